Background: an optimization exercise with open tools, aiming at small area. Do not read the settings as production practice. RTL that was checked went through simulation tests only; none was proved equivalent to the original. Order is by start time. A run may have started before the one above it ended, and the first run may already hold edits. Not every run is shown, and edits may drop behaviour that the tests do not exercise. No functional check of the RTL was part of run 20. In runs 8 and 12 to 26 the design's own scripts or RTL, not TritonCTS, make the clock network. The clock input has no modelled driver; a real chip could not lean on it and would need a root buffer or a full tree. Power figures rest on the tool's default switching activity, not on a simulated workload.

**flow/design.v**
```verilog
`timescale 1ns / 1ps
module bin2dec (
    input clk,
    input rst,
    input start,
    input [15:0] din,
    output done,
    output reg [15:0] dout
);
    reg [2:0] state;
    reg [31:0] data;
    reg [31:0] div;
    reg [3:0] mod;
    reg [1:0] byte_count;
    assign done = (state == 0 || state == 1) ? 1 : 0;
    always@(posedge clk)
        if (rst) begin
            state <= 0;
            data <= 0;
            div <= 0;
            mod <= 0;
            byte_count <= 0;
            dout <= 0;
        end
        else
        case (state)
        0: begin
            if (start == 1) begin
                state <= 2;
                data <= ({16'b0, din} * 1000) >> 16;
                byte_count <= 0;
            end
        end
        1: begin
            if (start == 0)
                state <= 0;
        end
        2: begin
            div <= data / 10;
            mod <= data % 10;
            state <= 4;
        end
        3: begin
            if (byte_count == 3)
                state <= 1;
            else
                state <= 2;
            data <= div;
            byte_count <= byte_count + 1;
        end
        4: begin
            dout[11:0] <= dout[15:4];
            dout[15:12] <= mod[3:0];
            state <= 3;
        end
        default: begin
            state <= 0;
        end
        endcase
endmodule
`timescale 1ns / 1ps
module current_sensor(
    input CLK100MHZ,
    input rst,
    input [15:0] adc_data,
    output [15:0] sseg_data_out
);
    localparam SAMPLE_COUNT = 1000;
    wire [15:0] data;
    reg [32:0] count;
    reg [1:0] state;
    reg [15:0] sseg_data;
    reg b2d_start;
    reg [15:0] b2d_din;
    wire [15:0] b2d_dout;
    wire b2d_done;
    assign data = adc_data;
    always @ (posedge(CLK100MHZ)) begin
        if (rst) begin
            state <= 0;
            count <= 0;
            sseg_data <= 0;
            b2d_start <= 1'b0;
            b2d_din <= 0;
        end
        else
        case (state)
        0: begin
            state <= 1;
            count <= 0;
        end
        1: begin
            if (count >= SAMPLE_COUNT) begin
                if (data > 16'hFFD0) begin
                    sseg_data <= 16'h1000;
                    state <= 0;
                end 
                else begin
                    b2d_start <= 1'b1;
                    b2d_din <= data;
                    state <= 2;
                end
            end else
            count <= count + 1'b1;
        end
        2: begin
            b2d_start <= 1'b0;
            if (b2d_done == 1'b1) begin
                sseg_data <= b2d_dout;
                state <= 0;
            end
        end
        endcase
    end
    bin2dec m_b2d (
        .clk(CLK100MHZ),
        .rst(rst),
        .start(b2d_start),
        .din(b2d_din),
        .done(b2d_done),
        .dout(b2d_dout)
    );
    assign sseg_data_out = sseg_data;
endmodule
`timescale 1ns/1ps
module comparator(
    input [15:0] current_num,
    input clk,
    input rst,
    output reg reset_out
);
    always @(posedge clk) begin
        if (rst)
            reset_out <= 0;
        else
            reset_out <= (current_num >= 900) ? 1 : 0;
    end
endmodule
`timescale 1ns / 1ps
module sevenseg_controller(
        input clk,             
        input rst,             
        input SW7,             
        input [15:0] current_num,  
        output [6:0] SEG,  
        output [3:0] AN    
    );
    reg [3:0] an_temp;
    reg [19:0] counter;  
    reg [3:0] LED_BCD;   
    reg [6:0] seg_temp;
    always @(posedge clk) begin
        if (rst)
            counter <= 0;
        else
            counter <= counter + 1;
    end
    always @(*) begin
        case(counter[19:18])
            2'b00: begin  
                an_temp = 4'b0111;
                if (SW7 == 1'b1) begin
                    LED_BCD = 4'b1010;  
                end
                else begin
                    LED_BCD = 4'b1011;  
                end
            end
            2'b01: begin  
                an_temp = 4'b1011;
                LED_BCD = ((current_num % 1000) / 100);  
            end
            2'b10: begin
                an_temp = 4'b1101;
                LED_BCD = ((current_num % 1000) % 100) / 10;  
            end
            2'b11: begin
                an_temp = 4'b1110;
                LED_BCD = ((current_num % 1000) % 100) % 10;  
            end
        endcase
    end
    assign AN = an_temp;
    always @(*) begin
        case(LED_BCD)             
            4'b0000: seg_temp = 7'b1000000;  
            4'b0001: seg_temp = 7'b1111001;  
            4'b0010: seg_temp = 7'b0100100;  
            4'b0011: seg_temp = 7'b0110000;  
            4'b0100: seg_temp = 7'b0011001;  
            4'b0101: seg_temp = 7'b0010010;  
            4'b0110: seg_temp = 7'b0000010;  
            4'b0111: seg_temp = 7'b1111000;  
            4'b1000: seg_temp = 7'b0000000;  
            4'b1001: seg_temp = 7'b0011000;  
            4'b1010: seg_temp = 7'b0101111;  
            4'b1011: seg_temp = 7'b0001110;  
            default: seg_temp = 7'b1000000;  
        endcase
    end
    assign SEG = seg_temp;
endmodule
`timescale 1ns/1ps
module motor_controller(
    input [7:0] SW,  
    input clk,
    input rst,
    input reset_in,
    output [3:0] IN
);
    reg [16:0] timer_counter;  
    reg [3:0] in_temp;
    reg [16:0] width;          
    reg [7:0] SW_out;
    always @(*) begin
        SW_out = SW;
        case (SW_out)
            8'b00000000: begin
                width = 17'd0;
            end
            8'b00000001: begin
                width = 17'd39321;   
            end
            8'b00000010: begin
                width = 17'd52428;  
            end
            8'b00000100: begin
                width = 17'd65536;  
            end
            8'b00001000: begin
                width = 17'd78643;  
            end
            8'b00010000: begin
                width = 17'd91750;  
            end
            8'b00100000: begin
                width = 17'd104858;  
            end
            8'b01000000: begin
                width = 17'd117965;  
            end
            8'b10000000: begin
                width = 17'd0;
            end
            8'b10000001: begin
                width = 17'd39321;  
            end
            8'b10000010: begin
                width = 17'd52428;  
            end
            8'b10000100: begin
                width = 17'd65536;  
            end
            8'b10001000: begin
                width = 17'd78643;  
            end
            8'b10010000: begin
                width = 17'd91750;  
            end
            8'b10100000: begin
                width = 17'd104858;  
            end
            8'b11000000: begin
                width = 17'd117965;  
            end
            default: begin
                width = 17'd0;  
            end
        endcase
    end
    always @(posedge clk) begin
        if (rst) begin
            timer_counter <= 0;
            in_temp <= 4'b0000;
        end
        else begin
        timer_counter <= timer_counter + 1;
        if ((timer_counter < width) && (SW[7] == 1) && (reset_in != 1)) begin
            in_temp <= 4'b1001;
        end
        else if ((timer_counter < width) && (SW[7] == 0) && (reset_in != 1)) begin
            in_temp <= 4'b0110;
        end
        else begin
            in_temp <= 4'b0000;
        end
        end
    end
    assign IN = in_temp;
endmodule
`timescale 1ns / 1ps
module motor_driver_top(
        input [7:0] SW,            
        input clk,                 
        input rst,                 
        input [15:0] adc_data,     
        output [7:0] LED,
        output [3:0] AN,
        output [6:0] SEG,
        output [3:0] IN
    );
    wire reset;               
    wire [15:0] current;  
    wire [3:0] in_temp;       
    wire [6:0] seg_temp;      
    wire [3:0] an_temp;       
    current_sensor u1 (.CLK100MHZ(clk),
                       .rst(rst),
                       .sseg_data_out(current),
                       .adc_data(adc_data)
                       );
    comparator u3 (.current_num(current),
                   .clk(clk),
                   .rst(rst),
                   .reset_out(reset)
                   );
    sevenseg_controller u2 (.clk(clk),
                            .rst(rst),
                            .SW7(SW[7]),
                            .current_num(current),
                            .SEG(seg_temp),
                            .AN(an_temp)
                            );
    motor_controller u0 (.SW(SW),         
                         .clk(clk),       
                         .rst(rst),
                         .reset_in(reset),
                         .IN(in_temp)
                         );
    assign SEG = seg_temp;
    assign AN = an_temp;
    assign IN = in_temp;
    assign LED = SW;
endmodule
```
**flow/run.sh**
```bash
#!/bin/bash
# synth_recipe.tcl (not shown) runs the flow's synth.tcl, then flattens the netlist and writes it again
# the make line also repeats each setting of config.mk as NAME=value (left out here)
make -C /OpenROAD-flow-scripts/flow DESIGN_CONFIG=/design/flow/config.mk WORK_HOME=/design/flow/orfs CLKGATE_MAP_FILE= SYNTH_SCRIPT=/design/flow/synth_recipe.tcl finish
```
**flow/config.mk**
```make
export PLATFORM = sky130hd
export DESIGN_NAME = motor_driver_top
export DESIGN_NICKNAME = motor_driver_top
export VERILOG_FILES = /design/flow/design.v
export SDC_FILE = /design/flow/constraint.sdc
export NUM_CORES = 4
export LEC_CHECK = 0
export CAP_MARGIN = 20
export CORE_MARGIN = 2
export CORE_UTILIZATION = 40
export SLEW_MARGIN = 20
```
**flow/constraint.sdc**
```tcl
create_clock -name core_clock -period 100.0 [get_ports {clk}]
set_input_delay 20.0000 -clock core_clock [delete_from_list [all_inputs] [get_ports {clk}]]
set_output_delay 20.0000 -clock core_clock [all_outputs]
set_load 0.01 [all_outputs]
```
==> results of run 1 <==
## worst reg2reg max path: stages, from the launching register on
cell	delay, ns
dfxtp_1	0.41
or2_2	0.34
ha_1	0.35
nand2b_1	0.16
a22o_1	0.21
nor2_1	0.44
xnor2_1	0.41
nor4b_1	0.10
nor3_1	0.52
buf_4	0.28
o21ai_0	0.18
a2111oi_0	0.66
and2_1	0.42
a211oi_1	0.09
a21oi_1	0.24
or3b_2	0.51
inv_1	0.12
o22ai_1	0.14
or4_1	0.60
inv_1	0.16
o221a_2	0.19
nor2_1	0.04
a211oi_1	0.53
nor2_1	0.11
xnor2_1	0.15
nand2_1	0.06
a21oi_1	0.13
## area by class of cell
class                      count  area [um2]  share of cell area, %
clock buffer                  21       450.4                  2.954
clock inverter                11       172.7                  1.132
inverter                      46       172.7                  1.132
multi-input combinational   1436       10360                  67.92
sequential                   150        3003                  19.69
tap                          455       569.3                  3.733
timing repair buffer          54       523.0                  3.430
## layer usage
layer / routed length [um] / GRT usage, %
met4: 764 / 5.635
met2: 15010 / 30.03
met5: 0 / 0
met1: 15980 / 25.00
met3: 982 / 2.130
## cell usage in the layout, fill, tap and decap left out, types with 46 or more instances in the layout
| cell type | Yosys | routed |
|---|---|---|
| fa_1 | 53 | 53 |
| o21ai_0 | 62 | 62 |
| dfxtp_1 | 150 | 150 |
| inv_1 | 46 | 46 |
| nand3_1 | 60 | 60 |
| ha_1 | 81 | 81 |
| nand2_1 | 178 | 178 |
| a21oi_1 | 116 | 116 |
| nor2_1 | 192 | 192 |
| clkdlybuf4s50_1 | 0 | 47 |
## stage by stage
stage               worst slack, ns  cells  area (um2)
floorplan                     58.94   1733       13990
global placement              57.77   2141       14630
detailed placement            57.71   2141       14630
CTS                           57.69   2173       15250
global route                  57.63   2173       15250
finish                        57.68   2173       15250
## final timing paths
| kind | startpoint | end | slack, ns | depth (start not counted) |
|---|---|---|---|---|
| worst max-delay path | SW[7] | SEG[5] | 57.68 | 8 |
| worst min-delay path | u1.sseg_data[0] | u1.sseg_data[0] | 0.45 | 2 |
| worst max register to register | u1.m_b2d.data[8] | u1.m_b2d.mod[3] | 92.37 | 26 |
| worst min register to register | u1.sseg_data[0] | u1.sseg_data[0] | 0.45 | 2 |
## power breakdown
part           leakage (nW)  total (mW)  switching, mW  internal [mW]
logic                  4.57      0.0241         0.0161        0.00801
clock network         0.290      0.0676         0.0251         0.0426
registers              1.21      0.0648        0.00259         0.0622
## flip-flops by register name, indices dropped and copies added, names as in the netlist
signal	cells
u2.counter	20
u1.m_b2d.data	10
u1.b2d_din	16
u1.count	33
u1.sseg_data	16
u3.reset_out	1
u0.timer_counter	17
u1.b2d_start	1
u1.m_b2d.mod	4
u0.in_temp	2
u1.m_b2d.byte_count	2
u1.m_b2d.dout	16
u1.m_b2d.div	7
u1.state	2
u1.m_b2d.state	3
## kinds of logic after synthesis
group           count (synthesis)
flops                         150
buf+inv                       147
compound gates                488
simple gates                  686
mux                            44
fa+ha+maj                     136
xor+xnor                       82
==> results_dict.tcl, run 1 <==
set metrics [dict create \
    synthAdderAreaFrac_pct 14.97 \
    via_per_inst 5.734 \
    antenna_found_initial 0 \
    finalSetupTns_ns 0 \
    diodes 0 \
    synth_nets 1893 \
    status "no timing/DRC/antenna violations" \
    min_period_over_period_pct 42.32 \
    synthArstFlopShare_pct 0 \
    dieHeight_um 191.0 \
    grt_setup_unrepaired "no" \
    clk_path_buf_depth 2 \
    post-route-util_pct 44.25 \
    rows 68 \
    grt_max_degree 65 \
    ctsResizeCount 0 \
    gp_congestion 0.8843 \
    synthesis.area_um2 13990 \
    synthDistinctLibCells 121 \
    synth_area_leader_cell "dfxtp_1" \
    synth_compound_gate_area_share_pct 26.02 \
    crit_fanout 5 \
    ios 49 \
    fmax_mhz 23.63 \
    final_nets 1865 \
    hold_path.class "flop to flop" \
    yosys_most_used_dff "dfxtp_1" \
    yosysMostFrequentCell "nor2_1" \
    wl_per_cell_um 15.06 \
    min_period_ns 42.32 \
    cts_setup_buffers 0 \
    slowest_delay_ns 0.58 \
    dp_hpwl_mm 24.63 \
    drt-total-wl_mm 32.73 \
    end_kind "output port" \
    synth_top_family_by_area "compound AO/OA/AOI/OAI gates" \
    die_w_um 191.0 \
    finalHoldViolCount 0 \
    syn2layout_area_growth_pct 8.959 \
    finalSetupViolCount 0 \
    cts_num_sinks 150 \
    synth_seq_cells 150 \
    initialDrtViolationCount 775 \
    slowest_stage "clkdlybuf4s50_1" \
    path_clk_slew_ns 0.06 \
    clockRootBuffer "clkbuf_16" \
    cts_tree "done" \
    ant_nets 0 \
    cp_top_family "buffers and inverters" \
    synth-simple-area-share_pct 24.40 \
    hold_buffers 0 \
    htreeDepth 4 \
    cap_violations 0 \
    numCtsBuffers 17 \
    overflow 0 \
    grt_pass1_vias 11740 \
    netlist_top_cells_count "nor2_1 (192), nand2_1 (178), dfxtp_1 (150)" \
    synth-seq-area-share_pct 21.46 \
    fill_cells 3384 \
    synth_warnings 5 \
    firstDrtPassIters 5 \
    die_area_um2 36500 \
    crit_top_cell "clkdlybuf4s50_1" \
    vias 12460 \
    path_cells "clkdlybuf4s50_1 > o21a_1 > o31ai_1 > inv_1 > ha_1 > or4b_4 > o221ai_1 > clkdlybuf4s50_1" \
    drive_gt1_share_pct 7.567 \
    drv_slew 0 \
    netlist_instances 1733 \
    arrival_ns 22.32 \
    synth_mux_area_share_pct 3.344 \
    clock_latency_ns 0.42 \
    portBuffers 48 \
    powerDensity_nw_per_um2 10.27 \
    synth_top_area_share_pct 21.46 \
    track_usage_pct 18.27 \
    crit_required_ns 80.00 \
    synth-edff-count 0 \
    skew_ns 0.006967 \
    grt_first_pass_wirelength_mm 56.62 \
    relSlewSlack_pct 27.88 \
    irDropWorstVdd_mv 0.01098 \
    cp_num_buf_inv 3 \
    whs_ns 0.4458 \
    worst_slew_pin_slew_ns 1.078 \
    setup.worst_path.class "input pin to output port" \
    syn_area_per_cell_um2 8.075 \
    finalPower_uw 156.5 \
    post-route-drc-count 0 \
    coreArea_um2 34460 \
    ys_top_cells_by_area "dfxtp_1 (21%), fa_1 (7.6%), ha_1 (7.2%)" \
    synthXorXnorAreaFrac_pct 5.239 \
    p_leak_nw 6.071 \
    start_kind "input pin" \
    initial_utilization_pct 40.61 \
]
==> inputs of run 2 (changes only) <==
==> flow/design.v (replaced) <==
`timescale 1ns / 1ps
module motor_driver_top(
        input [7:0] SW,
        input clk,
        input rst,
        input [15:0] adc_data,
        output [7:0] LED,
        output [3:0] AN,
        output [6:0] SEG,
        output [3:0] IN
    );
    assign LED = SW;
    reg [19:0] cnt;
    always @(posedge clk)
        if (rst) cnt <= 0;
        else cnt <= cnt + 1'b1;
    reg [9:0] m;
    wire dec = (m[9:5] == 5'b11111) & m[3] & m[0];    
    wire s2  = (m[9:5] == 5'b11111) & m[3] & m[1];    
    wire ovf = (&adc_data[15:6]) & (adc_data[5] | (adc_data[4] & |adc_data[3:0]));
    always @(posedge clk)
        if (rst | s2 | (dec & ovf)) m <= 0;
        else m <= m + 1'b1;
    reg busy;
    wire last = (m == 10'd81);
    always @(posedge clk)
        if (rst) busy <= 0;
        else if (s2) busy <= 1;
        else if (last) busy <= 0;
    wire lo = (m[9:7] == 3'b000);
    wire [6:0] ml = m[6:0];
    wire pass = lo & ((ml <= 7'd15) | (ml >= 7'd31 && ml <= 7'd46) | (ml >= 7'd62 && ml <= 7'd77));
    wire mask = lo & ((ml == 7'd31) | (ml == 7'd62));
    wire st16 = lo & ((ml == 7'd16) | (ml == 7'd47) | (ml == 7'd78));
    wire st17 = lo & ((ml == 7'd17) | (ml == 7'd48) | (ml == 7'd79));
    wire st18 = lo & ((ml == 7'd18) | (ml == 7'd49) | (ml == 7'd80));
    wire st19 = lo & ((ml == 7'd19) | (ml == 7'd50) | (ml == 7'd81));
    wire dab = busy & (st16 | st17 | st18 | st19);
    reg [15:0] W;
    reg d1, d2, cy;
    wire in = pass & ~mask & W[0];
    wire s0 = in ^ d2 ^ cy;
    wire s1 = (in & d2) | (in & cy) | (d2 & cy);
    always @(posedge clk) begin
        if (dec) W <= {adc_data[14:0], adc_data[15]};
        else W <= {pass ? s0 : W[0], W[15:1]};
        d1 <= pass ? in : ((st16 | st17) & s0);
        d2 <= d1;
        cy <= s1;
    end
    wire dbit = st16 ? (d1 & d2 & cy) :
                st17 ? (d2 ^ cy) :
                st18 ? d2 : W[12];
    reg [3:0] YH, YT, YO;
    reg YS;
    function [2:0] mod5;
        input [3:0] n;
        begin
            mod5[2] = (n[2] & ~n[1] & ~n[0]) | (n[3] & n[0]);
            mod5[1] = (~n[2] & n[1]) | (n[2] & n[1] & n[0]) | (n[3] & ~n[0]);
            mod5[0] = (~n[3] & ~n[2] & n[0]) | (n[2] & n[1] & ~n[0]) | (n[3] & ~n[0]);
        end
    endfunction
    function ge5;
        input [3:0] n;
        ge5 = n[3] | (n[2] & (n[1] | n[0]));
    endfunction
    always @(posedge clk)
        if (rst | s2) begin
            YH <= 0; YT <= 0; YO <= 0; YS <= 0;
        end else if (dab) begin
            YS <= YS | ge5(YH);
            YH <= {mod5(YH), ge5(YT)};
            YT <= {mod5(YT), ge5(YO)};
            YO <= {mod5(YO), dbit};
        end
    reg [3:0] VH, VT, VO;
    reg VG;
    always @(posedge clk)
        if (rst) begin
            VH <= 0; VT <= 0; VO <= 0; VG <= 0;
        end else if (dec & ovf) begin
            VH <= 0; VT <= 4'd9; VO <= 4'd6; VG <= 1;     
        end else if (s2) begin
            VH <= YH; VT <= YT; VO <= YO; VG <= YS | (YH == 4'd9);
        end
    reg flag;
    always @(posedge clk)
        if (rst) flag <= 0;
        else flag <= VG;
    wire [1:0] sel = cnt[19:18];
    reg [3:0] dig;
    reg [6:0] seg;
    always @(*) begin
        case (sel)
            2'd0: dig = SW[7] ? 4'd10 : 4'd11;
            2'd1: dig = VH;
            2'd2: dig = VT;
            default: dig = VO;
        endcase
        case (dig)
            4'd0: seg = 7'b1000000;
            4'd1: seg = 7'b1111001;
            4'd2: seg = 7'b0100100;
            4'd3: seg = 7'b0110000;
            4'd4: seg = 7'b0011001;
            4'd5: seg = 7'b0010010;
            4'd6: seg = 7'b0000010;
            4'd7: seg = 7'b1111000;
            4'd8: seg = 7'b0000000;
            4'd9: seg = 7'b0011000;
            4'd10: seg = 7'b0101111;
            4'd11: seg = 7'b0001110;
            default: seg = 7'b1000000;
        endcase
    end
    assign SEG = seg;
    assign AN = ~(4'b1000 >> sel);
    wire [16:0] t = cnt[16:0];
    reg p;
    always @(*)
        case (SW[6:0])
            7'b0000001: p = t < 17'd39321;
            7'b0000010: p = t < 17'd52428;
            7'b0000100: p = t < 17'd65536;
            7'b0001000: p = t < 17'd78643;
            7'b0010000: p = t < 17'd91750;
            7'b0100000: p = t < 17'd104858;
            7'b1000000: p = t < 17'd117965;
            default: p = 1'b0;
        endcase
    reg inA, inB;
    always @(posedge clk)
        if (rst) begin
            inA <= 0; inB <= 0;
        end else begin
            inA <= p & SW[7] & ~flag;
            inB <= p & ~SW[7] & ~flag;
        end
    assign IN = {inA, inB, inB, inA};
endmodule
==> run 2 against run 1 <==
Count of clock-buffer cells in the layout decreased by 10. Core utilization increased by 3.7 points. Critical path depth unchanged. Synthesized cell count decreased by 70%. Cell count decreased by 69%. Area after synthesis decreased by 69%. Design area decreased by 67%. Sequential power decreased by 49%. Die area decreased by 68%. Maximum frequency increased by 0.16%. Clock power decreased by 59%.
==> results_dict.tcl, run 2 <==
set metrics [dict create \
    portBuffers 48 \
    netlist_instances 516 \
    finalPower_uw 64.49 \
    top_regs "cnt: 20 flops, W: 16 flops, m: 10 flops" \
    grt_pass1_vias 3451 \
    clockRootBuffer "clkbuf_8" \
    largest_reg_flops 20 \
    clock_latency_ns 0.35 \
    clk_path_buf_depth 2 \
    drv_slew 0 \
    die_area_um2 11550 \
    dieHeight_um 107.5 \
    syn2layout_area_growth_pct 16.13 \
    synth_top_area_share_pct 36.93 \
    fmax_mhz 23.67 \
    irDropWorstVdd_mv 0.006503 \
    ios 49 \
    ys_top_cells_by_area "dfxtp_1 (37%), nand2_1 (5.4%), mux2_2 (3.9%)" \
    grt_setup_unrepaired "no" \
    setup.worst_path.class "input pin to output port" \
    worstHoldPathCells 0 \
    synth_seq_cells 79 \
    finalSetupTns_ns 0 \
    status "no timing/DRC/antenna violations" \
    top_register "cnt" \
    coreArea_um2 10370 \
    post-route-drc-count 0 \
    cts_setup_buffers 0 \
    synth_warnings 1 \
    crit_fanout 4 \
    numCtsBuffers 9 \
    fill_cells 1032 \
    yosys_most_used_dff "dfxtp_1" \
    dp_hpwl_mm 6.426 \
    syn_area_per_cell_um2 8.300 \
    drt-total-wl_mm 9.068 \
    synthDistinctLibCells 64 \
    finalWorstSetupSlack_ns 57.75 \
    r2r-start "m[0]" \
    min_period_over_period_pct 42.25 \
    die_w_um 107.5 \
    reg2reg_depth 9 \
    yosysMostFrequentCell "dfxtp_1" \
    gp_congestion 0.8981 \
    worstHoldStart "d1" \
    ctsResizeCount 0 \
    arrival_ns 22.25 \
    powerDensity_nw_per_um2 12.97 \
    final_nets 573 \
    diodes 0 \
    p_leak_nw 1.709 \
    end_kind "output port" \
    finalHoldViolCount 0 \
    antenna_found_initial 0 \
    via_per_inst 5.367 \
    drt-met1-wl_mm 4.468 \
    synthesis.area_um2 4283 \
    relSlewSlack_pct 47.42 \
    synth-seq-area-share_pct 36.93 \
    cts_num_sinks 79 \
    vias 3623 \
    skew_ns 0.009040 \
    synthArstFlopShare_pct 0 \
    synth_area_leader_cell "dfxtp_1" \
    synth-edff-count 0 \
    multi_input_area_um2 2421 \
    final_common_cell "dfxtp_1" \
    placed_cells 660 \
    netlist_top_cells_count "dfxtp_1 (79), nand2_1 (62), nor2_1 (45)" \
    worst_slew_pin_slew_ns 0.7887 \
    firstDrtPassIters 4 \
    drive_gt1_share_pct 7.792 \
    grt_max_degree 33 \
    initial_utilization_pct 41.30 \
    cap_violations 0 \
    hold_buffers 0 \
    cts_tree "done" \
    dr_wl_met2_mm 4.019 \
    met3_length_um 421 \
    crit_required_ns 80.00 \
    track_usage_pct 16.80 \
    finalSetupViolCount 0 \
    grt_first_pass_wirelength_mm 15.75 \
    min_period_ns 42.25 \
    path_clk_slew_ns 0.07 \
    hold_end "d2" \
    initialDrtViolationCount 166 \
    r2r_slack_ns 97.40 \
    overflow 0 \
    htreeDepth 3 \
    final_cell_mix "dfxtp_1 (79), nand2_1 (62), clkdlybuf4s50_1 (48), nor2_1 (45), a21oi_1 (33)" \
    wl_per_cell_um 13.43 \
    top_layer "met4" \
    hold_path.class "flop to flop" \
    dp_slack_ns 57.72 \
    start_kind "input pin" \
    ff_latch_area_um2 1582 \
    ant_nets 0 \
    layoutNonFillerInstCount 675 \
    whs_ns 0.3561 \
    rows 37 \
    synth_nets 554 \
]
-- run 2: cell types whose count changed after synthesis, moves of 51 or more --
cell,delta
ha_1,-70
fa_1,-52
nor2_1,-147
a21oi_1,-83
nand2_1,-116
nand3_1,-51
dfxtp_1,-71
-- run 2: cell families (layout without fill, tap and decap cells) --
kind of cell | count (synthesis) | after routing | share of synthesized area [%]
DFF | 79 | 79 | 36.93
xor gates and xnor gates | 25 | 25 | 5.112
buffers and inverters | 61 | 84 | 6.544
muxes | 24 | 24 | 6.339
adders and majority gates | 12 | 12 | 3.681
AOI/OAI and AO/OA | 111 | 111 | 16.77
and+or+nand+nor | 204 | 204 | 24.63
-- run 2: metrics by stage --
stage | instance area (um2) | util [%]
6_report | 4974 | 47.96
4_1_cts | 4974 | 47.96
2_1_floorplan | 4283 | -
5_1_grt | 4974 | 47.96
3_3_place_gp | 4747 | 45.78
3_5_place_dp | 4747 | 45.78
-- run 2: how the worst max path moves through the flow --
stage	start	endpoint	slack, ns	cells after the start
finish	SW[7]	SEG[0]	57.75	8
global route	SW[7]	SEG[0]	57.58	8
CTS	SW[7]	SEG[0]	57.72	8
detailed placement	SW[7]	SEG[0]	57.72	8
global placement	SW[7]	SEG[0]	57.83	8
floorplan	SW[7]	SEG[0]	58.84	6
-- run 2: critical path, stage by stage --
cell and delay [ns]:
clkdlybuf4s50_1 0.50, inv_1 0.06, mux4_2 0.50, inv_1 0.13, ha_1 0.21, mux2i_1 0.09, o21ai_0 0.19, clkdlybuf4s50_1 0.56
-- run 2: power by group --
group / total, mW / switching [mW] / leakage (nW) / internal (mW)
logic: 0.00412 / 0.00179 / 0.953 / 0.00233
clock network: 0.0275 / 0.0111 / 0.113 / 0.0164
registers: 0.0328 / 0.000551 / 0.643 / 0.0323
total: 0.0645 / 0.0134 / 1.71 / 0.0510
-- run 2: area by class of cell --
cell class	count	share of cell area, %
Tap cell	136	3.421
Timing Repair Buffer	52	10.26
Clock inverter	4	1.912
Multi-Input combinational cell	376	48.68
Inverter	17	1.283
Clock buffer	11	2.642
Sequential cell	79	31.80
-- run 2: routing by layer --
metal,GRT usage [%],vias to the layer above
met1,21.34,1674
met3,3.450,11
met5,0,-
li1,-,1857
met2,28.07,81
met4,6.319,0
==> inputs of run 3 (changes only) <==
==> flow/flow/run.sh (new file) <==
#!/bin/bash
# standard ORFS layout with smaller port buffers / clock tree settings
bash standard.sh "BUFFER_PORTS_ARGS=-buffer_cell sky130_fd_sc_hd__buf_1" "CTS_ARGS=-sink_clustering_enable -repair_clock_nets -dont_use_dummy_load" finish > standard.log 2>&1
==> flow/standard.sh (new file) <==
#!/bin/bash
# synth_recipe.tcl (not shown) runs the flow's synth.tcl, then flattens the netlist and writes it again
# the make line also repeats each setting of config.mk as NAME=value (left out here)
make -C /OpenROAD-flow-scripts/flow DESIGN_CONFIG=/design/flow/config.mk WORK_HOME=/design/flow/orfs CLKGATE_MAP_FILE= SYNTH_SCRIPT=/design/flow/synth_recipe.tcl "${@:-finish}"
removed: flow/run.sh
==> run 3 against run 2 <==
Sequential cell count stayed put. Non-clock buffer count unchanged. Clock skew is 0.012 ns higher. Sequential share of layout area up 2.8 points. Design area is 8.1% lower. Via count down 2.1%. Critical path depth is the same. Clock power shrank 35%. Global-route usage decreased by 0.31 points. Cell count shrank 0.89%. Total power is 16% lower. Largest cell class unchanged.
==> results_dict.tcl, run 3 <==
set metrics [dict create \
    slowest_stage "mux4_2" \
    htreeDepth 3 \
    synth_nets 554 \
    hold_path.class "flop to flop" \
    synth_seq_cells 79 \
    setup.worst_path.class "input pin to output port" \
    powerDensity_nw_per_um2 11.82 \
    pwr-share-seq_pct 60.9 \
    gp_congestion 0.8634 \
    final_nets 573 \
    crit_fanout 4 \
    numCtsBuffers 9 \
    wl_per_cell_um 13.18 \
    die_area_um2 11550 \
    synth_top_area_share_pct 36.93 \
    netlist_top_cells_count "dfxtp_1 (79), nand2_1 (62), nor2_1 (45)" \
    dp_hpwl_mm 6.313 \
    ctsResizeCount 0 \
    rows 37 \
    largest_reg_flops 20 \
    path_cells "buf_1 > inv_1 > mux4_2 > inv_1 > ha_1 > mux2i_1 > o21ai_0 > buf_1" \
    whs_ns 0.3733 \
    clockRootBuffer "clkbuf_8" \
    top_regs "cnt: 20 flops, W: 16 flops, m: 10 flops" \
    post-route-drc-count 0 \
    p_switching_uw 12.27 \
    syn_area_per_cell_um2 8.300 \
    coreArea_um2 10370 \
    yosysMostFrequentCell "dfxtp_1" \
    synth-seq-area-share_pct 36.93 \
    initial_utilization_pct 41.30 \
    p_leak_nw 1.530 \
    synthesis.area_um2 4283 \
    grt_setup_unrepaired "no" \
    status "no timing/DRC/antenna violations" \
    layoutNonFillerInstCount 669 \
    pwr-share-comb_pct 5.9 \
    drive_gt1_share_pct 7.129 \
    ios 49 \
    grt_first_pass_wirelength_mm 15.55 \
    finalSetupTns_ns 0 \
    fmax_mhz 24.10 \
    synthArstFlopShare_pct 0 \
    via_per_inst 5.302 \
    vias 3547 \
    synth_area_leader_cell "dfxtp_1" \
    netlist_instances 516 \
    yosys_most_used_dff "dfxtp_1" \
    hold_buffers 0 \
    overflow 0 \
    min_period_over_period_pct 41.49 \
    top_register "cnt" \
    slowest_delay_ns 0.50 \
    initialDrtViolationCount 192 \
    ant_nets 0 \
    drv_slew 0 \
    end_kind "output port" \
    power_frac_clock_pct 33.2 \
    min_period_ns 41.49 \
    swShare_pct 22.71 \
    finalHoldViolCount 0 \
    internal_power_uw 41.76 \
    clk_path_buf_depth 2 \
    syn2layout_area_growth_pct 6.719 \
    final_cell_mix "dfxtp_1 (79), nand2_1 (62), buf_1 (48), nor2_1 (45), a21oi_1 (33)" \
    arrival_ns 21.49 \
    ys_top_cells_by_area "dfxtp_1 (37%), nand2_1 (5.4%), mux2_2 (3.9%)" \
    irDropWorstVdd_mv 0.007081 \
    cap_violations 0 \
    fill_cells 1066 \
    placed_cells 660 \
    grt_pass1_vias 3417 \
    track_usage_pct 16.49 \
    diodes 0 \
    finalSetupViolCount 0 \
    synthDistinctLibCells 64 \
    dieHeight_um 107.5 \
    crit_required_ns 80.00 \
    cts_num_sinks 79 \
    clock_latency_ns 0.35 \
    drt-total-wl_mm 8.817 \
    cts_tree "done" \
    final_common_cell "dfxtp_1" \
    antenna_found_initial 0 \
    path_clk_slew_ns 0.08 \
    grt_max_degree 33 \
    skew_ns 0.02087 \
    synth_warnings 1 \
    die_w_um 107.5 \
    start_kind "input pin" \
    relSlewSlack_pct 47.51 \
    worst_slew_pin_slew_ns 0.7874 \
    cts_setup_buffers 0 \
    portBuffers 48 \
    firstDrtPassIters 4 \
    synth-edff-count 0 \
]
==> run 3: cell counts after synthesis <==
No cell type changed its count.
==> run 3: final cells by class <==
| class | instances | area (um2) | share of cell area [%] |
|---|---|---|---|
| repair buffers | 52 | 210.2 | 4.599 |
| inverters | 17 | 63.81 | 1.396 |
| flip-flops and latches | 79 | 1582 | 34.60 |
| multi-input cells | 376 | 2421 | 52.97 |
| well taps | 136 | 170.2 | 3.723 |
| clock buffers | 9 | 123.9 | 2.710 |
==> run 3: through the flow <==
stage          utilization, %  setup WS (ns)  power, mW  area, um2
5_1_grt                 44.08          58.33    0.05648       4571
3_3_place_gp            42.88          58.59    0.03668       4447
4_1_cts                 44.08          58.51    0.05493       4571
2_1_floorplan               -          58.84    0.03575       4283
3_5_place_dp            42.88          58.51    0.03681       4447
6_report                44.08          58.51    0.05403       4571
==> run 3: final timing paths <==
kind                            start     end  slack, ns  cells past startpoint
worst max-delay path            SW[7]  SEG[0]      58.51                      8
worst min-delay path               d1      d2       0.37                      0
worst max register to register   m[0]    flop      97.28                      9
worst min register to register     d1      d2       0.37                      0
==> run 3: cell families (layout without fill, tap and decap cells) <==
logic type	Yosys count	count (layout)	synth area share (%)
xor gates and xnor gates	25	25	5.112
buffers and inverters	61	78	6.544
DFF	79	79	36.93
and+or+nand+nor	204	204	24.63
muxes	24	24	6.339
AOI/OAI and AO/OA	111	111	16.77
adders and majority gates	12	12	3.681
==> run 3: metal layers <==
metal / share of wire, % / global-route usage [%] / vias up
met3: 3.9 / 2.966 / 9
met4: 1.4 / 6.136 / 0
li1: - / - / 1839
met5: 0 / 0 / -
met2: 44 / 27.67 / 72
met1: 50 / 21.12 / 1627
==> run 3: critical path: cells and delay by family <==
family          cells  cell delay, ns
mux                 2            0.58
buf+inv             4            0.50
fa+ha+maj           1            0.22
compound gates      1            0.18
==> run 3: power groups by stage <==
stage,Sequential [mW],Combinational [mW],Clock (mW)
5_1_grt,0.0330,0.00366,0.0199
3_5_place_dp,0.0336,0.00321,0
3_3_place_gp,0.0336,0.00310,0
6_report,0.0329,0.00320,0.0179
4_1_cts,0.0329,0.00323,0.0188
2_1_floorplan,0.0334,0.00239,0
==> inputs of run 4 (changes only) <==
==> flow/flow/run.sh (replaced) <==
#!/bin/bash
# standard ORFS layout with smaller port buffers / clock tree settings
bash standard.sh "BUFFER_PORTS_ARGS=-buffer_cell sky130_fd_sc_hd__buf_1" finish > standard.log 2>&1
==> run 4 against run 3 <==
Sequential share of layout area is 0.80 points lower. Largest power group unchanged. Routed wire length is 0.71% higher. Non-clock buffer count stayed put. Combinational power hardly changed. Clock power is about 50% higher. Via count is 0.82% higher. Register-to-register slack hardly changed. Core utilization is 1.0 points higher. Design area is 2.4% higher. Critical path depth stayed put. Area after synthesis stayed put. Global-route usage is 0.077 points higher. Critical path type unchanged.
==> results_dict.tcl, run 4 <==
set metrics [dict create \
    grt_setup_unrepaired "no" \
    vias 3576 \
    finalSetupTns_ns 0 \
    synthesis.area_um2 4283 \
    slowest_delay_ns 0.50 \
    syn_area_per_cell_um2 8.300 \
    final_nets 573 \
    arrival_ns 21.49 \
    grt_first_pass_wirelength_mm 15.67 \
    layoutNonFillerInstCount 676 \
    reg2reg_depth 9 \
    powerDensity_nw_per_um2 13.44 \
    die_w_um 107.5 \
    r2r-start "m[0]" \
    crit_required_ns 80.00 \
    numCtsBuffers 9 \
    min_period_over_period_pct 41.49 \
    synth_nets 554 \
    synthDistinctLibCells 64 \
    multi_input_area_um2 2421 \
    cts_tree "done" \
    gp_congestion 0.8634 \
    final_common_cell "dfxtp_1" \
    ant_nets 0 \
    cp_num_buf_inv 4 \
    placed_cells 660 \
    status "no timing/DRC/antenna violations" \
    cap_violations 0 \
    skew_ns 0.01222 \
    diodes 0 \
    top_register "cnt" \
    finalHoldViolCount 0 \
    fmax_mhz 24.10 \
    p_leak_nw 1.578 \
    final_cell_mix "dfxtp_1 (79), nand2_1 (62), buf_1 (48), nor2_1 (45), a21oi_1 (33)" \
    slowest_stage "mux4_2" \
    synthArstFlopShare_pct 0 \
    path_clk_slew_ns 0.08 \
    ctsResizeCount 0 \
    ios 49 \
    crit_fanout 4 \
    hold_path.class "flop to flop" \
    drt-total-wl_mm 8.880 \
    syn2layout_area_growth_pct 9.232 \
    firstDrtPassIters 4 \
    netlist_instances 516 \
    track_usage_pct 16.56 \
    drive_gt1_share_pct 8.333 \
    rows 37 \
    yosysMostFrequentCell "dfxtp_1" \
    ff_latch_area_um2 1582 \
    yosys_most_used_dff "dfxtp_1" \
    via_per_inst 5.290 \
    antenna_found_initial 0 \
    drv_slew 0 \
    r2r_slack_ns 97.27 \
    post-route-drc-count 0 \
    worstHoldStart "d1" \
    netlist_top_cells_count "dfxtp_1 (79), nand2_1 (62), nor2_1 (45)" \
    clock_latency_ns 0.35 \
    ys_top_cells_by_area "dfxtp_1 (37%), nand2_1 (5.4%), mux2_2 (3.9%)" \
    clockRootBuffer "clkbuf_8" \
    top_regs "cnt: 20 flops, W: 16 flops, m: 10 flops" \
    start_kind "input pin" \
    htreeDepth 3 \
    synth-edff-count 0 \
    synth_top_area_share_pct 36.93 \
    synth_warnings 1 \
    worst_slew_pin_slew_ns 0.7881 \
    dieHeight_um 107.5 \
    hold_end "d2" \
    initialDrtViolationCount 212 \
    irDropWorstVdd_mv 0.007520 \
    coreArea_um2 10370 \
    die_area_um2 11550 \
    wl_per_cell_um 13.14 \
    setup.worst_path.class "input pin to output port" \
    cts_num_sinks 79 \
    cp_top_family "multiplexers" \
    end_kind "output port" \
    dp_hpwl_mm 6.313 \
    cts_setup_buffers 0 \
    largest_reg_flops 20 \
    overflow 0 \
    synth_area_leader_cell "dfxtp_1" \
    fill_cells 1057 \
    synth_seq_cells 79 \
    portBuffers 48 \
    relSlewSlack_pct 47.46 \
    path_cells "buf_1 > inv_1 > mux4_2 > inv_1 > ha_1 > mux2i_1 > o21ai_0 > buf_1" \
    min_period_ns 41.49 \
    initial_utilization_pct 41.30 \
    hold_buffers 0 \
    clk_path_buf_depth 2 \
    grt_max_degree 33 \
    worstHoldPathCells 0 \
    grt_pass1_vias 3429 \
    finalSetupViolCount 0 \
    synth-seq-area-share_pct 36.93 \
]
## run 4: cell counts after synthesis
Identical to the previous run, type by type.
## run 4: cell families after synthesis
family | after synthesis | share of synthesized area (%)
AND/OR/NAND/NOR | 204 | 24.63
adder cells (fa/ha/maj) | 12 | 3.681
XOR/XNOR | 25 | 5.112
AO/OA/AOI/OAI | 111 | 16.77
multiplexers | 24 | 6.339
buffers and inverters | 61 | 6.544
flip-flops | 79 | 36.93
## run 4: worst max-delay path by stage
| stage | start | cells past startpoint | end | slack (ns) |
|---|---|---|---|---|
| final | SW[7] | 8 | SEG[0] | 58.51 |
| after global routing | SW[7] | 8 | SEG[0] | 58.33 |
| after CTS | SW[7] | 8 | SEG[0] | 58.51 |
| after detailed placement | SW[7] | 8 | SEG[0] | 58.51 |
| after global placement | SW[7] | 8 | SEG[3] | 58.59 |
| after floorplan | SW[7] | 6 | SEG[0] | 58.84 |
## run 4: through the flow
stage	hold WS (ns)	utilization (%)	setup WS (ns)	total power [mW]	cell area (um2)
6_report	0.3648	45.11	58.51	0.06288	4678
5_1_grt	0.3741	45.11	58.33	0.06547	4678
4_1_cts	0.3633	45.11	58.51	0.06382	4678
3_5_place_dp	0.3488	42.88	58.51	0.03681	4447
3_3_place_gp	0.3445	42.88	58.59	0.03668	4447
2_1_floorplan	0.3311	-	58.84	0.03575	4283
## run 4: layout make-up
cell class              count  area share, %
well taps                 136          3.637
multi-input cells         376          51.75
flip-flops and latches     79          33.81
inverters                  17          1.364
repair buffers             52          4.493
clock inverters             6          2.006
clock buffers              10          2.942
## run 4: worst register-to-register path: stages (launching register included)
cell	delay, ns
dfxtp_1	0.40
inv_1	0.20
ha_1	0.24
nand3b_1	0.11
a2111oi_2	0.39
a31o_2	0.22
o311ai_2	0.22
buf_4	0.27
or4b_1	0.50
a21oi_1	0.15
## run 4: where the power goes
| group | switching (mW) | leakage (nW) | internal, mW | total [mW] |
|---|---|---|---|---|
| Sequential | 0.000570 | 0.643 | 0.0323 | 0.0328 |
| Clock | 0.0120 | 0.113 | 0.0149 | 0.0268 |
| Combinational | 0.00179 | 0.823 | 0.00141 | 0.00320 |
| Total | 0.0143 | 1.58 | 0.0486 | 0.0629 |
## run 4: per-layer routing
| metal | GRT usage [%] | share of wire (%) | vias up |
|---|---|---|---|
| met4 | 5.311 | 0.89 | 0 |
| met3 | 3.329 | 4.3 | 6 |
| met1 | 21.23 | 50 | 1636 |
| met2 | 27.94 | 45 | 85 |
| met5 | 0 | 0 | - |
| li1 | - | - | 1849 |
==> inputs of run 5 (changes only) <==
==> flow/flow/run.sh (replaced) <==
#!/bin/bash
# standard ORFS layout with smaller port buffers / clock tree settings
bash standard.sh "BUFFER_PORTS_ARGS=-buffer_cell sky130_fd_sc_hd__buf_1" "CTS_ARGS=-sink_clustering_enable -repair_clock_nets -dont_use_dummy_load -sink_clustering_size 40 -sink_clustering_max_diameter 150" finish > standard.log 2>&1
==> run 5 against run 4 <==
Design area is 2.3% lower. Critical endpoint unchanged. Critical path type unchanged. Critical path depth unchanged. Via count shrank 0.81%. Setup slack got worse by 0.0028 ns. First-iteration DRC count shrank 9.4%. Sequential share of layout area grew 0.80 points. Routed wire length decreased by 0.71%. Sequential power hardly changed. Die area is the same. Hold slack better by 0.0085 ns.
==> results_dict.tcl, run 5 <==
set metrics [dict create \
    final_cell_mix "dfxtp_1 (79), nand2_1 (62), buf_1 (48), nor2_1 (45), a21oi_1 (33)" \
    synth-seq-area-share_pct 36.93 \
    swShare_pct 22.71 \
    grt_max_degree 33 \
    powerDensity_nw_per_um2 11.82 \
    via_per_inst 5.302 \
    syn_area_per_cell_um2 8.300 \
    final_area_um2 4571 \
    start_kind "input pin" \
    htreeDepth 3 \
    netlist_top_cells_count "dfxtp_1 (79), nand2_1 (62), nor2_1 (45)" \
    min_period_over_period_pct 41.49 \
    post-route-drc-count 0 \
    initial_utilization_pct 41.30 \
    top_regs "cnt: 20 flops, W: 16 flops, m: 10 flops" \
    cap_violations 0 \
    vias 3547 \
    fmax_mhz 24.10 \
    finalHoldViolCount 0 \
    hold_path.class "flop to flop" \
    netlist_instances 516 \
    min_period_ns 41.49 \
    track_usage_pct 16.49 \
    finalPower_uw 54.03 \
    overflow 0 \
    antenna_found_initial 0 \
    p_switching_uw 12.27 \
    power_frac_clock_pct 33.2 \
    end_kind "output port" \
    synth-edff-count 0 \
    synth_seq_cells 79 \
    drive_gt1_share_pct 7.129 \
    arrival_ns 21.49 \
    synth_area_leader_cell "dfxtp_1" \
    largest_reg_flops 20 \
    ctsResizeCount 0 \
    die_area_um2 11550 \
    final_nets 573 \
    dp_slack_ns 58.51 \
    whs_ns 0.3733 \
    pwr-share-seq_pct 60.9 \
    path_clk_slew_ns 0.08 \
    cts_tree "done" \
    place_area_um2 4447 \
    cp_top_family "multiplexers" \
    clk_path_buf_depth 2 \
    cts_setup_buffers 0 \
    setup.worst_path.class "input pin to output port" \
    diodes 0 \
    synth_nets 554 \
    synthesis.area_um2 4283 \
    crit_fanout 4 \
    p_leak_nw 1.530 \
    grt_setup_unrepaired "no" \
    multi_input_area_um2 2421 \
    rows 37 \
    relSlewSlack_pct 47.51 \
    clock_latency_ns 0.35 \
    coreArea_um2 10370 \
    portBuffers 48 \
    path_cells "buf_1 > inv_1 > mux4_2 > inv_1 > ha_1 > mux2i_1 > o21ai_0 > buf_1" \
    slowest_stage "mux4_2" \
    dieHeight_um 107.5 \
    wl_per_cell_um 13.18 \
    worst_slew_pin_slew_ns 0.7874 \
    grt_pass1_vias 3417 \
    internal_power_uw 41.76 \
    cts_num_sinks 79 \
    synth_top_area_share_pct 36.93 \
    top_register "cnt" \
    final_common_cell "dfxtp_1" \
    syn2layout_area_growth_pct 6.719 \
    ys_top_cells_by_area "dfxtp_1 (37%), nand2_1 (5.4%), mux2_2 (3.9%)" \
    dp_hpwl_mm 6.313 \
    gp_congestion 0.8634 \
    initialDrtViolationCount 192 \
    cp_num_buf_inv 4 \
    r2r_slack_ns 97.28 \
    slowest_delay_ns 0.50 \
    finalSetupTns_ns 0 \
    synthDistinctLibCells 64 \
    hold_buffers 0 \
    clockRootBuffer "clkbuf_8" \
    drv_slew 0 \
    die_w_um 107.5 \
    status "no timing/DRC/antenna violations" \
    finalSetupViolCount 0 \
    crit_required_ns 80.00 \
    ant_nets 0 \
    skew_ns 0.02087 \
    yosysMostFrequentCell "dfxtp_1" \
    pwr-share-comb_pct 5.9 \
    fill_cells 1066 \
    synth_warnings 1 \
    firstDrtPassIters 4 \
    synthArstFlopShare_pct 0 \
    numCtsBuffers 9 \
    ios 49 \
    drt-total-wl_mm 8.817 \
    grt_first_pass_wirelength_mm 15.55 \
    yosys_most_used_dff "dfxtp_1" \
    irDropWorstVdd_mv 0.007081 \
    ff_latch_area_um2 1582 \
    finalWorstSetupSlack_ns 58.51 \
]
run 5: final timing paths:
check                           cells past startpoint  start     end
worst max-delay path                                8  SW[7]  SEG[0]
worst min-delay path                                0     d1      d2
worst max register to register                      9   m[0]    flop
worst min register to register                      0     d1      d2
run 5: cell families after synthesis:
kind of cell	after synthesis	synth area share (%)
xor+xnor	25	5.112
buf+inv	61	6.544
compound gates	111	16.77
fa+ha+maj	12	3.681
mux	24	6.339
simple gates	204	24.63
flops	79	36.93
run 5: power by group through the flow:
stage	Clock [mW]	Sequential, mW	Combinational, mW
floorplan	0	0.0334	0.00239
global placement	0	0.0336	0.00310
detailed placement	0	0.0336	0.00321
CTS	0.0188	0.0329	0.00323
global route	0.0199	0.0330	0.00366
finish	0.0179	0.0329	0.00320
run 5: layout make-up:
cell class | instances | share of cell area, %
Clock buffer | 9 | 2.710
Multi-Input combinational cell | 376 | 52.97
Sequential cell | 79 | 34.60
Inverter | 17 | 1.396
Tap cell | 136 | 3.723
Timing Repair Buffer | 52 | 4.599
run 5: per-layer routing:
metal	up-vias	wire length (um)	global-route usage, %
met1	1627	4429	21.12
met3	9	346	2.966
met2	72	3921	27.67
met5	-	0	0
li1	1839	-	-
met4	0	120	6.136
run 5: metrics by stage:
step	utilization [%]	std cells
2_1_floorplan	-	516
3_3_place_gp	42.88	660
3_5_place_dp	42.88	660
4_1_cts	44.08	669
5_1_grt	44.08	669
6_report	44.08	669
==> inputs of run 6 (changes only) <==
==> flow/flow/run.sh (replaced) <==
#!/bin/bash
# standard ORFS layout with smaller port buffers / clock tree settings
bash standard.sh "BUFFER_PORTS_ARGS=-buffer_cell sky130_fd_sc_hd__buf_1" "CTS_ARGS=-sink_clustering_enable -repair_clock_nets -dont_use_dummy_load -sink_clustering_size 80 -sink_clustering_max_diameter 300 -buf_list sky130_fd_sc_hd__clkbuf_16" finish > standard.log 2>&1
==> run 6 against run 5 <==
Still clean on timing, DRC and antenna. Core utilization grew 0.98 points. Clock power rose by 49%. Register-to-register slack barely moved. First-iteration DRC count increased by 8.9%. Synthesized cell count unchanged. Die area is the same. Sequential share of layout area shrank 0.75 points. Critical path depth unchanged. Critical path type unchanged.
==> results_dict.tcl, run 6 <==
set metrics [dict create \
    crit_fanout 4 \
    synth_nets 554 \
    synthXorXnorAreaFrac_pct 5.112 \
    grt_pass1_vias 3428 \
    cts_setup_buffers 0 \
    via_per_inst 5.297 \
    clk_path_buf_depth 2 \
    fill_cells 1055 \
    ios 49 \
    yosysMostFrequentCell "dfxtp_1" \
    synth-simple-area-share_pct 24.63 \
    htreeDepth 3 \
    netlist_top_cells_count "dfxtp_1 (79), nand2_1 (62), nor2_1 (45)" \
    hold_path.class "flop to flop" \
    relSlewSlack_pct 45.51 \
    synthAdderAreaFrac_pct 3.681 \
    synth_compound_gate_area_share_pct 16.77 \
    rows 37 \
    synthesis.area_um2 4283 \
    yosys_most_used_dff "dfxtp_1" \
    end_kind "output port" \
    synth_top_area_share_pct 36.93 \
    finalSetupViolCount 0 \
    gp_congestion 0.8634 \
    antenna_found_initial 0 \
    finalHoldViolCount 0 \
    cts_num_sinks 79 \
    path_clk_slew_ns 0.06 \
    finalSetupTns_ns 0 \
    dp_hpwl_mm 6.313 \
    post-route-drc-count 0 \
    wl_per_cell_um 13.22 \
    drt-total-wl_mm 8.846 \
    clock_latency_ns 0.33 \
    synthArstFlopShare_pct 0 \
    skew_ns 0.01202 \
    numCtsBuffers 9 \
    start_kind "input pin" \
    synth_mux_area_share_pct 6.339 \
    netlist_instances 516 \
    grt_max_degree 33 \
    firstDrtPassIters 4 \
    initial_utilization_pct 41.30 \
    largest_reg_flops 20 \
    initialDrtViolationCount 209 \
    irDropWorstVdd_mv 0.008658 \
    worst_slew_pin_slew_ns 0.8173 \
    top_regs "cnt: 20 flops, W: 16 flops, m: 10 flops" \
    clockRootBuffer "clkbuf_16" \
    post-route-util_pct 45.05 \
    syn2layout_area_growth_pct 9.086 \
    ant_nets 0 \
    powerDensity_nw_per_um2 13.42 \
    grt_first_pass_wirelength_mm 15.68 \
    synth_seq_cells 79 \
    portBuffers 48 \
    track_usage_pct 16.77 \
    min_period_ns 41.50 \
    overflow 0 \
    synth-edff-count 0 \
    final_nets 573 \
    finalPower_uw 62.72 \
    synth_top_family_by_area "simple AND/OR/NAND/NOR gates" \
    p_leak_nw 1.576 \
    min_period_over_period_pct 41.50 \
    synth-seq-area-share_pct 36.93 \
    synthDistinctLibCells 64 \
    crit_required_ns 80.00 \
    final_cell_mix "dfxtp_1 (79), nand2_1 (62), buf_1 (48), nor2_1 (45), a21oi_1 (33)" \
    hold_buffers 0 \
    top_register "cnt" \
    drv_slew 0 \
    arrival_ns 21.50 \
    dp_slack_ns 58.51 \
    die_w_um 107.5 \
    synth_warnings 1 \
    grt_setup_unrepaired "no" \
    cap_violations 0 \
    ys_top_cells_by_area "dfxtp_1 (37%), nand2_1 (5.4%), mux2_2 (3.9%)" \
    ctsResizeCount 0 \
    finalWorstSetupSlack_ns 58.50 \
    vias 3544 \
    fmax_mhz 24.10 \
    coreArea_um2 10370 \
    synth_area_leader_cell "dfxtp_1" \
    syn_area_per_cell_um2 8.300 \
    final_common_cell "dfxtp_1" \
    dieHeight_um 107.5 \
    die_area_um2 11550 \
    status "no timing/DRC/antenna violations" \
    setup.worst_path.class "input pin to output port" \
    cts_tree "done" \
    diodes 0 \
    drive_gt1_share_pct 7.129 \
]
run 6: cell counts after synthesis:
No cell type changed its count.
run 6: power breakdown:
group	internal (mW)	switching, mW	total, mW
registers	0.0324	0.000571	0.0329
logic	0.00141	0.00179	0.00320
clock network	0.0158	0.0108	0.0266
total	0.0495	0.0132	0.0627
run 6: metrics by stage:
step	hold WS, ns	instance area, um2	instances
after global placement	0.3445	4447	660
after floorplan	0.3311	4283	516
after global routing	0.3731	4672	669
after CTS	0.3663	4672	669
after detailed placement	0.3488	4447	660
final	0.3610	4672	669
run 6: metal layers:
layer | vias up | wire (um) | GRT usage [%]
met2 | 69 | 4070 | 28.03
met5 | - | 0 | 0
met3 | 4 | 345 | 4.056
met4 | 0 | 80 | 5.861
met1 | 1626 | 4350 | 21.08
li1 | 1845 | - | -
run 6: cell type report:
class                   instances  area, um2  area share (%)
multi-input cells             376       2421           51.82
flip-flops and latches         79       1582           33.85
clock buffers                   9      225.2           4.821
repair buffers                 52      210.2           4.499
well taps                     136      170.2           3.642
inverters                      17      63.81           1.366
run 6: worst paths after layout:
path,start,to,slack [ns],depth (start not counted)
setup reg to reg,m[0],flop,97.27,9
hold / removal,d1,d2,0.36,0
hold reg to reg,d1,d2,0.36,0
setup / recovery,SW[7],SEG[3],58.50,8
run 6: worst max-delay path, cell delays in order:
cell and delay, ns:
buf_1 0.12, inv_1 0.07, mux4_2 0.50, inv_1 0.13, ha_1 0.26, mux2i_1 0.15, o22ai_1 0.10, buf_1 0.16
run 6: logic make-up after synthesis:
logic type,Yosys count
and+or+nand+nor,204
AOI/OAI and AO/OA,111
DFF,79
buffers and inverters,61
xor gates and xnor gates,25
muxes,24
adders and majority gates,12
==> inputs of run 7 (changes only) <==
--- a/flow/design.v
+++ b/flow/design.v
@@ -24,7 +24,6 @@
     reg busy;
-    wire last = (m == 10'd81);
     always @(posedge clk)
         if (rst) busy <= 0;
-        else if (s2) busy <= 1;
-        else if (last) busy <= 0;
+        else if (dec & ~ovf) busy <= 1;
+        else if (m[7] & ~m[9]) busy <= 0;
     wire lo = (m[9:7] == 3'b000);
@@ -44,4 +43,3 @@
     always @(posedge clk) begin
-        if (dec) W <= {adc_data[14:0], adc_data[15]};
-        else W <= {pass ? s0 : W[0], W[15:1]};
+        W <= {pass ? s0 : (busy & W[0]), W[15:1]} | ({16{dec}} & {adc_data[14:0], adc_data[15]});
         d1 <= pass ? in : ((st16 | st17) & s0);
==> flow/flow/run.sh (replaced) <==
#!/bin/bash
# standard ORFS layout with smaller port buffers / clock tree settings
bash standard.sh "BUFFER_PORTS_ARGS=-buffer_cell sky130_fd_sc_hd__buf_1" "CTS_ARGS=-sink_clustering_enable -repair_clock_nets -dont_use_dummy_load" finish > standard.log 2>&1
==> run 7 against run 6 <==
Routed wire length up 1.3%. Setup slack worse by 0.0045 ns. Maximum frequency about the same. Total power down 15%. Core utilization down 1.1 points. Design area down 2.1%. Largest power group unchanged. Die area up 0.98%. Combinational power down 9.1%. Synthesized cell count up 0.58%. Sequential share of layout area up 0.73 points.
==> results_dict.tcl, run 7 <==
set metrics [dict create \
    status "no timing/DRC/antenna violations" \
    synth_top_area_share_pct 36.55 \
    netlist_instances 519 \
    cts_tree "done" \
    final_common_cell "dfxtp_1" \
    fill_cells 1050 \
    final_nets 573 \
    worst_slew_pin_slew_ns 0.7487 \
    p_switching_uw 12.46 \
    yosys_most_used_dff "dfxtp_1" \
    drive_gt1_share_pct 4.315 \
    arrival_ns 21.50 \
    top_regs "cnt: 20 flops, W: 16 flops, m: 10 flops" \
    end_kind "output port" \
    finalHoldViolCount 0 \
    coreArea_um2 10420 \
    finalWorstSetupSlack_ns 58.50 \
    post-route-drc-count 0 \
    cts_num_sinks 79 \
    grt_max_degree 32 \
    hold_buffers 0 \
    clockRootBuffer "clkbuf_8" \
    synth_nets 557 \
    yosysMostFrequentCell "dfxtp_1" \
    power_frac_clock_pct 34.4 \
    dp_hpwl_mm 6.320 \
    overflow 0 \
    pwr-share-seq_pct 60.2 \
    dp_slack_ns 58.49 \
    syn_area_per_cell_um2 8.337 \
    min_period_ns 41.50 \
    finalSetupTns_ns 0 \
    rows 37 \
    relSlewSlack_pct 49.90 \
    grt_first_pass_wirelength_mm 15.53 \
    multi_input_area_um2 2431 \
    r2r_slack_ns 97.29 \
    critPathLaunch "SW[7]" \
    setup.worst_path.class "input pin to output port" \
    gp_congestion 0.8488 \
    crit_required_ns 80.00 \
    pwr-share-comb_pct 5.5 \
    cts_setup_buffers 0 \
    start_kind "input pin" \
    worstHoldStart "d1" \
    crit_fanout 4 \
    synthDistinctLibCells 68 \
    min_period_over_period_pct 41.50 \
    synth_area_leader_cell "dfxtp_1" \
    clock_latency_ns 0.36 \
    powerDensity_nw_per_um2 11.65 \
    ff_latch_area_um2 1582 \
    antenna_found_initial 0 \
    netlist_top_cells_count "dfxtp_1 (79), nand2_1 (59), nor2_1 (53)" \
    dieHeight_um 108 \
    top_register "cnt" \
    synthesis.area_um2 4327 \
    via_per_inst 5.354 \
    whs_ns 0.3597 \
    synth-edff-count 0 \
    fmax_mhz 24.10 \
    largest_reg_flops 20 \
    track_usage_pct 16.49 \
    synth-seq-area-share_pct 36.55 \
    final_cell_mix "dfxtp_1 (79), nand2_1 (59), nor2_1 (52), buf_1 (48), a21oi_1 (24)" \
    endpoint "SEG[3]" \
    syn2layout_area_growth_pct 5.697 \
    ys_top_cells_by_area "dfxtp_1 (37%), nand2_1 (5.1%), nor2_1 (4.6%)" \
    ctsResizeCount 0 \
    drv_slew 0 \
    irDropWorstVdd_mv 0.006946 \
    internal_power_uw 40.82 \
    rr_endpoint "YO[0]" \
    ios 49 \
    reg2reg_depth 5 \
    vias 3582 \
    die_area_um2 11660 \
    grt_pass1_vias 3324 \
    ant_nets 0 \
    synthArstFlopShare_pct 0 \
    finalSetupViolCount 0 \
    p_leak_nw 1.628 \
    htreeDepth 3 \
    diodes 0 \
    wl_per_cell_um 13.39 \
    path_clk_slew_ns 0.07 \
    cap_violations 0 \
    numCtsBuffers 9 \
    drt-total-wl_mm 8.959 \
    firstDrtPassIters 7 \
    swShare_pct 23.39 \
    r2r-start "m[6]" \
    portBuffers 48 \
    initial_utilization_pct 41.54 \
    hold_path.class "flop to flop" \
    post-route-util_pct 43.90 \
    clk_path_buf_depth 2 \
    skew_ns 0.01227 \
    synth_seq_cells 79 \
    grt_setup_unrepaired "no" \
    die_w_um 108 \
    initialDrtViolationCount 261 \
    synth_warnings 1 \
]
## run 7: layout make-up
type	count	area share [%]
clock buffers	9	2.709
inverters	21	1.724
multi-input cells	375	53.16
flip-flops and latches	79	34.58
well taps	136	3.721
repair buffers	49	4.104
## run 7: worst max-delay path, stage by stage
cell     delay (ns)
buf_1          0.13
inv_1          0.08
mux4_2         0.50
inv_1          0.12
ha_1           0.25
mux2i_1        0.14
o22ai_1        0.10
buf_1          0.16
## run 7: routing by layer
| metal | GRT usage (%) | up-vias | share of wire [%] |
|---|---|---|---|
| li1 | - | 1829 | - |
| met1 | 21.57 | 1651 | 49 |
| met2 | 26.24 | 92 | 46 |
| met3 | 4.159 | 10 | 4.5 |
| met4 | 6.319 | 0 | 1.5 |
| met5 | 0 | - | 0 |
## run 7: through the flow
| step | cells | power, mW | area, um2 |
|---|---|---|---|
| after detailed placement | 660 | 0.03567 | 4447 |
| after CTS | 669 | 0.05422 | 4571 |
| final | 669 | 0.05328 | 4573 |
| after global placement | 660 | 0.03560 | 4447 |
| after floorplan | 519 | 0.03476 | 4327 |
| after global routing | 669 | 0.05557 | 4573 |
## run 7: power groups by stage
stage	sequential, mW	combinational [mW]	clock, mW
floorplan	0.0326	0.00212	0
global placement	0.0328	0.00281	0
detailed placement	0.0328	0.00289	0
CTS	0.0321	0.00291	0.0193
global route	0.0321	0.00329	0.0202
finish	0.0321	0.00291	0.0183
## run 7: logic make-up (layout without fill, tap and decap cells)
logic type / after synthesis / count (layout) / share of synthesized area [%]
and+or+nand+nor: 213 / 213 / 25.91
AOI/OAI and AO/OA: 110 / 110 / 17.79
DFF: 79 / 79 / 36.55
buffers and inverters: 65 / 79 / 7.316
xor gates and xnor gates: 26 / 26 / 5.263
muxes: 14 / 14 / 3.528
adders and majority gates: 12 / 12 / 3.644
## run 7: how the worst min path moves through the flow
| stage | slack, ns | endpoint | cells after the start |
|---|---|---|---|
| after floorplan | 0.33 | d2 | 0 |
| after global placement | 0.34 | d2 | 0 |
| after detailed placement | 0.34 | d2 | 0 |
| after CTS | 0.36 | d2 | 0 |
| after global routing | 0.38 | d2 | 0 |
| final | 0.36 | d2 | 0 |
==> inputs of run 8 (changes only) <==
==> flow/flow/run.sh (replaced) <==
#!/bin/bash
# Standard ORFS layout with two changes:
#  - port buffers are sky130_fd_sc_hd__buf_1 instead of the default cell;
#  - clock tree synthesis is replaced by a few clock buffers (clkbuf.tcl),
#    each driving one cluster of registers, fed straight from the clock port.
# Each tool's output goes to its own log file in this folder.
set -euo pipefail
source flow/params.sh
ARGS=("BUFFER_PORTS_ARGS=-buffer_cell sky130_fd_sc_hd__buf_1")
bash standard.sh "${ARGS[@]}" place > standard_place.log 2>&1
R=$PWD/orfs/results/$FLOW_PLATFORM/motor_driver_top/base
PLAT=$FLOW_HOME/platforms/$FLOW_PLATFORM IN_ODB=$R/3_place.odb IN_SDC=$R/3_place.sdc \
  OUT_ODB=$R/4_1_cts.odb OUT_SDC=$R/4_cts.sdc CLKBUF_CELL=$CLKBUF_CELL CLKBUF_K=$CLKBUF_K \
  openroad -no_init -exit flow/clkbuf.tcl > clkbuf.log 2>&1
cp $R/4_1_cts.odb $R/4_cts.odb
touch $R/4_cts.sdc
bash standard.sh "${ARGS[@]}" finish > standard_finish.log 2>&1
==> flow/flow/clkbuf.tcl (new file) <==
# Replace clock tree synthesis by K clock buffers, each driving one
# cluster of registers and placed at its centre; the clock port drives
# the K buffers directly.
# env: PLAT IN_ODB IN_SDC OUT_ODB OUT_SDC CLKBUF_CELL CLKBUF_K
read_lef $::env(PLAT)/lef/sky130_fd_sc_hd.tlef
read_lef $::env(PLAT)/lef/sky130_fd_sc_hd_merged.lef
read_liberty $::env(PLAT)/lib/sky130_fd_sc_hd__tt_025C_1v80.lib
read_db $::env(IN_ODB)
read_sdc $::env(IN_SDC)
source $::env(PLAT)/setRC.tcl
set block [ord::get_db_block]
set db [ord::get_db]
set clknet [$block findNet clk]
set master [$db findMaster $::env(CLKBUF_CELL)]
set K $::env(CLKBUF_K)
set sinks {}
foreach iterm [$clknet getITerms] {
  set loc [[$iterm getInst] getLocation]
  lappend sinks [list $iterm [lindex $loc 0] [lindex $loc 1]]
}
set n [llength $sinks]
# k-means on sink locations, started from sinks sorted along x then y
set sorted [lsort -integer -index 1 $sinks]
set cx {}; set cy {}
for {set k 0} {$k < $K} {incr k} {
  set s [lindex $sorted [expr {int(($k + 0.5) * $n / $K)}]]
  lappend cx [lindex $s 1]; lappend cy [lindex $s 2]
}
for {set it 0} {$it < 50} {incr it} {
  set asg {}
  foreach s $sinks {
    set best 0; set bd 1e30
    for {set k 0} {$k < $K} {incr k} {
      set d [expr {abs([lindex $s 1] - [lindex $cx $k]) + abs([lindex $s 2] - [lindex $cy $k])}]
      if {$d < $bd} { set bd $d; set best $k }
    }
    lappend asg $best
  }
  set nx {}; set ny {}
  for {set k 0} {$k < $K} {incr k} {
    set sx 0; set sy 0; set c 0
    foreach s $sinks a $asg {
      if {$a == $k} { set sx [expr {$sx + [lindex $s 1]}]; set sy [expr {$sy + [lindex $s 2]}]; incr c }
    }
    if {$c > 0} { lappend nx [expr {$sx / $c}]; lappend ny [expr {$sy / $c}] } else { lappend nx [lindex $cx $k]; lappend ny [lindex $cy $k] }
  }
  set cx $nx; set cy $ny
}
for {set k 0} {$k < $K} {incr k} {
  set inst [odb::dbInst_create $block $master clkbuf_$k]
  set net [odb::dbNet_create $block clknet_$k]
  $net setSigType CLOCK
  set c 0
  foreach s $sinks a $asg {
    if {$a == $k} { set it [lindex $s 0]; $it disconnect; $it connect $net; incr c }
  }
  puts "clock buffer $k: $c sinks"
  [$inst findITerm A] connect $clknet
  [$inst findITerm X] connect $net
  $inst setLocation [lindex $cx $k] [lindex $cy $k]
  $inst setPlacementStatus PLACED
}
detailed_placement
check_placement
set_propagated_clock [all_clocks]
estimate_parasitics -placement
report_clock_skew
for {set k 0} {$k < $K} {incr k} { report_slews [get_pins clkbuf_$k/X] }
write_db $::env(OUT_ODB)
write_sdc $::env(OUT_SDC)
==> flow/flow/params.sh (new file) <==
CLKBUF_K=4
CLKBUF_CELL=sky130_fd_sc_hd__clkbuf_8
==> run 8 against run 7 <==
Synthesized cell count did not move. Cell count fell by 0.75%. Combinational power barely moved. Highest routed layer unchanged. Still clean. Global-route usage fell by 1.5 points. Register-to-register slack got worse by 0.06 ns. Via count fell by 0.28%. Area after synthesis did not move. Clock skew rose by 0.013 ns. Design area fell by 1.5%.
==> results_dict.tcl, run 8 <==
set metrics [dict create \
    r2r-start "m[6]" \
    multi_input_area_um2 2431 \
    initialDrtViolationCount 235 \
    drt-total-wl_mm 8.711 \
    finalHoldViolCount 0 \
    die_area_um2 11660 \
    netlist_instances 519 \
    initial_utilization_pct 41.54 \
    gp_congestion 0.8488 \
    rr_endpoint "YO[0]" \
    synthArstFlopShare_pct 0 \
    hold_path.class "flop to flop" \
    yosysMostFrequentCell "dfxtp_1" \
    grt_first_pass_wirelength_mm 15.15 \
    netlist_top_cells_count "dfxtp_1 (79), nand2_1 (59), nor2_1 (53)" \
    synthesis.area_um2 4327 \
    fill_cells 1052 \
    finalSetupTns_ns 0 \
    drv_slew 0 \
    powerDensity_nw_per_um2 10.32 \
    slowest_stage "mux4_2" \
    post-route-drc-count 0 \
    status "no timing/DRC/antenna violations" \
    die_w_um 108 \
    antenna_found_initial 0 \
    reg2reg_depth 5 \
    start_kind "input pin" \
    setup.worst_path.class "input pin to output port" \
    diodes 0 \
    crit_fanout 4 \
    p_switching_uw 9.961 \
    ff_latch_area_um2 1582 \
    internal_power_uw 36.53 \
    syn_area_per_cell_um2 8.337 \
    dieHeight_um 108 \
    endpoint "SEG[3]" \
    final_common_cell "dfxtp_1" \
    swShare_pct 21.42 \
    critPathLaunch "SW[7]" \
    drive_gt1_share_pct 3.409 \
    vias 3572 \
    ios 49 \
    final_area_um2 4504 \
    place_area_um2 4447 \
    top_regs "cnt: 20 flops, W: 16 flops, m: 10 flops" \
    end_kind "output port" \
    via_per_inst 5.380 \
    synth_seq_cells 79 \
    pwr-share-seq_pct 69.0 \
    crit_required_ns 80.00 \
    overflow 0 \
    firstDrtPassIters 5 \
    yosys_most_used_dff "dfxtp_1" \
    skew_ns 0.02549 \
    rows 37 \
    slowest_delay_ns 0.50 \
    dp_hpwl_mm 6.320 \
    pwr-share-comb_pct 6.3 \
    final_nets 568 \
    wl_per_cell_um 13.12 \
    synthDistinctLibCells 68 \
    ys_top_cells_by_area "dfxtp_1 (37%), nand2_1 (5.1%), nor2_1 (4.6%)" \
    grt_pass1_vias 3263 \
    cap_violations 0 \
    synth_nets 557 \
    final_cell_mix "dfxtp_1 (79), nand2_1 (59), nor2_1 (52), buf_1 (48), a21oi_1 (24)" \
    min_period_over_period_pct 41.49 \
    synth-seq-area-share_pct 36.55 \
    relSlewSlack_pct 51.00 \
    power_frac_clock_pct 24.8 \
    top_register "cnt" \
    irDropWorstVdd_mv 0.01331 \
    min_period_ns 41.49 \
    finalPower_uw 46.50 \
    grt_setup_unrepaired "no" \
    post-route-util_pct 43.24 \
    grt_max_degree 32 \
    path_clk_slew_ns 0.10 \
    p_leak_nw 1.593 \
    synth-edff-count 0 \
    syn2layout_area_growth_pct 4.106 \
    coreArea_um2 10420 \
    track_usage_pct 14.94 \
    worst_slew_pin_slew_ns 0.7323 \
    ant_nets 0 \
    synth_warnings 1 \
    finalSetupViolCount 0 \
    arrival_ns 21.49 \
    path_cells "buf_1 > inv_1 > mux4_2 > inv_1 > ha_1 > mux2i_1 > o22ai_1 > buf_1" \
    largest_reg_flops 20 \
    portBuffers 48 \
    r2r_slack_ns 97.23 \
    synth_top_area_share_pct 36.55 \
    synth_area_leader_cell "dfxtp_1" \
    clock_latency_ns 0.18 \
    fmax_mhz 24.10 \
]
-- run 8: cell count changes in the layout (fill, tap and decap cells not counted), sizes merged --
| cell | before | now |
|---|---|---|
| clkbuf | 9 | 4 |
-- run 8: area by class of cell --
class	instances	area share, %
multi-input combinational	375	53.97
sequential	79	35.11
timing repair buffer	49	4.167
tap	136	3.778
inverter	21	1.750
buffer	4	1.222
-- run 8: worst min path at each step --
stage          from  end  depth (start not counted)
6_report         d1   d2                          0
3_5_place_dp     d1   d2                          0
3_3_place_gp     d1   d2                          0
5_1_grt          d1   d2                          0
2_1_floorplan    d1   d2                          0
-- run 8: metal layers --
layer / routed length [um] / part of all wire (%) / global-route usage [%] / up-vias
met5: 0 / 0 / 0 / -
met4: 85 / 0.98 / 1.190 / 0
met3: 300 / 3.4 / 0.6631 / 7
met2: 3998 / 46 / 25.65 / 73
met1: 4327 / 50 / 21.76 / 1672
li1: - / - / - / 1820
-- run 8: stage by stage --
stage / setup WS [ns] / hold slack (ns) / cells
2_1_floorplan: 58.89 / 0.3315 / 519
3_3_place_gp: 58.54 / 0.3392 / 660
3_5_place_dp: 58.49 / 0.3421 / 660
5_1_grt: 58.38 / 0.3771 / 664
6_report: 58.51 / 0.3606 / 664
-- run 8: cells by family (layout without fill, tap and decap cells) --
family	after synthesis	in the layout	synth area share, %
compound gates	110	110	17.79
simple gates	213	213	25.91
flops	79	79	36.55
mux	14	14	3.528
xor+xnor	26	26	5.263
fa+ha+maj	12	12	3.644
buf+inv	65	74	7.316
-- run 8: critical path: cells and delay by family --
kind,cells,cell delay [ns]
buf+inv,4,0.49
compound gates,1,0.10
fa+ha+maj,1,0.25
mux,2,0.64
-- run 8: power groups by stage --
stage | clock (mW) | combinational (mW) | sequential [mW]
5_1_grt | 0.0131 | 0.00329 | 0.0322
2_1_floorplan | 0 | 0.00212 | 0.0326
3_3_place_gp | 0 | 0.00281 | 0.0328
3_5_place_dp | 0 | 0.00289 | 0.0328
6_report | 0.0115 | 0.00291 | 0.0321
==> inputs of run 9 (changes only) <==
--- a/flow/design.v
+++ b/flow/design.v
@@ -28,11 +28,9 @@
         else if (m[7] & ~m[9]) busy <= 0;
-    wire lo = (m[9:7] == 3'b000);
-    wire [6:0] ml = m[6:0];
-    wire pass = lo & ((ml <= 7'd15) | (ml >= 7'd31 && ml <= 7'd46) | (ml >= 7'd62 && ml <= 7'd77));
-    wire mask = lo & ((ml == 7'd31) | (ml == 7'd62));
-    wire st16 = lo & ((ml == 7'd16) | (ml == 7'd47) | (ml == 7'd78));
-    wire st17 = lo & ((ml == 7'd17) | (ml == 7'd48) | (ml == 7'd79));
-    wire st18 = lo & ((ml == 7'd18) | (ml == 7'd49) | (ml == 7'd80));
-    wire st19 = lo & ((ml == 7'd19) | (ml == 7'd50) | (ml == 7'd81));
-    wire dab = busy & (st16 | st17 | st18 | st19);
+    wire [1:0] k = m[6:5];
+    wire [1:0] j = m[1:0];
+    wire pass = ~m[4] & ~(k[1] & k[0]);
+    wire mask = (k[0] & (m[3:0] == 4'd15)) | (k[1] & (m[3:1] == 3'd7));
+    wire dw = m[4] & (m[3:2] == 2'b00) & ~(k[1] & k[0]);
+    wire stash = dw & ~m[1];
+    wire dab = busy & dw;
     reg [15:0] W;
@@ -44,3 +42,3 @@
         W <= {pass ? s0 : (busy & W[0]), W[15:1]} | ({16{dec}} & {adc_data[14:0], adc_data[15]});
-        d1 <= pass ? in : ((st16 | st17) & s0);
+        d1 <= pass ? in : (stash & s0);
         d2 <= d1;
@@ -48,5 +46,14 @@
     end
-    wire dbit = st16 ? (d1 & d2 & cy) :
-                st17 ? (d2 ^ cy) :
-                st18 ? d2 : W[12];
+    reg dbit;
+    always @(*)
+        case ({k[1], j})
+            3'b0_00: dbit = k[0] ? (d2 & cy) : (d1 & d2 & cy);
+            3'b0_01: dbit = k[0] ? d1 : (d2 ^ cy);
+            3'b0_10: dbit = k[0] ? W[13] : d2;
+            3'b0_11: dbit = k[0] ? W[11] : W[12];
+            3'b1_00: dbit = cy;
+            3'b1_01: dbit = W[14];
+            3'b1_10: dbit = W[12];
+            default: dbit = W[10];
+        endcase
     reg [3:0] YH, YT, YO;
@@ -82,3 +89,3 @@
         end else if (s2) begin
-            VH <= YH; VT <= YT; VO <= YO; VG <= YS | (YH == 4'd9);
+            VH <= YH; VT <= YT; VO <= YO; VG <= YS | (YH[3] & YH[0]);    
         end
@@ -89,11 +96,5 @@
     wire [1:0] sel = cnt[19:18];
-    reg [3:0] dig;
+    wire [3:0] dig = sel[1] ? (sel[0] ? VO : VT) : VH;
     reg [6:0] seg;
-    always @(*) begin
-        case (sel)
-            2'd0: dig = SW[7] ? 4'd10 : 4'd11;
-            2'd1: dig = VH;
-            2'd2: dig = VT;
-            default: dig = VO;
-        endcase
+    always @(*)
         case (dig)
@@ -107,10 +108,5 @@
             4'd7: seg = 7'b1111000;
-            4'd8: seg = 7'b0000000;
-            4'd9: seg = 7'b0011000;
-            4'd10: seg = 7'b0101111;
-            4'd11: seg = 7'b0001110;
-            default: seg = 7'b1000000;
+            default: seg = dig[0] ? 7'b0011000 : 7'b0000000;
         endcase
-    end
-    assign SEG = seg;
+    assign SEG = (sel == 2'd0) ? {1'b0, SW[7], 3'b011, 1'b1, SW[7]} : seg;
     assign AN = ~(4'b1000 >> sel);
==> flow/flow/run.sh (replaced) <==
#!/bin/bash
# ORFS layout of the standard synthesis, with three changes:
#  - after the standard synthesis, its combinational cells are mapped again
#    by ABC for area (remap.tcl); the registers, their cells and their names
#    are the standard synthesis's, untouched;
#  - port buffers are sky130_fd_sc_hd__buf_1 instead of the default cell;
#  - clock tree synthesis adds no dummy loads.
# Each tool's output goes to its own log file in this folder.
set -euo pipefail
ARGS=("BUFFER_PORTS_ARGS=-buffer_cell sky130_fd_sc_hd__buf_1"
      "CTS_ARGS=-sink_clustering_enable -repair_clock_nets -dont_use_dummy_load")
bash standard.sh "${ARGS[@]}" synth > standard_synth.log 2>&1
R=$PWD/orfs/results/$FLOW_PLATFORM/motor_driver_top/base
cp $R/1_2_yosys.v standard_netlist.v
LIB=$FLOW_HOME/platforms/$FLOW_PLATFORM/lib/sky130_fd_sc_hd__tt_025C_1v80.lib \
  IN_V=standard_netlist.v OUT_V=remapped_netlist.v \
  yosys -c flow/remap.tcl > remap.log 2>&1
cp remapped_netlist.v $R/1_2_yosys.v
rm -f $R/1_synth.odb $R/1_synth.sdc
bash standard.sh "${ARGS[@]}" finish > standard_finish.log 2>&1
==> flow/flow/remap.tcl (new file) <==
# Map the combinational logic of a synthesized netlist again, for area.
# The flip-flop instances are kept as they are (same cells, same names).
# env: LIB IN_V OUT_V
yosys read_liberty -ignore_miss_func $::env(LIB)
yosys read_verilog $::env(IN_V)
yosys hierarchy -top motor_driver_top
# registers stay cell instances; every other cell becomes plain logic
set seq {sky130_fd_sc_hd__df* sky130_fd_sc_hd__edf* sky130_fd_sc_hd__sdf* sky130_fd_sc_hd__sedf* sky130_fd_sc_hd__dl*}
yosys setattr -mod -set keep_hierarchy 1 {*}$seq
yosys flatten
yosys opt_clean -purge
yosys abc -liberty $::env(LIB) -dont_use *lpflow* -dont_use *probe* -D 100000
yosys opt_clean -purge
yosys hilomap -singleton -hicell sky130_fd_sc_hd__conb_1 HI -locell sky130_fd_sc_hd__conb_1 LO
yosys insbuf -buf sky130_fd_sc_hd__buf_4 A X
yosys blackbox {*}$seq
yosys tee -o remap_stat.log stat -liberty $::env(LIB)
yosys write_verilog -noattr -noexpr -nohex -nodec -selected $::env(OUT_V)
removed: flow/flow/clkbuf.tcl
removed: flow/flow/params.sh
==> run 9 against run 8 <==
Sequential share of layout area up 5.5 points. Routed wire length is 12% lower. Critical endpoint is now SEG[0]. Sequential power about the same. Clock power is 54% higher.
==> results_dict.tcl, run 9 <==
set metrics [dict create \
    status "no timing/DRC/antenna violations" \
    drt-total-wl_mm 7.709 \
    largest_reg_flops 20 \
    dr_wl_met2_mm 3.453 \
    wl_per_cell_um 13.31 \
    start_kind "input pin" \
    clk_path_buf_depth 2 \
    synthesis.area_um2 3541 \
    path_cells "buf_1 > nand2_1 > o21ai_0 > buf_1" \
    powerDensity_nw_per_um2 13.30 \
    hold_path.class "flop to flop" \
    final_common_cell "dfxtp_1" \
    final_cell_mix "dfxtp_1 (79), nor2_1 (64), buf_1 (48), a21oi_1 (36), nand2_1 (29)" \
    clock_latency_ns 0.35 \
    synth_warnings 1 \
    gp_congestion 0.9488 \
    irDropWorstVdd_mv 0.005611 \
    top_regs "cnt: 20 flops, W: 16 flops, m: 10 flops" \
    relSlewSlack_pct 53.66 \
    end_kind "output port" \
    netlist_instances 425 \
    min_period_ns 40.48 \
    overflow 0 \
    arrival_ns 20.48 \
    final_nets 499 \
    initialDrtViolationCount 173 \
    htreeDepth 3 \
    vias 3201 \
    grt_setup_unrepaired "no" \
    drv_slew 0 \
    rows 34 \
    cts_setup_buffers 0 \
    crit_top_cell "buf_1" \
    worst_slew_pin_slew_ns 0.6931 \
    antenna_found_initial 0 \
    grt_first_pass_wirelength_mm 13.34 \
    diodes 0 \
    slowest_stage "buf_1" \
    drive_gt1_share_pct 2.123 \
    path_clk_slew_ns 0.06 \
    coreArea_um2 8636 \
    syn2layout_area_growth_pct 10.07 \
    initial_utilization_pct 41.00 \
    crit_fanout 4 \
    synth_nets 451 \
    finalHoldViolCount 0 \
    top_layer "met4" \
    firstDrtPassIters 4 \
    finalSetupViolCount 0 \
    skew_ns 0.03276 \
    final_area_um2 3897 \
    via_per_inst 5.528 \
    syn_area_per_cell_um2 8.332 \
    clockRootBuffer "clkbuf_8" \
    p_leak_nw 1.517 \
    die_area_um2 9621 \
    numCtsBuffers 9 \
    cap_violations 0 \
    portBuffers 48 \
    crit_required_ns 80.00 \
    min_period_over_period_pct 40.48 \
    drt-met1-wl_mm 3.793 \
    ant_nets 0 \
    dp_hpwl_mm 5.567 \
    cts_num_sinks 79 \
    slowest_delay_ns 0.17 \
    dieHeight_um 98.09 \
    track_usage_pct 16.48 \
    ctsResizeCount 0 \
    post-route-util_pct 45.13 \
    ios 49 \
    finalSetupTns_ns 0 \
    grt_pass1_vias 2952 \
    grt_max_degree 32 \
    fmax_mhz 24.71 \
    met3_length_um 339 \
    cts_tree "done" \
    setup.worst_path.class "input pin to output port" \
    post-route-drc-count 0 \
    top_register "cnt" \
    die_w_um 98.09 \
    place_area_um2 3774 \
    fill_cells 888 \
    hold_buffers 0 \
]
==> run 9: final cells by class <==
class	instances	area, um2	share of cell area, %
Tap cell	108	135.1	3.467
Sequential cell	79	1582	40.58
Inverter	12	45.04	1.156
Clock buffer	9	123.9	3.178
Multi-Input combinational cell	322	1824	46.81
Timing Repair Buffer	49	187.7	4.815
==> run 9: final timing paths <==
check	start	endpoint	slack, ns	cells past startpoint
setup reg to reg	m[5]	m[4]	97.43	6
hold / removal	d1	d2	0.39	0
hold reg to reg	d1	d2	0.39	0
setup / recovery	SW[7]	SEG[0]	59.52	4
==> run 9: critical path: cells and delay by family <==
| family | cells | cell delay (ns) |
|---|---|---|
| compound gates | 1 | 0.09 |
| simple gates | 1 | 0.08 |
| buf+inv | 2 | 0.30 |
==> run 9: through the flow <==
step                hold WS (ns)  total power [mW]  setup WS [ns]  cells
global route              0.4046           0.05414          59.41    579
finish                    0.3912           0.05185          59.52    579
CTS                       0.3889           0.05261          59.51    579
floorplan                 0.3454           0.03390          59.82    425
detailed placement        0.3685           0.03489          59.51    570
global placement          0.3627           0.03484          59.55    570
==> run 9: routing by layer <==
metal / vias up / GRT usage (%)
li1: 1658 / -
met2: 62 / 25.97
met5: - / 0
met1: 1471 / 22.17
met3: 10 / 3.579
met4: 0 / 6.303
==> run 9: power by group <==
| group | leakage [nW] | switching [mW] | internal (mW) | total [mW] |
|---|---|---|---|---|
| clock | 0.0647 | 0.00965 | 0.00803 | 0.0177 |
| combinational | 0.811 | 0.00133 | 0.000805 | 0.00213 |
| sequential | 0.641 | 0.000401 | 0.0316 | 0.0320 |
==> inputs of run 10 (changes only) <==
--- a/flow/flow/run.sh
+++ b/flow/flow/run.sh
@@ -15,3 +15,3 @@
 LIB=$FLOW_HOME/platforms/$FLOW_PLATFORM/lib/sky130_fd_sc_hd__tt_025C_1v80.lib \
-  IN_V=standard_netlist.v OUT_V=remapped_netlist.v \
+  IN_V=standard_netlist.v OUT_V=remapped_netlist.v ABC_SCRIPT=$PWD/flow/area.abc \
   yosys -c flow/remap.tcl > remap.log 2>&1
==> flow/flow/area.abc (new file) <==
strash
&get -n
&fraig -x
&put
scorr
dc2
strash
&get -n
&dch -f
&nf -R 1000
&put
mfs2
strash
&get -n
&dch -f
&nf -R 1000
&put
mfs2
strash
&get -n
&dch -f
&nf -R 1000
&put
mfs2
strash
&get -n
&dch -f
&nf -R 1000
&put
mfs2
strash
&get -n
&dch -f
&nf -R 1000
&put
mfs2
strash
&get -n
&dch -f
&nf -R 1000
&put
mfs2
strash
&get -n
&dch -f
&nf -R 1000
&put
mfs2
strash
&get -n
&dch -f
&nf -R 1000
&put
mfs2
strash
&get -n
&dch -f
&nf -R 1000
&put
--- a/flow/flow/remap.tcl
+++ b/flow/flow/remap.tcl
@@ -2,3 +2,3 @@
 # The flip-flop instances are kept as they are (same cells, same names).
-# env: LIB IN_V OUT_V
+# env: LIB IN_V OUT_V ABC_SCRIPT
 yosys read_liberty -ignore_miss_func $::env(LIB)
@@ -11,3 +11,5 @@
 yosys opt_clean -purge
-yosys abc -liberty $::env(LIB) -dont_use *lpflow* -dont_use *probe* -D 100000
+# area.abc: ABC's default mapping followed by rounds of don't-care
+# optimisation (mfs2) and area-recovering remapping
+yosys abc -liberty $::env(LIB) -dont_use *lpflow* -dont_use *probe* -script $::env(ABC_SCRIPT)
 yosys opt_clean -purge
==> run 10 against run 9 <==
Sequential share of layout area is 1.0 points higher. Still clean on timing, DRC and antenna. Non-clock buffer count is 1 higher. Routed wire length is 4.6% lower. Clock power hardly changed. Clock skew is 0.0041 ns lower. Synthesized cell count is 0.47% higher. Design area is 2.4% lower. Critical endpoint unchanged. Global-route usage is 0.39 points lower.
==> results_dict.tcl, run 10 <==
set metrics [dict create \
    drive_gt1_share_pct 2.321 \
    cap_violations 0 \
    die_w_um 96.77 \
    crit_fanout 4 \
    clock_latency_ns 0.35 \
    slowest_stage "buf_1" \
    track_usage_pct 16.09 \
    final_common_cell "dfxtp_1" \
    ant_nets 0 \
    ctsResizeCount 0 \
    final_nets 502 \
    slowest_delay_ns 0.17 \
    largest_reg_flops 20 \
    cts_tree "done" \
    final_cell_mix "dfxtp_1 (79), nor2_1 (65), nand2_1 (49), buf_1 (48)" \
    post-route-util_pct 45.82 \
    path_cells "buf_1 > nand2_1 > o21ai_0 > buf_1" \
    drv_slew 0 \
    use_met2_pct 25.43 \
    dieHeight_um 96.77 \
    irDropWorstVdd_mv 0.007018 \
    firstDrtPassIters 4 \
    cp_num_buf_inv 2 \
    die_area_um2 9363 \
    cts_setup_buffers 0 \
    ios 49 \
    drt-total-wl_mm 7.352 \
    critPathLaunch "SW[7]" \
    synth_nets 453 \
    setup.worst_path.class "input pin to output port" \
    finalHoldViolCount 0 \
    htreeDepth 3 \
    cts_num_sinks 79 \
    coreArea_um2 8299 \
    fmax_mhz 24.71 \
    numCtsBuffers 9 \
    p_leak_nw 1.404 \
    relSlewSlack_pct 43.77 \
    status "no timing/DRC/antenna violations" \
    path_clk_slew_ns 0.06 \
    cp.depth 4 \
    cp_top_family "buffers and inverters" \
    diodes 0 \
    synth_warnings 1 \
    grt_setup_unrepaired "no" \
    syn2layout_area_growth_pct 10.47 \
    worst_slew_pin_slew_ns 0.8435 \
    r2r_slack_ns 97.30 \
    wl_per_cell_um 12.70 \
    grt_pass1_vias 2856 \
    crit_top_cell "buf_1" \
    start_kind "input pin" \
    end_kind "output port" \
    synthesis.area_um2 3442 \
    top_regs "cnt: 20 flops, W: 16 flops, m: 10 flops" \
    portBuffers 48 \
    grt_use_met1_pct 21.41 \
    finalSetupTns_ns 0 \
    r2r-start "cnt[1]" \
    skew_ns 0.02866 \
    initialDrtViolationCount 134 \
    rr_endpoint "cnt[19]" \
    netlist_instances 427 \
    reg2reg_depth 10 \
    crit_required_ns 80.00 \
    hold_path.class "flop to flop" \
    finalSetupViolCount 0 \
    hold_buffers 0 \
    via_per_inst 5.415 \
    gp_congestion 0.8812 \
    vias 3135 \
    grt_first_pass_wirelength_mm 12.78 \
    top_register "cnt" \
    rows 33 \
    clk_path_buf_depth 2 \
    powerDensity_nw_per_um2 13.63 \
    min_period_over_period_pct 40.47 \
    clockRootBuffer "clkbuf_8" \
    initial_utilization_pct 41.47 \
    grt_max_degree 31 \
    antenna_found_initial 0 \
    post-route-drc-count 0 \
    syn_area_per_cell_um2 8.061 \
    min_period_ns 40.47 \
    arrival_ns 20.47 \
    endpoint "SEG[0]" \
    dp_hpwl_mm 5.269 \
    overflow 0 \
    met3_usage_pct 3.757 \
    grt.busiest_layer "met2" \
]
-- run 10: metrics by stage --
stage	cells	cell area, um2	power [mW]	setup slack [ns]	hold WS [ns]
2_1_floorplan	427	3442	0.03379	59.82	0.3507
3_3_place_gp	570	3679	0.03468	59.54	0.3678
3_5_place_dp	570	3679	0.03473	59.52	0.3786
4_1_cts	579	3802	0.05267	59.52	0.3808
5_1_grt	579	3802	0.05399	59.39	0.3984
6_report	579	3802	0.05182	59.53	0.3744
-- run 10: metal layers --
metal  wire [um]  share of wire, %
met1        3866                53
met2        3111                42
met3         293               4.0
met4          79               1.1
met5           0                 0
-- run 10: worst min path at each step --
stage | endpoint | slack [ns] | depth (start not counted) | start
2_1_floorplan | d2 | 0.35 | 0 | d1
3_3_place_gp | d2 | 0.37 | 0 | d1
3_5_place_dp | d2 | 0.38 | 0 | d1
4_1_cts | d2 | 0.38 | 0 | d1
5_1_grt | d2 | 0.40 | 0 | d1
6_report | d2 | 0.37 | 0 | d1
-- run 10: area by class of cell --
type	count	area, um2
multi-input cells	329	1744
clock buffers	9	123.9
repair buffers	50	195.2
flip-flops and latches	79	1582
inverters	7	26.28
fillers	839	4497
well taps	105	131.4
-- run 10: where the power goes --
| part | internal (mW) | total, mW | switching (mW) |
|---|---|---|---|
| clock network | 0.00804 | 0.0178 | 0.00976 |
| logic | 0.000754 | 0.00211 | 0.00135 |
| registers | 0.0316 | 0.0319 | 0.000268 |
==> inputs of run 11 (changes only) <==
--- a/flow/design.v
+++ b/flow/design.v
@@ -12,6 +12,19 @@
     assign LED = SW;
-    reg [19:0] cnt;
+    reg [13:0] r;       
+    reg [3:0] q;        
+    reg [2:0] hi;       
+    wire long = q[2] & ~(q[1] ^ q[0]);                             
+    wire wrap = (r[13:1] == 13'b1100110011001) & (r[0] == long);   
     always @(posedge clk)
-        if (rst) cnt <= 0;
-        else cnt <= cnt + 1'b1;
+        if (rst) begin
+            r <= 0; q <= 0; hi <= 0;
+        end else if (wrap) begin
+            r <= 0;
+            if (q[3] & q[0]) begin           
+                q <= 0;
+                hi <= hi + 1'b1;
+            end else
+                q <= q + 1'b1;
+        end else
+            r <= r + 1'b1;
     reg [9:0] m;
@@ -95,3 +108,3 @@
         else flag <= VG;
-    wire [1:0] sel = cnt[19:18];
+    wire [1:0] sel = hi[2:1];
     wire [3:0] dig = sel[1] ? (sel[0] ? VO : VT) : VH;
@@ -112,3 +125,2 @@
     assign AN = ~(4'b1000 >> sel);
-    wire [16:0] t = cnt[16:0];
     reg p;
@@ -116,9 +128,9 @@
         case (SW[6:0])
-            7'b0000001: p = t < 17'd39321;
-            7'b0000010: p = t < 17'd52428;
-            7'b0000100: p = t < 17'd65536;
-            7'b0001000: p = t < 17'd78643;
-            7'b0010000: p = t < 17'd91750;
-            7'b0100000: p = t < 17'd104858;
-            7'b1000000: p = t < 17'd117965;
+            7'b0000001: p = q < 4'd3;
+            7'b0000010: p = q < 4'd4;
+            7'b0000100: p = q < 4'd5;
+            7'b0001000: p = q < 4'd6;
+            7'b0010000: p = q < 4'd7;
+            7'b0100000: p = q < 4'd8;
+            7'b1000000: p = q < 4'd9;
             default: p = 1'b0;
==> run 11 against run 10 <==
Cell count is 7.1% lower. Routed wire length is 5.4% lower. Synthesized cell count is 9.1% lower. Largest power group unchanged. Core utilization is 0.55 points lower. Area after synthesis is 3.1% lower. Global-route usage is 0.062 points higher. Total power is 5.5% higher. First-iteration DRC count is 6.0% lower. Combinational power is 36% higher. Sequential share of layout area is 1.9 points higher. Clock power hardly changed. Setup slack worse by 0.0056 ns. Still clean.
==> results_dict.tcl, run 11 <==
set metrics [dict create \
    relSlewSlack_pct 43.18 \
    coreArea_um2 8134 \
    synthesis.area_um2 3337 \
    largest_reg_flops 16 \
    initial_utilization_pct 41.02 \
    finalSetupViolCount 0 \
    min_period_over_period_pct 40.47 \
    cts_setup_buffers 0 \
    synth_warnings 1 \
    swShare_pct 22.29 \
    overflow 0 \
    end_kind "output port" \
    crit_fanout 5 \
    final_common_cell "dfxtp_1" \
    diodes 0 \
    min_period_ns 40.47 \
    numCtsBuffers 9 \
    initialDrtViolationCount 126 \
    start_kind "input pin" \
    syn_area_per_cell_um2 8.600 \
    crit_required_ns 80.00 \
    path_clk_slew_ns 0.08 \
    fmax_mhz 24.71 \
    endpoint "SEG[5]" \
    dieHeight_um 95.34 \
    post-route-util_pct 45.27 \
    hold_buffers 0 \
    status "no timing/DRC/antenna violations" \
    ctsResizeCount 0 \
    pwr-share-comb_pct 5.3 \
    cts_tree "done" \
    grt_setup_unrepaired "no" \
    cap_violations 0 \
    ant_nets 0 \
    top_regs "W: 16 flops, r: 14 flops, m: 10 flops" \
    worst_slew_pin_slew_ns 0.8523 \
    post-route-drc-count 0 \
    portBuffers 48 \
    grt_max_degree 20 \
    grt_pass1_vias 2501 \
    final_nets 461 \
    skew_ns 0.02227 \
    p_leak_nw 1.336 \
    netlist_instances 388 \
    vias 2862 \
    cts_num_sinks 80 \
    drt-total-wl_mm 6.954 \
    final_cell_mix "dfxtp_1 (80), buf_1 (48), nor2_1 (43), a21oi_1 (40), nand2_1 (30)" \
    clock_latency_ns 0.36 \
    r2r-start "m[5]" \
    clk_path_buf_depth 2 \
    gp_congestion 0.8417 \
    irDropWorstVdd_mv 0.008223 \
    clockRootBuffer "clkbuf_8" \
    via_per_inst 5.320 \
    ios 49 \
    hold_path.class "flop to flop" \
    grt_first_pass_wirelength_mm 11.46 \
    die_area_um2 9089 \
    antenna_found_initial 0 \
    pwr-share-seq_pct 61.8 \
    arrival_ns 20.47 \
    power_frac_clock_pct 32.9 \
    reg2reg_depth 5 \
    r2r_slack_ns 97.58 \
    htreeDepth 3 \
    rows 33 \
    finalSetupTns_ns 0 \
    critPathLaunch "SW[7]" \
    dp_hpwl_mm 4.996 \
    track_usage_pct 16.15 \
    rr_endpoint "VH[1]" \
    synth_nets 414 \
    p_switching_uw 12.18 \
    die_w_um 95.34 \
    powerDensity_nw_per_um2 14.85 \
    finalHoldViolCount 0 \
    syn2layout_area_growth_pct 10.35 \
    whs_ns 0.3614 \
    firstDrtPassIters 4 \
    top_register "W" \
    drv_slew 0 \
    internal_power_uw 42.48 \
    drive_gt1_share_pct 2.079 \
    wl_per_cell_um 12.93 \
    setup.worst_path.class "input pin to output port" \
]
[run 11: worst min path at each step]
stage               depth (start not counted)  slack (ns)  end  start
floorplan                                   0        0.35   d2     d1
global placement                            0        0.37   d2     d1
detailed placement                          0        0.38   d2     d1
CTS                                         0        0.36   d2     d1
global route                                0        0.36   d2     d1
finish                                      0        0.36   d2     d1
[run 11: power groups by stage]
stage	sequential [mW]	combinational [mW]	clock, mW
finish	0.0338	0.00288	0.0180
global route	0.0339	0.00326	0.0201
CTS	0.0338	0.00292	0.0188
detailed placement	0.0345	0.00292	0
global placement	0.0345	0.00281	0
floorplan	0.0343	0.00200	0
[run 11: area by class of cell]
cell class / instances / area, um2
clock buffers: 9 / 123.9
inverters: 10 / 37.54
repair buffers: 48 / 180.2
multi-input cells: 286 / 1608
well taps: 105 / 131.4
flip-flops and latches: 80 / 1602
fillers: 813 / 4452
[run 11: per-layer routing]
layer	track usage [%]	part of all wire, %	up-vias
met3	4.822	3.7	12
met4	5.797	1.5	0
met1	20.44	49	1331
li1	-	-	1481
met2	26.06	46	38
met5	0	0	-
[run 11: metrics by stage]
stage          total power [mW]  area, um2  cells  setup WS, ns
3_5_place_dp            0.03738       3558    529         59.52
6_report                0.05467       3682    538         59.53
4_1_cts                 0.05550       3682    538         59.52
2_1_floorplan           0.03630       3337    388         59.81
3_3_place_gp            0.03728       3558    529         59.56
5_1_grt                 0.05731       3682    538         59.43
[run 11: critical path, stage by stage]
cell	delay [ns]
buf_1	0.16
nand2_1	0.06
o21ai_0	0.08
buf_1	0.17
==> inputs of run 12 (changes only) <==
==> flow/flow/run.sh (replaced) <==
#!/bin/bash
# ORFS layout of the standard synthesis, with these changes:
#  - after the standard synthesis, its combinational cells are mapped again
#    by ABC for area (remap.tcl, area.abc); the registers, their cells and
#    their names are the standard synthesis's, untouched;
#  - port buffers are sky130_fd_sc_hd__buf_1 instead of the default cell;
#  - the clock tree is a few large clock buffers, each driving a cluster of
#    registers (clkbuf.tcl), if the register clock pins' slew stays well
#    under the limit; otherwise ORFS's clock tree synthesis without dummy
#    loads.
# Each tool's output goes to its own log file in this folder.
set -euo pipefail
ARGS=("BUFFER_PORTS_ARGS=-buffer_cell sky130_fd_sc_hd__buf_1"
      "CTS_ARGS=-sink_clustering_enable -repair_clock_nets -dont_use_dummy_load")
bash standard.sh "${ARGS[@]}" synth > standard_synth.log 2>&1
R=$PWD/orfs/results/$FLOW_PLATFORM/motor_driver_top/base
PLAT=$FLOW_HOME/platforms/$FLOW_PLATFORM
cp $R/1_2_yosys.v standard_netlist.v
LIB=$PLAT/lib/sky130_fd_sc_hd__tt_025C_1v80.lib \
  IN_V=standard_netlist.v OUT_V=remapped_netlist.v ABC_SCRIPT=$PWD/flow/area.abc \
  yosys -c flow/remap.tcl > remap.log 2>&1
cp remapped_netlist.v $R/1_2_yosys.v
rm -f $R/1_synth.odb $R/1_synth.sdc
bash standard.sh "${ARGS[@]}" place > standard_place.log 2>&1
# clock buffers: the first configuration whose worst register clock-pin
# slew (placement parasitics) is at most 110 ps
done_cts=0
for cfg in "3 sky130_fd_sc_hd__clkbuf_16" "4 sky130_fd_sc_hd__clkbuf_16"; do
  set -- $cfg
  log=clkbuf_${1}.log
  PLAT=$PLAT IN_ODB=$R/3_place.odb IN_SDC=$R/3_place.sdc \
    OUT_ODB=$PWD/clkbuf_try.odb OUT_SDC=$PWD/clkbuf_try.sdc \
    CLKBUF_CELL=$2 CLKBUF_K=$1 CLKROOT_CELL=sky130_fd_sc_hd__clkbuf_4 \
    openroad -no_init -exit flow/clkbuf.tcl > $log 2>&1 || continue
  worst=$(sed -n '/CLOCK PIN SLEWS/,$p' $log | grep '/CLK ^' | awk '{print $3; print $5}' | cut -d: -f1 | sort -g | tail -1)
  echo "$cfg: worst clock pin slew $worst" >> clkbuf_choice.log
  if [[ -n "$worst" ]] && awk -v w="$worst" 'BEGIN { exit !(w <= 0.110) }'; then
    cp clkbuf_try.odb $R/4_1_cts.odb
    cp $R/4_1_cts.odb $R/4_cts.odb
    cp clkbuf_try.sdc $R/4_cts.sdc
    done_cts=1
    echo "chosen: $cfg" >> clkbuf_choice.log
    break
  fi
done
[[ $done_cts == 1 ]] || echo "chosen: ORFS clock tree synthesis" >> clkbuf_choice.log
bash standard.sh "${ARGS[@]}" finish > standard_finish.log 2>&1
==> flow/flow/clkbuf.tcl (new file) <==
# Replace clock tree synthesis by K clock buffers, each driving one
# cluster of registers (k-means on their placement) and placed at its
# centre; the clock port drives the K buffers directly (with more than four,
# through one root buffer).  Prints every register clock pin's slew so that
# run.sh can check it.
# env: PLAT IN_ODB IN_SDC OUT_ODB OUT_SDC CLKBUF_CELL CLKBUF_K CLKROOT_CELL
read_lef $::env(PLAT)/lef/sky130_fd_sc_hd.tlef
read_lef $::env(PLAT)/lef/sky130_fd_sc_hd_merged.lef
read_liberty $::env(PLAT)/lib/sky130_fd_sc_hd__tt_025C_1v80.lib
read_db $::env(IN_ODB)
read_sdc $::env(IN_SDC)
source $::env(PLAT)/setRC.tcl
set block [ord::get_db_block]
set db [ord::get_db]
set clknet [$block findNet clk]
set master [$db findMaster $::env(CLKBUF_CELL)]
set K $::env(CLKBUF_K)
set sinks {}
foreach iterm [$clknet getITerms] {
  set loc [[$iterm getInst] getLocation]
  lappend sinks [list $iterm [lindex $loc 0] [lindex $loc 1]]
}
set n [llength $sinks]
# k-means on sink locations, started from sinks sorted along x then y
set sorted [lsort -integer -index 1 $sinks]
set cx {}; set cy {}
for {set k 0} {$k < $K} {incr k} {
  set s [lindex $sorted [expr {int(($k + 0.5) * $n / $K)}]]
  lappend cx [lindex $s 1]; lappend cy [lindex $s 2]
}
for {set it 0} {$it < 50} {incr it} {
  set asg {}
  foreach s $sinks {
    set best 0; set bd 1e30
    for {set k 0} {$k < $K} {incr k} {
      set d [expr {abs([lindex $s 1] - [lindex $cx $k]) + abs([lindex $s 2] - [lindex $cy $k])}]
      if {$d < $bd} { set bd $d; set best $k }
    }
    lappend asg $best
  }
  set nx {}; set ny {}
  for {set k 0} {$k < $K} {incr k} {
    set sx 0; set sy 0; set c 0
    foreach s $sinks a $asg {
      if {$a == $k} { set sx [expr {$sx + [lindex $s 1]}]; set sy [expr {$sy + [lindex $s 2]}]; incr c }
    }
    if {$c > 0} { lappend nx [expr {$sx / $c}]; lappend ny [expr {$sy / $c}] } else { lappend nx [lindex $cx $k]; lappend ny [lindex $cy $k] }
  }
  set cx $nx; set cy $ny
}
set drv $clknet
if {$K > 4} {
  set root [odb::dbInst_create $block [$db findMaster $::env(CLKROOT_CELL)] clkbuf_root]
  set drv [odb::dbNet_create $block clknet_root]
  $drv setSigType CLOCK
  [$root findITerm A] connect $clknet
  [$root findITerm X] connect $drv
  set rx 0; set ry 0
  for {set k 0} {$k < $K} {incr k} { set rx [expr {$rx + [lindex $cx $k]}]; set ry [expr {$ry + [lindex $cy $k]}] }
  $root setLocation [expr {$rx / $K}] [expr {$ry / $K}]
  $root setPlacementStatus PLACED
}
for {set k 0} {$k < $K} {incr k} {
  set inst [odb::dbInst_create $block $master clkbuf_$k]
  set net [odb::dbNet_create $block clknet_$k]
  $net setSigType CLOCK
  set c 0
  foreach s $sinks a $asg {
    if {$a == $k} { set it [lindex $s 0]; $it disconnect; $it connect $net; incr c }
  }
  puts "clock buffer $k: $c sinks"
  [$inst findITerm A] connect $drv
  [$inst findITerm X] connect $net
  $inst setLocation [lindex $cx $k] [lindex $cy $k]
  $inst setPlacementStatus PLACED
}
detailed_placement
check_placement
set_propagated_clock [all_clocks]
estimate_parasitics -placement
report_clock_skew
puts "CLOCK PIN SLEWS"
foreach p [get_pins -hierarchical */CLK] { report_slews -digits 4 $p }
write_db $::env(OUT_ODB)
write_sdc $::env(OUT_SDC)
==> run 12 against run 11 <==
Still clean on timing, DRC and antenna. Critical path depth stayed put. Hold slack better by 0.026 ns. Sequential power barely moved.
==> results_dict.tcl, run 12 <==
set metrics [dict create \
    status "no timing/DRC/antenna violations" \
    gp_congestion 0.8417 \
    dieHeight_um 95.34 \
    syn_area_per_cell_um2 8.600 \
    track_usage_pct 14.58 \
    setup.worst_path.class "input pin to output port" \
    post-route-util_pct 44.98 \
    die_w_um 95.34 \
    diodes 0 \
    final_nets 456 \
    top_register "W" \
    irDropWorstVdd_mv 0.01145 \
    overflow 0 \
    portBuffers 48 \
    start_kind "input pin" \
    coreArea_um2 8134 \
    arrival_ns 20.47 \
    powerDensity_nw_per_um2 14.14 \
    largest_reg_flops 16 \
    clock_latency_ns 0.16 \
    pwr-share-seq_pct 65.3 \
    grt_setup_unrepaired "no" \
    hold_path.class "flop to flop" \
    drt-total-wl_mm 6.831 \
    min_period_over_period_pct 40.47 \
    p_leak_nw 1.321 \
    worst_slew_pin_slew_ns 0.8553 \
    synth_warnings 1 \
    r2r-start "m[5]" \
    swShare_pct 19.42 \
    synthesis.area_um2 3337 \
    syn2layout_area_growth_pct 9.636 \
    fill_cells 807 \
    drive_gt1_share_pct 0.9346 \
    grt_max_degree 26 \
    r2r_slack_ns 97.60 \
    crit_required_ns 80.00 \
    die_area_um2 9089 \
    finalSetupTns_ns 0 \
    path_clk_slew_ns 0.09 \
    finalSetupViolCount 0 \
    power_frac_clock_pct 29.2 \
    rows 33 \
    reg2reg_depth 5 \
    relSlewSlack_pct 42.98 \
    wl_per_cell_um 12.82 \
    fmax_mhz 24.71 \
    pwr-share-comb_pct 5.6 \
    firstDrtPassIters 5 \
    skew_ns 0.01924 \
    cap_violations 0 \
    worstHoldPathCells 0 \
    grt_pass1_vias 2467 \
    via_per_inst 5.319 \
    worstHoldStart "d1" \
    placed_cells 529 \
    grt_first_pass_wirelength_mm 11.19 \
    min_period_ns 40.47 \
    final_cell_mix "dfxtp_1 (80), buf_1 (48), nor2_1 (43), a21oi_1 (40), nand2_1 (30)" \
    end_kind "output port" \
    top_regs "W: 16 flops, r: 14 flops, m: 10 flops" \
    antenna_found_initial 0 \
    finalHoldViolCount 0 \
    initialDrtViolationCount 144 \
    final_common_cell "dfxtp_1" \
    post-route-drc-count 0 \
    ff_latch_area_um2 1602 \
    ios 49 \
    initial_utilization_pct 41.02 \
    drv_slew 0 \
    multi_input_area_um2 1608 \
    p_switching_uw 10.05 \
    dp_hpwl_mm 4.996 \
    ant_nets 0 \
    netlist_instances 388 \
    vias 2835 \
    critPathLaunch "SW[7]" \
    internal_power_uw 41.69 \
    layoutNonFillerInstCount 533 \
    crit_fanout 5 \
    synth_nets 414 \
]
-- run 12: worst paths after layout --
kind         endpoint
min                d2
max            SEG[5]
max reg2reg     VH[1]
min reg2reg        d2
-- run 12: metal layers --
layer  share of wire, %  track usage (%)  wire, um  vias to the layer above
met1                 50            20.44      3402                     1320
met2                 46            25.12      3145                       40
li1                   -                -         -                     1472
met3                3.2            1.265       220                        3
met5                  0                0         0                        -
met4               0.92            1.812        63                        0
-- run 12: layout make-up --
type                            count  share of cell area, %
Buffer                              4                  2.736
Inverter                           10                  1.026
Multi-Input combinational cell    286                  43.95
Sequential cell                    80                  43.78
Tap cell                          105                  3.591
Timing Repair Buffer               48                  4.925
-- run 12: critical path, stage by stage --
cell,delay (ns)
buf_1,0.16
nand2_1,0.06
o21ai_0,0.08
buf_1,0.17
-- run 12: through the flow --
| stage | hold WS (ns) | power [mW] | worst slack [ns] | cell area, um2 |
|---|---|---|---|---|
| after floorplan | 0.3511 | 0.03630 | 59.81 | 3337 |
| after detailed placement | 0.3761 | 0.03738 | 59.52 | 3558 |
| after global placement | 0.3688 | 0.03728 | 59.56 | 3558 |
| final | 0.3872 | 0.05174 | 59.53 | 3659 |
| after global routing | 0.3958 | 0.05391 | 59.43 | 3659 |
-- run 12: power by group through the flow --
stage | combinational [mW] | sequential [mW] | clock (mW)
after floorplan | 0.00200 | 0.0343 | 0
after global routing | 0.00326 | 0.0339 | 0.0167
after detailed placement | 0.00292 | 0.0345 | 0
after global placement | 0.00281 | 0.0345 | 0
final | 0.00289 | 0.0338 | 0.0151
==> inputs of run 13 (changes only) <==
--- a/flow/design.v
+++ b/flow/design.v
@@ -12,7 +12,7 @@
     assign LED = SW;
-    reg [13:0] r;       
+    reg [13:0] r;
     reg [3:0] q;        
     reg [2:0] hi;       
-    wire long = q[2] & ~(q[1] ^ q[0]);                             
-    wire wrap = (r[13:1] == 13'b1100110011001) & (r[0] == long);   
+    wire wrap = (r == 14'b10101101110101);                    
+    wire long_next = ~q[3] & q[1] & (q[2] ^ q[0]);            
     always @(posedge clk)
@@ -21,4 +21,4 @@
         end else if (wrap) begin
-            r <= 0;
-            if (q[3] & q[0]) begin           
+            r <= {long_next, 13'd0};                          
+            if (q[3] & q[0]) begin                            
                 q <= 0;
@@ -28,3 +28,3 @@
         end else
-            r <= r + 1'b1;
+            r <= {r[12:0], ~(r[13] ^ r[12] ^ r[11] ^ r[1])};
     reg [9:0] m;
==> run 13 against run 12 <==
Still clean. First-iteration DRC count decreased by 37%. Area after synthesis decreased by 3.1%. Total power decreased by 3.0%. Clock power about the same.
==> results_dict.tcl, run 13 <==
set metrics [dict create \
    layoutNonFillerInstCount 508 \
    crit_required_ns 80.00 \
    relSlewSlack_pct 60.89 \
    netlist_instances 365 \
    wl_per_cell_um 12.96 \
    ant_nets 0 \
    pwr-share-comb_pct 4.7 \
    path_cells "buf_1 > nand2_1 > o21ai_0 > buf_1" \
    crit_fanout 4 \
    irDropWorstVdd_mv 0.009351 \
    grt_pass1_vias 2490 \
    die_area_um2 8818 \
    initialDrtViolationCount 91 \
    arrival_ns 20.47 \
    finalSetupTns_ns 0 \
    placed_cells 504 \
    firstDrtPassIters 4 \
    gp_congestion 0.7573 \
    die_w_um 93.91 \
    path_clk_slew_ns 0.08 \
    start_kind "input pin" \
    syn_area_per_cell_um2 8.858 \
    slowest_delay_ns 0.17 \
    via_per_inst 5.281 \
    synthesis.area_um2 3233 \
    top_register "W" \
    post-route-util_pct 45.81 \
    fill_cells 787 \
    grt_use_met1_pct 20.56 \
    worstHoldPathCells 0 \
    dieHeight_um 93.91 \
    final_nets 434 \
    diodes 0 \
    finalSetupViolCount 0 \
    syn2layout_area_growth_pct 10.06 \
    power_frac_clock_pct 29.8 \
    dp_slack_ns 59.53 \
    cap_violations 0 \
    status "no timing/DRC/antenna violations" \
    pwr-share-seq_pct 65.6 \
    final_common_cell "dfxtp_1" \
    final_cell_mix "dfxtp_1 (80), buf_1 (48), nor2_1 (46), a21oi_1 (30), nand2_1 (27)" \
    synth_nets 391 \
    antenna_found_initial 0 \
    end_kind "output port" \
    ios 49 \
    crit_top_cell "buf_1" \
    dp_hpwl_mm 4.831 \
    drv_slew 0 \
    slowest_stage "buf_1" \
    finalWorstSetupSlack_ns 59.53 \
    overflow 0 \
    finalHoldViolCount 0 \
    clock_latency_ns 0.15 \
    cp_num_buf_inv 2 \
    cp.depth 4 \
    skew_ns 0.01613 \
    setup.worst_path.class "input pin to output port" \
    grt_max_degree 25 \
    rows 32 \
    cp_top_family "buffers and inverters" \
    min_period_over_period_pct 40.47 \
    vias 2683 \
    coreArea_um2 7767 \
    p_switching_uw 9.460 \
    top_regs "W: 16 flops, r: 14 flops, m: 10 flops" \
    fmax_mhz 24.71 \
    use_met2_pct 26.37 \
    grt.busiest_layer "met2" \
    reg2reg_depth 5 \
    internal_power_uw 40.71 \
    met3_usage_pct 1.043 \
    worst_slew_pin_slew_ns 0.5867 \
    hold_path.class "flop to flop" \
    track_usage_pct 14.83 \
    grt_first_pass_wirelength_mm 11.24 \
    largest_reg_flops 16 \
    synth_warnings 1 \
    grt_setup_unrepaired "no" \
    post-route-drc-count 0 \
    initial_utilization_pct 41.62 \
    drt-total-wl_mm 6.586 \
    swShare_pct 18.86 \
    min_period_ns 40.47 \
    portBuffers 48 \
    drive_gt1_share_pct 1.232 \
    p_leak_nw 1.305 \
    powerDensity_nw_per_um2 14.10 \
]
run 13: cell type report:
type	instances	area, um2	share of cell area [%]
inverter	4	15.01	0.4219
multi-input combinational	269	1526	42.90
sequential	80	1602	45.01
buffer	4	100.1	2.813
timing repair buffer	49	187.7	5.274
tap	102	127.6	3.586
run 13: power groups by stage:
stage | clock network, mW | logic [mW] | registers [mW]
global route | 0.0167 | 0.00268 | 0.0330
global placement | 0 | 0.00229 | 0.0336
detailed placement | 0 | 0.00235 | 0.0336
finish | 0.0149 | 0.00234 | 0.0329
floorplan | 0 | 0.00150 | 0.0335
run 13: layer usage:
| layer | share of wire [%] | up-vias | wire length (um) |
|---|---|---|---|
| met5 | 0 | - | 0 |
| met4 | 0.99 | 0 | 65 |
| met3 | 3.8 | 5 | 252 |
| met2 | 45 | 49 | 2955 |
| met1 | 50 | 1247 | 3313 |
| li1 | - | 1382 | - |
run 13: final timing paths:
path,from,endpoint,slack (ns)
worst min register to register,d1,d2,0.38
worst max-delay path,SW[7],SEG[5],59.53
worst min-delay path,d1,d2,0.38
worst max register to register,m[5],VO[0],97.57
run 13: stage by stage:
step	area (um2)	hold slack (ns)	power (mW)
global placement	3458	0.3581	0.03590
global route	3558	0.3859	0.05240
detailed placement	3458	0.3653	0.03597
floorplan	3233	0.3459	0.03501
finish	3558	0.3757	0.05017
==> inputs of run 14 (changes only) <==
--- a/flow/flow/run.sh
+++ b/flow/flow/run.sh
@@ -27,3 +27,3 @@
 done_cts=0
-for cfg in "3 sky130_fd_sc_hd__clkbuf_16" "4 sky130_fd_sc_hd__clkbuf_16"; do
+for cfg in "4 sky130_fd_sc_hd__clkbuf_8" "3 sky130_fd_sc_hd__clkbuf_16" "4 sky130_fd_sc_hd__clkbuf_16"; do
   set -- $cfg
--- a/flow/config.mk
+++ b/flow/config.mk
@@ -9,3 +9,3 @@
 export CORE_MARGIN = 2
-export CORE_UTILIZATION = 40
+export CORE_UTILIZATION = 70
 export SLEW_MARGIN = 20
==> run 14 against run 13 <==
Combinational power about the same. Global-route usage up 9.7 points. Maximum frequency barely moved. Sequential share of layout area is 1.1 points higher. Core utilization grew 33 points. Via count increased by 1.5%. Setup slack improved by 0.0021 ns. Still clean. Sequential power is essentially flat. Critical path type unchanged. Clock power fell by 13%.
==> results_dict.tcl, run 14 <==
set metrics [dict create \
    status "no timing/DRC/antenna violations" \
    wl_per_cell_um 13.36 \
    multi_input_area_um2 1526 \
    min_period_ns 40.47 \
    die_area_um2 5178 \
    firstDrtPassIters 4 \
    r2r_slack_ns 97.65 \
    fmax_mhz 24.71 \
    layoutNonFillerInstCount 457 \
    initialDrtViolationCount 155 \
    syn_area_per_cell_um2 8.858 \
    drv_slew 0 \
    skew_ns 0.01354 \
    grt_setup_unrepaired "no" \
    reg2reg_depth 5 \
    portBuffers 48 \
    fill_cells 328 \
    end_kind "output port" \
    final_cell_mix "dfxtp_1 (80), buf_1 (48), nor2_1 (46), a21oi_1 (30), nand2_1 (27)" \
    endpoint "SEG[5]" \
    ant_nets 0 \
    die_w_um 71.96 \
    finalSetupTns_ns 0 \
    p_leak_nw 1.292 \
    synthesis.area_um2 3233 \
    initial_utilization_pct 73.24 \
    netlist_instances 365 \
    diodes 0 \
    via_per_inst 5.956 \
    setup.worst_path.class "input pin to output port" \
    largest_reg_flops 16 \
    coreArea_um2 4414 \
    grt_max_degree 29 \
    clock_latency_ns 0.16 \
    rows 24 \
    drive_gt1_share_pct 0.9877 \
    top_register "W" \
    crit_fanout 4 \
    dieHeight_um 71.96 \
    final_nets 433 \
    min_period_over_period_pct 40.47 \
    antenna_found_initial 0 \
    path_clk_slew_ns 0.10 \
    ff_latch_area_um2 1602 \
    r2r-start "m[5]" \
    finalSetupViolCount 0 \
    final_common_cell "dfxtp_1" \
    cap_violations 0 \
    powerDensity_nw_per_um2 13.86 \
    vias 2722 \
    post-route-drc-count 0 \
    overflow 0 \
    track_usage_pct 24.52 \
    synth_nets 391 \
    dp_hpwl_mm 4.569 \
    gp_congestion 0.7803 \
    worstHoldStart "d1" \
    finalHoldViolCount 0 \
    synth_warnings 1 \
    hold_path.class "flop to flop" \
    placed_cells 454 \
    crit_required_ns 80.00 \
    drt-total-wl_mm 6.104 \
    syn2layout_area_growth_pct 7.353 \
    rr_endpoint "VO[0]" \
    worst_slew_pin_slew_ns 0.5911 \
    relSlewSlack_pct 60.59 \
    critPathLaunch "SW[7]" \
    start_kind "input pin" \
    arrival_ns 20.47 \
    ios 49 \
    grt_pass1_vias 2417 \
    irDropWorstVdd_mv 0.01642 \
    top_regs "W: 16 flops, r: 14 flops, m: 10 flops" \
    grt_first_pass_wirelength_mm 10.66 \
]
[run 14: report_power, final]
| part | leakage (nW) | total, mW | switching, mW | internal, mW |
|---|---|---|---|---|
| Clock | 0.0370 | 0.0129 | 0.00737 | 0.00551 |
| Combinational | 0.604 | 0.00234 | 0.00139 | 0.000955 |
| Sequential | 0.651 | 0.0329 | 0.000382 | 0.0325 |
| Total | 1.29 | 0.0481 | 0.00914 | 0.0390 |
[run 14: area by class of cell]
cell class	instances	area share, %
repair buffers	49	5.407
plain buffers	3	2.163
multi-input cells	269	43.98
inverters	4	0.4326
flip-flops and latches	80	46.14
well taps	52	1.875
[run 14: how the worst min path moves through the flow]
stage	endpoint	slack, ns	depth (start not counted)
global placement	d2	0.36	0
global route	d2	0.38	0
floorplan	d2	0.35	0
detailed placement	d2	0.37	0
finish	d2	0.38	0
[run 14: through the flow]
step                util, %  hold slack [ns]  worst slack, ns  cell area, um2  total power, mW
global placement      76.93           0.3553            59.53            3396          0.03586
global route          78.63           0.3811            59.45            3471          0.04991
finish                78.63           0.3773            59.53            3471          0.04812
detailed placement    76.93           0.3668            59.51            3396          0.03595
floorplan                 -           0.3459            59.81            3233          0.03501
[run 14: per-layer routing]
metal | track usage, % | share of wire (%) | up-vias
li1 | - | - | 1393
met1 | 35.75 | 47 | 1234
met2 | 41.87 | 46 | 91
met3 | 1.667 | 6.0 | 4
met4 | 2.725 | 0.49 | 0
met5 | 0 | 0 | -
[run 14: critical path, cell delays in order]
cell and delay [ns]:
buf_1 0.14, nand2_1 0.09, o21ai_0 0.08, buf_1 0.16
==> inputs of run 15 (changes only) <==
--- a/flow/config.mk
+++ b/flow/config.mk
@@ -9,3 +9,3 @@
 export CORE_MARGIN = 2
-export CORE_UTILIZATION = 70
+export CORE_UTILIZATION = 55
 export SLEW_MARGIN = 20
==> run 15 against run 14 <==
Register-to-register slack worse by 0.09 ns. Global-route usage down 5.2 points. Maximum frequency about the same. Combinational power is essentially flat. Critical path depth unchanged. Core utilization decreased by 16 points. Largest cell class unchanged. Largest power group unchanged. Sequential cell count unchanged. Setup slack got worse by 0.0027 ns. Critical path type unchanged.
==> results_dict.tcl, run 15 <==
set metrics [dict create \
    synthesis.area_um2 3233 \
    fill_cells 517 \
    cp_num_buf_inv 2 \
    synth_nets 391 \
    critPathLaunch "SW[7]" \
    ff_latch_area_um2 1602 \
    placed_cells 474 \
    final_nets 433 \
    path_clk_slew_ns 0.10 \
    multi_input_area_um2 1526 \
    syn2layout_area_growth_pct 8.127 \
    powerDensity_nw_per_um2 13.89 \
    wl_per_cell_um 12.86 \
    track_usage_pct 19.30 \
    initialDrtViolationCount 124 \
    slowest_stage "buf_1" \
    die_w_um 80.67 \
    via_per_inst 5.608 \
    post-route-drc-count 0 \
    grt_pass1_vias 2426 \
    min_period_over_period_pct 40.47 \
    post-route-util_pct 62.34 \
    synth_warnings 1 \
    cap_violations 0 \
    layoutNonFillerInstCount 477 \
    dp_hpwl_mm 4.601 \
    hold_path.class "flop to flop" \
    final_area_um2 3496 \
    coreArea_um2 5608 \
    grt_setup_unrepaired "no" \
    skew_ns 0.006944 \
    finalSetupTns_ns 0 \
    path_cells "buf_1 > nand2_1 > o21ai_0 > buf_1" \
    grt_first_pass_wirelength_mm 10.54 \
    r2r-start "m[5]" \
    rows 27 \
    vias 2675 \
    largest_reg_flops 16 \
    end_kind "output port" \
    finalSetupViolCount 0 \
    p_leak_nw 1.292 \
    status "no timing/DRC/antenna violations" \
    whs_ns 0.3806 \
    antenna_found_initial 0 \
    ant_nets 0 \
    clock_latency_ns 0.16 \
    finalWorstSetupSlack_ns 59.53 \
    diodes 0 \
    irDropWorstVdd_mv 0.01899 \
    ios 49 \
    dieHeight_um 80.67 \
    initial_utilization_pct 57.65 \
    firstDrtPassIters 4 \
    fmax_mhz 24.71 \
    drv_slew 0 \
    dp_slack_ns 59.53 \
    finalHoldViolCount 0 \
    overflow 0 \
    top_regs "W: 16 flops, r: 14 flops, m: 10 flops" \
    start_kind "input pin" \
    setup.worst_path.class "input pin to output port" \
    worst_slew_pin_slew_ns 0.5842 \
    portBuffers 48 \
    place_area_um2 3421 \
    final_cell_mix "dfxtp_1 (80), buf_1 (48), nor2_1 (46), a21oi_1 (30), nand2_1 (27)" \
    crit_top_cell "buf_1" \
    final_common_cell "dfxtp_1" \
    cp_top_family "buffers and inverters" \
    netlist_instances 365 \
    top_register "W" \
    relSlewSlack_pct 60.50 \
    drive_gt1_share_pct 0.9877 \
    gp_congestion 0.8418 \
    finalPower_uw 48.56 \
    die_area_um2 6508 \
    grt_max_degree 29 \
    worstHoldStart "d1" \
    min_period_ns 40.47 \
    arrival_ns 20.47 \
    syn_area_per_cell_um2 8.858 \
    slowest_delay_ns 0.17 \
    crit_fanout 4 \
    drt-total-wl_mm 6.134 \
    crit_required_ns 80.00 \
]
==> run 15: final timing paths <==
check	endpoint	slack, ns	cells after the start
worst max-delay path	SEG[5]	59.53	4
worst min-delay path	d2	0.38	0
worst max register to register	YO[1]	97.56	6
worst min register to register	d2	0.38	0
==> run 15: area by class of cell <==
class	count	area share, %
Multi-Input combinational cell	269	43.66
Buffer	3	2.147
Sequential cell	80	45.81
Timing Repair Buffer	49	5.369
Inverter	4	0.4295
Tap cell	72	2.577
==> run 15: routing by layer <==
layer / part of all wire, % / GRT usage (%)
met1: 50 / 26.73
met2: 44 / 33.42
met3: 3.8 / 1.236
met4: 1.7 / 3.559
met5: 0 / 0
==> run 15: where the power goes <==
group	internal [mW]	leakage (nW)	switching, mW	total (mW)
Clock	0.00554	0.0370	0.00782	0.0134
Combinational	0.000955	0.604	0.00137	0.00233
Sequential	0.0325	0.651	0.000363	0.0329
Total	0.0390	1.29	0.00956	0.0486
==> inputs of run 16 (changes only) <==
--- a/flow/flow/run.sh
+++ b/flow/flow/run.sh
@@ -27,3 +27,3 @@
 done_cts=0
-for cfg in "4 sky130_fd_sc_hd__clkbuf_8" "3 sky130_fd_sc_hd__clkbuf_16" "4 sky130_fd_sc_hd__clkbuf_16"; do
+for cfg in "3 sky130_fd_sc_hd__clkbuf_8" "2 sky130_fd_sc_hd__clkbuf_16" "4 sky130_fd_sc_hd__clkbuf_8" "3 sky130_fd_sc_hd__clkbuf_16" "4 sky130_fd_sc_hd__clkbuf_16"; do
   set -- $cfg
--- a/flow/config.mk
+++ b/flow/config.mk
@@ -10,2 +10,3 @@
 export CORE_UTILIZATION = 55
+export PLACE_DENSITY = 0.8
 export SLEW_MARGIN = 20
==> run 16 against run 15 <==
Clock skew is 0.016 ns higher. Design area did not move. Routed wire length shrank 0.46%.
==> results_dict.tcl, run 16 <==
set metrics [dict create \
    status "no timing/DRC/antenna violations" \
    cap_violations 0 \
    overflow 0 \
    synth_nets 391 \
    r2r_slack_ns 97.71 \
    synthesis.area_um2 3233 \
    wl_per_cell_um 12.80 \
    internal_power_uw 38.99 \
    largest_reg_flops 16 \
    power_frac_clock_pct 27.0 \
    ios 49 \
    dp_hpwl_mm 4.524 \
    initialDrtViolationCount 111 \
    swShare_pct 19.21 \
    finalSetupTns_ns 0 \
    drive_gt1_share_pct 0.9877 \
    top_regs "W: 16 flops, r: 14 flops, m: 10 flops" \
    top_register "W" \
    hold_path.class "flop to flop" \
    finalHoldViolCount 0 \
    arrival_ns 20.46 \
    gp_congestion 0.8522 \
    dp_slack_ns 59.53 \
    min_period_ns 40.46 \
    start_kind "input pin" \
    powerDensity_nw_per_um2 13.80 \
    pwr-share-seq_pct 68.1 \
    setup.worst_path.class "input pin to output port" \
    ant_nets 0 \
    firstDrtPassIters 4 \
    track_usage_pct 18.74 \
    post-route-drc-count 0 \
    whs_ns 0.3758 \
    portBuffers 48 \
    fmax_mhz 24.72 \
    clock_latency_ns 0.17 \
    pwr-share-comb_pct 4.9 \
    diodes 0 \
    irDropWorstVdd_mv 0.01110 \
    skew_ns 0.02292 \
    final_cell_mix "dfxtp_1 (80), buf_1 (48), nor2_1 (46), a21oi_1 (30), nand2_1 (27)" \
    finalWorstSetupSlack_ns 59.54 \
    grt_max_degree 31 \
    initial_utilization_pct 57.65 \
    p_leak_nw 1.292 \
    syn_area_per_cell_um2 8.858 \
    finalSetupViolCount 0 \
    worst_slew_pin_slew_ns 0.5653 \
    syn2layout_area_growth_pct 8.127 \
    antenna_found_initial 0 \
    drv_slew 0 \
    vias 2665 \
    crit_required_ns 80.00 \
    via_per_inst 5.587 \
    crit_fanout 4 \
    final_common_cell "dfxtp_1" \
    relSlewSlack_pct 62.32 \
    drt-total-wl_mm 6.106 \
    rows 27 \
    finalPower_uw 48.26 \
    path_clk_slew_ns 0.08 \
    ff_latch_area_um2 1602 \
    dieHeight_um 80.67 \
    die_w_um 80.67 \
    grt_first_pass_wirelength_mm 10.16 \
    coreArea_um2 5608 \
    p_switching_uw 9.270 \
    grt_setup_unrepaired "no" \
    synth_warnings 1 \
    grt_pass1_vias 2392 \
    die_area_um2 6508 \
    end_kind "output port" \
    netlist_instances 365 \
    multi_input_area_um2 1526 \
    final_nets 433 \
    fill_cells 498 \
    min_period_over_period_pct 40.46 \
]
[run 16: final timing paths]
| kind | from | to | cells after the start |
|---|---|---|---|
| worst max-delay path | SW[7] | SEG[5] | 4 |
| worst min-delay path | d1 | d2 | 0 |
| worst max register to register | m[6] | YO[1] | 6 |
| worst min register to register | d1 | d2 | 0 |
[run 16: routing by layer]
layer / GRT usage (%) / routed length (um) / up-vias
li1: - / - / 1384
met1: 25.37 / 3009 / 1217
met2: 34.42 / 2813 / 60
met3: 0.8989 / 234 / 4
met4: 1.356 / 48 / 0
met5: 0 / 0 / -
[run 16: per-stage QoR]
step / instances / utilization (%) / cell area (um2)
after global placement: 474 / 61.00 / 3421
final: 477 / 62.34 / 3496
after floorplan: 365 / - / 3233
after detailed placement: 474 / 61.00 / 3421
after global routing: 477 / 62.34 / 3496
[run 16: critical path: stages]
cell and delay (ns):
buf_1 0.13, nand2_1 0.08, o21ai_0 0.08, buf_1 0.16
[run 16: power groups by stage]
stage	clock network, mW	registers (mW)	logic (mW)
after global routing	0.0144	0.0330	0.00264
after global placement	0	0.0336	0.00226
after detailed placement	0	0.0336	0.00236
final	0.0130	0.0329	0.00236
after floorplan	0	0.0335	0.00150
[run 16: cell type report]
class                           instances  area share (%)
Buffer                                  3           2.147
Tap cell                               72           2.577
Multi-Input combinational cell        269           43.66
Sequential cell                        80           45.81
Timing Repair Buffer                   49           5.369
Inverter                                4          0.4295
==> inputs of run 17 (changes only) <==
--- a/flow/config.mk
+++ b/flow/config.mk
@@ -9,4 +9,4 @@
 export CORE_MARGIN = 2
-export CORE_UTILIZATION = 55
-export PLACE_DENSITY = 0.8
+export CORE_UTILIZATION = 45
+export PLACE_DENSITY = 0.9
 export SLEW_MARGIN = 20
==> run 17 against run 16 <==
Cell count up 5.0%. Maximum frequency about the same. Clock skew is 0.0042 ns lower. Design area is 0.86% higher. Hold slack better by 0.0097 ns. Routed wire length is 4.3% higher. Total power about the same. Sequential cell count unchanged. Core utilization is 11 points lower. Synthesized cell count stayed put. Clock power about the same. Critical path type unchanged.
==> results_dict.tcl, run 17 <==
set metrics [dict create \
    skew_ns 0.01871 \
    netlist_instances 365 \
    drt-total-wl_mm 6.371 \
    ant_nets 0 \
    final_cell_mix "dfxtp_1 (80), buf_1 (48), nor2_1 (46), a21oi_1 (30), nand2_1 (27)" \
    relSlewSlack_pct 61.07 \
    overflow 0 \
    status "no timing/DRC/antenna violations" \
    multi_input_area_um2 1526 \
    die_area_um2 7878 \
    post-route-drc-count 0 \
    final_common_cell "dfxtp_1" \
    setup.worst_path.class "input pin to output port" \
    clock_latency_ns 0.16 \
    finalHoldViolCount 0 \
    final_nets 433 \
    via_per_inst 5.419 \
    diodes 0 \
    dieHeight_um 88.76 \
    irDropWorstVdd_mv 0.01375 \
    top_regs "W: 16 flops, r: 14 flops, m: 10 flops" \
    syn_area_per_cell_um2 8.858 \
    top_register "W" \
    rows 30 \
    ff_latch_area_um2 1602 \
    arrival_ns 20.47 \
    synth_nets 391 \
    grt_first_pass_wirelength_mm 10.69 \
    firstDrtPassIters 4 \
    end_kind "output port" \
    portBuffers 48 \
    finalSetupViolCount 0 \
    critPathLaunch "SW[7]" \
    synthesis.area_um2 3233 \
    finalSetupTns_ns 0 \
    worst_slew_pin_slew_ns 0.5839 \
    largest_reg_flops 16 \
    min_period_ns 40.47 \
    p_leak_nw 1.292 \
    drv_slew 0 \
    wl_per_cell_um 12.72 \
    min_period_over_period_pct 40.47 \
    hold_path.class "flop to flop" \
    powerDensity_nw_per_um2 13.70 \
    post-route-util_pct 51.33 \
    start_kind "input pin" \
    die_w_um 88.76 \
    coreArea_um2 6869 \
    grt_pass1_vias 2517 \
    fmax_mhz 24.71 \
    initial_utilization_pct 47.07 \
    crit_required_ns 80.00 \
    drive_gt1_share_pct 0.9877 \
    grt_setup_unrepaired "no" \
    syn2layout_area_growth_pct 9.056 \
    ios 49 \
    grt_max_degree 31 \
    path_clk_slew_ns 0.10 \
    antenna_found_initial 0 \
    r2r-start "m[5]" \
    vias 2715 \
    cap_violations 0 \
    fill_cells 635 \
    synth_warnings 1 \
    gp_congestion 0.8375 \
    track_usage_pct 16.12 \
    dp_hpwl_mm 4.732 \
    initialDrtViolationCount 172 \
    crit_fanout 4 \
    worstHoldStart "d1" \
]
[run 17: worst paths after layout]
kind	endpoint	slack, ns	cells after the start
max	SEG[5]	59.53	4
min	d2	0.39	0
max reg2reg	YO[1]	97.60	6
min reg2reg	d2	0.39	0
[run 17: worst max-delay path, stage by stage]
cell	delay (ns)
buf_1	0.13
nand2_1	0.08
o21ai_0	0.09
buf_1	0.17
[run 17: per-stage QoR]
stage	worst slack, ns	total power [mW]	hold slack, ns	instances	cell area, um2
2_1_floorplan	59.81	0.03501	0.3459	365	3233
3_3_place_gp	59.55	0.03582	0.3557	498	3451
3_5_place_dp	59.52	0.03594	0.3735	498	3451
5_1_grt	59.46	0.05018	0.3921	501	3526
6_report	59.53	0.04830	0.3855	501	3526
[run 17: report_power, final]
group          switching (mW)  internal (mW)
combinational         0.00140       0.000957
sequential           0.000358         0.0325
clock                 0.00755        0.00552
total                 0.00931         0.0390
[run 17: layer usage]
metal  track usage, %  routed length (um)  vias up
li1                 -                   -     1383
met1            20.17                2901     1258
met2            30.94                3107       70
met3            1.306                 309        4
met4            1.653                  53        0
met5                0                   0        -
[run 17: final cells by class]
type | count | area share, %
buffer | 3 | 2.129
inverter | 4 | 0.4258
multi-input combinational | 269 | 43.29
sequential | 80 | 45.42
tap | 96 | 3.407
timing repair buffer | 49 | 5.323
==> inputs of run 18 (changes only) <==
--- a/flow/config.mk
+++ b/flow/config.mk
@@ -9,4 +9,3 @@
 export CORE_MARGIN = 2
-export CORE_UTILIZATION = 45
-export PLACE_DENSITY = 0.9
+export CORE_UTILIZATION = 55
 export SLEW_MARGIN = 20
==> run 18 against run 17 <==
Largest cell class unchanged. Still clean. Maximum frequency hardly changed. Clock skew shrank 0.012 ns. Total power increased by 0.55%. Core utilization is 11 points higher. Global-route usage increased by 3.2 points. Clock power about the same. Setup slack got worse by 0.0031 ns. Die area decreased by 17%. Routed wire length shrank 3.7%. Area after synthesis unchanged.
==> results_dict.tcl, run 18 <==
set metrics [dict create \
    top_register "W" \
    synth_nets 391 \
    dieHeight_um 80.67 \
    post-route-drc-count 0 \
    grt_max_degree 29 \
    hold_path.class "flop to flop" \
    power_frac_clock_pct 27.5 \
    die_area_um2 6508 \
    p_switching_uw 9.558 \
    synthesis.area_um2 3233 \
    p_leak_nw 1.292 \
    pwr-share-seq_pct 67.7 \
    drt-total-wl_mm 6.134 \
    initialDrtViolationCount 124 \
    r2r-start "m[5]" \
    grt.busiest_layer "met2" \
    crit_fanout 4 \
    relSlewSlack_pct 60.50 \
    met3_usage_pct 1.236 \
    grt_setup_unrepaired "no" \
    syn2layout_area_growth_pct 8.127 \
    pwr-share-comb_pct 4.8 \
    vias 2675 \
    end_kind "output port" \
    portBuffers 48 \
    grt_first_pass_wirelength_mm 10.54 \
    critPathLaunch "SW[7]" \
    fmax_mhz 24.71 \
    via_per_inst 5.608 \
    die_w_um 80.67 \
    swShare_pct 19.68 \
    worst_slew_pin_slew_ns 0.5842 \
    arrival_ns 20.47 \
    min_period_ns 40.47 \
    wl_per_cell_um 12.86 \
    final_common_cell "dfxtp_1" \
    synth_warnings 1 \
    min_period_over_period_pct 40.47 \
    final_nets 433 \
    powerDensity_nw_per_um2 13.89 \
    drive_gt1_share_pct 0.9877 \
    placed_cells 474 \
    cap_violations 0 \
    coreArea_um2 5608 \
    finalHoldViolCount 0 \
    firstDrtPassIters 4 \
    ff_latch_area_um2 1602 \
    diodes 0 \
    use_met2_pct 33.42 \
    irDropWorstVdd_mv 0.01899 \
    ant_nets 0 \
    setup.worst_path.class "input pin to output port" \
    track_usage_pct 19.30 \
    ios 49 \
    place_area_um2 3421 \
    finalSetupTns_ns 0 \
    final_cell_mix "dfxtp_1 (80), buf_1 (48), nor2_1 (46), a21oi_1 (30), nand2_1 (27)" \
    status "no timing/DRC/antenna violations" \
    crit_required_ns 80.00 \
    start_kind "input pin" \
    top_regs "W: 16 flops, r: 14 flops, m: 10 flops" \
    worstHoldStart "d1" \
    overflow 0 \
    grt_use_met1_pct 26.73 \
    internal_power_uw 39.00 \
    clock_latency_ns 0.16 \
    drv_slew 0 \
    post-route-util_pct 62.34 \
    rows 27 \
    multi_input_area_um2 1526 \
    antenna_found_initial 0 \
    fill_cells 517 \
    largest_reg_flops 16 \
    skew_ns 0.006944 \
    grt_pass1_vias 2426 \
    final_area_um2 3496 \
    initial_utilization_pct 57.65 \
    syn_area_per_cell_um2 8.858 \
    path_clk_slew_ns 0.10 \
    finalSetupViolCount 0 \
    netlist_instances 365 \
    dp_hpwl_mm 4.601 \
    layoutNonFillerInstCount 477 \
    gp_congestion 0.8418 \
]
[run 18: final cells by class]
cell class,instances,share of cell area (%)
flip-flops and latches,80,45.81
multi-input cells,269,43.66
repair buffers,49,5.369
plain buffers,3,2.147
well taps,72,2.577
inverters,4,0.4295
[run 18: worst paths after layout]
path              slack [ns]  cells past startpoint     end
setup / recovery       59.53                      4  SEG[5]
hold reg to reg         0.38                      0      d2
setup reg to reg       97.56                      6   YO[1]
hold / removal          0.38                      0      d2
[run 18: worst max-delay path, stage by stage]
cell     delay [ns]
buf_1          0.14
nand2_1        0.08
o21ai_0        0.09
buf_1          0.17
[run 18: power by group through the flow]
| stage | registers, mW | clock network [mW] | logic (mW) |
|---|---|---|---|
| finish | 0.0329 | 0.0134 | 0.00233 |
| global route | 0.0330 | 0.0148 | 0.00267 |
| global placement | 0.0336 | 0 | 0.00230 |
| detailed placement | 0.0336 | 0 | 0.00234 |
| floorplan | 0.0335 | 0 | 0.00150 |
[run 18: per-stage QoR]
step / total power, mW / hold slack [ns] / setup slack (ns)
floorplan: 0.03501 / 0.3459 / 59.81
global placement: 0.03592 / 0.3597 / 59.56
detailed placement: 0.03595 / 0.3703 / 59.53
global route: 0.05044 / 0.3822 / 59.48
finish: 0.04856 / 0.3806 / 59.53
[run 18: per-layer routing]
| layer | vias to the layer above | routed length (um) |
|---|---|---|
| met1 | 1221 | 3081 |
| met2 | 54 | 2716 |
| met3 | 7 | 232 |
| met4 | 0 | 103 |
| met5 | - | 0 |
| li1 | 1393 | - |
==> inputs of run 19 (changes only) <==
--- a/flow/design.v
+++ b/flow/design.v
@@ -12,3 +12,5 @@
     assign LED = SW;
-    reg [13:0] r;
+    localparam [13:0] RPOL = 14'h2AAA;
+    reg [13:0] rs;
+    wire [13:0] r = rs ^ RPOL;
     reg [3:0] q;        
@@ -19,5 +21,5 @@
         if (rst) begin
-            r <= 0; q <= 0; hi <= 0;
+            rs <= RPOL; q <= 0; hi <= 0;
         end else if (wrap) begin
-            r <= {long_next, 13'd0};                          
+            rs <= {long_next, 13'd0} ^ RPOL;                  
             if (q[3] & q[0]) begin                            
@@ -28,3 +30,3 @@
         end else
-            r <= {r[12:0], ~(r[13] ^ r[12] ^ r[11] ^ r[1])};
+            rs <= {r[12:0], ~(r[13] ^ r[12] ^ r[11] ^ r[1])} ^ RPOL;
     reg [9:0] m;
@@ -48,3 +50,5 @@
     wire dab = busy & dw;
-    reg [15:0] W;
+    localparam [15:0] WPOL = 16'hAAAA;
+    reg [15:0] Ws;
+    wire [15:0] W = Ws ^ WPOL;
     reg d1, d2, cy;
@@ -54,3 +58,3 @@
     always @(posedge clk) begin
-        W <= {pass ? s0 : (busy & W[0]), W[15:1]} | ({16{dec}} & {adc_data[14:0], adc_data[15]});
+        Ws <= ({pass ? s0 : (busy & W[0]), W[15:1]} | ({16{dec}} & {adc_data[14:0], adc_data[15]})) ^ WPOL;
         d1 <= pass ? in : (stash & s0);
--- a/flow/flow/run.sh
+++ b/flow/flow/run.sh
@@ -3,3 +3,4 @@
 #  - after the standard synthesis, its combinational cells are mapped again
-#    by ABC for area (remap.tcl, area.abc); the registers, their cells and
+#    by ABC for area (remap.tcl), with a few ABC scripts (area_*.abc) of
+#    which the smallest result is kept; the registers, their cells and
 #    their names are the standard synthesis's, untouched;
@@ -18,5 +19,17 @@
 cp $R/1_2_yosys.v standard_netlist.v
-LIB=$PLAT/lib/sky130_fd_sc_hd__tt_025C_1v80.lib \
-  IN_V=standard_netlist.v OUT_V=remapped_netlist.v ABC_SCRIPT=$PWD/flow/area.abc \
-  yosys -c flow/remap.tcl > remap.log 2>&1
+# several ABC scripts (area_*.abc); the smallest result is used
+best=""; best_area=""
+for abc in flow/area_*.abc; do
+  name=$(basename $abc .abc)
+  LIB=$PLAT/lib/sky130_fd_sc_hd__tt_025C_1v80.lib \
+    IN_V=standard_netlist.v OUT_V=remapped_$name.v ABC_SCRIPT=$PWD/$abc STAT_OUT=remap_stat_$name.log \
+    yosys -c flow/remap.tcl > remap_$name.log 2>&1 || continue
+  area=$(grep 'Chip area' remap_stat_$name.log | awk '{print $NF}')
+  echo "$name $area" >> remap_choice.log
+  if [[ -n "$area" ]] && { [[ -z "$best_area" ]] || awk -v a="$area" -v b="$best_area" 'BEGIN { exit !(a < b) }'; }; then
+    best=$name; best_area=$area
+  fi
+done
+echo "chosen: $best $best_area" >> remap_choice.log
+cp remapped_$best.v remapped_netlist.v
 cp remapped_netlist.v $R/1_2_yosys.v
@@ -29,3 +42,3 @@
   set -- $cfg
-  log=clkbuf_${1}.log
+  log=clkbuf_${1}_${2##*__}.log
   PLAT=$PLAT IN_ODB=$R/3_place.odb IN_SDC=$R/3_place.sdc \
==> flow/flow/area_s17.abc (new file) <==
strash
&get -n
&fraig -x
&put
scorr
dc2
strash
&get -n
&dch -f
&nf
&put
mfs2
strash
&get -n
&dch -f
&nf -R 1000
&put
mfs2
strash
&get -n
&dch -f
&nf -R 1000
&put
mfs2
strash
&get -n
&dch -f
&nf -R 1000
&put
mfs2
strash
&get -n
&dch -f
&nf -R 1000
&put
==> flow/flow/area_s19.abc (new file) <==
strash
&get -n
&fraig -x
&put
scorr
dc2
strash
&get -n
&dch -f
&nf -R 1000
&put
mfs2
strash
&get -n
&dch -f
&nf -R 1000
&put
mfs2
strash
&get -n
&dch -f
&nf -R 1000
&put
mfs2
strash
&get -n
&dch -f
&nf -R 1000
&put
mfs2
strash
&get -n
&dch -f
&nf -R 1000
&put
mfs2
strash
&get -n
&dch -f
&nf -R 1000
&put
mfs2
strash
&get -n
&dch -f
&nf -R 1000
&put
mfs2
strash
&get -n
&dch -f
&nf -R 1000
&put
mfs2
strash
&get -n
&dch -f
&nf -R 1000
&put
==> flow/flow/area_s25.abc (new file) <==
strash
&get -n
&fraig -x
&put
scorr
dc2
strash
&get -n
&dch -f
&nf -R 1000
&put
mfs2
strash
&get -n
&dch -f
&nf -R 1000
&put
mfs2
strash
&get -n
&dch -f
&nf -R 1000
&put
mfs2
strash
&get -n
&dch -f
&nf -R 1000
&put
mfs2
strash
&get -n
&dch -f
&nf -R 1000
&put
mfs2
strash
&get -n
&dch -f
&nf -R 1000
&put
mfs2
strash
&get -n
&dch -f
&nf -R 1000
&put
mfs2
strash
&get -n
&dch -f
&nf -R 1000
&put
mfs2
strash
&get -n
&dch -f
&nf -R 1000
&put
mfs2
strash
&get -n
&dch -f
&nf -R 1000
&put
mfs2
strash
&get -n
&dch -f
&nf -R 1000
&put
mfs2
strash
&get -n
&dch -f
&nf -R 1000
&put
mfs2
strash
&get -n
&dch -f
&nf -R 1000
&put
mfs2
strash
&get -n
&dch -f
&nf -R 1000
&put
mfs2
strash
&get -n
&dch -f
&nf -R 1000
&put
mfs2
strash
&get -n
&dch -f
&nf -R 1000
&put
mfs2
strash
&get -n
&dch -f
&nf -R 1000
&put
==> flow/flow/area_t2.abc (new file) <==
strash
&get -n
&fraig -x
&put
scorr
dc2
strash
&get -n
&dch -f
&nf -R 1000
&put
mfs2
strash
dc2
&get -n
&dch -f
&nf -R 1000
&put
mfs2
strash
&get -n
&dch
&nf -R 1000
&put
mfs2
strash
dc2
&get -n
&dch -f
&nf -R 1000
&put
mfs2
strash
&get -n
&dch
&nf -R 1000
&put
mfs2
strash
dc2
&get -n
&dch -f
&nf -R 1000
&put
mfs2
strash
&get -n
&dch
&nf -R 1000
&put
mfs2
strash
dc2
&get -n
&dch -f
&nf -R 1000
&put
mfs2
strash
&get -n
&dch
&nf -R 1000
&put
==> flow/flow/area_t4.abc (new file) <==
strash
dc2
&get -n
&dch -f
&nf -R 1000
&put
mfs2
strash
&get -n
&dch -f
&nf -R 1000
&put
mfs2
strash
&get -n
&dch -f
&nf -R 1000
&put
mfs2
strash
&get -n
&dch -f
&nf -R 1000
&put
mfs2
strash
&get -n
&dch -f
&nf -R 1000
&put
mfs2
strash
&get -n
&dch -f
&nf -R 1000
&put
mfs2
strash
&get -n
&dch -f
&nf -R 1000
&put
mfs2
strash
&get -n
&dch -f
&nf -R 1000
&put
mfs2
strash
&get -n
&dch -f
&nf -R 1000
&put
--- a/flow/flow/remap.tcl
+++ b/flow/flow/remap.tcl
@@ -2,3 +2,3 @@
 # The flip-flop instances are kept as they are (same cells, same names).
-# env: LIB IN_V OUT_V ABC_SCRIPT
+# env: LIB IN_V OUT_V ABC_SCRIPT STAT_OUT
 yosys read_liberty -ignore_miss_func $::env(LIB)
@@ -18,3 +18,3 @@
 yosys blackbox {*}$seq
-yosys tee -o remap_stat.log stat -liberty $::env(LIB)
+yosys tee -o $::env(STAT_OUT) stat -liberty $::env(LIB)
 yosys write_verilog -noattr -noexpr -nohex -nodec -selected $::env(OUT_V)
removed: flow/flow/area.abc
==> run 19 against run 18 <==
Cell count increased by 3.1%. Combinational power increased by 62%. Highest routed layer unchanged. Still clean on timing, DRC and antenna. Synthesized cell count increased by 3.8%. Clock skew increased by 0.0096 ns. Routed wire length increased by 1.5%. Die area decreased by 1.7%. Design area decreased by 0.93%. Global-route usage increased by 0.69 points. Register-to-register slack improved by 0.21 ns. Critical endpoint is now SEG[0]. Largest power group unchanged. Hold slack got worse by 0.015 ns.
==> results_dict.tcl, run 19 <==
set metrics [dict create \
    diodes 0 \
    final_common_cell "dfxtp_1" \
    drt-total-wl_mm 6.228 \
    min_period_ns 40.47 \
    relSlewSlack_pct 39.21 \
    drive_gt1_share_pct 1.429 \
    skew_ns 0.01653 \
    finalHoldViolCount 0 \
    fill_cells 496 \
    irDropWorstVdd_mv 0.01376 \
    swShare_pct 20.52 \
    netlist_instances 379 \
    gp_congestion 0.7867 \
    coreArea_um2 5540 \
    antenna_found_initial 0 \
    setup.worst_path.class "input pin to output port" \
    arrival_ns 20.47 \
    largest_reg_flops 16 \
    grt_first_pass_wirelength_mm 10.80 \
    track_usage_pct 19.99 \
    path_clk_slew_ns 0.07 \
    place_area_um2 3363 \
    min_period_over_period_pct 40.47 \
    syn_area_per_cell_um2 8.379 \
    initialDrtViolationCount 94 \
    wl_per_cell_um 12.66 \
    end_kind "output port" \
    pwr-share-comb_pct 6.9 \
    syn2layout_area_growth_pct 9.062 \
    start_kind "input pin" \
    grt_pass1_vias 2370 \
    pwr-share-seq_pct 66.0 \
    synth_warnings 1 \
    top_register "Ws" \
    met3_usage_pct 1.584 \
    status "no timing/DRC/antenna violations" \
    synth_nets 405 \
    via_per_inst 5.439 \
    post-route-drc-count 0 \
    cap_violations 0 \
    top_regs "Ws: 16 flops, rs: 14 flops, m: 10 flops" \
    powerDensity_nw_per_um2 15.90 \
    final_area_um2 3463 \
    rows 27 \
    ios 49 \
    fmax_mhz 24.71 \
    synthesis.area_um2 3176 \
    grt_max_degree 25 \
    crit_required_ns 80.00 \
    grt_use_met1_pct 29.41 \
    finalSetupViolCount 0 \
    firstDrtPassIters 4 \
    p_leak_nw 1.241 \
    grt_setup_unrepaired "no" \
    internal_power_uw 43.77 \
    ant_nets 0 \
    initial_utilization_pct 57.32 \
    worst_slew_pin_slew_ns 0.9119 \
    vias 2676 \
    crit_fanout 4 \
    dieHeight_um 79.99 \
    overflow 0 \
    finalSetupTns_ns 0 \
    grt.busiest_layer "met2" \
    die_w_um 79.99 \
    use_met2_pct 33.50 \
    portBuffers 48 \
    final_nets 448 \
    final_cell_mix "dfxtp_1 (80), nand2_1 (57), nor2_1 (53), buf_1 (48), a21oi_1 (40)" \
    clock_latency_ns 0.15 \
    hold_path.class "flop to flop" \
    drv_slew 0 \
    power_frac_clock_pct 27.1 \
    p_switching_uw 11.30 \
    die_area_um2 6398 \
    dp_hpwl_mm 4.478 \
]
==> run 19: changes by cell type in the layout (fill, tap and decap cells not counted), sizes merged, moves of 4 or more <==
cell   previous run  this run
nor2b             7         1
a22oi             1         6
a21o             16         2
nand2            27        57
mux2i             4         0
nor2             46        53
a21oi            30        40
and2             12         4
==> run 19: final timing paths <==
kind	start	to	slack, ns	cells after the start
worst max register to register	m[5]	m[8]	97.77	6
worst min-delay path	Ws[15]	Ws[14]	0.37	1
worst min register to register	Ws[15]	Ws[14]	0.37	1
worst max-delay path	SW[7]	SEG[0]	59.53	4
==> run 19: per-stage QoR <==
step	util [%]	hold slack (ns)	std cells	total power [mW]	setup slack [ns]
after floorplan	-	0.3434	379	0.03924	59.82
after global placement	60.70	0.3454	488	0.04059	59.54
after detailed placement	60.70	0.3512	488	0.04086	59.52
after global routing	62.51	0.3784	492	0.05745	59.45
final	62.51	0.3658	492	0.05507	59.53
==> run 19: worst max-delay path, cell delays in order <==
cell     delay, ns
buf_1         0.14
nand2_1       0.08
o21ai_0       0.07
buf_1         0.17
==> run 19: area by class of cell <==
cell class              instances  area, um2  share of cell area, %
repair buffers                 49      187.7                  5.419
plain buffers                   4      100.1                  2.890
multi-input cells             280       1458                  42.09
well taps                      72      90.09                  2.601
inverters                       7      26.28                 0.7587
flip-flops and latches         80       1602                  46.24
==> run 19: power groups by stage <==
stage / sequential (mW) / clock, mW / combinational (mW)
2_1_floorplan: 0.0366 / 0 / 0.00269
3_3_place_gp: 0.0370 / 0 / 0.00357
3_5_place_dp: 0.0371 / 0 / 0.00380
5_1_grt: 0.0367 / 0.0163 / 0.00445
6_report: 0.0364 / 0.0149 / 0.00378
==> run 19: metal layers <==
layer / wire [um] / share of wire (%)
met5: 0 / 0
met4: 64 / 1.0
met3: 209 / 3.4
met2: 2708 / 43
met1: 3246 / 52
==> inputs of run 20 (changes only) <==
--- a/flow/design.v
+++ b/flow/design.v
@@ -108,6 +108,7 @@
         end
-    reg flag;
+    reg flagn;    
+    wire flag = ~flagn;
     always @(posedge clk)
-        if (rst) flag <= 0;
-        else flag <= VG;
+        if (rst) flagn <= 1;
+        else flagn <= ~VG;
     wire [1:0] sel = hi[2:1];
@@ -141,9 +142,10 @@
         endcase
-    reg inA, inB;
+    reg inAn, inBn;    
+    wire inA = ~inAn, inB = ~inBn;
     always @(posedge clk)
         if (rst) begin
-            inA <= 0; inB <= 0;
+            inAn <= 1; inBn <= 1;
         end else begin
-            inA <= p & SW[7] & ~flag;
-            inB <= p & ~SW[7] & ~flag;
+            inAn <= ~(p & SW[7] & ~flag);
+            inBn <= ~(p & ~SW[7] & ~flag);
         end
--- a/flow/flow/run.sh
+++ b/flow/flow/run.sh
@@ -41,18 +41,20 @@
 for cfg in "3 sky130_fd_sc_hd__clkbuf_8" "2 sky130_fd_sc_hd__clkbuf_16" "4 sky130_fd_sc_hd__clkbuf_8" "3 sky130_fd_sc_hd__clkbuf_16" "4 sky130_fd_sc_hd__clkbuf_16"; do
-  set -- $cfg
-  log=clkbuf_${1}_${2##*__}.log
-  PLAT=$PLAT IN_ODB=$R/3_place.odb IN_SDC=$R/3_place.sdc \
-    OUT_ODB=$PWD/clkbuf_try.odb OUT_SDC=$PWD/clkbuf_try.sdc \
-    CLKBUF_CELL=$2 CLKBUF_K=$1 CLKROOT_CELL=sky130_fd_sc_hd__clkbuf_4 \
-    openroad -no_init -exit flow/clkbuf.tcl > $log 2>&1 || continue
-  worst=$(sed -n '/CLOCK PIN SLEWS/,$p' $log | grep '/CLK ^' | awk '{print $3; print $5}' | cut -d: -f1 | sort -g | tail -1)
-  echo "$cfg: worst clock pin slew $worst" >> clkbuf_choice.log
-  if [[ -n "$worst" ]] && awk -v w="$worst" 'BEGIN { exit !(w <= 0.110) }'; then
-    cp clkbuf_try.odb $R/4_1_cts.odb
-    cp $R/4_1_cts.odb $R/4_cts.odb
-    cp clkbuf_try.sdc $R/4_cts.sdc
-    done_cts=1
-    echo "chosen: $cfg" >> clkbuf_choice.log
-    break
-  fi
+  for slack in 1000 0; do
+    set -- $cfg
+    log=clkbuf_${1}_${2##*__}_$slack.log
+    PLAT=$PLAT IN_ODB=$R/3_place.odb IN_SDC=$R/3_place.sdc \
+      OUT_ODB=$PWD/clkbuf_try.odb OUT_SDC=$PWD/clkbuf_try.sdc \
+      CLKBUF_CELL=$2 CLKBUF_K=$1 CLKROOT_CELL=sky130_fd_sc_hd__clkbuf_4 CLKBUF_SLACK=$slack \
+      openroad -no_init -exit flow/clkbuf.tcl > $log 2>&1 || continue
+    worst=$(sed -n '/CLOCK PIN SLEWS/,$p' $log | grep '/CLK ^' | awk '{print $3; print $5}' | cut -d: -f1 | sort -g | tail -1)
+    echo "$cfg capacity slack $slack: worst clock pin slew $worst" >> clkbuf_choice.log
+    if [[ -n "$worst" ]] && awk -v w="$worst" 'BEGIN { exit !(w <= 0.110) }'; then
+      cp clkbuf_try.odb $R/4_1_cts.odb
+      cp $R/4_1_cts.odb $R/4_cts.odb
+      cp clkbuf_try.sdc $R/4_cts.sdc
+      done_cts=1
+      echo "chosen: $cfg capacity slack $slack" >> clkbuf_choice.log
+      break 2
+    fi
+  done
 done
--- a/flow/flow/clkbuf.tcl
+++ b/flow/flow/clkbuf.tcl
@@ -6,2 +6,3 @@
 # env: PLAT IN_ODB IN_SDC OUT_ODB OUT_SDC CLKBUF_CELL CLKBUF_K CLKROOT_CELL
+#      CLKBUF_SLACK (cluster capacity above an even split; large = plain k-means)
 read_lef $::env(PLAT)/lef/sky130_fd_sc_hd.tlef
@@ -30,11 +31,22 @@
 }
-for {set it 0} {$it < 50} {incr it} {
-  set asg {}
+# k-means with a capacity per cluster (greedy assignment of the closest
+# sink-centre pairs), so that the buffers carry similar loads
+set cap [expr {($n + $K - 1) / $K + $::env(CLKBUF_SLACK)}]
+for {set it 0} {$it < 30} {incr it} {
+  set pairs {}
+  set si 0
   foreach s $sinks {
-    set best 0; set bd 1e30
     for {set k 0} {$k < $K} {incr k} {
-      set d [expr {abs([lindex $s 1] - [lindex $cx $k]) + abs([lindex $s 2] - [lindex $cy $k])}]
-      if {$d < $bd} { set bd $d; set best $k }
+      lappend pairs [list [expr {abs([lindex $s 1] - [lindex $cx $k]) + abs([lindex $s 2] - [lindex $cy $k])}] $si $k]
     }
-    lappend asg $best
+    incr si
+  }
+  set pairs [lsort -real -index 0 $pairs]
+  set asg [lrepeat $n -1]
+  set cnt [lrepeat $K 0]
+  foreach pr $pairs {
+    set si [lindex $pr 1]; set k [lindex $pr 2]
+    if {[lindex $asg $si] >= 0 || [lindex $cnt $k] >= $cap} { continue }
+    lset asg $si $k
+    lset cnt $k [expr {[lindex $cnt $k] + 1}]
   }
==> run 20 against run 19 <==
Core utilization barely moved. Setup slack got worse by 0.10 ns. Still clean. Area after synthesis did not move. Hold slack improved by 0.0076 ns. Critical path depth did not move. Via count rose by 2.2%. Die area did not move. Clock power fell by 13%. Sequential power barely moved. Sequential cell count did not move. Routed wire length fell by 0.24%. Total power fell by 4.3%.
==> results_dict.tcl, run 20 <==
set metrics [dict create \
    status "no timing/DRC/antenna violations" \
    initial_utilization_pct 57.32 \
    fill_cells 508 \
    path_clk_slew_ns 0.09 \
    crit_top_cell "buf_1" \
    grt_first_pass_wirelength_mm 10.83 \
    slowest_delay_ns 0.19 \
    end_kind "output port" \
    final_nets 447 \
    worstHoldStart "d1" \
    synthesis.area_um2 3176 \
    finalWorstSetupSlack_ns 59.43 \
    final_common_cell "dfxtp_1" \
    reg2reg_depth 6 \
    r2r-start "m[5]" \
    largest_reg_flops 16 \
    die_w_um 79.99 \
    antenna_found_initial 0 \
    grt_max_degree 31 \
    min_period_ns 40.57 \
    finalHoldViolCount 0 \
    drive_gt1_share_pct 1.432 \
    vias 2734 \
    initialDrtViolationCount 96 \
    place_area_um2 3386 \
    dp_slack_ns 59.46 \
    r2r_slack_ns 97.77 \
    slowest_stage "buf_1" \
    via_per_inst 5.568 \
    syn2layout_area_growth_pct 8.983 \
    drv_slew 0 \
    arrival_ns 20.57 \
    final_area_um2 3461 \
    synth_nets 402 \
    rr_endpoint "VO[0]" \
    finalSetupViolCount 0 \
    relSlewSlack_pct 56.86 \
    path_cells "buf_1 > nand2_1 > o41ai_1 > buf_1" \
    skew_ns 0.01009 \
    worst_slew_pin_slew_ns 0.6404 \
    setup.worst_path.class "input pin to output port" \
    post-route-drc-count 0 \
    ios 49 \
    critPathLaunch "SW[7]" \
    wl_per_cell_um 12.65 \
    start_kind "input pin" \
    top_regs "Ws: 16 flops, rs: 14 flops, m: 10 flops" \
    coreArea_um2 5540 \
    multi_input_area_um2 1465 \
    firstDrtPassIters 4 \
    diodes 0 \
    ff_latch_area_um2 1602 \
    track_usage_pct 20.02 \
    irDropWorstVdd_mv 0.01606 \
    finalSetupTns_ns 0 \
    gp_congestion 0.8094 \
    min_period_over_period_pct 40.57 \
    portBuffers 48 \
    grt_setup_unrepaired "no" \
    rows 27 \
    netlist_instances 376 \
    cap_violations 0 \
    syn_area_per_cell_um2 8.446 \
    powerDensity_nw_per_um2 15.23 \
    p_leak_nw 1.217 \
    drt-total-wl_mm 6.213 \
    overflow 0 \
    final_cell_mix "dfxtp_1 (80), nand2_1 (50), buf_1 (48), nor2_1 (46), a21oi_1 (43)" \
    hold_path.class "flop to flop" \
    dieHeight_um 79.99 \
    endpoint "SEG[5]" \
    dp_hpwl_mm 4.411 \
    crit_fanout 4 \
    grt_pass1_vias 2442 \
    crit_required_ns 80.00 \
    fmax_mhz 24.65 \
    synth_warnings 1 \
    ant_nets 0 \
    die_area_um2 6398 \
    clock_latency_ns 0.16 \
    top_register "Ws" \
]
[run 20: area by class of cell]
class                      instances  share of cell area, %
multi-input combinational        277                  42.34
inverter                           9                 0.9761
buffer                             3                  2.169
tap                               72                  2.603
sequential                        80                  46.28
timing repair buffer              50                  5.640
[run 20: per-layer routing]
layer,track usage (%),wire length [um],vias up
li1,-,-,1420
met1,27.85,2991,1235
met4,1.356,55,0
met2,36.00,2879,73
met5,0,0,-
met3,0.9050,287,6
[run 20: where the power goes]
group / total, mW / internal (mW) / leakage, nW / switching, mW
combinational: 0.00356 / 0.00160 / 0.527 / 0.00196
clock: 0.0130 / 0.00552 / 0.0370 / 0.00751
sequential: 0.0361 / 0.0348 / 0.653 / 0.00127
total: 0.0527 / 0.0419 / 1.22 / 0.0107
[run 20: worst min path at each step]
stage,to,slack (ns),cells after the start
after global routing,d2,0.39,0
after global placement,Ws[4],0.35,1
final,d2,0.37,0
after floorplan,Ws[0],0.34,1
after detailed placement,Ws[4],0.35,1
[run 20: worst max-delay path: cells and delay by family]
| family | cells | cell delay, ns |
|---|---|---|
| buf+inv | 2 | 0.35 |
| simple gates | 1 | 0.11 |
| compound gates | 1 | 0.11 |
[run 20: per-stage QoR]
stage	instances	power (mW)	utilization, %	hold slack, ns
2_1_floorplan	376	0.03900	-	0.3434
3_3_place_gp	488	0.04035	61.11	0.3453
3_5_place_dp	488	0.04044	61.11	0.3544
5_1_grt	491	0.05501	62.47	0.3873
6_report	491	0.05269	62.47	0.3734
==> inputs of run 21 (changes only) <==
--- a/flow/design.v
+++ b/flow/design.v
@@ -108,7 +108,6 @@
         end
-    reg flagn;    
-    wire flag = ~flagn;
+    reg flag;
     always @(posedge clk)
-        if (rst) flagn <= 1;
-        else flagn <= ~VG;
+        if (rst) flag <= 0;
+        else flag <= VG;
     wire [1:0] sel = hi[2:1];
@@ -142,10 +141,9 @@
         endcase
-    reg inAn, inBn;    
-    wire inA = ~inAn, inB = ~inBn;
+    reg inA, inB;
     always @(posedge clk)
         if (rst) begin
-            inAn <= 1; inBn <= 1;
+            inA <= 0; inB <= 0;
         end else begin
-            inAn <= ~(p & SW[7] & ~flag);
-            inBn <= ~(p & ~SW[7] & ~flag);
+            inA <= p & SW[7] & ~flag;
+            inB <= p & ~SW[7] & ~flag;
         end
==> run 21 against run 20 <==
First-iteration DRC count grew 5.2%. Design area fell by 0.65%. Clock skew is 0.0012 ns lower. Hold slack worse by 0.00076 ns. Sequential share of layout area increased by 0.30 points. Combinational power up 5.9%. Maximum frequency grew 0.25%. Cell count stayed put. Clock power about the same. Critical endpoint is now SEG[0].
==> results_dict.tcl, run 21 <==
set metrics [dict create \
    grt_first_pass_wirelength_mm 10.72 \
    finalHoldViolCount 0 \
    largest_reg_flops 16 \
    start_kind "input pin" \
    gp_congestion 0.7867 \
    power_frac_clock_pct 24.7 \
    multi_input_area_um2 1458 \
    min_period_over_period_pct 40.47 \
    clock_latency_ns 0.16 \
    coreArea_um2 5540 \
    cap_violations 0 \
    swShare_pct 21.08 \
    grt.busiest_layer "met2" \
    powerDensity_nw_per_um2 15.50 \
    grt_pass1_vias 2355 \
    fmax_mhz 24.71 \
    skew_ns 0.008930 \
    wl_per_cell_um 12.63 \
    p_leak_nw 1.228 \
    crit_top_cell "buf_1" \
    antenna_found_initial 0 \
    use_met2_pct 33.67 \
    top_register "Ws" \
    finalPower_uw 53.28 \
    final_cell_mix "dfxtp_1 (80), nand2_1 (57), nor2_1 (53), buf_1 (48), a21oi_1 (40)" \
    overflow 0 \
    min_period_ns 40.47 \
    final_nets 447 \
    relSlewSlack_pct 37.91 \
    portBuffers 48 \
    grt_max_degree 28 \
    pwr-share-seq_pct 68.3 \
    synth_warnings 1 \
    end_kind "output port" \
    arrival_ns 20.47 \
    die_area_um2 6398 \
    syn2layout_area_growth_pct 8.274 \
    worst_slew_pin_slew_ns 0.9314 \
    layoutNonFillerInstCount 491 \
    crit_required_ns 80.00 \
    synth_nets 405 \
    final_common_cell "dfxtp_1" \
    status "no timing/DRC/antenna violations" \
    setup.worst_path.class "input pin to output port" \
    placed_cells 488 \
    irDropWorstVdd_mv 0.01381 \
    finalSetupTns_ns 0 \
    cp_top_family "buffers and inverters" \
    initialDrtViolationCount 101 \
    ios 49 \
    hold_path.class "flop to flop" \
    finalSetupViolCount 0 \
    internal_power_uw 42.05 \
    dieHeight_um 79.99 \
    p_switching_uw 11.23 \
    initial_utilization_pct 57.32 \
    die_w_um 79.99 \
    ant_nets 0 \
    cp_num_buf_inv 2 \
    top_regs "Ws: 16 flops, rs: 14 flops, m: 10 flops" \
    path_clk_slew_ns 0.10 \
    drt-total-wl_mm 6.200 \
    path_cells "buf_1 > nand2_1 > o21ai_0 > buf_1" \
    vias 2676 \
    firstDrtPassIters 4 \
    fill_cells 498 \
    netlist_instances 379 \
    post-route-drc-count 0 \
    rows 27 \
    via_per_inst 5.450 \
    track_usage_pct 19.90 \
    grt_use_met1_pct 29.15 \
    diodes 0 \
    slowest_stage "buf_1" \
    drive_gt1_share_pct 1.193 \
    grt_setup_unrepaired "no" \
    pwr-share-comb_pct 7.1 \
    syn_area_per_cell_um2 8.379 \
    drv_slew 0 \
    met3_usage_pct 1.471 \
    ff_latch_area_um2 1602 \
    synthesis.area_um2 3176 \
    dp_hpwl_mm 4.478 \
    slowest_delay_ns 0.17 \
    crit_fanout 4 \
]
## run 21: power by group through the flow
stage	combinational [mW]	sequential [mW]	clock (mW)
global placement	0.00357	0.0370	0
global route	0.00444	0.0367	0.0147
finish	0.00377	0.0364	0.0131
detailed placement	0.00380	0.0371	0
floorplan	0.00269	0.0366	0
## run 21: area by class of cell
| type | instances | area share [%] |
|---|---|---|
| plain buffers | 3 | 2.183 |
| inverters | 7 | 0.7642 |
| multi-input cells | 280 | 42.39 |
| flip-flops and latches | 80 | 46.58 |
| well taps | 72 | 2.620 |
| repair buffers | 49 | 5.459 |
## run 21: per-layer routing
layer  vias to the layer above  share of wire [%]
met5                         -                  0
met4                         0               0.84
met3                         4                2.7
met2                        39                 45
met1                      1227                 52
li1                       1406                  -
## run 21: stage by stage
step | setup WS, ns | area (um2) | hold WS, ns | utilization [%]
5_1_grt | 59.45 | 3438 | 0.3861 | 62.06
3_3_place_gp | 59.54 | 3363 | 0.3454 | 60.70
2_1_floorplan | 59.82 | 3176 | 0.3434 | -
3_5_place_dp | 59.52 | 3363 | 0.3512 | 60.70
6_report | 59.53 | 3438 | 0.3726 | 62.06
## run 21: path summary, 6_finish.rpt
check | start | end | slack [ns] | depth (start not counted)
hold / removal | Ws[15] | Ws[14] | 0.37 | 1
hold reg to reg | Ws[15] | Ws[14] | 0.37 | 1
setup reg to reg | m[5] | m[8] | 97.77 | 6
setup / recovery | SW[7] | SEG[0] | 59.53 | 4
==> inputs of run 22 (changes only) <==
--- a/flow/flow/run.sh
+++ b/flow/flow/run.sh
@@ -3,5 +3,6 @@
 #  - after the standard synthesis, its combinational cells are mapped again
-#    by ABC for area (remap.tcl), with a few ABC scripts (area_*.abc) of
-#    which the smallest result is kept; the registers, their cells and
-#    their names are the standard synthesis's, untouched;
+#    by ABC for area (remap.tcl): a few ABC scripts (area_*.abc) are tried
+#    and the smallest result is mapped again while that still helps; the
+#    registers, their cells and their names are the standard synthesis's,
+#    untouched;
 #  - port buffers are sky130_fd_sc_hd__buf_1 instead of the default cell;
@@ -19,17 +20,26 @@
 cp $R/1_2_yosys.v standard_netlist.v
-# several ABC scripts (area_*.abc); the smallest result is used
-best=""; best_area=""
-for abc in flow/area_*.abc; do
-  name=$(basename $abc .abc)
-  LIB=$PLAT/lib/sky130_fd_sc_hd__tt_025C_1v80.lib \
-    IN_V=standard_netlist.v OUT_V=remapped_$name.v ABC_SCRIPT=$PWD/$abc STAT_OUT=remap_stat_$name.log \
-    yosys -c flow/remap.tcl > remap_$name.log 2>&1 || continue
-  area=$(grep 'Chip area' remap_stat_$name.log | awk '{print $NF}')
-  echo "$name $area" >> remap_choice.log
-  if [[ -n "$area" ]] && { [[ -z "$best_area" ]] || awk -v a="$area" -v b="$best_area" 'BEGIN { exit !(a < b) }'; }; then
-    best=$name; best_area=$area
+# Several ABC scripts (area_*.abc) map the netlist; the smallest result is
+# mapped again the same way, for as long as that still makes it smaller.
+cur=standard_netlist.v; cur_area=""
+for round in 1 2 3 4 5 6 7 8; do
+  best=""; best_area=""
+  for abc in flow/area_*.abc; do
+    name=r${round}_$(basename $abc .abc)
+    LIB=$PLAT/lib/sky130_fd_sc_hd__tt_025C_1v80.lib \
+      IN_V=$cur OUT_V=remapped_$name.v ABC_SCRIPT=$PWD/$abc STAT_OUT=remap_stat_$name.log \
+      yosys -c flow/remap.tcl > remap_$name.log 2>&1 || continue
+    area=$(grep 'Chip area' remap_stat_$name.log | awk '{print $NF}')
+    echo "$name $area" >> remap_choice.log
+    if [[ -n "$area" ]] && { [[ -z "$best_area" ]] || awk -v a="$area" -v b="$best_area" 'BEGIN { exit !(a < b) }'; }; then
+      best=$name; best_area=$area
+    fi
+  done
+  if [[ -n "$best_area" ]] && { [[ -z "$cur_area" ]] || awk -v a="$best_area" -v b="$cur_area" 'BEGIN { exit !(a < b) }'; }; then
+    cur=remapped_$best.v; cur_area=$best_area
+  else
+    break
   fi
 done
-echo "chosen: $best $best_area" >> remap_choice.log
-cp remapped_$best.v remapped_netlist.v
+echo "chosen: $cur $cur_area" >> remap_choice.log
+cp $cur remapped_netlist.v
 cp remapped_netlist.v $R/1_2_yosys.v
==> run 22 against run 21 <==
Total power barely moved. Maximum frequency barely moved. Setup slack got worse by 0.022 ns. Via count fell by 1.4%. Hold slack got worse by 0.034 ns. Routed wire length fell by 1.9%. Still clean on timing, DRC and antenna. Sequential power fell by 2%. Synthesized cell count fell by 3.4%. Critical path depth did not move. Area after synthesis fell by 1.0%. Combinational power fell by 18%.
==> results_dict.tcl, run 22 <==
set metrics [dict create \
    worst_slew_pin_slew_ns 0.9058 \
    crit_fanout 5 \
    rows 27 \
    critPathLaunch "SW[7]" \
    arrival_ns 20.49 \
    final_cell_mix "dfxtp_1 (80), nor2_1 (48), buf_1 (48), nand2_1 (45), a21oi_1 (40)" \
    ant_nets 0 \
    ios 49 \
    dp_hpwl_mm 4.520 \
    finalHoldViolCount 0 \
    reg2reg_depth 5 \
    r2r_slack_ns 97.44 \
    firstDrtPassIters 4 \
    synth_nets 392 \
    grt_setup_unrepaired "no" \
    synthesis.area_um2 3143 \
    end_kind "output port" \
    r2r-start "m[5]" \
    drt-total-wl_mm 6.084 \
    clock_latency_ns 0.16 \
    antenna_found_initial 0 \
    top_regs "Ws: 16 flops, rs: 14 flops, m: 10 flops" \
    powerDensity_nw_per_um2 15.53 \
    post-route-drc-count 0 \
    die_w_um 79.60 \
    initialDrtViolationCount 117 \
    start_kind "input pin" \
    min_period_over_period_pct 40.49 \
    setup.worst_path.class "input pin to output port" \
    status "no timing/DRC/antenna violations" \
    relSlewSlack_pct 39.58 \
    rr_endpoint "VH[0]" \
    skew_ns 0.02913 \
    largest_reg_flops 16 \
    path_clk_slew_ns 0.09 \
    synth_warnings 1 \
    track_usage_pct 19.71 \
    top_register "Ws" \
    netlist_instances 366 \
    syn2layout_area_growth_pct 9.116 \
    fmax_mhz 24.70 \
    grt_pass1_vias 2335 \
    diodes 0 \
    dieHeight_um 79.60 \
    vias 2639 \
    min_period_ns 40.49 \
    drive_gt1_share_pct 1.232 \
    irDropWorstVdd_mv 0.01362 \
    initial_utilization_pct 57.08 \
    endpoint "SEG[0]" \
    wl_per_cell_um 12.73 \
    gp_congestion 0.7907 \
    final_nets 434 \
    coreArea_um2 5507 \
    via_per_inst 5.521 \
    finalSetupViolCount 0 \
    grt_first_pass_wirelength_mm 10.49 \
    finalSetupTns_ns 0 \
    die_area_um2 6335 \
    drv_slew 0 \
    cap_violations 0 \
    final_common_cell "dfxtp_1" \
    crit_required_ns 80.00 \
    worstHoldPathCells 1 \
    p_leak_nw 1.216 \
    syn_area_per_cell_um2 8.587 \
    worstHoldStart "Ws[9]" \
    layoutNonFillerInstCount 478 \
    hold_path.class "flop to flop" \
    portBuffers 48 \
    whs_ns 0.3387 \
    grt_max_degree 28 \
    overflow 0 \
    placed_cells 474 \
]
-- run 22: layout make-up --
type,instances,area [um2]
Buffer,4,100.1
Multi-Input combinational cell,268,1435
Sequential cell,80,1602
Fill cell,519,2077
Tap cell,72,90.09
Inverter,6,22.52
Timing Repair Buffer,48,180.2
-- run 22: through the flow --
stage | cell area, um2 | power, mW | setup WS [ns] | utilization, %
after floorplan | 3143 | 0.03805 | 59.79 | -
after global placement | 3323 | 0.03920 | 59.53 | 60.35
after detailed placement | 3323 | 0.03930 | 59.51 | 60.35
after global routing | 3430 | 0.05575 | 59.46 | 62.28
final | 3430 | 0.05327 | 59.51 | 62.28
-- run 22: worst min-delay path by stage --
stage          endpoint  slack [ns]
6_report          Ws[8]        0.34
3_3_place_gp      Ws[4]        0.34
5_1_grt           Ws[8]        0.37
3_5_place_dp     Ws[14]        0.35
2_1_floorplan     Ws[0]        0.34
-- run 22: report_power, final --
| part | total, mW | internal [mW] | switching (mW) |
|---|---|---|---|
| combinational | 0.00308 | 0.00127 | 0.00181 |
| clock | 0.0147 | 0.00725 | 0.00744 |
| sequential | 0.0355 | 0.0344 | 0.00108 |
| total | 0.0533 | 0.0429 | 0.0103 |
-- run 22: critical path, stage by stage --
cell and delay (ns):
buf_1 0.16, a21oi_1 0.09, nor2_1 0.09, buf_1 0.15
-- run 22: routing by layer --
metal | up-vias | global-route usage [%] | share of wire (%)
li1 | 1402 | - | -
met1 | 1193 | 27.30 | 49
met2 | 37 | 34.87 | 46
met3 | 7 | 1.357 | 3.3
met4 | 0 | 2.069 | 1.2
met5 | - | 0 | 0
==> inputs of run 23 (changes only) <==
--- a/flow/flow/run.sh
+++ b/flow/flow/run.sh
@@ -8,6 +8,6 @@
 #  - port buffers are sky130_fd_sc_hd__buf_1 instead of the default cell;
-#  - the clock tree is a few large clock buffers, each driving a cluster of
-#    registers (clkbuf.tcl), if the register clock pins' slew stays well
-#    under the limit; otherwise ORFS's clock tree synthesis without dummy
-#    loads.
+#  - the clock tree is a few clock buffers fed from the clock port, each
+#    driving a cluster of registers (clkbuf.tcl), if the register clock
+#    pins' slew stays well under the limit; otherwise ORFS's clock tree
+#    synthesis without dummy loads.
 # Each tool's output goes to its own log file in this folder.
@@ -47,22 +47,26 @@
 bash standard.sh "${ARGS[@]}" place > standard_place.log 2>&1
-# clock buffers: the first configuration whose worst register clock-pin
-# slew (placement parasitics) is at most 110 ps
-done_cts=0
-for cfg in "3 sky130_fd_sc_hd__clkbuf_8" "2 sky130_fd_sc_hd__clkbuf_16" "4 sky130_fd_sc_hd__clkbuf_8" "3 sky130_fd_sc_hd__clkbuf_16" "4 sky130_fd_sc_hd__clkbuf_16"; do
+# clock buffers: of K = 2, 3, 4 clusters (plain or evenly filled), the
+# smallest set of buffers whose worst register clock-pin slew (placement
+# parasitics) is at most 110 ps; each buffer is a clkbuf_16, or a smaller
+# clock buffer if its cluster's slew stays within 105 ps with it
+done_cts=0; best_area=""
+for K in 2 3 4; do
   for slack in 1000 0; do
-    set -- $cfg
-    log=clkbuf_${1}_${2##*__}_$slack.log
+    log=clkbuf_${K}_$slack.log
     PLAT=$PLAT IN_ODB=$R/3_place.odb IN_SDC=$R/3_place.sdc \
-      OUT_ODB=$PWD/clkbuf_try.odb OUT_SDC=$PWD/clkbuf_try.sdc \
-      CLKBUF_CELL=$2 CLKBUF_K=$1 CLKROOT_CELL=sky130_fd_sc_hd__clkbuf_4 CLKBUF_SLACK=$slack \
+      OUT_ODB=$PWD/clkbuf_${K}_$slack.odb OUT_SDC=$PWD/clkbuf_${K}_$slack.sdc \
+      CLKBUF_CELL=sky130_fd_sc_hd__clkbuf_16 CLKBUF_K=$K CLKROOT_CELL=sky130_fd_sc_hd__clkbuf_4 \
+      CLKBUF_SLACK=$slack CLKBUF_LIMIT=0.105 \
+      CLKBUF_DOWNSIZE="sky130_fd_sc_hd__clkbuf_4 sky130_fd_sc_hd__clkbuf_8" \
       openroad -no_init -exit flow/clkbuf.tcl > $log 2>&1 || continue
     worst=$(sed -n '/CLOCK PIN SLEWS/,$p' $log | grep '/CLK ^' | awk '{print $3; print $5}' | cut -d: -f1 | sort -g | tail -1)
-    echo "$cfg capacity slack $slack: worst clock pin slew $worst" >> clkbuf_choice.log
-    if [[ -n "$worst" ]] && awk -v w="$worst" 'BEGIN { exit !(w <= 0.110) }'; then
-      cp clkbuf_try.odb $R/4_1_cts.odb
+    area=$(grep 'CLOCK BUFFER AREA' $log | awk '{print $NF}')
+    echo "K $K capacity slack $slack: buffer area $area, worst clock pin slew $worst" >> clkbuf_choice.log
+    if [[ -n "$worst" && -n "$area" ]] && awk -v w="$worst" 'BEGIN { exit !(w <= 0.110) }' &&
+       { [[ -z "$best_area" ]] || awk -v a="$area" -v b="$best_area" 'BEGIN { exit !(a < b) }'; }; then
+      cp clkbuf_${K}_$slack.odb $R/4_1_cts.odb
       cp $R/4_1_cts.odb $R/4_cts.odb
-      cp clkbuf_try.sdc $R/4_cts.sdc
-      done_cts=1
-      echo "chosen: $cfg capacity slack $slack" >> clkbuf_choice.log
-      break 2
+      cp clkbuf_${K}_$slack.sdc $R/4_cts.sdc
+      done_cts=1; best_area=$area
+      echo "best so far: K $K capacity slack $slack" >> clkbuf_choice.log
     fi
--- a/flow/flow/clkbuf.tcl
+++ b/flow/flow/clkbuf.tcl
@@ -7,2 +7,3 @@
 #      CLKBUF_SLACK (cluster capacity above an even split; large = plain k-means)
+#      CLKBUF_DOWNSIZE (smaller cells to try per buffer) CLKBUF_LIMIT (slew, ns)
 read_lef $::env(PLAT)/lef/sky130_fd_sc_hd.tlef
@@ -92,2 +93,32 @@
 estimate_parasitics -placement
+# worst slew at the register clock pins of cluster k
+proc cluster_slew {k} {
+  set w 0
+  foreach p [get_pins -of_objects [get_nets clknet_$k]] {
+    if {[get_property $p direction] ne "input"} { continue }
+    set v [get_property $p slew_max]
+    if {$v > $w} { set w $v }
+  }
+  return $w
+}
+# each buffer is made as small as its cluster allows (DOWNSIZE cells, from
+# the smallest)
+set limit $::env(CLKBUF_LIMIT)
+for {set k 0} {$k < $K} {incr k} {
+  set inst [sta::find_instance clkbuf_$k]
+  foreach cell $::env(CLKBUF_DOWNSIZE) {
+    replace_cell $inst $cell
+    estimate_parasitics -placement
+    if {[cluster_slew $k] <= $limit} { break }
+    replace_cell $inst $::env(CLKBUF_CELL)
+    estimate_parasitics -placement
+  }
+}
+set area 0
+foreach inst [[ord::get_db_block] getInsts] {
+  if {[string match clkbuf_* [$inst getName]]} {
+    set area [expr {$area + [[$inst getMaster] getWidth] * [[$inst getMaster] getHeight] / 1e6}]
+  }
+}
+puts "CLOCK BUFFER AREA $area"
 report_clock_skew
==> run 23 against run 22 <==
Synthesized cell count unchanged. Area after synthesis unchanged. Hold slack improved by 0.020 ns. Combinational power about the same. Core utilization decreased by 0.41 points. Sequential cell count unchanged. Die area unchanged. Clock skew decreased by 0.012 ns. Global-route usage unchanged. Highest routed layer unchanged.
==> results_dict.tcl, run 23 <==
set metrics [dict create \
    syn2layout_area_growth_pct 8.400 \
    final_common_cell "dfxtp_1" \
    arrival_ns 20.49 \
    dp_hpwl_mm 4.520 \
    top_register "Ws" \
    final_nets 434 \
    skew_ns 0.01709 \
    track_usage_pct 19.71 \
    finalPower_uw 51.60 \
    initialDrtViolationCount 118 \
    crit_required_ns 80.00 \
    wl_per_cell_um 12.76 \
    drv_slew 0 \
    synth_nets 392 \
    drt-total-wl_mm 6.097 \
    coreArea_um2 5507 \
    antenna_found_initial 0 \
    cp_top_family "buffers and inverters" \
    place_area_um2 3323 \
    status "no timing/DRC/antenna violations" \
    dieHeight_um 79.60 \
    rows 27 \
    final_cell_mix "dfxtp_1 (80), nor2_1 (48), buf_1 (48), nand2_1 (45), a21oi_1 (40)" \
    cp_num_buf_inv 2 \
    drive_gt1_share_pct 1.232 \
    finalSetupTns_ns 0 \
    slowest_delay_ns 0.16 \
    start_kind "input pin" \
    grt_setup_unrepaired "no" \
    grt_max_degree 28 \
    end_kind "output port" \
    dp_slack_ns 59.51 \
    path_cells "buf_1 > a21oi_1 > nor2_1 > buf_1" \
    min_period_over_period_pct 40.49 \
    firstDrtPassIters 4 \
    initial_utilization_pct 57.08 \
    finalHoldViolCount 0 \
    die_area_um2 6335 \
    powerDensity_nw_per_um2 15.15 \
    crit_fanout 5 \
    top_regs "Ws: 16 flops, rs: 14 flops, m: 10 flops" \
    largest_reg_flops 16 \
    layoutNonFillerInstCount 478 \
    placed_cells 474 \
    grt_pass1_vias 2333 \
    netlist_instances 366 \
    finalSetupViolCount 0 \
    hold_path.class "flop to flop" \
    fmax_mhz 24.70 \
    p_leak_nw 1.205 \
    ios 49 \
    synthesis.area_um2 3143 \
    die_w_um 79.60 \
    portBuffers 48 \
    crit_top_cell "buf_1" \
    irDropWorstVdd_mv 0.01215 \
    fill_cells 523 \
    slowest_stage "buf_1" \
    clock_latency_ns 0.16 \
    min_period_ns 40.49 \
    diodes 0 \
    cap_violations 0 \
    final_area_um2 3407 \
    finalWorstSetupSlack_ns 59.51 \
    path_clk_slew_ns 0.10 \
    post-route-drc-count 0 \
    gp_congestion 0.7907 \
    synth_warnings 1 \
    ant_nets 0 \
    via_per_inst 5.510 \
    relSlewSlack_pct 39.87 \
    whs_ns 0.3586 \
    setup.worst_path.class "input pin to output port" \
    grt_first_pass_wirelength_mm 10.49 \
    worst_slew_pin_slew_ns 0.9015 \
    overflow 0 \
    post-route-util_pct 61.87 \
    syn_area_per_cell_um2 8.587 \
    vias 2634 \
]
[run 23: final timing paths]
| kind | from | end | slack (ns) | cells past startpoint |
|---|---|---|---|---|
| max | SW[7] | SEG[0] | 59.51 | 4 |
| min | Ws[9] | Ws[8] | 0.36 | 1 |
| max reg2reg | m[5] | VH[0] | 97.41 | 5 |
| min reg2reg | Ws[9] | Ws[8] | 0.36 | 1 |
[run 23: final cells by class]
| type | count | area, um2 | share of cell area [%] |
|---|---|---|---|
| flip-flops and latches | 80 | 1602 | 47.01 |
| inverters | 6 | 22.52 | 0.6610 |
| repair buffers | 48 | 180.2 | 5.288 |
| plain buffers | 4 | 77.57 | 2.277 |
| multi-input cells | 268 | 1435 | 42.12 |
| well taps | 72 | 90.09 | 2.644 |
[run 23: worst reg2reg max path: cells and delay by family (launching register included)]
family | cells | cell delay (ns)
flip-flops | 1 | 0.56
AO/OA/AOI/OAI | 2 | 0.84
AND/OR/NAND/NOR | 3 | 1.10
[run 23: where the power goes]
part,internal (mW),switching [mW],total (mW)
clock network,0.00551,0.00752,0.0130
logic,0.00127,0.00181,0.00308
registers,0.0344,0.00108,0.0355
total,0.0412,0.0104,0.0516
[run 23: metal layers]
layer	part of all wire (%)	routed length [um]	GRT usage (%)
met5	0	0	0
met4	1.2	76	2.069
met3	2.9	179	1.357
met2	46	2807	34.79
met1	50	3034	27.37
==> inputs of run 24 (changes only) <==
--- a/flow/flow/run.sh
+++ b/flow/flow/run.sh
@@ -30,2 +30,7 @@
       yosys -c flow/remap.tcl > remap_$name.log 2>&1 || continue
+    # only netlists made of library cells count
+    if grep -q '^ *[0-9.E+-]* *[0-9.E+-]* *\$' remap_stat_$name.log || grep -q '^ *\\\?\$' remapped_$name.v; then
+      echo "$name: not fully mapped, ignored" >> remap_choice.log
+      continue
+    fi
     area=$(grep 'Chip area' remap_stat_$name.log | awk '{print $NF}')
==> run 24 against run 23 <==
Register-to-register slack hardly changed. Total power stayed put. Setup slack stayed put. Synthesized cell count stayed put. Sequential cell count stayed put. Core utilization stayed put. Hold slack stayed put. Combinational power hardly changed. Global-route usage stayed put. Area after synthesis stayed put. Critical path type unchanged. Critical endpoint unchanged.
==> results_dict.tcl, run 24 <==
set metrics [dict create \
    final_common_cell "dfxtp_1" \
    finalSetupTns_ns 0 \
    drt-total-wl_mm 6.097 \
    status "no timing/DRC/antenna violations" \
    skew_ns 0.01709 \
    cap_violations 0 \
    slowest_delay_ns 0.16 \
    drv_slew 0 \
    post-route-drc-count 0 \
    relSlewSlack_pct 39.87 \
    diodes 0 \
    reg2reg_depth 5 \
    crit_required_ns 80.00 \
    fmax_mhz 24.70 \
    overflow 0 \
    dp_hpwl_mm 4.520 \
    top_regs "Ws: 16 flops, rs: 14 flops, m: 10 flops" \
    initialDrtViolationCount 118 \
    cp_top_family "buffers and inverters" \
    powerDensity_nw_per_um2 15.15 \
    netlist_instances 366 \
    placed_cells 474 \
    crit_fanout 5 \
    worst_slew_pin_slew_ns 0.9015 \
    setup.worst_path.class "input pin to output port" \
    grt_pass1_vias 2333 \
    start_kind "input pin" \
    finalSetupViolCount 0 \
    min_period_over_period_pct 40.49 \
    worstHoldStart "Ws[9]" \
    rr_endpoint "VH[0]" \
    initial_utilization_pct 57.08 \
    path_cells "buf_1 > a21oi_1 > nor2_1 > buf_1" \
    die_area_um2 6335 \
    clock_latency_ns 0.16 \
    gp_congestion 0.7907 \
    fill_cells 523 \
    min_period_ns 40.49 \
    via_per_inst 5.510 \
    largest_reg_flops 16 \
    hold_path.class "flop to flop" \
    final_cell_mix "dfxtp_1 (80), nor2_1 (48), buf_1 (48), nand2_1 (45), a21oi_1 (40)" \
    firstDrtPassIters 4 \
    synth_nets 392 \
    synth_warnings 1 \
    path_clk_slew_ns 0.10 \
    syn2layout_area_growth_pct 8.400 \
    whs_ns 0.3586 \
    arrival_ns 20.49 \
    track_usage_pct 19.71 \
    antenna_found_initial 0 \
    coreArea_um2 5507 \
    irDropWorstVdd_mv 0.01215 \
    grt_first_pass_wirelength_mm 10.49 \
    worstHoldPathCells 1 \
    ant_nets 0 \
    grt_max_degree 28 \
    drive_gt1_share_pct 1.232 \
    vias 2634 \
    grt_setup_unrepaired "no" \
    synthesis.area_um2 3143 \
    dieHeight_um 79.60 \
    finalHoldViolCount 0 \
    end_kind "output port" \
    cp_num_buf_inv 2 \
    post-route-util_pct 61.87 \
    portBuffers 48 \
    layoutNonFillerInstCount 478 \
    die_w_um 79.60 \
    final_nets 434 \
    slowest_stage "buf_1" \
    crit_top_cell "buf_1" \
    r2r_slack_ns 97.41 \
    ios 49 \
    r2r-start "m[5]" \
    top_register "Ws" \
    p_leak_nw 1.205 \
    rows 27 \
    wl_per_cell_um 12.76 \
    hold_end "Ws[8]" \
    syn_area_per_cell_um2 8.587 \
]
## run 24: routing by layer
metal	wire length, um	global-route usage, %
met4	76	2.069
met3	179	1.357
met1	3034	27.37
met5	0	0
met2	2807	34.79
## run 24: metrics by stage
| step | setup WS [ns] | area [um2] | power, mW |
|---|---|---|---|
| 2_1_floorplan | 59.79 | 3143 | 0.03805 |
| 3_5_place_dp | 59.51 | 3323 | 0.03930 |
| 5_1_grt | 59.46 | 3407 | 0.05401 |
| 6_report | 59.51 | 3407 | 0.05160 |
| 3_3_place_gp | 59.53 | 3323 | 0.03920 |
## run 24: worst register-to-register path: stages (launching register included)
cell	delay (ns)
dfxtp_1	0.56
nand2_1	0.16
nor2_1	0.20
and2_0	0.74
a21oi_1	0.49
a22o_1	0.35
## run 24: area by class of cell
class,instances,area (um2),share of cell area (%)
Timing Repair Buffer,48,180.2,5.288
Tap cell,72,90.09,2.644
Sequential cell,80,1602,47.01
Buffer,4,77.57,2.277
Multi-Input combinational cell,268,1435,42.12
Inverter,6,22.52,0.6610
## run 24: worst max-delay path by stage
stage	startpoint	to	cells past startpoint
floorplan	SW[7]	SEG[0]	2
finish	SW[7]	SEG[0]	4
detailed placement	SW[7]	SEG[0]	4
global route	SW[7]	SEG[0]	4
global placement	SW[7]	SEG[0]	4
## run 24: report_power, final
group | internal (mW) | total, mW | switching (mW)
Clock | 0.00551 | 0.0130 | 0.00752
Combinational | 0.00127 | 0.00308 | 0.00181
Sequential | 0.0344 | 0.0355 | 0.00108
Total | 0.0412 | 0.0516 | 0.0104
==> inputs of run 25 (changes only) <==
--- a/flow/config.mk
+++ b/flow/config.mk
@@ -9,3 +9,3 @@
 export CORE_MARGIN = 2
-export CORE_UTILIZATION = 55
+export CORE_UTILIZATION = 45
 export SLEW_MARGIN = 20
==> run 25 against run 24 <==
Global-route usage down 3.8 points. Area after synthesis unchanged. Sequential power about the same. Via count up 0.42%. Clock power about the same. Register-to-register slack worse by 0.05 ns. Sequential share of layout area down 0.39 points. Synthesized cell count unchanged. Critical path depth unchanged. Core utilization down 11 points. Total power up 0.54%. Largest cell class unchanged. Die area up 21%.
==> results_dict.tcl, run 25 <==
set metrics [dict create \
    status "no timing/DRC/antenna violations" \
    largest_reg_flops 16 \
    powerDensity_nw_per_um2 15.10 \
    hold_end "Ws[14]" \
    r2r_slack_ns 97.36 \
    dieHeight_um 87.58 \
    die_area_um2 7669 \
    p_leak_nw 1.209 \
    dp_hpwl_mm 4.618 \
    overflow 0 \
    finalPower_uw 51.88 \
    rows 30 \
    worst_slew_pin_slew_ns 0.9086 \
    post-route-util_pct 50.57 \
    finalSetupViolCount 0 \
    slowest_delay_ns 0.17 \
    drv_slew 0 \
    wl_per_cell_um 12.28 \
    min_period_over_period_pct 40.53 \
    synthesis.area_um2 3143 \
    portBuffers 48 \
    setup.worst_path.class "input pin to output port" \
    syn_area_per_cell_um2 8.587 \
    fmax_mhz 24.68 \
    irDropWorstVdd_mv 0.01150 \
    cap_violations 0 \
    synth_nets 392 \
    skew_ns 0.009260 \
    final_cell_mix "dfxtp_1 (80), nor2_1 (48), buf_1 (48), nand2_1 (45), a21oi_1 (40)" \
    via_per_inst 5.269 \
    crit_top_cell "buf_1" \
    grt_max_degree 28 \
    reg2reg_depth 5 \
    crit_fanout 5 \
    fill_cells 668 \
    final_common_cell "dfxtp_1" \
    top_register "Ws" \
    rr_endpoint "VO[3]" \
    diodes 0 \
    finalSetupTns_ns 0 \
    die_w_um 87.58 \
    final_nets 434 \
    ios 49 \
    path_cells "buf_1 > a21oi_1 > nor2_1 > buf_1" \
    relSlewSlack_pct 39.39 \
    start_kind "input pin" \
    coreArea_um2 6794 \
    dp_slack_ns 59.45 \
    crit_required_ns 80.00 \
    gp_congestion 0.7536 \
    vias 2645 \
    path_clk_slew_ns 0.10 \
    syn2layout_area_growth_pct 9.315 \
    grt_first_pass_wirelength_mm 10.43 \
    worstHoldPathCells 1 \
    clock_latency_ns 0.16 \
    post-route-drc-count 0 \
    top_regs "Ws: 16 flops, rs: 14 flops, m: 10 flops" \
    track_usage_pct 15.94 \
    ant_nets 0 \
    grt_pass1_vias 2385 \
    slowest_stage "buf_1" \
    min_period_ns 40.53 \
    firstDrtPassIters 4 \
    hold_path.class "flop to flop" \
    netlist_instances 366 \
    finalHoldViolCount 0 \
    drt-total-wl_mm 6.167 \
    drive_gt1_share_pct 0.9852 \
    worstHoldStart "Ws[15]" \
    r2r-start "m[5]" \
    end_kind "output port" \
    arrival_ns 20.53 \
    grt_setup_unrepaired "no" \
    finalWorstSetupSlack_ns 59.47 \
    initial_utilization_pct 46.26 \
    initialDrtViolationCount 136 \
    antenna_found_initial 0 \
    whs_ns 0.3728 \
    synth_warnings 1 \
]
run 25: cell type report:
| class | count | area, um2 | area share, % |
|---|---|---|---|
| Buffer | 3 | 75.07 | 2.185 |
| Inverter | 6 | 22.52 | 0.6555 |
| Timing Repair Buffer | 49 | 187.7 | 5.462 |
| Tap cell | 96 | 120.1 | 3.496 |
| Multi-Input combinational cell | 268 | 1429 | 41.59 |
| Sequential cell | 80 | 1602 | 46.61 |
run 25: metal layers:
metal | wire [um] | global-route usage [%] | vias up
met5 | 0 | 0 | -
met4 | 93 | 2.098 | 0
met3 | 119 | 0.7540 | 8
met2 | 2817 | 28.44 | 37
met1 | 3136 | 22.03 | 1207
li1 | - | - | 1393
run 25: worst max path at each step:
stage                from  endpoint  slack, ns  depth (start not counted)
floorplan           SW[7]    SEG[0]      59.79                          2
global placement    SW[7]    SEG[0]      59.52                          4
detailed placement  SW[7]    SEG[0]      59.45                          4
global route        SW[7]    SEG[0]      59.37                          4
finish              SW[7]    SEG[0]      59.47                          4
run 25: where the power goes:
| part | internal (mW) | switching [mW] | total [mW] |
|---|---|---|---|
| combinational | 0.00127 | 0.00180 | 0.00307 |
| sequential | 0.0344 | 0.00111 | 0.0355 |
| clock | 0.00553 | 0.00775 | 0.0133 |
run 25: metrics by stage:
stage,instances,area [um2]
final,502,3436
after global routing,502,3436
after detailed placement,499,3361
after global placement,499,3361
after floorplan,366,3143
run 25: worst max-delay path, delay by kind of cell:
family / cells / cell delay [ns]
buf+inv: 2 / 0.33
simple gates: 1 / 0.10
compound gates: 1 / 0.09
==> inputs of run 26 (changes only) <==
--- a/flow/config.mk
+++ b/flow/config.mk
@@ -9,3 +9,3 @@
 export CORE_MARGIN = 2
-export CORE_UTILIZATION = 45
+export CORE_UTILIZATION = 65
 export SLEW_MARGIN = 20
==> run 26 against run 25 <==
Global-route usage rose by 6.6 points. Clock power barely moved. Critical path depth did not move. Sequential power barely moved. Still clean on timing, DRC and antenna. First-iteration DRC count fell by 15%. Critical path type unchanged. Largest power group unchanged. Sequential share of layout area rose by 0.74 points. Register-to-register slack improved by 0.04 ns. Synthesized cell count did not move.
==> results_dict.tcl, run 26 <==
set metrics [dict create \
    clock_latency_ns 0.16 \
    whs_ns 0.3701 \
    crit_required_ns 80.00 \
    overflow 0 \
    initial_utilization_pct 66.99 \
    slowest_delay_ns 0.16 \
    final_common_cell "dfxtp_1" \
    finalSetupViolCount 0 \
    pwr-share-seq_pct 68.7 \
    top_layer "met4" \
    p_leak_nw 1.203 \
    coreArea_um2 4692 \
    skew_ns 0.007025 \
    dp_hpwl_mm 4.573 \
    portBuffers 48 \
    drt-total-wl_mm 6.137 \
    rows 25 \
    dr_wl_met2_mm 2.937 \
    setup.worst_path.class "input pin to output port" \
    antenna_found_initial 0 \
    met3_length_um 185 \
    status "no timing/DRC/antenna violations" \
    synth_warnings 1 \
    crit_fanout 5 \
    grt_pass1_vias 2334 \
    diodes 0 \
    firstDrtPassIters 4 \
    min_period_ns 40.50 \
    die_w_um 73.54 \
    largest_reg_flops 16 \
    arrival_ns 20.50 \
    syn_area_per_cell_um2 8.587 \
    dieHeight_um 73.54 \
    min_period_over_period_pct 40.50 \
    synthesis.area_um2 3143 \
    drv_slew 0 \
    path_cells "buf_1 > a21oi_1 > nor2_1 > buf_1" \
    internal_power_uw 41.21 \
    p_switching_uw 10.47 \
    track_usage_pct 22.53 \
    top_register "Ws" \
    fmax_mhz 24.69 \
    worst_slew_pin_slew_ns 0.9109 \
    die_area_um2 5407 \
    grt_first_pass_wirelength_mm 10.05 \
    wl_per_cell_um 13.37 \
    netlist_instances 366 \
    fill_cells 367 \
    start_kind "input pin" \
    ios 49 \
    initialDrtViolationCount 116 \
    hold_path.class "flop to flop" \
    gp_congestion 0.7986 \
    grt_max_degree 28 \
    power_frac_clock_pct 25.3 \
    via_per_inst 5.863 \
    syn2layout_area_growth_pct 7.603 \
    final_nets 433 \
    post-route-drc-count 0 \
    end_kind "output port" \
    swShare_pct 20.26 \
    ant_nets 0 \
    pwr-share-comb_pct 6.0 \
    top_regs "Ws: 16 flops, rs: 14 flops, m: 10 flops" \
    vias 2691 \
    path_clk_slew_ns 0.09 \
    relSlewSlack_pct 39.24 \
    cap_violations 0 \
    final_cell_mix "dfxtp_1 (80), nor2_1 (48), buf_1 (48), nand2_1 (45), a21oi_1 (40)" \
    drive_gt1_share_pct 0.9877 \
    irDropWorstVdd_mv 0.01634 \
    synth_nets 392 \
    drt-met1-wl_mm 2.949 \
    powerDensity_nw_per_um2 15.28 \
    ff_latch_area_um2 1602 \
    grt_setup_unrepaired "no" \
    crit_top_cell "buf_1" \
    finalSetupTns_ns 0 \
    slowest_stage "buf_1" \
    finalHoldViolCount 0 \
    multi_input_area_um2 1435 \
]
## run 26: per-layer routing
| metal | global-route usage [%] | vias to the layer above |
|---|---|---|
| met5 | 0 | - |
| met4 | 2.626 | 0 |
| met3 | 1.646 | 7 |
| met2 | 40.58 | 44 |
| met1 | 30.48 | 1247 |
| li1 | - | 1393 |
## run 26: final timing paths
path,cells past startpoint,from,to,slack [ns]
worst max-delay path,4,SW[7],SEG[0],59.50
worst min-delay path,0,d1,d2,0.37
worst max register to register,5,m[5],VH[3],97.40
worst min register to register,0,d1,d2,0.37
## run 26: power groups by stage
stage | Clock, mW | Combinational [mW] | Sequential [mW]
floorplan | 0 | 0.00216 | 0.0359
global placement | 0 | 0.00301 | 0.0362
detailed placement | 0 | 0.00312 | 0.0362
global route | 0.0144 | 0.00367 | 0.0357
finish | 0.0131 | 0.00311 | 0.0355
## run 26: area by class of cell
class / instances / area share (%)
Tap cell: 54 / 1.998
Sequential cell: 80 / 47.35
Multi-Input combinational cell: 268 / 42.43
Buffer: 3 / 2.220
Inverter: 6 / 0.6659
Timing Repair Buffer: 48 / 5.327
## run 26: critical path: cells and delay by family
| kind | cells | cell delay, ns |
|---|---|---|
| buffers and inverters | 2 | 0.31 |
| AO/OA/AOI/OAI | 1 | 0.09 |
| AND/OR/NAND/NOR | 1 | 0.09 |
## run 26: per-stage QoR
step | util, % | area, um2 | worst slack [ns] | power [mW] | cells
floorplan | - | 3143 | 59.79 | 0.03805 | 366
global placement | 70.35 | 3301 | 59.53 | 0.03916 | 456
detailed placement | 70.35 | 3301 | 59.51 | 0.03933 | 456
global route | 72.08 | 3382 | 59.45 | 0.05379 | 459
finish | 72.08 | 3382 | 59.50 | 0.05168 | 459

==> what the ideal ports hide <==
The flow's constraints put no driver on any port. The routed layouts listed below were extracted and timed again, unchanged, in two steps.
Step 1, drivers: a clkbuf_16 drives clk and a buf_2 each remaining input, both assumed.
Step 2 adds t to the input delays and takes it off the output delays; t is the mean of the earliest and latest rising clock arrival at the registers after step 1. Input paths then give back, and output paths get back, about the clock's delay inside the block.
Slacks: ideal ports / drivers / drivers and shift; pairs: ideal ports / drivers.
run	t (ns)	setup slack, ns	hold slack, ns	worst slew at a driven data input, ns
run 1	0.458	57.684 / 57.660 / 57.660	0.446 / 0.446 / 0.446	0.04
run 2	0.378	57.751 / 57.725 / 57.725	0.356 / 0.356 / 0.356	0.04
run 3	0.370	58.511 / 58.489 / 58.489	0.373 / 0.373 / 0.373	0.03
run 4	0.378	58.514 / 58.492 / 58.492	0.365 / 0.365 / 0.365	0.03
run 5	0.370	58.511 / 58.489 / 58.489	0.373 / 0.373 / 0.373	0.03
run 6	0.360	58.505 / 58.482 / 58.482	0.361 / 0.361 / 0.361	0.03
run 7	0.384	58.500 / 58.477 / 58.477	0.360 / 0.360 / 0.360	0.03
run 8	0.228	58.511 / 58.488 / 58.488	0.361 / 0.361 / 0.361	0.03
run 9	0.365	59.523 / 59.499 / 59.499	0.391 / 0.391 / 0.391	0.03
run 10	0.365	59.534 / 59.512 / 59.512	0.374 / 0.374 / 0.374	0.03
run 11	0.379	59.528 / 59.506 / 59.506	0.361 / 0.361 / 0.361	0.03
run 12	0.222	59.528 / 59.506 / 59.506	0.387 / 0.387 / 0.387	0.03
run 13	0.220	59.527 / 59.505 / 59.505	0.376 / 0.376 / 0.376	0.03
run 14	0.210	59.530 / 59.507 / 59.507	0.377 / 0.377 / 0.377	0.04
run 15	0.222	59.527 / 59.504 / 59.504	0.381 / 0.381 / 0.381	0.03
run 16	0.214	59.545 / 59.524 / 59.524	0.376 / 0.376 / 0.376	0.03
run 17	0.218	59.530 / 59.505 / 59.505	0.385 / 0.386 / 0.386	0.03
run 18	0.222	59.527 / 59.504 / 59.504	0.381 / 0.381 / 0.381	0.03
run 19	0.219	59.531 / 59.505 / 59.505	0.366 / 0.366 / 0.366	0.04
run 20	0.216	59.430 / 59.408 / 59.408	0.373 / 0.373 / 0.373	0.03
run 21	0.224	59.531 / 59.505 / 59.505	0.373 / 0.373 / 0.373	0.04
run 22	0.217	59.510 / 59.488 / 59.488	0.339 / 0.339 / 0.339	0.04
run 23	0.217	59.510 / 59.488 / 59.488	0.359 / 0.359 / 0.359	0.04
run 24	0.217	59.510 / 59.488 / 59.488	0.359 / 0.359 / 0.359	0.04
run 25	0.223	59.473 / 59.451 / 59.451	0.373 / 0.373 / 0.373	0.03
run 26	0.218	59.501 / 59.479 / 59.479	0.370 / 0.370 / 0.370	0.03
After both steps every run listed still meets setup and hold.
